From an optimization exercise on the open Yosys and OpenROAD flow, aimed at small area; shortcuts taken in it are not production practice.
RTL that was checked went through simulation tests only; none was proved equivalent to the original.
The runs stand in the order in which they began. Some may have run side by side, so a run need not build on the results above it, and the first need not be the original design.
Not every run is shown, and edits may drop behaviour that the tests do not exercise.
No functional check of the RTL was part of runs 2 and 3.
No activity file was given, so power comes from the tool's default toggle rates.

`run.sh`:
```
#!/bin/bash
# synth_recipe.tcl (not shown) runs the flow's synth.tcl, then flattens the netlist and writes it again
# the make line also repeats each setting of config.mk as NAME=value (left out here)
make -C /OpenROAD-flow-scripts/flow DESIGN_CONFIG=/design/flow/config.mk WORK_HOME=/design/flow/orfs CLKGATE_MAP_FILE= SYNTH_SCRIPT=/design/flow/synth_recipe.tcl finish
```
`config.mk`:
```
export PLATFORM = sky130hd
export DESIGN_NAME = z80
export DESIGN_NICKNAME = z80
export VERILOG_FILES = /design/flow/design.v
export SDC_FILE = /design/flow/constraint.sdc
export NUM_CORES = 4
export LEC_CHECK = 0
export CAP_MARGIN = 20
export CORE_MARGIN = 2
export CORE_UTILIZATION = 40
export SLEW_MARGIN = 20
```
`constraint.sdc`:
```
create_clock -name core_clock -period 12.0 [get_ports {clk}]
set_input_delay 2.4000 -clock core_clock [delete_from_list [all_inputs] [get_ports {clk}]]
set_output_delay 2.4000 -clock core_clock [all_outputs]
set_load 0.01 [all_outputs]
```
`design.v`:
```
module tv80_alu ( 
  Q, F_Out,
  Arith16, Z16, ALU_Op, IR, ISet, BusA, BusB, F_In
  );
  parameter		Mode   = 0;
  parameter		Flag_C = 0;
  parameter		Flag_N = 1;
  parameter		Flag_P = 2;
  parameter		Flag_X = 3;
  parameter		Flag_H = 4;
  parameter		Flag_Y = 5;
  parameter		Flag_Z = 6;
  parameter		Flag_S = 7;
  input 		Arith16;
  input 		Z16;
  input [3:0]           ALU_Op ;
  input [5:0]           IR;
  input [1:0]           ISet;
  input [7:0]           BusA;
  input [7:0]           BusB;
  input [7:0]           F_In;
  output [7:0]          Q;
  output [7:0]          F_Out;
  reg [7:0]             Q;
  reg [7:0]             F_Out;
  function [4:0] AddSub4;
    input [3:0] A;
    input [3:0] B;
    input Sub;
    input Carry_In;
    begin
      AddSub4 = { 1'b0, A } + { 1'b0, (Sub)?~B:B } + {4'h0,Carry_In};
    end
  endfunction  
  function [3:0] AddSub3;
    input [2:0] A;
    input [2:0] B;
    input Sub;
    input Carry_In;
    begin
      AddSub3 = { 1'b0, A } + { 1'b0, (Sub)?~B:B } + {3'h0,Carry_In};
    end
  endfunction  
  function [1:0] AddSub1;
    input A;
    input B;
    input Sub;
    input Carry_In;
    begin
      AddSub1 = { 1'b0, A } + { 1'b0, (Sub)?~B:B } + {1'h0,Carry_In};
    end
  endfunction  
  reg UseCarry;
  reg Carry7_v;
  reg OverFlow_v;
  reg HalfCarry_v;
  reg Carry_v;
  reg [7:0] Q_v;
  reg [7:0] BitMask;
  always @( ALU_Op or BusA or BusB or F_In or IR)
    begin
      case (IR[5:3])
        3'b000 : BitMask = 8'b00000001;
        3'b001 : BitMask = 8'b00000010;
        3'b010 : BitMask = 8'b00000100;
        3'b011 : BitMask = 8'b00001000;
        3'b100 : BitMask = 8'b00010000;
        3'b101 : BitMask = 8'b00100000;
        3'b110 : BitMask = 8'b01000000;
        default: BitMask = 8'b10000000;
      endcase  
      UseCarry = ~ ALU_Op[2] && ALU_Op[0];
      { HalfCarry_v, Q_v[3:0] } = AddSub4(BusA[3:0], BusB[3:0], ALU_Op[1], ALU_Op[1] ^ (UseCarry && F_In[Flag_C]) );
      { Carry7_v, Q_v[6:4]  } = AddSub3(BusA[6:4], BusB[6:4], ALU_Op[1], HalfCarry_v);
      { Carry_v, Q_v[7] } = AddSub1(BusA[7], BusB[7], ALU_Op[1], Carry7_v);
      OverFlow_v = Carry_v ^ Carry7_v;
    end  
  reg [7:0] Q_t;
  reg [8:0] DAA_Q;
  always @ ( ALU_Op or Arith16 or BitMask or BusA or BusB
	    or Carry_v or F_In or HalfCarry_v or IR or ISet
	    or OverFlow_v or Q_v or Z16)
    begin
      Q_t = 8'hxx;
      DAA_Q = {9{1'bx}};
      F_Out = F_In;
      case (ALU_Op)
	4'b0000, 4'b0001,  4'b0010, 4'b0011, 4'b0100, 4'b0101, 4'b0110, 4'b0111 :
          begin
	    F_Out[Flag_N] = 1'b0;
	    F_Out[Flag_C] = 1'b0;
	    case (ALU_Op[2:0])
	      3'b000, 3'b001 :  
                begin
		  Q_t = Q_v;
		  F_Out[Flag_C] = Carry_v;
		  F_Out[Flag_H] = HalfCarry_v;
		  F_Out[Flag_P] = OverFlow_v;
                end
	      3'b010, 3'b011, 3'b111 :  
                begin
		  Q_t = Q_v;
		  F_Out[Flag_N] = 1'b1;
		  F_Out[Flag_C] = ~ Carry_v;
		  F_Out[Flag_H] = ~ HalfCarry_v;
		  F_Out[Flag_P] = OverFlow_v;
                end
	      3'b100 :  
                begin
		  Q_t[7:0] = BusA & BusB;
		  F_Out[Flag_H] = 1'b1;
                end
	      3'b101 :  
                begin
		  Q_t[7:0] = BusA ^ BusB;
		  F_Out[Flag_H] = 1'b0;
                end
	      default :  
                begin
		  Q_t[7:0] = BusA | BusB;
		  F_Out[Flag_H] = 1'b0;
                end
	    endcase  
	    if (ALU_Op[2:0] == 3'b111 )
              begin  
		F_Out[Flag_X] = BusB[3];
		F_Out[Flag_Y] = BusB[5];
	      end
            else
              begin
		F_Out[Flag_X] = Q_t[3];
		F_Out[Flag_Y] = Q_t[5];
	      end
	    if (Q_t[7:0] == 8'b00000000 )
              begin
		F_Out[Flag_Z] = 1'b1;
		if (Z16 == 1'b1 )
                  begin
		    F_Out[Flag_Z] = F_In[Flag_Z];	 
		  end
	      end
            else
              begin
		F_Out[Flag_Z] = 1'b0;
	      end  
	    F_Out[Flag_S] = Q_t[7];
	    case (ALU_Op[2:0])
	      3'b000, 3'b001, 3'b010, 3'b011, 3'b111 :  
                ;
	      default :
	        F_Out[Flag_P] = ~(^Q_t);
	    endcase  
	    if (Arith16 == 1'b1 )
              begin
		F_Out[Flag_S] = F_In[Flag_S];
		F_Out[Flag_Z] = F_In[Flag_Z];
		F_Out[Flag_P] = F_In[Flag_P];
	      end
          end  
	4'b1100 :
          begin
	    F_Out[Flag_H] = F_In[Flag_H];
	    F_Out[Flag_C] = F_In[Flag_C];
	    DAA_Q[7:0] = BusA;
	    DAA_Q[8] = 1'b0;
	    if (F_In[Flag_N] == 1'b0 )
              begin
		if (DAA_Q[3:0] > 9 || F_In[Flag_H] == 1'b1 )
                  begin
		    if ((DAA_Q[3:0] > 9) )
                      begin
			F_Out[Flag_H] = 1'b1;
		      end
                    else
                      begin
			F_Out[Flag_H] = 1'b0;
		      end
		    DAA_Q = DAA_Q + 6;
		  end  
		if (DAA_Q[8:4] > 9 || F_In[Flag_C] == 1'b1 )
                  begin
		    DAA_Q = DAA_Q + 96;  
		  end
	      end
            else
              begin
		if (DAA_Q[3:0] > 9 || F_In[Flag_H] == 1'b1 )
                  begin
		    if (DAA_Q[3:0] > 5 )
                      begin
			F_Out[Flag_H] = 1'b0;
		      end
		    DAA_Q[7:0] = DAA_Q[7:0] - 6;
		  end
		if (BusA > 153 || F_In[Flag_C] == 1'b1 )
                  begin
		    DAA_Q = DAA_Q - 352;  
		  end
	      end  
	    F_Out[Flag_X] = DAA_Q[3];
	    F_Out[Flag_Y] = DAA_Q[5];
	    F_Out[Flag_C] = F_In[Flag_C] || DAA_Q[8];
	    Q_t = DAA_Q[7:0];
	    if (DAA_Q[7:0] == 8'b00000000 )
              begin
		F_Out[Flag_Z] = 1'b1;
	      end
            else
              begin
		F_Out[Flag_Z] = 1'b0;
	      end
	    F_Out[Flag_S] = DAA_Q[7];
	    F_Out[Flag_P] = ~ (^DAA_Q);
          end  
	4'b1101, 4'b1110 :
          begin
	    Q_t[7:4] = BusA[7:4];
	    if (ALU_Op[0] == 1'b1 )
              begin
		Q_t[3:0] = BusB[7:4];
	      end
            else
              begin
		Q_t[3:0] = BusB[3:0];
	      end
	    F_Out[Flag_H] = 1'b0;
	    F_Out[Flag_N] = 1'b0;
	    F_Out[Flag_X] = Q_t[3];
	    F_Out[Flag_Y] = Q_t[5];
	    if (Q_t[7:0] == 8'b00000000 )
              begin
		F_Out[Flag_Z] = 1'b1;
	      end
            else
              begin
		F_Out[Flag_Z] = 1'b0;
	      end
	    F_Out[Flag_S] = Q_t[7];
            F_Out[Flag_P] = ~(^Q_t);
          end  
	4'b1001 :
          begin
	    Q_t[7:0] = BusB & BitMask;
	    F_Out[Flag_S] = Q_t[7];
	    if (Q_t[7:0] == 8'b00000000 )
              begin
		F_Out[Flag_Z] = 1'b1;
		F_Out[Flag_P] = 1'b1;
	      end
            else
              begin
		F_Out[Flag_Z] = 1'b0;
		F_Out[Flag_P] = 1'b0;
	      end
	    F_Out[Flag_H] = 1'b1;
	    F_Out[Flag_N] = 1'b0;
	    F_Out[Flag_X] = 1'b0;
	    F_Out[Flag_Y] = 1'b0;
	    if (IR[2:0] != 3'b110 )
              begin
		F_Out[Flag_X] = BusB[3];
		F_Out[Flag_Y] = BusB[5];
	      end
          end  
	4'b1010 :
	  Q_t[7:0] = BusB | BitMask;
	4'b1011 :
	  Q_t[7:0] = BusB & ~ BitMask;
	4'b1000 :
          begin
	    case (IR[5:3])
	      3'b000 :  
                begin
		  Q_t[7:1] = BusA[6:0];
		  Q_t[0] = BusA[7];
		  F_Out[Flag_C] = BusA[7];
                end
	      3'b010 :  
                begin
		  Q_t[7:1] = BusA[6:0];
		  Q_t[0] = F_In[Flag_C];
		  F_Out[Flag_C] = BusA[7];
                end
	      3'b001 :  
                begin
		  Q_t[6:0] = BusA[7:1];
		  Q_t[7] = BusA[0];
		  F_Out[Flag_C] = BusA[0];
                end
	      3'b011 :  
                begin
		  Q_t[6:0] = BusA[7:1];
		  Q_t[7] = F_In[Flag_C];
		  F_Out[Flag_C] = BusA[0];
                end
	      3'b100 :  
                begin
		  Q_t[7:1] = BusA[6:0];
		  Q_t[0] = 1'b0;
		  F_Out[Flag_C] = BusA[7];
                end
	      3'b110 :  
                begin
		  if (Mode == 3 )
                    begin
		      Q_t[7:4] = BusA[3:0];
		      Q_t[3:0] = BusA[7:4];
		      F_Out[Flag_C] = 1'b0;
		    end
                  else
                    begin
		      Q_t[7:1] = BusA[6:0];
		      Q_t[0] = 1'b1;
		      F_Out[Flag_C] = BusA[7];
		    end  
                end  
	      3'b101 :  
                begin
		  Q_t[6:0] = BusA[7:1];
		  Q_t[7] = BusA[7];
		  F_Out[Flag_C] = BusA[0];
                end
	      default :  
                begin
		  Q_t[6:0] = BusA[7:1];
		  Q_t[7] = 1'b0;
		  F_Out[Flag_C] = BusA[0];
                end
	    endcase  
	    F_Out[Flag_H] = 1'b0;
	    F_Out[Flag_N] = 1'b0;
	    F_Out[Flag_X] = Q_t[3];
	    F_Out[Flag_Y] = Q_t[5];
	    F_Out[Flag_S] = Q_t[7];
	    if (Q_t[7:0] == 8'b00000000 )
              begin
		F_Out[Flag_Z] = 1'b1;
	      end
            else
              begin
		F_Out[Flag_Z] = 1'b0;
	      end
            F_Out[Flag_P] = ~(^Q_t);
	    if (ISet == 2'b00 )
              begin
		F_Out[Flag_P] = F_In[Flag_P];
		F_Out[Flag_S] = F_In[Flag_S];
		F_Out[Flag_Z] = F_In[Flag_Z];
	      end
          end  
	default :
	  ;
      endcase  
      Q = Q_t;
    end  
endmodule  
module tv80_reg ( 
  DOBH, DOAL, DOCL, DOBL, DOCH, DOAH,
  AddrC, AddrA, AddrB, DIH, DIL, clk, CEN, WEH, WEL
  );
    input  [2:0] AddrC;
    output [7:0] DOBH;
    input  [2:0] AddrA;
    input  [2:0] AddrB;
    input  [7:0] DIH;
    output [7:0] DOAL;
    output [7:0] DOCL;
    input  [7:0] DIL;
    output [7:0] DOBL;
    output [7:0] DOCH;
    output [7:0] DOAH;
    input  clk, CEN, WEH, WEL;
  reg [7:0] RegsH [0:7];
  reg [7:0] RegsL [0:7];
  always @(posedge clk)
    begin
      if (CEN)
        begin
          if (WEH) RegsH[AddrA] <= DIH;
          if (WEL) RegsL[AddrA] <= DIL;
        end
    end
  assign DOAH = RegsH[AddrA];
  assign DOAL = RegsL[AddrA];
  assign DOBH = RegsH[AddrB];
  assign DOBL = RegsL[AddrB];
  assign DOCH = RegsH[AddrC];
  assign DOCL = RegsL[AddrC];
  wire [7:0] B = RegsH[0];
  wire [7:0] C = RegsL[0];
  wire [7:0] D = RegsH[1];
  wire [7:0] E = RegsL[1];
  wire [7:0] H = RegsH[2];
  wire [7:0] L = RegsL[2];
  wire [15:0] IX = { RegsH[3], RegsL[3] };
  wire [15:0] IY = { RegsH[7], RegsL[7] };
endmodule
module tv80_mcode
  ( 
  MCycles, TStates, Prefix, Inc_PC, Inc_WZ, IncDec_16, Read_To_Reg,
  Read_To_Acc, Set_BusA_To, Set_BusB_To, ALU_Op, Save_ALU, PreserveC,
  Arith16, Set_Addr_To, IORQ, Jump, JumpE, JumpXY, Call, RstP, LDZ,
  LDW, LDSPHL, Special_LD, ExchangeDH, ExchangeRp, ExchangeAF,
  ExchangeRS, I_DJNZ, I_CPL, I_CCF, I_SCF, I_RETN, I_BT, I_BC, I_BTR,
  I_RLD, I_RRD, I_INRC, SetDI, SetEI, IMode, Halt, NoRead, Write,
  IR, ISet, MCycle, F, NMICycle, IntCycle
  );
  parameter             Mode   = 0;
  parameter             Flag_C = 0;
  parameter             Flag_N = 1;
  parameter             Flag_P = 2;
  parameter             Flag_X = 3;
  parameter             Flag_H = 4;
  parameter             Flag_Y = 5;
  parameter             Flag_Z = 6;
  parameter             Flag_S = 7;
  input [7:0]           IR;
  input [1:0]           ISet                    ;
  input [6:0]           MCycle                  ;
  input [7:0]           F                       ;
  input                 NMICycle                ;
  input                 IntCycle                ;
  output [2:0]          MCycles                 ;
  output [2:0]          TStates                 ;
  output [1:0]          Prefix                  ;  
  output                Inc_PC                  ;
  output                Inc_WZ                  ;
  output [3:0]          IncDec_16               ;  
  output                Read_To_Reg             ;
  output                Read_To_Acc             ;
  output [3:0]          Set_BusA_To     ;  
  output [3:0]          Set_BusB_To     ;  
  output [3:0]          ALU_Op                  ;
  output                Save_ALU                ;
  output                PreserveC               ;
  output                Arith16                 ;
  output [2:0]          Set_Addr_To             ;  
  output                IORQ                    ;
  output                Jump                    ;
  output                JumpE                   ;
  output                JumpXY                  ;
  output                Call                    ;
  output                RstP                    ;
  output                LDZ                     ;
  output                LDW                     ;
  output                LDSPHL                  ;
  output [2:0]          Special_LD              ;  
  output                ExchangeDH              ;
  output                ExchangeRp              ;
  output                ExchangeAF              ;
  output                ExchangeRS              ;
  output                I_DJNZ                  ;
  output                I_CPL                   ;
  output                I_CCF                   ;
  output                I_SCF                   ;
  output                I_RETN                  ;
  output                I_BT                    ;
  output                I_BC                    ;
  output                I_BTR                   ;
  output                I_RLD                   ;
  output                I_RRD                   ;
  output                I_INRC                  ;
  output                SetDI                   ;
  output                SetEI                   ;
  output [1:0]          IMode                   ;
  output                Halt                    ;
  output                NoRead                  ;
  output                Write   ;
  reg [2:0]             MCycles                 ;
  reg [2:0]             TStates                 ;
  reg [1:0]             Prefix                  ;  
  reg                   Inc_PC                  ;
  reg                   Inc_WZ                  ;
  reg [3:0]             IncDec_16               ;  
  reg                   Read_To_Reg             ;
  reg                   Read_To_Acc             ;
  reg [3:0]             Set_BusA_To     ;  
  reg [3:0]             Set_BusB_To     ;  
  reg [3:0]             ALU_Op                  ;
  reg                   Save_ALU                ;
  reg                   PreserveC               ;
  reg                   Arith16                 ;
  reg [2:0]             Set_Addr_To             ;  
  reg                   IORQ                    ;
  reg                   Jump                    ;
  reg                   JumpE                   ;
  reg                   JumpXY                  ;
  reg                   Call                    ;
  reg                   RstP                    ;
  reg                   LDZ                     ;
  reg                   LDW                     ;
  reg                   LDSPHL                  ;
  reg [2:0]             Special_LD              ;  
  reg                   ExchangeDH              ;
  reg                   ExchangeRp              ;
  reg                   ExchangeAF              ;
  reg                   ExchangeRS              ;
  reg                   I_DJNZ                  ;
  reg                   I_CPL                   ;
  reg                   I_CCF                   ;
  reg                   I_SCF                   ;
  reg                   I_RETN                  ;
  reg                   I_BT                    ;
  reg                   I_BC                    ;
  reg                   I_BTR                   ;
  reg                   I_RLD                   ;
  reg                   I_RRD                   ;
  reg                   I_INRC                  ;
  reg                   SetDI                   ;
  reg                   SetEI                   ;
  reg [1:0]             IMode                   ;
  reg                   Halt                    ;
  reg                   NoRead                  ;
  reg                   Write   ;
  parameter             aNone   = 3'b111;
  parameter             aBC     = 3'b000;
  parameter             aDE     = 3'b001;
  parameter             aXY     = 3'b010;
  parameter             aIOA    = 3'b100;
  parameter             aSP     = 3'b101;
  parameter             aZI     = 3'b110;
  function is_cc_true;
    input [7:0] FF;
    input [2:0] cc;
    begin
      if (Mode == 3 )
        begin
          case (cc)
            3'b000  : is_cc_true = FF[7] == 1'b0;  
            3'b001  : is_cc_true = FF[7] == 1'b1;  
            3'b010  : is_cc_true = FF[4] == 1'b0;  
            3'b011  : is_cc_true = FF[4] == 1'b1;  
            3'b100  : is_cc_true = 0;
            3'b101  : is_cc_true = 0;
            3'b110  : is_cc_true = 0;
            3'b111  : is_cc_true = 0;
          endcase
        end
      else
        begin
          case (cc)
            3'b000  : is_cc_true = FF[6] == 1'b0;  
            3'b001  : is_cc_true = FF[6] == 1'b1;  
            3'b010  : is_cc_true = FF[0] == 1'b0;  
            3'b011  : is_cc_true = FF[0] == 1'b1;  
            3'b100  : is_cc_true = FF[2] == 1'b0;  
            3'b101  : is_cc_true = FF[2] == 1'b1;  
            3'b110  : is_cc_true = FF[7] == 1'b0;  
            3'b111  : is_cc_true = FF[7] == 1'b1;  
          endcase
        end
    end
  endfunction  
  reg [2:0] DDD;
  reg [2:0] SSS;
  reg [1:0] DPAIR;
  always @ ( F or IR or ISet or IntCycle or MCycle
            or NMICycle)
    begin
      DDD = IR[5:3];
      SSS = IR[2:0];
      DPAIR = IR[5:4];
      MCycles = 3'b001;
      if (MCycle[0] )
        begin
          TStates = 3'b100;
        end
      else
        begin
          TStates = 3'b011;
        end
      Prefix = 2'b00;
      Inc_PC = 1'b0;
      Inc_WZ = 1'b0;
      IncDec_16 = 4'b0000;
      Read_To_Acc = 1'b0;
      Read_To_Reg = 1'b0;
      Set_BusB_To = 4'b0000;
      Set_BusA_To = 4'b0000;
      ALU_Op = { 1'b0, IR[5:3] };
      Save_ALU = 1'b0;
      PreserveC = 1'b0;
      Arith16 = 1'b0;
      IORQ = 1'b0;
      Set_Addr_To = aNone;
      Jump = 1'b0;
      JumpE = 1'b0;
      JumpXY = 1'b0;
      Call = 1'b0;
      RstP = 1'b0;
      LDZ = 1'b0;
      LDW = 1'b0;
      LDSPHL = 1'b0;
      Special_LD = 3'b000;
      ExchangeDH = 1'b0;
      ExchangeRp = 1'b0;
      ExchangeAF = 1'b0;
      ExchangeRS = 1'b0;
      I_DJNZ = 1'b0;
      I_CPL = 1'b0;
      I_CCF = 1'b0;
      I_SCF = 1'b0;
      I_RETN = 1'b0;
      I_BT = 1'b0;
      I_BC = 1'b0;
      I_BTR = 1'b0;
      I_RLD = 1'b0;
      I_RRD = 1'b0;
      I_INRC = 1'b0;
      SetDI = 1'b0;
      SetEI = 1'b0;
      IMode = 2'b11;
      Halt = 1'b0;
      NoRead = 1'b0;
      Write = 1'b0;
      case (ISet)
        2'b00  :
          begin
            casez (IR)
              8'b01zzzzzz :
                begin
                  if (IR[5:0] == 6'b110110)
                    Halt = 1'b1;
                  else if (IR[2:0] == 3'b110)
                    begin
                      MCycles = 3'b010;
                      if (MCycle[0])
                        Set_Addr_To = aXY;
                      if (MCycle[1])
                        begin
                          Set_BusA_To[2:0] = DDD;
                          Read_To_Reg = 1'b1;
                        end
                    end  
                  else if (IR[5:3] == 3'b110)
                    begin
                      MCycles = 3'b010;
                      if (MCycle[0])
                        begin
                          Set_Addr_To = aXY;
                          Set_BusB_To[2:0] = SSS;
                          Set_BusB_To[3] = 1'b0;
                        end
                      if (MCycle[1])
                        Write = 1'b1;
                    end  
                  else
                    begin
                      Set_BusB_To[2:0] = SSS;
                      ExchangeRp = 1'b1;
                      Set_BusA_To[2:0] = DDD;
                      Read_To_Reg = 1'b1;
                    end  
                end  
              8'b00zzz110 :
                begin
                  if (IR[5:3] == 3'b110)
                    begin
                      MCycles = 3'b011;
                      if (MCycle[1])
                        begin
                          Inc_PC = 1'b1;
                          Set_Addr_To = aXY;
                          Set_BusB_To[2:0] = SSS;
                          Set_BusB_To[3] = 1'b0;
                        end
                      if (MCycle[2])
                        Write = 1'b1;
                    end  
                  else
                    begin
                      MCycles = 3'b010;
                      if (MCycle[1])
                        begin
                          Inc_PC = 1'b1;
                          Set_BusA_To[2:0] = DDD;
                          Read_To_Reg = 1'b1;
                        end
                    end
                end
              8'b00001010  :
                begin
                  MCycles = 3'b010;
                  if (MCycle[0])
                    Set_Addr_To = aBC;
                  if (MCycle[1])
                    Read_To_Acc = 1'b1;
                end  
              8'b00011010  :
                begin
                  MCycles = 3'b010;
                  if (MCycle[0])
                    Set_Addr_To = aDE;
                  if (MCycle[1])
                    Read_To_Acc = 1'b1;
                end  
              8'b00111010  :
                begin
                  if (Mode == 3 )
                    begin
                      MCycles = 3'b010;
                      if (MCycle[0])
                        Set_Addr_To = aXY;
                      if (MCycle[1])
                        begin
                          Read_To_Acc = 1'b1;
                          IncDec_16 = 4'b1110;
                        end
                    end
                  else
                    begin
                      MCycles = 3'b100;
                      if (MCycle[1])
                        begin
                          Inc_PC = 1'b1;
                          LDZ = 1'b1;
                        end
                      if (MCycle[2])
                        begin
                          Set_Addr_To = aZI;
                          Inc_PC = 1'b1;
                        end
                      if (MCycle[3])
                        begin
                          Read_To_Acc = 1'b1;
                        end
                    end  
                end  
              8'b00000010  :
                begin
                  MCycles = 3'b010;
                  if (MCycle[0])
                    begin
                      Set_Addr_To = aBC;
                      Set_BusB_To = 4'b0111;
                    end
                  if (MCycle[1])
                    begin
                      Write = 1'b1;
                    end
                end  
              8'b00010010  :
                begin
                  MCycles = 3'b010;
                  case (1'b1)  
                    MCycle[0] :
                      begin
                        Set_Addr_To = aDE;
                        Set_BusB_To = 4'b0111;
                      end
                    MCycle[1] :
                      Write = 1'b1;
                    default :;
                  endcase  
                end  
              8'b00110010  :
                begin
                  if (Mode == 3 )
                    begin
                      MCycles = 3'b010;
                      case (1'b1)  
                        MCycle[0] :
                          begin
                            Set_Addr_To = aXY;
                            Set_BusB_To = 4'b0111;
                          end
                        MCycle[1] :
                          begin
                            Write = 1'b1;
                            IncDec_16 = 4'b1110;
                          end
                        default :;
                      endcase  
                    end
                  else
                    begin
                      MCycles = 3'b100;
                      case (1'b1)  
                        MCycle[1] :
                          begin
                            Inc_PC = 1'b1;
                            LDZ = 1'b1;
                          end
                        MCycle[2] :
                          begin
                            Set_Addr_To = aZI;
                            Inc_PC = 1'b1;
                            Set_BusB_To = 4'b0111;
                          end
                        MCycle[3] :
                          begin
                            Write = 1'b1;
                          end
                        default :;
                      endcase
                    end  
                end  
              8'b00000001,8'b00010001,8'b00100001,8'b00110001  :
                begin
                  MCycles = 3'b011;
                  case (1'b1)  
                    MCycle[1] :
                      begin
                        Inc_PC = 1'b1;
                        Read_To_Reg = 1'b1;
                        if (DPAIR == 2'b11 )
                          begin
                            Set_BusA_To[3:0] = 4'b1000;
                          end
                        else
                          begin
                            Set_BusA_To[2:1] = DPAIR;
                            Set_BusA_To[0] = 1'b1;
                          end
                      end  
                    MCycle[2] :
                      begin
                        Inc_PC = 1'b1;
                        Read_To_Reg = 1'b1;
                        if (DPAIR == 2'b11 )
                          begin
                            Set_BusA_To[3:0] = 4'b1001;
                          end
                        else
                          begin
                            Set_BusA_To[2:1] = DPAIR;
                            Set_BusA_To[0] = 1'b0;
                          end
                      end  
                    default :;
                  endcase  
                end  
              8'b00101010  :
                begin
                  if (Mode == 3 )
                    begin
                      MCycles = 3'b010;
                      case (1'b1)  
                        MCycle[0] :
                          Set_Addr_To = aXY;
                        MCycle[1] :
                          begin
                            Read_To_Acc = 1'b1;
                            IncDec_16 = 4'b0110;
                          end
                        default :;
                      endcase
                    end
                  else
                    begin
                      MCycles = 3'b101;
                      case (1'b1)  
                        MCycle[1] :
                          begin
                            Inc_PC = 1'b1;
                            LDZ = 1'b1;
                          end
                        MCycle[2] :
                          begin
                            Set_Addr_To = aZI;
                            Inc_PC = 1'b1;
                            LDW = 1'b1;
                          end
                        MCycle[3] :
                          begin
                            Set_BusA_To[2:0] = 3'b101;  
                            Read_To_Reg = 1'b1;
                            Inc_WZ = 1'b1;
                            Set_Addr_To = aZI;
                          end
                        MCycle[4] :
                          begin
                            Set_BusA_To[2:0] = 3'b100;  
                            Read_To_Reg = 1'b1;
                          end
                        default :;
                      endcase
                    end  
                end  
              8'b00100010  :
                begin
                  if (Mode == 3 )
                    begin
                      MCycles = 3'b010;
                      case (1'b1)  
                        MCycle[0] :
                          begin
                            Set_Addr_To = aXY;
                            Set_BusB_To = 4'b0111;
                          end
                        MCycle[1] :
                          begin
                            Write = 1'b1;
                            IncDec_16 = 4'b0110;
                          end
                        default :;
                      endcase
                    end
                  else
                    begin
                      MCycles = 3'b101;
                      case (1'b1)  
                        MCycle[1] :
                          begin
                            Inc_PC = 1'b1;
                            LDZ = 1'b1;
                          end
                        MCycle[2] :
                          begin
                            Set_Addr_To = aZI;
                            Inc_PC = 1'b1;
                            LDW = 1'b1;
                            Set_BusB_To = 4'b0101;  
                          end
                        MCycle[3] :
                          begin
                            Inc_WZ = 1'b1;
                            Set_Addr_To = aZI;
                            Write = 1'b1;
                            Set_BusB_To = 4'b0100;  
                          end
                        MCycle[4] :
                          Write = 1'b1;
                        default :;
                      endcase
                    end  
                end  
              8'b11111001  :
                begin
                  TStates = 3'b110;
                  LDSPHL = 1'b1;
                end
              8'b11zz0101 :
                begin
                  MCycles = 3'b011;
                  case (1'b1)  
                    MCycle[0] :
                      begin
                        TStates = 3'b101;
                        IncDec_16 = 4'b1111;
                        Set_Addr_To = aSP;
                        if (DPAIR == 2'b11 )
                          begin
                            Set_BusB_To = 4'b0111;
                          end
                        else
                          begin
                            Set_BusB_To[2:1] = DPAIR;
                            Set_BusB_To[0] = 1'b0;
                            Set_BusB_To[3] = 1'b0;
                          end
                      end  
                    MCycle[1] :
                      begin
                        IncDec_16 = 4'b1111;
                        Set_Addr_To = aSP;
                        if (DPAIR == 2'b11 )
                          begin
                            Set_BusB_To = 4'b1011;
                          end
                        else
                          begin
                            Set_BusB_To[2:1] = DPAIR;
                            Set_BusB_To[0] = 1'b1;
                            Set_BusB_To[3] = 1'b0;
                          end
                        Write = 1'b1;
                      end  
                    MCycle[2] :
                      Write = 1'b1;
                    default :;
                  endcase  
                end  
              8'b11zz0001 :
                begin
                  MCycles = 3'b011;
                  case (1'b1)  
                    MCycle[0] :
                      Set_Addr_To = aSP;
                    MCycle[1] :
                      begin
                        IncDec_16 = 4'b0111;
                        Set_Addr_To = aSP;
                        Read_To_Reg = 1'b1;
                        if (DPAIR == 2'b11 )
                          begin
                            Set_BusA_To[3:0] = 4'b1011;
                          end
                        else
                          begin
                            Set_BusA_To[2:1] = DPAIR;
                            Set_BusA_To[0] = 1'b1;
                          end
                      end  
                    MCycle[2] :
                      begin
                        IncDec_16 = 4'b0111;
                        Read_To_Reg = 1'b1;
                        if (DPAIR == 2'b11 )
                          begin
                            Set_BusA_To[3:0] = 4'b0111;
                          end
                        else
                          begin
                            Set_BusA_To[2:1] = DPAIR;
                            Set_BusA_To[0] = 1'b0;
                          end
                      end  
                    default :;
                  endcase  
                end  
              8'b11101011  :
                begin
                  if (Mode != 3 )
                    begin
                      ExchangeDH = 1'b1;
                    end
                end
              8'b00001000  :
                begin
                  if (Mode == 3 )
                    begin
                      MCycles = 3'b101;
                      case (1'b1)  
                        MCycle[1] :
                          begin
                            Inc_PC = 1'b1;
                            LDZ = 1'b1;
                          end
                        MCycle[2] :
                          begin
                            Set_Addr_To = aZI;
                            Inc_PC = 1'b1;
                            LDW = 1'b1;
                            Set_BusB_To = 4'b1000;
                          end
                        MCycle[3] :
                          begin
                            Inc_WZ = 1'b1;
                            Set_Addr_To = aZI;
                            Write = 1'b1;
                            Set_BusB_To = 4'b1001;
                          end
                        MCycle[4] :
                          Write = 1'b1;
                        default :;
                      endcase
                    end
                  else if (Mode < 2 )
                    begin
                      ExchangeAF = 1'b1;
                    end
                end  
              8'b11011001  :
                begin
                  if (Mode == 3 )
                    begin
                      MCycles = 3'b011;
                      case (1'b1)  
                        MCycle[0] :
                          Set_Addr_To = aSP;
                        MCycle[1] :
                          begin
                            IncDec_16 = 4'b0111;
                            Set_Addr_To = aSP;
                            LDZ = 1'b1;
                          end
                        MCycle[2] :
                          begin
                            Jump = 1'b1;
                            IncDec_16 = 4'b0111;
                            I_RETN = 1'b1;
                            SetEI = 1'b1;
                          end
                        default :;
                      endcase
                    end
                  else if (Mode < 2 )
                    begin
                      ExchangeRS = 1'b1;
                    end
                end  
              8'b11100011  :
                begin
                  if (Mode != 3 )
                    begin
                      MCycles = 3'b101;
                      case (1'b1)  
                        MCycle[0] :
                          Set_Addr_To = aSP;
                        MCycle[1] :
                          begin
                            Read_To_Reg = 1'b1;
                            Set_BusA_To = 4'b0101;
                            Set_BusB_To = 4'b0101;
                            Set_Addr_To = aSP;
                          end
                        MCycle[2] :
                          begin
                            IncDec_16 = 4'b0111;
                            Set_Addr_To = aSP;
                            TStates = 3'b100;
                            Write = 1'b1;
                          end
                        MCycle[3] :
                          begin
                            Read_To_Reg = 1'b1;
                            Set_BusA_To = 4'b0100;
                            Set_BusB_To = 4'b0100;
                            Set_Addr_To = aSP;
                          end
                        MCycle[4] :
                          begin
                            IncDec_16 = 4'b1111;
                            TStates = 3'b101;
                            Write = 1'b1;
                          end
                        default :;
                      endcase
                    end  
                end  
              8'b10zzzzzz :
                begin
                  if (IR[2:0] == 3'b110)
                    begin
                      MCycles = 3'b010;
                      case (1'b1)  
                        MCycle[0] :
                          Set_Addr_To = aXY;
                        MCycle[1] :
                          begin
                            Read_To_Reg = 1'b1;
                            Save_ALU = 1'b1;
                            Set_BusB_To[2:0] = SSS;
                            Set_BusA_To[2:0] = 3'b111;
                          end
                        default :;
                      endcase  
                    end  
                  else
                    begin
                      Set_BusB_To[2:0] = SSS;
                      Set_BusA_To[2:0] = 3'b111;
                      Read_To_Reg = 1'b1;
                      Save_ALU = 1'b1;
                    end  
                end  
              8'b11zzz110 :
                begin
                  MCycles = 3'b010;
                  if (MCycle[1] )
                    begin
                      Inc_PC = 1'b1;
                      Read_To_Reg = 1'b1;
                      Save_ALU = 1'b1;
                      Set_BusB_To[2:0] = SSS;
                      Set_BusA_To[2:0] = 3'b111;
                    end
                end
              8'b00zzz100 :
                begin
                  if (IR[5:3] == 3'b110)
                    begin
                      MCycles = 3'b011;
                      case (1'b1)  
                        MCycle[0] :
                          Set_Addr_To = aXY;
                        MCycle[1] :
                          begin
                            TStates = 3'b100;
                            Set_Addr_To = aXY;
                            Read_To_Reg = 1'b1;
                            Save_ALU = 1'b1;
                            PreserveC = 1'b1;
                            ALU_Op = 4'b0000;
                            Set_BusB_To = 4'b1010;
                            Set_BusA_To[2:0] = DDD;
                          end  
                        MCycle[2] :
                          Write = 1'b1;
                        default :;
                      endcase  
                    end  
                  else
                    begin
                      Set_BusB_To = 4'b1010;
                      Set_BusA_To[2:0] = DDD;
                      Read_To_Reg = 1'b1;
                      Save_ALU = 1'b1;
                      PreserveC = 1'b1;
                      ALU_Op = 4'b0000;
                    end
                end
              8'b00zzz101 :
                begin
                  if (IR[5:3] == 3'b110)
                    begin
                      MCycles = 3'b011;
                      case (1'b1)  
                        MCycle[0] :
                          Set_Addr_To = aXY;
                        MCycle[1] :
                          begin
                            TStates = 3'b100;
                            Set_Addr_To = aXY;
                            ALU_Op = 4'b0010;
                            Read_To_Reg = 1'b1;
                            Save_ALU = 1'b1;
                            PreserveC = 1'b1;
                            Set_BusB_To = 4'b1010;
                            Set_BusA_To[2:0] = DDD;
                          end  
                        MCycle[2] :
                          Write = 1'b1;
                        default :;
                      endcase  
                    end
                  else
                    begin
                      Set_BusB_To = 4'b1010;
                      Set_BusA_To[2:0] = DDD;
                      Read_To_Reg = 1'b1;
                      Save_ALU = 1'b1;
                      PreserveC = 1'b1;
                      ALU_Op = 4'b0010;
                    end
                end
              8'b00100111  :
                begin
                  Set_BusA_To[2:0] = 3'b111;
                  Read_To_Reg = 1'b1;
                  ALU_Op = 4'b1100;
                  Save_ALU = 1'b1;
                end
              8'b00101111  :
                I_CPL = 1'b1;
              8'b00111111  :
                I_CCF = 1'b1;
              8'b00110111  :
                I_SCF = 1'b1;
              8'b00000000  :
                begin
                  if (NMICycle == 1'b1 )
                    begin
                      MCycles = 3'b011;
                      case (1'b1)  
                        MCycle[0] :
                          begin
                            TStates = 3'b101;
                            IncDec_16 = 4'b1111;
                            Set_Addr_To = aSP;
                            Set_BusB_To = 4'b1101;
                          end
                        MCycle[1] :
                          begin
                            TStates = 3'b100;
                            Write = 1'b1;
                            IncDec_16 = 4'b1111;
                            Set_Addr_To = aSP;
                            Set_BusB_To = 4'b1100;
                          end
                        MCycle[2] :
                          begin
                            TStates = 3'b100;
                            Write = 1'b1;
                          end
                        default :;
                      endcase  
                    end
                  else if (IntCycle == 1'b1 )
                    begin
                      MCycles = 3'b101;
                      case (1'b1)  
                        MCycle[0] :
                          begin
                            LDZ = 1'b1;
                            TStates = 3'b101;
                            IncDec_16 = 4'b1111;
                            Set_Addr_To = aSP;
                            Set_BusB_To = 4'b1101;
                          end
                        MCycle[1] :
                          begin
                            TStates = 3'b100;
                            Write = 1'b1;
                            IncDec_16 = 4'b1111;
                            Set_Addr_To = aSP;
                            Set_BusB_To = 4'b1100;
                          end
                        MCycle[2] :
                          begin
                            TStates = 3'b100;
                            Write = 1'b1;
                          end
                        MCycle[3] :
                          begin
                            Inc_PC = 1'b1;
                            LDZ = 1'b1;
                          end
                        MCycle[4] :
                          Jump = 1'b1;
                        default :;
                      endcase
                    end
                end  
              8'b11110011  :
                SetDI = 1'b1;
              8'b11111011  :
                SetEI = 1'b1;
              8'b00zz1001  :
                begin
                  MCycles = 3'b011;
                  case (1'b1)  
                    MCycle[1] :
                      begin
                        NoRead = 1'b1;
                        ALU_Op = 4'b0000;
                        Read_To_Reg = 1'b1;
                        Save_ALU = 1'b1;
                        Set_BusA_To[2:0] = 3'b101;
                        case (IR[5:4])
                          0,1,2  :
                            begin
                              Set_BusB_To[2:1] = IR[5:4];
                              Set_BusB_To[0] = 1'b1;
                            end
                          default :
                            Set_BusB_To = 4'b1000;
                        endcase  
                        TStates = 3'b100;
                        Arith16 = 1'b1;
                      end  
                    MCycle[2] :
                      begin
                        NoRead = 1'b1;
                        Read_To_Reg = 1'b1;
                        Save_ALU = 1'b1;
                        ALU_Op = 4'b0001;
                        Set_BusA_To[2:0] = 3'b100;
                        case (IR[5:4])
                          0,1,2  :
                            Set_BusB_To[2:1] = IR[5:4];
                          default :
                            Set_BusB_To = 4'b1001;
                        endcase
                        Arith16 = 1'b1;
                      end  
                    default :;
                  endcase  
                end  
              8'b00zz0011 :
                begin
                  TStates = 3'b110;
                  IncDec_16[3:2] = 2'b01;
                  IncDec_16[1:0] = DPAIR;
                end
              8'b00zz1011 :
                begin
                  TStates = 3'b110;
                  IncDec_16[3:2] = 2'b11;
                  IncDec_16[1:0] = DPAIR;
                end
              8'b00000111,
                  8'b00010111,
                  8'b00001111,
                  8'b00011111 :
                    begin
                      Set_BusA_To[2:0] = 3'b111;
                      ALU_Op = 4'b1000;
                      Read_To_Reg = 1'b1;
                      Save_ALU = 1'b1;
                    end  
              8'b11000011  :
                begin
                  MCycles = 3'b011;
                  if (MCycle[1])
                    begin
                      Inc_PC = 1'b1;
                      LDZ = 1'b1;
                    end
                  if (MCycle[2])
                    begin
                      Inc_PC = 1'b1;
                      Jump = 1'b1;
                    end
                end  
              8'b11zzz010  :
                begin
                  if (IR[5] == 1'b1 && Mode == 3 )
                    begin
                      case (IR[4:3])
                        2'b00  :
                          begin
                            MCycles = 3'b010;
                            case (1'b1)  
                              MCycle[0] :
                                begin
                                  Set_Addr_To = aBC;
                                  Set_BusB_To   = 4'b0111;
                                end
                              MCycle[1] :
                                begin
                                  Write = 1'b1;
                                  IORQ = 1'b1;
                                end
                              default :;
                            endcase  
                          end  
                        2'b01  :
                          begin
                            MCycles = 3'b100;
                            case (1'b1)  
                              MCycle[1] :
                                begin
                                  Inc_PC = 1'b1;
                                  LDZ = 1'b1;
                                end
                              MCycle[2] :
                                begin
                                  Set_Addr_To = aZI;
                                  Inc_PC = 1'b1;
                                  Set_BusB_To = 4'b0111;
                                end
                              MCycle[3] :
                                Write = 1'b1;
                              default :;
                            endcase  
                          end  
                        2'b10  :
                          begin
                            MCycles = 3'b010;
                            case (1'b1)  
                              MCycle[0] :
                                Set_Addr_To = aBC;
                              MCycle[1] :
                                begin
                                  Read_To_Acc = 1'b1;
                                  IORQ = 1'b1;
                                end
                              default :;
                            endcase  
                          end  
                        2'b11  :
                          begin
                            MCycles = 3'b100;
                            case (1'b1)  
                              MCycle[1] :
                                begin
                                  Inc_PC = 1'b1;
                                  LDZ = 1'b1;
                                end
                              MCycle[2] :
                                begin
                                  Set_Addr_To = aZI;
                                  Inc_PC = 1'b1;
                                end
                              MCycle[3] :
                                Read_To_Acc = 1'b1;
                              default :;
                            endcase  
                          end
                      endcase
                    end
                  else
                    begin
                      MCycles = 3'b011;
                      case (1'b1)  
                        MCycle[1] :
                          begin
                            Inc_PC = 1'b1;
                            LDZ = 1'b1;
                          end
                        MCycle[2] :
                          begin
                            Inc_PC = 1'b1;
                            if (is_cc_true(F, IR[5:3]) )
                              begin
                                Jump = 1'b1;
                              end
                          end
                        default :;
                      endcase
                    end  
                end  
              8'b00011000  :
                begin
                  if (Mode != 2 )
                    begin
                      MCycles = 3'b011;
                      case (1'b1)  
                        MCycle[1] :
                          Inc_PC = 1'b1;
                        MCycle[2] :
                          begin
                            NoRead = 1'b1;
                            JumpE = 1'b1;
                            TStates = 3'b101;
                          end
                        default :;
                      endcase
                    end  
                end  
              8'b001zz000  :
                begin
                  if (Mode != 2 )
                    begin
                      MCycles = 3'd3;
                      case (1'b1)  
                        MCycle[1] :
                          begin
                            Inc_PC = 1'b1;
                            case (IR[4:3])
                              0 : MCycles = (F[Flag_Z]) ? 3'd2 : 3'd3;
                              1 : MCycles = (!F[Flag_Z]) ? 3'd2 : 3'd3;
                              2 : MCycles = (F[Flag_C]) ? 3'd2 : 3'd3;
                              3 : MCycles = (!F[Flag_C]) ? 3'd2 : 3'd3;
                            endcase
                          end
                        MCycle[2] :
                          begin
                            NoRead = 1'b1;
                            JumpE = 1'b1;
                            TStates = 3'd5;
                          end
                        default :;
                      endcase
                    end  
                end  
              8'b11101001  :
                JumpXY = 1'b1;
              8'b00010000  :
                begin
                  if (Mode == 3 )
                    begin
                      I_DJNZ = 1'b1;
                    end
                  else if (Mode < 2 )
                    begin
                      MCycles = 3'b011;
                      case (1'b1)  
                        MCycle[0] :
                          begin
                            TStates = 3'b101;
                            I_DJNZ = 1'b1;
                            Set_BusB_To = 4'b1010;
                            Set_BusA_To[2:0] = 3'b000;
                            Read_To_Reg = 1'b1;
                            Save_ALU = 1'b1;
                            ALU_Op = 4'b0010;
                          end
                        MCycle[1] :
                          begin
                            I_DJNZ = 1'b1;
                            Inc_PC = 1'b1;
                          end
                        MCycle[2] :
                          begin
                            NoRead = 1'b1;
                            JumpE = 1'b1;
                            TStates = 3'b101;
                          end
                        default :;
                      endcase
                    end  
                end  
              8'b11001101  :
                begin
                  MCycles = 3'b101;
                  case (1'b1)  
                    MCycle[1] :
                      begin
                        Inc_PC = 1'b1;
                        LDZ = 1'b1;
                      end
                    MCycle[2] :
                      begin
                        IncDec_16 = 4'b1111;
                        Inc_PC = 1'b1;
                        TStates = 3'b100;
                        Set_Addr_To = aSP;
                        LDW = 1'b1;
                        Set_BusB_To = 4'b1101;
                      end
                    MCycle[3] :
                      begin
                        Write = 1'b1;
                        IncDec_16 = 4'b1111;
                        Set_Addr_To = aSP;
                        Set_BusB_To = 4'b1100;
                      end
                    MCycle[4] :
                      begin
                        Write = 1'b1;
                        Call = 1'b1;
                      end
                    default :;
                  endcase  
                end  
              8'b11zzz100  :
                begin
                  if (IR[5] == 1'b0 || Mode != 3 )
                    begin
                      MCycles = 3'b101;
                      case (1'b1)  
                        MCycle[1] :
                          begin
                            Inc_PC = 1'b1;
                            LDZ = 1'b1;
                          end
                        MCycle[2] :
                          begin
                            Inc_PC = 1'b1;
                            LDW = 1'b1;
                            if (is_cc_true(F, IR[5:3]) )
                              begin
                                IncDec_16 = 4'b1111;
                                Set_Addr_To = aSP;
                                TStates = 3'b100;
                                Set_BusB_To = 4'b1101;
                              end
                            else
                              begin
                                MCycles = 3'b011;
                              end  
                          end  
                        MCycle[3] :
                          begin
                            Write = 1'b1;
                            IncDec_16 = 4'b1111;
                            Set_Addr_To = aSP;
                            Set_BusB_To = 4'b1100;
                          end
                        MCycle[4] :
                          begin
                            Write = 1'b1;
                            Call = 1'b1;
                          end
                        default :;
                      endcase
                    end  
                end  
              8'b11001001  :
                begin
                  MCycles = 3'b011;
                  case (1'b1)  
                    MCycle[0] :
                      begin
                        TStates = 3'b101;
                        Set_Addr_To = aSP;
                      end
                    MCycle[1] :
                      begin
                        IncDec_16 = 4'b0111;
                        Set_Addr_To = aSP;
                        LDZ = 1'b1;
                      end
                    MCycle[2] :
                      begin
                        Jump = 1'b1;
                        IncDec_16 = 4'b0111;
                      end
                    default :;
                  endcase  
                end  
              8'b11000000,8'b11001000,8'b11010000,8'b11011000,8'b11100000,8'b11101000,8'b11110000,8'b11111000  :
                begin
                  if (IR[5] == 1'b1 && Mode == 3 )
                    begin
                      case (IR[4:3])
                        2'b00  :
                          begin
                            MCycles = 3'b011;
                            case (1'b1)  
                              MCycle[1] :
                                begin
                                  Inc_PC = 1'b1;
                                  Set_Addr_To = aIOA;
                                  Set_BusB_To   = 4'b0111;
                                end
                              MCycle[2] :
                                Write = 1'b1;
                              default :;
                            endcase  
                          end  
                        2'b01  :
                          begin
                            MCycles = 3'b011;
                            case (1'b1)  
                              MCycle[1] :
                                begin
                                  ALU_Op = 4'b0000;
                                  Inc_PC = 1'b1;
                                  Read_To_Reg = 1'b1;
                                  Save_ALU = 1'b1;
                                  Set_BusA_To = 4'b1000;
                                  Set_BusB_To = 4'b0110;
                                end
                              MCycle[2] :
                                begin
                                  NoRead = 1'b1;
                                  Read_To_Reg = 1'b1;
                                  Save_ALU = 1'b1;
                                  ALU_Op = 4'b0001;
                                  Set_BusA_To = 4'b1001;
                                  Set_BusB_To = 4'b1110;         
                                end
                              default :;
                            endcase  
                          end  
                        2'b10  :
                          begin
                            MCycles = 3'b011;
                            case (1'b1)  
                              MCycle[1] :
                                begin
                                  Inc_PC = 1'b1;
                                  Set_Addr_To = aIOA;
                                end
                              MCycle[2] :
                                Read_To_Acc = 1'b1;
                              default :;
                            endcase  
                          end  
                        2'b11  :
                          begin
                            MCycles = 3'b101;
                            case (1'b1)  
                              MCycle[1] :
                                begin
                                  Inc_PC = 1'b1;
                                  LDZ = 1'b1;
                                end
                              MCycle[2] :
                                begin
                                  Set_Addr_To = aZI;
                                  Inc_PC = 1'b1;
                                  LDW = 1'b1;
                                end
                              MCycle[3] :
                                begin
                                  Set_BusA_To[2:0] = 3'b101;  
                                  Read_To_Reg = 1'b1;
                                  Inc_WZ = 1'b1;
                                  Set_Addr_To = aZI;
                                end
                              MCycle[4] :
                                begin
                                  Set_BusA_To[2:0] = 3'b100;  
                                  Read_To_Reg = 1'b1;
                                end
                              default :;
                            endcase  
                          end  
                      endcase  
                    end
                  else
                    begin
                      MCycles = 3'b011;
                      case (1'b1)  
                        MCycle[0] :
                          begin
                            if (is_cc_true(F, IR[5:3]) )
                              begin
                                Set_Addr_To = aSP;
                              end
                            else
                              begin
                                MCycles = 3'b001;
                              end
                            TStates = 3'b101;
                          end  
                        MCycle[1] :
                          begin
                            IncDec_16 = 4'b0111;
                            Set_Addr_To = aSP;
                            LDZ = 1'b1;
                          end
                        MCycle[2] :
                          begin
                            Jump = 1'b1;
                            IncDec_16 = 4'b0111;
                          end
                        default :;
                      endcase
                    end  
                end  
              8'b11000111,8'b11001111,8'b11010111,8'b11011111,8'b11100111,8'b11101111,8'b11110111,8'b11111111  :
                begin
                  MCycles = 3'b011;
                  case (1'b1)  
                    MCycle[0] :
                      begin
                        TStates = 3'b101;
                        IncDec_16 = 4'b1111;
                        Set_Addr_To = aSP;
                        Set_BusB_To = 4'b1101;
                      end
                    MCycle[1] :
                      begin
                        Write = 1'b1;
                        IncDec_16 = 4'b1111;
                        Set_Addr_To = aSP;
                        Set_BusB_To = 4'b1100;
                      end
                    MCycle[2] :
                      begin
                        Write = 1'b1;
                        RstP = 1'b1;
                      end
                    default :;
                  endcase  
                end  
              8'b11011011  :
                begin
                  if (Mode != 3 )
                    begin
                      MCycles = 3'b011;
                      case (1'b1)  
                        MCycle[1] :
                          begin
                            Inc_PC = 1'b1;
                            Set_Addr_To = aIOA;
                          end
                        MCycle[2] :
                          begin
                            Read_To_Acc = 1'b1;
                            IORQ = 1'b1;
                          end
                        default :;
                      endcase
                    end  
                end  
              8'b11010011  :
                begin
                  if (Mode != 3 )
                    begin
                      MCycles = 3'b011;
                      case (1'b1)  
                        MCycle[1] :
                          begin
                            Inc_PC = 1'b1;
                            Set_Addr_To = aIOA;
                            Set_BusB_To = 4'b0111;
                          end
                        MCycle[2] :
                          begin
                            Write = 1'b1;
                            IORQ = 1'b1;
                          end
                        default :;
                      endcase
                    end  
                end  
              8'b11001011  :
                begin
                  if (Mode != 2 )
                    begin
                      Prefix = 2'b01;
                    end
                end
              8'b11101101  :
                begin
                  if (Mode < 2 )
                    begin
                      Prefix = 2'b10;
                    end
                end
              8'b11011101,8'b11111101  :
                begin
                  if (Mode < 2 )
                    begin
                      Prefix = 2'b11;
                    end
                end
            endcase  
          end  
        2'b01  :
          begin
            Set_BusA_To[2:0] = IR[2:0];
            Set_BusB_To[2:0] = IR[2:0];
            casez (IR)
              8'b00000000,8'b00000001,8'b00000010,8'b00000011,8'b00000100,8'b00000101,8'b00000111,
              8'b00010000,8'b00010001,8'b00010010,8'b00010011,8'b00010100,8'b00010101,8'b00010111,
              8'b00001000,8'b00001001,8'b00001010,8'b00001011,8'b00001100,8'b00001101,8'b00001111,
              8'b00011000,8'b00011001,8'b00011010,8'b00011011,8'b00011100,8'b00011101,8'b00011111,
              8'b00100000,8'b00100001,8'b00100010,8'b00100011,8'b00100100,8'b00100101,8'b00100111,
              8'b00101000,8'b00101001,8'b00101010,8'b00101011,8'b00101100,8'b00101101,8'b00101111,
              8'b00110000,8'b00110001,8'b00110010,8'b00110011,8'b00110100,8'b00110101,8'b00110111,
              8'b00111000,8'b00111001,8'b00111010,8'b00111011,8'b00111100,8'b00111101,8'b00111111 :
                begin
                  if (MCycle[0] ) begin
                    ALU_Op = 4'b1000;
                    Read_To_Reg = 1'b1;
                    Save_ALU = 1'b1;
                  end
                end  
              8'b00zzz110  :
                begin
                  MCycles = 3'b011;
                  case (1'b1)  
                    MCycle[0], MCycle[6] :
                      Set_Addr_To = aXY;
                    MCycle[1] :
                      begin
                        ALU_Op = 4'b1000;
                        Read_To_Reg = 1'b1;
                        Save_ALU = 1'b1;
                        Set_Addr_To = aXY;
                        TStates = 3'b100;
                      end
                    MCycle[2] :
                      Write = 1'b1;
                    default :;
                  endcase  
                end  
              8'b01000000,8'b01000001,8'b01000010,8'b01000011,8'b01000100,8'b01000101,8'b01000111,
                  8'b01001000,8'b01001001,8'b01001010,8'b01001011,8'b01001100,8'b01001101,8'b01001111,
                  8'b01010000,8'b01010001,8'b01010010,8'b01010011,8'b01010100,8'b01010101,8'b01010111,
                  8'b01011000,8'b01011001,8'b01011010,8'b01011011,8'b01011100,8'b01011101,8'b01011111,
                  8'b01100000,8'b01100001,8'b01100010,8'b01100011,8'b01100100,8'b01100101,8'b01100111,
                  8'b01101000,8'b01101001,8'b01101010,8'b01101011,8'b01101100,8'b01101101,8'b01101111,
                  8'b01110000,8'b01110001,8'b01110010,8'b01110011,8'b01110100,8'b01110101,8'b01110111,
                  8'b01111000,8'b01111001,8'b01111010,8'b01111011,8'b01111100,8'b01111101,8'b01111111 :
                    begin
                      if (MCycle[0] )
                        begin
                          Set_BusB_To[2:0] = IR[2:0];
                          ALU_Op = 4'b1001;
                        end
                    end  
              8'b01000110,8'b01001110,8'b01010110,8'b01011110,8'b01100110,8'b01101110,8'b01110110,8'b01111110  :
                begin
                  MCycles = 3'b010;
                  case (1'b1)  
                    MCycle[0], MCycle[6] :
                      Set_Addr_To = aXY;
                    MCycle[1] :
                      begin
                        ALU_Op = 4'b1001;
                        TStates = 3'b100;
                      end
                    default :;
                  endcase  
                end  
              8'b11000000,8'b11000001,8'b11000010,8'b11000011,8'b11000100,8'b11000101,8'b11000111,
                  8'b11001000,8'b11001001,8'b11001010,8'b11001011,8'b11001100,8'b11001101,8'b11001111,
                  8'b11010000,8'b11010001,8'b11010010,8'b11010011,8'b11010100,8'b11010101,8'b11010111,
                  8'b11011000,8'b11011001,8'b11011010,8'b11011011,8'b11011100,8'b11011101,8'b11011111,
                  8'b11100000,8'b11100001,8'b11100010,8'b11100011,8'b11100100,8'b11100101,8'b11100111,
                  8'b11101000,8'b11101001,8'b11101010,8'b11101011,8'b11101100,8'b11101101,8'b11101111,
                  8'b11110000,8'b11110001,8'b11110010,8'b11110011,8'b11110100,8'b11110101,8'b11110111,
                  8'b11111000,8'b11111001,8'b11111010,8'b11111011,8'b11111100,8'b11111101,8'b11111111 :
                    begin
                      if (MCycle[0] )
                        begin
                          ALU_Op = 4'b1010;
                          Read_To_Reg = 1'b1;
                          Save_ALU = 1'b1;
                        end
                    end  
              8'b11000110,8'b11001110,8'b11010110,8'b11011110,8'b11100110,8'b11101110,8'b11110110,8'b11111110  :
                begin
                  MCycles = 3'b011;
                  case (1'b1)  
                    MCycle[0], MCycle[6] :
                      Set_Addr_To = aXY;
                    MCycle[1] :
                      begin
                        ALU_Op = 4'b1010;
                        Read_To_Reg = 1'b1;
                        Save_ALU = 1'b1;
                        Set_Addr_To = aXY;
                        TStates = 3'b100;
                      end
                    MCycle[2] :
                      Write = 1'b1;
                    default :;
                  endcase  
                end  
              8'b10000000,8'b10000001,8'b10000010,8'b10000011,8'b10000100,8'b10000101,8'b10000111,
                  8'b10001000,8'b10001001,8'b10001010,8'b10001011,8'b10001100,8'b10001101,8'b10001111,
                  8'b10010000,8'b10010001,8'b10010010,8'b10010011,8'b10010100,8'b10010101,8'b10010111,
                  8'b10011000,8'b10011001,8'b10011010,8'b10011011,8'b10011100,8'b10011101,8'b10011111,
                  8'b10100000,8'b10100001,8'b10100010,8'b10100011,8'b10100100,8'b10100101,8'b10100111,
                  8'b10101000,8'b10101001,8'b10101010,8'b10101011,8'b10101100,8'b10101101,8'b10101111,
                  8'b10110000,8'b10110001,8'b10110010,8'b10110011,8'b10110100,8'b10110101,8'b10110111,
                  8'b10111000,8'b10111001,8'b10111010,8'b10111011,8'b10111100,8'b10111101,8'b10111111 :
                    begin
                      if (MCycle[0] )
                        begin
                          ALU_Op = 4'b1011;
                          Read_To_Reg = 1'b1;
                          Save_ALU = 1'b1;
                        end
                    end  
              8'b10000110,8'b10001110,8'b10010110,8'b10011110,8'b10100110,8'b10101110,8'b10110110,8'b10111110  :
                begin
                  MCycles = 3'b011;
                  case (1'b1)  
                    MCycle[0], MCycle[6] :
                      Set_Addr_To = aXY;
                    MCycle[1] :
                      begin
                        ALU_Op = 4'b1011;
                        Read_To_Reg = 1'b1;
                        Save_ALU = 1'b1;
                        Set_Addr_To = aXY;
                        TStates = 3'b100;
                      end
                    MCycle[2] :
                      Write = 1'b1;
                    default :;
                  endcase  
                end  
            endcase  
          end  
        default :
          begin : default_ed_block
            casez (IR)
              8'b01010111  :
                begin
                  Special_LD = 3'b100;
                  TStates = 3'b101;
                end
              8'b01011111  :
                begin
                  Special_LD = 3'b101;
                  TStates = 3'b101;
                end
              8'b01000111  :
                begin
                  Special_LD = 3'b110;
                  TStates = 3'b101;
                end
              8'b01001111  :
                begin
                  Special_LD = 3'b111;
                  TStates = 3'b101;
                end
              8'b01001011,8'b01011011,8'b01101011,8'b01111011  :
                begin
                  MCycles = 3'b101;
                  case (1'b1)  
                    MCycle[1] :
                      begin
                        Inc_PC = 1'b1;
                        LDZ = 1'b1;
                      end
                    MCycle[2] :
                      begin
                        Set_Addr_To = aZI;
                        Inc_PC = 1'b1;
                        LDW = 1'b1;
                      end
                    MCycle[3] :
                      begin
                        Read_To_Reg = 1'b1;
                        if (IR[5:4] == 2'b11 )
                          begin
                            Set_BusA_To = 4'b1000;
                          end
                        else
                          begin
                            Set_BusA_To[2:1] = IR[5:4];
                            Set_BusA_To[0] = 1'b1;
                          end
                        Inc_WZ = 1'b1;
                        Set_Addr_To = aZI;
                      end  
                    MCycle[4] :
                      begin
                        Read_To_Reg = 1'b1;
                        if (IR[5:4] == 2'b11 )
                          begin
                            Set_BusA_To = 4'b1001;
                          end
                        else
                          begin
                            Set_BusA_To[2:1] = IR[5:4];
                            Set_BusA_To[0] = 1'b0;
                          end
                      end  
                    default :;
                  endcase  
                end  
              8'b01000011,8'b01010011,8'b01100011,8'b01110011  :
                begin
                  MCycles = 3'b101;
                  case (1'b1)  
                    MCycle[1] :
                      begin
                        Inc_PC = 1'b1;
                        LDZ = 1'b1;
                      end
                    MCycle[2] :
                      begin
                        Set_Addr_To = aZI;
                        Inc_PC = 1'b1;
                        LDW = 1'b1;
                        if (IR[5:4] == 2'b11 )
                          begin
                            Set_BusB_To = 4'b1000;
                          end
                        else
                          begin
                            Set_BusB_To[2:1] = IR[5:4];
                            Set_BusB_To[0] = 1'b1;
                            Set_BusB_To[3] = 1'b0;
                          end
                      end  
                    MCycle[3] :
                      begin
                        Inc_WZ = 1'b1;
                        Set_Addr_To = aZI;
                        Write = 1'b1;
                        if (IR[5:4] == 2'b11 )
                          begin
                            Set_BusB_To = 4'b1001;
                          end
                        else
                          begin
                            Set_BusB_To[2:1] = IR[5:4];
                            Set_BusB_To[0] = 1'b0;
                            Set_BusB_To[3] = 1'b0;
                          end
                      end  
                    MCycle[4] :
                      begin
                        Write = 1'b1;
                      end
                    default :;
                  endcase  
                end  
              8'b10100000 , 8'b10101000 , 8'b10110000 , 8'b10111000  :
                begin
                  MCycles = 3'b100;
                  case (1'b1)  
                    MCycle[0] :
                      begin
                        Set_Addr_To = aXY;
                        IncDec_16 = 4'b1100;  
                      end
                    MCycle[1] :
                      begin
                        Set_BusB_To = 4'b0110;
                        Set_BusA_To[2:0] = 3'b111;
                        ALU_Op = 4'b0000;
                        Set_Addr_To = aDE;
                        if (IR[3] == 1'b0 )
                          begin
                            IncDec_16 = 4'b0110;  
                          end
                        else
                          begin
                            IncDec_16 = 4'b1110;
                          end
                      end  
                    MCycle[2] :
                      begin
                        I_BT = 1'b1;
                        TStates = 3'b101;
                        Write = 1'b1;
                        if (IR[3] == 1'b0 )
                          begin
                            IncDec_16 = 4'b0101;  
                          end
                        else
                          begin
                            IncDec_16 = 4'b1101;
                          end
                      end  
                    MCycle[3] :
                      begin
                        NoRead = 1'b1;
                        TStates = 3'b101;
                      end
                    default :;
                  endcase  
                end  
              8'b10100001 , 8'b10101001 , 8'b10110001 , 8'b10111001  :
                begin
                  MCycles = 3'b100;
                  case (1'b1)  
                    MCycle[0] :
                      begin
                        Set_Addr_To = aXY;
                        IncDec_16 = 4'b1100;  
                      end
                    MCycle[1] :
                      begin
                        Set_BusB_To = 4'b0110;
                        Set_BusA_To[2:0] = 3'b111;
                        ALU_Op = 4'b0111;
                        Save_ALU = 1'b1;
                        PreserveC = 1'b1;
                        if (IR[3] == 1'b0 )
                          begin
                            IncDec_16 = 4'b0110;
                          end
                        else
                          begin
                            IncDec_16 = 4'b1110;
                          end
                      end  
                    MCycle[2] :
                      begin
                        NoRead = 1'b1;
                        I_BC = 1'b1;
                        TStates = 3'b101;
                      end
                    MCycle[3] :
                      begin
                        NoRead = 1'b1;
                        TStates = 3'b101;
                      end
                    default :;
                  endcase  
                end  
              8'b01000100,8'b01001100,8'b01010100,8'b01011100,8'b01100100,8'b01101100,8'b01110100,8'b01111100  :
                begin
                  ALU_Op = 4'b0010;
                  Set_BusB_To = 4'b0111;
                  Set_BusA_To = 4'b1010;
                  Read_To_Acc = 1'b1;
                  Save_ALU = 1'b1;
                end
              8'b01000110,8'b01001110,8'b01100110,8'b01101110  :
                begin
                  IMode = 2'b00;
                end
              8'b01010110,8'b01110110  :
                IMode = 2'b01;
              8'b01011110,8'b01110111  :
                IMode = 2'b10;
              8'b01001010,8'b01011010,8'b01101010,8'b01111010  :
                begin
                  MCycles = 3'b011;
                  case (1'b1)  
                    MCycle[1] :
                      begin
                        NoRead = 1'b1;
                        ALU_Op = 4'b0001;
                        Read_To_Reg = 1'b1;
                        Save_ALU = 1'b1;
                        Set_BusA_To[2:0] = 3'b101;
                        case (IR[5:4])
                          0,1,2  :
                            begin
                              Set_BusB_To[2:1] = IR[5:4];
                              Set_BusB_To[0] = 1'b1;
                            end
                          default :
                            Set_BusB_To = 4'b1000;
                        endcase
                        TStates = 3'b100;
                      end  
                    MCycle[2] :
                      begin
                        NoRead = 1'b1;
                        Read_To_Reg = 1'b1;
                        Save_ALU = 1'b1;
                        ALU_Op = 4'b0001;
                        Set_BusA_To[2:0] = 3'b100;
                        case (IR[5:4])
                          0,1,2  :
                            begin
                              Set_BusB_To[2:1] = IR[5:4];
                              Set_BusB_To[0] = 1'b0;
                            end
                          default :
                            Set_BusB_To = 4'b1001;
                        endcase  
                      end  
                    default :;
                  endcase  
                end  
              8'b01000010,8'b01010010,8'b01100010,8'b01110010  :
                begin
                  MCycles = 3'b011;
                  case (1'b1)  
                    MCycle[1] :
                      begin
                        NoRead = 1'b1;
                        ALU_Op = 4'b0011;
                        Read_To_Reg = 1'b1;
                        Save_ALU = 1'b1;
                        Set_BusA_To[2:0] = 3'b101;
                        case (IR[5:4])
                          0,1,2  :
                            begin
                              Set_BusB_To[2:1] = IR[5:4];
                              Set_BusB_To[0] = 1'b1;
                            end
                          default :
                            Set_BusB_To = 4'b1000;
                        endcase
                        TStates = 3'b100;
                      end  
                    MCycle[2] :
                      begin
                        NoRead = 1'b1;
                        ALU_Op = 4'b0011;
                        Read_To_Reg = 1'b1;
                        Save_ALU = 1'b1;
                        Set_BusA_To[2:0] = 3'b100;
                        case (IR[5:4])
                          0,1,2  :
                            Set_BusB_To[2:1] = IR[5:4];
                          default :
                            Set_BusB_To = 4'b1001;
                        endcase
                      end  
                    default :;
                  endcase  
                end  
              8'b01101111  :
                begin
                  MCycles = 3'b100;
                  case (1'b1)  
                    MCycle[1] :
                      begin
                        NoRead = 1'b1;
                        Set_Addr_To = aXY;
                      end
                    MCycle[2] :
                      begin
                        Read_To_Reg = 1'b1;
                        Set_BusB_To[2:0] = 3'b110;
                        Set_BusA_To[2:0] = 3'b111;
                        ALU_Op = 4'b1101;
                        TStates = 3'b100;
                        Set_Addr_To = aXY;
                        Save_ALU = 1'b1;
                      end
                    MCycle[3] :
                      begin
                        I_RLD = 1'b1;
                        Write = 1'b1;
                      end
                    default :;
                  endcase  
                end  
              8'b01100111  :
                begin
                  MCycles = 3'b100;
                  case (1'b1)  
                    MCycle[1] :
                      Set_Addr_To = aXY;
                    MCycle[2] :
                      begin
                        Read_To_Reg = 1'b1;
                        Set_BusB_To[2:0] = 3'b110;
                        Set_BusA_To[2:0] = 3'b111;
                        ALU_Op = 4'b1110;
                        TStates = 3'b100;
                        Set_Addr_To = aXY;
                        Save_ALU = 1'b1;
                      end
                    MCycle[3] :
                      begin
                        I_RRD = 1'b1;
                        Write = 1'b1;
                      end
                    default :;
                  endcase  
                end  
              8'b01000101,8'b01001101,8'b01010101,8'b01011101,8'b01100101,8'b01101101,8'b01110101,8'b01111101  :
                begin
                  MCycles = 3'b011;
                  case (1'b1)  
                    MCycle[0] :
                      Set_Addr_To = aSP;
                    MCycle[1] :
                      begin
                        IncDec_16 = 4'b0111;
                        Set_Addr_To = aSP;
                        LDZ = 1'b1;
                      end
                    MCycle[2] :
                      begin
                        Jump = 1'b1;
                        IncDec_16 = 4'b0111;
                        I_RETN = 1'b1;
                      end
                    default :;
                  endcase  
                end  
              8'b01000000,8'b01001000,8'b01010000,8'b01011000,8'b01100000,8'b01101000,8'b01110000,8'b01111000  :
                begin
                  MCycles = 3'b010;
                  case (1'b1)  
                    MCycle[0] :
                      Set_Addr_To = aBC;
                    MCycle[1] :
                      begin
                        IORQ = 1'b1;
                        if (IR[5:3] != 3'b110 )
                          begin
                            Read_To_Reg = 1'b1;
                            Set_BusA_To[2:0] = IR[5:3];
                          end
                        I_INRC = 1'b1;
                      end
                    default :;
                  endcase  
                end  
              8'b01000001,8'b01001001,8'b01010001,8'b01011001,8'b01100001,8'b01101001,8'b01110001,8'b01111001  :
                begin
                  MCycles = 3'b010;
                  case (1'b1)  
                    MCycle[0] :
                      begin
                        Set_Addr_To = aBC;
                        Set_BusB_To[2:0]        = IR[5:3];
                        if (IR[5:3] == 3'b110 )
                          begin
                            Set_BusB_To[3] = 1'b1;
                          end
                      end
                    MCycle[1] :
                      begin
                        Write = 1'b1;
                        IORQ = 1'b1;
                      end
                    default :;
                  endcase  
                end  
              8'b10100010 , 8'b10101010 , 8'b10110010 , 8'b10111010  :
                begin
                  MCycles = 3'b100;
                  case (1'b1)  
                    MCycle[0] :
                      begin
                        Set_Addr_To = aBC;
                        Set_BusB_To = 4'b1010;
                        Set_BusA_To = 4'b0000;
                        Read_To_Reg = 1'b1;
                        Save_ALU = 1'b1;
                        ALU_Op = 4'b0010;
                      end
                    MCycle[1] :
                      begin
                        IORQ = 1'b1;
                        Set_BusB_To = 4'b0110;
                        Set_Addr_To = aXY;
                      end
                    MCycle[2] :
                      begin
                        if (IR[3] == 1'b0 )
                          begin
			    IncDec_16 = 4'b0110;
                          end
                        else
                          begin
			    IncDec_16 = 4'b1110;
                          end
                        TStates = 3'b100;
                        Write = 1'b1;
                        I_BTR = 1'b1;
                      end  
                    MCycle[3] :
                      begin
                        NoRead = 1'b1;
                        TStates = 3'b101;
                      end
                    default :;
                  endcase  
                end  
              8'b10100011 , 8'b10101011 , 8'b10110011 , 8'b10111011  :
                begin
                  MCycles = 3'b100;
                  case (1'b1)  
                    MCycle[0] :
                      begin
                        TStates = 3'b101;
                        Set_Addr_To = aXY;
                        Set_BusB_To = 4'b1010;
                        Set_BusA_To = 4'b0000;
                        Read_To_Reg = 1'b1;
                        Save_ALU = 1'b1;
                        ALU_Op = 4'b0010;
                      end
                    MCycle[1] :
                      begin
                        Set_BusB_To = 4'b0110;
                        Set_Addr_To = aBC;
                        if (IR[3] == 1'b0 )
                          begin
                            IncDec_16 = 4'b0110;
                          end
                        else
                          begin
                            IncDec_16 = 4'b1110;
                          end
                      end
                    MCycle[2] :
                      begin
                        if (IR[3] == 1'b0 )
                          begin
                            IncDec_16 = 4'b0010;
                          end
                        else
                          begin
                            IncDec_16 = 4'b1010;
                          end
                        IORQ = 1'b1;
                        Write = 1'b1;
                        I_BTR = 1'b1;
                      end  
                    MCycle[3] :
                      begin
                        NoRead = 1'b1;
                        TStates = 3'b101;
                      end
                    default :;
                  endcase  
                end  
              default : ;
            endcase  
          end  
      endcase  
      if (Mode == 1 )
        begin
          if (MCycle[0] )
            begin
            end
          else
            begin
              TStates = 3'b011;
            end
        end
      if (Mode == 3 )
        begin
          if (MCycle[0] )
            begin
            end
          else
            begin
              TStates = 3'b100;
            end
        end
      if (Mode < 2 )
        begin
          if (MCycle[5] )
            begin
              Inc_PC = 1'b1;
              if (Mode == 1 )
                begin
                  Set_Addr_To = aXY;
                  TStates = 3'b100;
                  Set_BusB_To[2:0] = SSS;
                  Set_BusB_To[3] = 1'b0;
                end
              if (IR == 8'b00110110 || IR == 8'b11001011 )
                begin
                  Set_Addr_To = aNone;
                end
            end
          if (MCycle[6] )
            begin
              if (Mode == 0 )
                begin
                  TStates = 3'b101;
                end
              if (ISet != 2'b01 )
                begin
                  Set_Addr_To = aXY;
                end
              Set_BusB_To[2:0] = SSS;
              Set_BusB_To[3] = 1'b0;
              if (IR == 8'b00110110 || ISet == 2'b01 )
                begin
                  Inc_PC = 1'b1;
                end
              else
                begin
                  NoRead = 1'b1;
                end
            end
        end  
    end  
endmodule  
module tv80_core ( 
  m1_n, iorq, no_read, write, rfsh_n, halt_n, busak_n, A, dout, mc,
  ts, intcycle_n, IntE, stop,
  reset_n, clk, cen, wait_n, int_n, nmi_n, busrq_n, dinst, di
  );
  parameter Mode = 1;    
  parameter IOWait = 1;  
  parameter Flag_C = 0;
  parameter Flag_N = 1;
  parameter Flag_P = 2;
  parameter Flag_X = 3;
  parameter Flag_H = 4;
  parameter Flag_Y = 5;
  parameter Flag_Z = 6;
  parameter Flag_S = 7;
  input     reset_n;
  input     clk;
  input     cen;
  input     wait_n;
  input     int_n;
  input     nmi_n;
  input     busrq_n;
  output    m1_n;
  output    iorq;
  output    no_read;
  output    write;
  output    rfsh_n;
  output    halt_n;
  output    busak_n;
  output [15:0] A;
  input [7:0]   dinst;
  input [7:0]   di;
  output [7:0]  dout;
  output [6:0]  mc;
  output [6:0]  ts;
  output        intcycle_n;
  output        IntE;
  output        stop;
  reg    m1_n;
  reg    iorq;
  reg    rfsh_n;
  reg    halt_n;
  reg    busak_n;
  reg [15:0] A;
  reg [7:0]  dout;
  reg [6:0]  mc;
  reg [6:0]  ts;
  reg   intcycle_n;
  reg   IntE;
  reg   stop;
  parameter     aNone    = 3'b111;
  parameter     aBC      = 3'b000;
  parameter     aDE      = 3'b001;
  parameter     aXY      = 3'b010;
  parameter     aIOA     = 3'b100;
  parameter     aSP      = 3'b101;
  parameter     aZI      = 3'b110;
  reg [7:0]     ACC, F;
  reg [7:0]     Ap, Fp;
  reg [7:0]     I;
  reg [7:0]     R;
  reg [15:0]    SP, PC;
  reg [7:0]     RegDIH;
  reg [7:0]     RegDIL;
  wire [15:0]   RegBusA;
  wire [15:0]   RegBusB;
  wire [15:0]   RegBusC;
  reg [2:0]     RegAddrA_r;
  reg [2:0]     RegAddrA;
  reg [2:0]     RegAddrB_r;
  reg [2:0]     RegAddrB;
  reg [2:0]     RegAddrC;
  reg           RegWEH;
  reg           RegWEL;
  reg           Alternate;
  reg [15:0]    TmpAddr;         
  reg [7:0]     IR;              
  reg [1:0]     ISet;            
  reg [15:0]    RegBusA_r;
  reg [15:0]    ID16;
  reg [7:0]     Save_Mux;
  reg [6:0]     tstate;
  reg [6:0]     mcycle;
  reg           last_mcycle, last_tstate;
  reg           IntE_FF1;
  reg           IntE_FF2;
  reg           Halt_FF;
  reg           BusReq_s;
  reg           BusAck;
  reg           ClkEn;
  reg           NMI_s;
  reg           INT_s;
  reg [1:0]     IStatus;
  reg [7:0]     DI_Reg;
  reg           T_Res;
  reg [1:0]     XY_State;
  reg [2:0]     Pre_XY_F_M;
  reg           NextIs_XY_Fetch;
  reg           XY_Ind;
  reg           No_BTR;
  reg           BTR_r;
  reg           Auto_Wait;
  reg           Auto_Wait_t1;
  reg           Auto_Wait_t2;
  reg           IncDecZ;
  reg [7:0]     BusB;
  reg [7:0]     BusA;
  wire [7:0]    ALU_Q;
  wire [7:0]    F_Out;
  reg [4:0]     Read_To_Reg_r;
  reg           Arith16_r;
  reg           Z16_r;
  reg [3:0]     ALU_Op_r;
  reg           Save_ALU_r;
  reg           PreserveC_r;
  reg [2:0]     mcycles;
  wire [2:0]    mcycles_d;
  wire [2:0]    tstates;
  reg           IntCycle;
  reg           NMICycle;
  wire          Inc_PC;
  wire          Inc_WZ;
  wire [3:0]    IncDec_16;
  wire [1:0]    Prefix;
  wire          Read_To_Acc;
  wire          Read_To_Reg;
  wire [3:0]     Set_BusB_To;
  wire [3:0]     Set_BusA_To;
  wire [3:0]     ALU_Op;
  wire           Save_ALU;
  wire           PreserveC;
  wire           Arith16;
  wire [2:0]     Set_Addr_To;
  wire           Jump;
  wire           JumpE;
  wire           JumpXY;
  wire           Call;
  wire           RstP;
  wire           LDZ;
  wire           LDW;
  wire           LDSPHL;
  wire           iorq_i;
  wire [2:0]     Special_LD;
  wire           ExchangeDH;
  wire           ExchangeRp;
  wire           ExchangeAF;
  wire           ExchangeRS;
  wire           I_DJNZ;
  wire           I_CPL;
  wire           I_CCF;
  wire           I_SCF;
  wire           I_RETN;
  wire           I_BT;
  wire           I_BC;
  wire           I_BTR;
  wire           I_RLD;
  wire           I_RRD;
  wire           I_INRC;
  wire           SetDI;
  wire           SetEI;
  wire [1:0]     IMode;
  wire           Halt;
  reg [15:0]     PC16;
  reg [15:0]     PC16_B;
  reg [15:0]     SP16, SP16_A, SP16_B;
  reg [15:0]     ID16_B;
  reg            Oldnmi_n;
  tv80_mcode #(Mode, Flag_C, Flag_N, Flag_P, Flag_X, Flag_H, Flag_Y, Flag_Z, Flag_S) i_mcode
    (
     .IR                   (IR),
     .ISet                 (ISet),
     .MCycle               (mcycle),
     .F                    (F),
     .NMICycle             (NMICycle),
     .IntCycle             (IntCycle),
     .MCycles              (mcycles_d),
     .TStates              (tstates),
     .Prefix               (Prefix),
     .Inc_PC               (Inc_PC),
     .Inc_WZ               (Inc_WZ),
     .IncDec_16            (IncDec_16),
     .Read_To_Acc          (Read_To_Acc),
     .Read_To_Reg          (Read_To_Reg),
     .Set_BusB_To          (Set_BusB_To),
     .Set_BusA_To          (Set_BusA_To),
     .ALU_Op               (ALU_Op),
     .Save_ALU             (Save_ALU),
     .PreserveC            (PreserveC),
     .Arith16              (Arith16),
     .Set_Addr_To          (Set_Addr_To),
     .IORQ                 (iorq_i),
     .Jump                 (Jump),
     .JumpE                (JumpE),
     .JumpXY               (JumpXY),
     .Call                 (Call),
     .RstP                 (RstP),
     .LDZ                  (LDZ),
     .LDW                  (LDW),
     .LDSPHL               (LDSPHL),
     .Special_LD           (Special_LD),
     .ExchangeDH           (ExchangeDH),
     .ExchangeRp           (ExchangeRp),
     .ExchangeAF           (ExchangeAF),
     .ExchangeRS           (ExchangeRS),
     .I_DJNZ               (I_DJNZ),
     .I_CPL                (I_CPL),
     .I_CCF                (I_CCF),
     .I_SCF                (I_SCF),
     .I_RETN               (I_RETN),
     .I_BT                 (I_BT),
     .I_BC                 (I_BC),
     .I_BTR                (I_BTR),
     .I_RLD                (I_RLD),
     .I_RRD                (I_RRD),
     .I_INRC               (I_INRC),
     .SetDI                (SetDI),
     .SetEI                (SetEI),
     .IMode                (IMode),
     .Halt                 (Halt),
     .NoRead               (no_read),
     .Write                (write)
     );
  tv80_alu #(Mode, Flag_C, Flag_N, Flag_P, Flag_X, Flag_H, Flag_Y, Flag_Z, Flag_S) i_alu
    (
     .Arith16              (Arith16_r),
     .Z16                  (Z16_r),
     .ALU_Op               (ALU_Op_r),
     .IR                   (IR[5:0]),
     .ISet                 (ISet),
     .BusA                 (BusA),
     .BusB                 (BusB),
     .F_In                 (F),
     .Q                    (ALU_Q),
     .F_Out                (F_Out)
     );
  function [6:0] number_to_bitvec;
    input [2:0] num;
    begin
      case (num)
        1 : number_to_bitvec = 7'b0000001;
        2 : number_to_bitvec = 7'b0000010;
        3 : number_to_bitvec = 7'b0000100;
        4 : number_to_bitvec = 7'b0001000;
        5 : number_to_bitvec = 7'b0010000;
        6 : number_to_bitvec = 7'b0100000;
        7 : number_to_bitvec = 7'b1000000;
        default : number_to_bitvec = 7'bx;
      endcase  
    end
  endfunction  
  function [2:0] mcyc_to_number;
    input [6:0] mcyc;
    begin
      casez (mcyc)
        7'b1zzzzzz : mcyc_to_number = 3'h7;
        7'b01zzzzz : mcyc_to_number = 3'h6;
        7'b001zzzz : mcyc_to_number = 3'h5;
        7'b0001zzz : mcyc_to_number = 3'h4;
        7'b00001zz : mcyc_to_number = 3'h3;
        7'b000001z : mcyc_to_number = 3'h2;
        7'b0000001 : mcyc_to_number = 3'h1;
        default : mcyc_to_number = 3'h1;
      endcase
    end
  endfunction
  always @( mcycle or mcycles or tstate or tstates)
    begin
      case (mcycles)
        1 : last_mcycle = mcycle[0];
        2 : last_mcycle = mcycle[1];
        3 : last_mcycle = mcycle[2];
        4 : last_mcycle = mcycle[3];
        5 : last_mcycle = mcycle[4];
        6 : last_mcycle = mcycle[5];
        7 : last_mcycle = mcycle[6];
        default : last_mcycle = 1'bx;
      endcase  
      case (tstates)
        0 : last_tstate = tstate[0];
        1 : last_tstate = tstate[1];
        2 : last_tstate = tstate[2];
        3 : last_tstate = tstate[3];
        4 : last_tstate = tstate[4];
        5 : last_tstate = tstate[5];
        6 : last_tstate = tstate[6];
        default : last_tstate = 1'bx;
      endcase
    end  
  always @( ALU_Q or BusAck or BusB or DI_Reg
	   or ExchangeRp or IR or Save_ALU_r or Set_Addr_To or XY_Ind
	   or XY_State or cen or last_tstate or mcycle)
    begin
      ClkEn = cen && ~ BusAck;
      if (last_tstate)
        T_Res = 1'b1;
      else T_Res = 1'b0;
      if (XY_State != 2'b00 && XY_Ind == 1'b0 &&
          ((Set_Addr_To == aXY) ||
           (mcycle[0] && IR == 8'b11001011) ||
           (mcycle[0] && IR == 8'b00110110)))
        NextIs_XY_Fetch = 1'b1;
      else
        NextIs_XY_Fetch = 1'b0;
      if (ExchangeRp)
        Save_Mux = BusB;
      else if (!Save_ALU_r)
        Save_Mux = DI_Reg;
      else
        Save_Mux = ALU_Q;
    end  
  always @ (posedge clk or negedge reset_n)
    begin
      if (reset_n == 1'b0 )
        begin
          PC <= 0;   
          A <= 0;
          TmpAddr <= 0;
          IR <= 8'b00000000;
          ISet <= 2'b00;
          XY_State <= 2'b00;
          IStatus <= 2'b00;
          mcycles <= 3'b000;
          dout <= 8'b00000000;
          ACC <= 8'hFF;
          F <= 8'hFF;
          Ap <= 8'hFF;
          Fp <= 8'hFF;
          I <= 0;
          R <= 0;
          SP <= 16'hFFFF;
          Alternate <= 1'b0;
          Read_To_Reg_r <= 5'b00000;
          Arith16_r <= 1'b0;
          BTR_r <= 1'b0;
          Z16_r <= 1'b0;
          ALU_Op_r <= 4'b0000;
          Save_ALU_r <= 1'b0;
          PreserveC_r <= 1'b0;
          XY_Ind <= 1'b0;
        end
      else
        begin
          if (ClkEn == 1'b1 )
            begin
              ALU_Op_r <= 4'b0000;
              Save_ALU_r <= 1'b0;
              Read_To_Reg_r <= 5'b00000;
              mcycles <= mcycles_d;
              if (IMode != 2'b11 )
                begin
                  IStatus <= IMode;
                end
              Arith16_r <= Arith16;
              PreserveC_r <= PreserveC;
              if (ISet == 2'b10 && ALU_Op[2] == 1'b0 && ALU_Op[0] == 1'b1 && mcycle[2] )
                begin
                  Z16_r <= 1'b1;
                end
              else
                begin
                  Z16_r <= 1'b0;
                end
              if (mcycle[0] && (tstate[1] | tstate[2] | tstate[3] ))
                begin
                  if (tstate[2] && wait_n == 1'b1 )
                    begin
                      if (Mode < 2 )
                        begin
                          A[7:0] <= R;
                          A[15:8] <= I;
                          R[6:0] <= R[6:0] + 1;
                        end
                      if (Jump == 1'b0 && Call == 1'b0 && NMICycle == 1'b0 && IntCycle == 1'b0 && ~ (Halt_FF == 1'b1 || Halt == 1'b1) )
                        begin
                          PC <= PC16;
                        end
                      if (IntCycle == 1'b1 && IStatus == 2'b01 )
                        begin
                          IR <= 8'b11111111;
                        end
                      else if (Halt_FF == 1'b1 || (IntCycle == 1'b1 && IStatus == 2'b10) || NMICycle == 1'b1 )
                        begin
                          IR <= 8'b00000000;
			  TmpAddr[7:0] <= dinst;  
                        end
                      else
                        begin
                          IR <= dinst;
                        end
                      ISet <= 2'b00;
                      if (Prefix != 2'b00 )
                        begin
                          if (Prefix == 2'b11 )
                            begin
                              if (IR[5] == 1'b1 )
                                begin
                                  XY_State <= 2'b10;
                                end
                              else
                                begin
                                  XY_State <= 2'b01;
                                end
                            end
                          else
                            begin
                              if (Prefix == 2'b10 )
                                begin
                                  XY_State <= 2'b00;
                                  XY_Ind <= 1'b0;
                                end
                              ISet <= Prefix;
                            end
                        end
                      else
                        begin
                          XY_State <= 2'b00;
                          XY_Ind <= 1'b0;
                        end
                    end  
                end
              else
                begin
                  if (mcycle[5] )
                    begin
                      XY_Ind <= 1'b1;
                      if (Prefix == 2'b01 )
                        begin
                          ISet <= 2'b01;
                        end
                    end
                  if (T_Res == 1'b1 )
                    begin
                      BTR_r <= (I_BT || I_BC || I_BTR) && ~ No_BTR;
                      if (Jump == 1'b1 )
                        begin
                          A[15:8] <= DI_Reg;
                          A[7:0] <= TmpAddr[7:0];
                          PC[15:8] <= DI_Reg;
                          PC[7:0] <= TmpAddr[7:0];
                        end
                      else if (JumpXY == 1'b1 )
                        begin
                          A <= RegBusC;
                          PC <= RegBusC;
                        end else if (Call == 1'b1 || RstP == 1'b1 )
                          begin
                            A <= TmpAddr;
                            PC <= TmpAddr;
                          end
                        else if (last_mcycle && NMICycle == 1'b1 )
                          begin
                            A <= 16'b0000000001100110;
                            PC <= 16'b0000000001100110;
                          end
                        else if (mcycle[2] && IntCycle == 1'b1 && IStatus == 2'b10 )
                          begin
                            A[15:8] <= I;
                            A[7:0] <= TmpAddr[7:0];
                            PC[15:8] <= I;
                            PC[7:0] <= TmpAddr[7:0];
                          end
                        else
                          begin
                            case (Set_Addr_To)
                              aXY :
                                begin
                                  if (XY_State == 2'b00 )
                                    begin
                                      A <= RegBusC;
                                    end
                                  else
                                    begin
                                      if (NextIs_XY_Fetch == 1'b1 )
                                        begin
                                          A <= PC;
                                        end
                                      else
                                        begin
                                          A <= TmpAddr;
                                        end
                                    end  
                                end  
                              aIOA :
                                begin
                                  if (Mode == 3 )
                                    begin
                                      A[15:8] <= 8'hFF;
                                    end
                                  else if (Mode == 2 )
                                    begin
                                      A[15:8] <= DI_Reg;
                                    end
                                  else
                                    begin
                                      A[15:8] <= ACC;
                                    end
                                  A[7:0] <= DI_Reg;
                                end  
                              aSP :
                                begin
                                  A <= SP;
                                end
                              aBC :
                                begin
                                  if (Mode == 3 && iorq_i == 1'b1 )
                                    begin
                                      A[15:8] <= 8'hFF;
                                      A[7:0] <= RegBusC[7:0];
                                    end
                                  else
                                    begin
                                      A <= RegBusC;
                                    end
                                end  
                              aDE :
                                begin
                                  A <= RegBusC;
                                end
                              aZI :
                                begin
                                  if (Inc_WZ == 1'b1 )
                                    begin
                                      A <= TmpAddr + 1;
                                    end
                                  else
                                    begin
                                      A[15:8] <= DI_Reg;
                                      A[7:0] <= TmpAddr[7:0];
                                    end
                                end  
                              default   :
                                begin
                                  A <= PC;
                                end
                            endcase  
                          end  
                      Save_ALU_r <= Save_ALU;
                      ALU_Op_r <= ALU_Op;
                      if (I_CPL == 1'b1 )
                        begin
                          ACC <= ~ ACC;
                          F[Flag_Y] <= ~ ACC[5];
                          F[Flag_H] <= 1'b1;
                          F[Flag_X] <= ~ ACC[3];
                          F[Flag_N] <= 1'b1;
                        end
                      if (I_CCF == 1'b1 )
                        begin
                          F[Flag_C] <= ~ F[Flag_C];
                          F[Flag_Y] <= ACC[5];
                          F[Flag_H] <= F[Flag_C];
                          F[Flag_X] <= ACC[3];
                          F[Flag_N] <= 1'b0;
                        end
                      if (I_SCF == 1'b1 )
                        begin
                          F[Flag_C] <= 1'b1;
                          F[Flag_Y] <= ACC[5];
                          F[Flag_H] <= 1'b0;
                          F[Flag_X] <= ACC[3];
                          F[Flag_N] <= 1'b0;
                        end
                    end  
                  if (tstate[2] && wait_n == 1'b1 )
                    begin
                      if (ISet == 2'b01 && mcycle[6] )
                        begin
                          IR <= dinst;
                        end
                      if (JumpE == 1'b1 )
                        begin
                          PC <= PC16;
                        end
                      else if (Inc_PC == 1'b1 )
                        begin
                          PC <= PC16;
                        end
                      if (BTR_r == 1'b1 )
                        begin
                          PC <= PC16;
                        end
                      if (RstP == 1'b1 )
                        begin
                          TmpAddr <= { 10'h0, IR[5:3], 3'h0 };
                        end
                    end
                  if (tstate[3] && mcycle[5] )
                    begin
                      TmpAddr <= SP16;
                    end
                  if ((tstate[2] && wait_n == 1'b1) || (tstate[4] && mcycle[0]) )
                    begin
                      if (IncDec_16[2:0] == 3'b111 )
                        begin
                          SP <= SP16;
                        end
                    end
                  if (LDSPHL == 1'b1 )
                    begin
                      SP <= RegBusC;
                    end
                  if (ExchangeAF == 1'b1 )
                    begin
                      Ap <= ACC;
                      ACC <= Ap;
                      Fp <= F;
                      F <= Fp;
                    end
                  if (ExchangeRS == 1'b1 )
                    begin
                      Alternate <= ~ Alternate;
                    end
                end  
              if (tstate[3] )
                begin
                  if (LDZ == 1'b1 )
                    begin
                      TmpAddr[7:0] <= DI_Reg;
                    end
                  if (LDW == 1'b1 )
                    begin
                      TmpAddr[15:8] <= DI_Reg;
                    end
                  if (Special_LD[2] == 1'b1 )
                    begin
                      case (Special_LD[1:0])
                        2'b00 :
                          begin
                            ACC <= I;
                            F[Flag_P] <= IntE_FF2;
			    F[Flag_Z] <= (I == 0);
			    F[Flag_S] <= I[7];
			    F[Flag_H] <= 0;
			    F[Flag_N] <= 0;
                          end
                        2'b01 :
                          begin
                            ACC <= R;
                            F[Flag_P] <= IntE_FF2;
			    F[Flag_Z] <= (I == 0);
			    F[Flag_S] <= I[7];
			    F[Flag_H] <= 0;
			    F[Flag_N] <= 0;
                          end
                        2'b10 :
                          I <= ACC;
                        default :
                          R <= ACC;
                      endcase
                    end
                end  
              if ((I_DJNZ == 1'b0 && Save_ALU_r == 1'b1) || ALU_Op_r == 4'b1001 )
                begin
                  if (Mode == 3 )
                    begin
                      F[6] <= F_Out[6];
                      F[5] <= F_Out[5];
                      F[7] <= F_Out[7];
                      if (PreserveC_r == 1'b0 )
                        begin
                          F[4] <= F_Out[4];
                        end
                    end
                  else
                    begin
                      F[7:1] <= F_Out[7:1];
                      if (PreserveC_r == 1'b0 )
                        begin
                          F[Flag_C] <= F_Out[0];
                        end
                    end
                end  
              if (T_Res == 1'b1 && I_INRC == 1'b1 )
                begin
                  F[Flag_H] <= 1'b0;
                  F[Flag_N] <= 1'b0;
                  if (DI_Reg[7:0] == 8'b00000000 )
                    begin
                      F[Flag_Z] <= 1'b1;
                    end
                  else
                    begin
                      F[Flag_Z] <= 1'b0;
                    end
                  F[Flag_S] <= DI_Reg[7];
                  F[Flag_P] <= ~ (^DI_Reg[7:0]);
                end  
              if (tstate[1] && Auto_Wait_t1 == 1'b0 )
                begin
                  dout <= BusB;
                  if (I_RLD == 1'b1 )
                    begin
                      dout[3:0] <= BusA[3:0];
                      dout[7:4] <= BusB[3:0];
                    end
                  if (I_RRD == 1'b1 )
                    begin
                      dout[3:0] <= BusB[7:4];
                      dout[7:4] <= BusA[3:0];
                    end
                end
              if (T_Res == 1'b1 )
                begin
                  Read_To_Reg_r[3:0] <= Set_BusA_To;
                  Read_To_Reg_r[4] <= Read_To_Reg;
                  if (Read_To_Acc == 1'b1 )
                    begin
                      Read_To_Reg_r[3:0] <= 4'b0111;
                      Read_To_Reg_r[4] <= 1'b1;
                    end
                end
              if (tstate[1] && I_BT == 1'b1 )
                begin
                  F[Flag_X] <= ALU_Q[3];
                  F[Flag_Y] <= ALU_Q[1];
                  F[Flag_H] <= 1'b0;
                  F[Flag_N] <= 1'b0;
                end
              if (I_BC == 1'b1 || I_BT == 1'b1 )
                begin
                  F[Flag_P] <= IncDecZ;
                end
              if ((tstate[1] && Save_ALU_r == 1'b0 && Auto_Wait_t1 == 1'b0) ||
                  (Save_ALU_r == 1'b1 && ALU_Op_r != 4'b0111) )
                begin
                  case (Read_To_Reg_r)
                    5'b10111 :
                      ACC <= Save_Mux;
                    5'b10110 :
                      dout <= Save_Mux;
                    5'b11000 :
                      SP[7:0] <= Save_Mux;
                    5'b11001 :
                      SP[15:8] <= Save_Mux;
                    5'b11011 :
                      F <= Save_Mux;
                    default : ;
                  endcase
                end  
            end  
        end  
    end
  always @ (posedge clk)
    begin
      if (ClkEn == 1'b1 )
        begin
          RegAddrA_r <=  { Alternate, Set_BusA_To[2:1] };
          if (XY_Ind == 1'b0 && XY_State != 2'b00 && Set_BusA_To[2:1] == 2'b10 )
            begin
              RegAddrA_r <= { XY_State[1],  2'b11 };
            end
          RegAddrB_r <= { Alternate, Set_BusB_To[2:1] };
          if (XY_Ind == 1'b0 && XY_State != 2'b00 && Set_BusB_To[2:1] == 2'b10 )
            begin
              RegAddrB_r <= { XY_State[1],  2'b11 };
            end
          RegAddrC <= { Alternate,  Set_Addr_To[1:0] };
          if ((JumpXY == 1'b1 || LDSPHL == 1'b1) )
            begin
              RegAddrC <= { Alternate, 2'b10 };
            end
          if (((JumpXY == 1'b1 || LDSPHL == 1'b1) && XY_State != 2'b00) || (mcycle[5]) )
            begin
              RegAddrC <= { XY_State[1],  2'b11 };
            end
          if (I_DJNZ == 1'b1 && Save_ALU_r == 1'b1 && Mode < 2 )
            begin
              IncDecZ <= F_Out[Flag_Z];
            end
          if ((tstate[2] || (tstate[3] && mcycle[0])) && IncDec_16[2:0] == 3'b100 )
            begin
              if (ID16 == 0 )
                begin
                  IncDecZ <= 1'b0;
                end
              else
                begin
                  IncDecZ <= 1'b1;
                end
            end
          RegBusA_r <= RegBusA;
        end
    end  
  always @( Alternate or ExchangeDH or IncDec_16
	   or RegAddrA_r or RegAddrB_r or XY_State or mcycle or tstate)
    begin
      if ((tstate[2] || (tstate[3] && mcycle[0] && IncDec_16[2] == 1'b1)) && XY_State == 2'b00)
        RegAddrA = { Alternate, IncDec_16[1:0] };
      else if ((tstate[2] || (tstate[3] && mcycle[0] && IncDec_16[2] == 1'b1)) && IncDec_16[1:0] == 2'b10)
        RegAddrA = { XY_State[1], 2'b11 };
      else if (ExchangeDH == 1'b1 && tstate[3])
        RegAddrA = { Alternate, 2'b10 };
      else if (ExchangeDH == 1'b1 && tstate[4])
        RegAddrA = { Alternate, 2'b01 };
      else
        RegAddrA = RegAddrA_r;
      if (ExchangeDH == 1'b1 && tstate[3])
        RegAddrB = { Alternate, 2'b01 };
      else
        RegAddrB = RegAddrB_r;
    end  
  always @( ALU_Op_r or Auto_Wait_t1 or ExchangeDH
	   or IncDec_16 or Read_To_Reg_r or Save_ALU_r or mcycle
	   or tstate or wait_n)
    begin
      RegWEH = 1'b0;
      RegWEL = 1'b0;
      if ((tstate[1] && ~Save_ALU_r && ~Auto_Wait_t1) ||
          (Save_ALU_r && (ALU_Op_r != 4'b0111)) )
        begin
          case (Read_To_Reg_r)
            5'b10000 , 5'b10001 , 5'b10010 , 5'b10011 , 5'b10100 , 5'b10101 :
              begin
                RegWEH = ~ Read_To_Reg_r[0];
                RegWEL = Read_To_Reg_r[0];
              end  
            default : ;
          endcase  
        end  
      if (ExchangeDH && (tstate[3] || tstate[4]) )
        begin
          RegWEH = 1'b1;
          RegWEL = 1'b1;
        end
      if (IncDec_16[2] && ((tstate[2] && wait_n && ~mcycle[0]) || (tstate[3] && mcycle[0])) )
        begin
          case (IncDec_16[1:0])
            2'b00 , 2'b01 , 2'b10 :
              begin
                RegWEH = 1'b1;
                RegWEL = 1'b1;
              end  
            default : ;
          endcase
        end
    end  
  always @( ExchangeDH or ID16 or IncDec_16 or RegBusA_r
	   or RegBusB or Save_Mux or mcycle or tstate)
    begin
      RegDIH = Save_Mux;
      RegDIL = Save_Mux;
      if (ExchangeDH == 1'b1 && tstate[3] )
        begin
          RegDIH = RegBusB[15:8];
          RegDIL = RegBusB[7:0];
        end
      else if (ExchangeDH == 1'b1 && tstate[4] )
        begin
          RegDIH = RegBusA_r[15:8];
          RegDIL = RegBusA_r[7:0];
        end
      else if (IncDec_16[2] == 1'b1 && ((tstate[2] && ~mcycle[0]) || (tstate[3] && mcycle[0])) )
        begin
          RegDIH = ID16[15:8];
          RegDIL = ID16[7:0];
        end
    end
  tv80_reg i_reg
    (
     .clk                  (clk),
     .CEN                  (ClkEn),
     .WEH                  (RegWEH),
     .WEL                  (RegWEL),
     .AddrA                (RegAddrA),
     .AddrB                (RegAddrB),
     .AddrC                (RegAddrC),
     .DIH                  (RegDIH),
     .DIL                  (RegDIL),
     .DOAH                 (RegBusA[15:8]),
     .DOAL                 (RegBusA[7:0]),
     .DOBH                 (RegBusB[15:8]),
     .DOBL                 (RegBusB[7:0]),
     .DOCH                 (RegBusC[15:8]),
     .DOCL                 (RegBusC[7:0])
     );
  always @ (posedge clk)
    begin
      if (ClkEn == 1'b1 )
        begin
          case (Set_BusB_To)
            4'b0111 :
              BusB <= ACC;
            4'b0000 , 4'b0001 , 4'b0010 , 4'b0011 , 4'b0100 , 4'b0101 :
              begin
                if (Set_BusB_To[0] == 1'b1 )
                  begin
                    BusB <= RegBusB[7:0];
                  end
                else
                  begin
                    BusB <= RegBusB[15:8];
                  end
              end
            4'b0110 :
              BusB <= DI_Reg;
            4'b1000 :
              BusB <= SP[7:0];
            4'b1001 :
              BusB <= SP[15:8];
            4'b1010 :
              BusB <= 8'b00000001;
            4'b1011 :
              BusB <= F;
            4'b1100 :
              BusB <= PC[7:0];
            4'b1101 :
              BusB <= PC[15:8];
            4'b1110 :
              BusB <= 8'b00000000;
            default :
              BusB <= 8'h0;
          endcase
          case (Set_BusA_To)
            4'b0111 :
              BusA <= ACC;
            4'b0000 , 4'b0001 , 4'b0010 , 4'b0011 , 4'b0100 , 4'b0101 :
              begin
                if (Set_BusA_To[0] == 1'b1 )
                  begin
                    BusA <= RegBusA[7:0];
                  end
                else
                  begin
                    BusA <= RegBusA[15:8];
                  end
              end
            4'b0110 :
              BusA <= DI_Reg;
            4'b1000 :
              BusA <= SP[7:0];
            4'b1001 :
              BusA <= SP[15:8];
            4'b1010 :
              BusA <= 8'b00000000;
            default :
              BusA <=  8'h0;
          endcase
        end
    end
  always @ (posedge clk or negedge reset_n)
    begin
      if (reset_n == 1'b0 )
        begin
          rfsh_n <= 1'b1;
        end
      else
        begin
          if (cen == 1'b1 )
            begin
              if (mcycle[0] && ((tstate[2]  && wait_n == 1'b1) || tstate[3]) )
                begin
                  rfsh_n <= 1'b0;
                end
              else
                begin
                  rfsh_n <= 1'b1;
                end
            end
        end
    end  
  always @( BusAck or Halt_FF or I_DJNZ or IntCycle
	   or IntE_FF1 or di or iorq_i or mcycle or tstate)
    begin
      mc = mcycle;
      ts = tstate;
      DI_Reg = di;
      halt_n = ~ Halt_FF;
      busak_n = ~ BusAck;
      intcycle_n = ~ IntCycle;
      IntE = IntE_FF1;
      iorq = iorq_i;
      stop = I_DJNZ;
    end
  always @ (posedge clk or negedge reset_n)
    begin : sync_inputs
      if (~reset_n)
        begin
          BusReq_s <= 1'b0;
          INT_s <= 1'b0;
          NMI_s <= 1'b0;
          Oldnmi_n <= 1'b0;
        end
      else
        begin
          if (cen == 1'b1 )
            begin
              BusReq_s <= ~ busrq_n;
              INT_s <= ~ int_n;
              if (NMICycle == 1'b1 )
                begin
                  NMI_s <= 1'b0;
                end
              else if (nmi_n == 1'b0 && Oldnmi_n == 1'b1 )
                begin
                  NMI_s <= 1'b1;
                end
              Oldnmi_n <= nmi_n;
            end
        end
    end
  always @ (posedge clk or negedge reset_n)
    begin
      if (reset_n == 1'b0 )
        begin
          mcycle <= 7'b0000001;
          tstate <= 7'b0000001;
          Pre_XY_F_M <= 3'b000;
          Halt_FF <= 1'b0;
          BusAck <= 1'b0;
          NMICycle <= 1'b0;
          IntCycle <= 1'b0;
          IntE_FF1 <= 1'b0;
          IntE_FF2 <= 1'b0;
          No_BTR <= 1'b0;
          Auto_Wait_t1 <= 1'b0;
          Auto_Wait_t2 <= 1'b0;
          m1_n <= 1'b1;
        end
      else
        begin
          if (cen == 1'b1 )
            begin
              if (T_Res == 1'b1 )
                begin
                  Auto_Wait_t1 <= 1'b0;
                end
              else
                begin
		  Auto_Wait_t1 <= Auto_Wait || (iorq_i & ~Auto_Wait_t2);
                end
              Auto_Wait_t2 <= Auto_Wait_t1 & !T_Res;
              No_BTR <= (I_BT && (~ IR[4] || ~ F[Flag_P])) ||
                        (I_BC && (~ IR[4] || F[Flag_Z] || ~ F[Flag_P])) ||
                        (I_BTR && (~ IR[4] || F[Flag_Z]));
              if (tstate[2] )
                begin
                  if (SetEI == 1'b1 )
                    begin
                      if (!NMICycle)
                        IntE_FF1 <= 1'b1;
                      IntE_FF2 <= 1'b1;
                    end
                  if (I_RETN == 1'b1 )
                    begin
                      IntE_FF1 <= IntE_FF2;
                    end
                end
              if (tstate[3] )
                begin
                  if (SetDI == 1'b1 )
                    begin
                      IntE_FF1 <= 1'b0;
                      IntE_FF2 <= 1'b0;
                    end
                end
              if (IntCycle == 1'b1 || NMICycle == 1'b1 )
                begin
                  Halt_FF <= 1'b0;
                end
              if (mcycle[0] && tstate[2] && wait_n == 1'b1 )
                begin
                  m1_n <= 1'b1;
                end
              if (BusReq_s == 1'b1 && BusAck == 1'b1 )
                begin
                end
              else
                begin
                  BusAck <= 1'b0;
                  if (tstate[2] && wait_n == 1'b0 )
                    begin
                    end
                  else if (T_Res == 1'b1 )
                    begin
                      if (Halt == 1'b1 )
                        begin
                          Halt_FF <= 1'b1;
                        end
                      if (BusReq_s == 1'b1 )
                        begin
                          BusAck <= 1'b1;
                        end
                      else
                        begin
                          tstate <= 7'b0000010;
                          if (NextIs_XY_Fetch == 1'b1 )
                            begin
                              mcycle <= 7'b0100000;
                              Pre_XY_F_M <= mcyc_to_number(mcycle);
                              if (IR == 8'b00110110 && Mode == 0 )
                                begin
                                  Pre_XY_F_M <= 3'b010;
                                end
                            end
                          else if ((mcycle[6]) || (mcycle[5] && Mode == 1 && ISet != 2'b01) )
                            begin
                              mcycle <= number_to_bitvec(Pre_XY_F_M + 1);
                            end
                          else if ((last_mcycle) ||
                                   No_BTR == 1'b1 ||
                                   (mcycle[1] && I_DJNZ == 1'b1 && IncDecZ == 1'b1) )
                            begin
                              m1_n <= 1'b0;
                              mcycle <= 7'b0000001;
                              IntCycle <= 1'b0;
                              NMICycle <= 1'b0;
                              if (NMI_s == 1'b1 && Prefix == 2'b00 )
                                begin
                                  NMICycle <= 1'b1;
                                  IntE_FF1 <= 1'b0;
                                end
                              else if ((IntE_FF1 == 1'b1 && INT_s == 1'b1) && Prefix == 2'b00 && SetEI == 1'b0 )
                                begin
                                  IntCycle <= 1'b1;
                                  IntE_FF1 <= 1'b0;
                                  IntE_FF2 <= 1'b0;
                                end
                            end
                          else
                            begin
                              mcycle <= { mcycle[5:0], mcycle[6] };
                            end
                        end
                    end
                  else
                    begin    
                      if ( ~(Auto_Wait == 1'b1 && Auto_Wait_t2 == 1'b0) &&
                           ~(IOWait == 1 && iorq_i == 1'b1 && Auto_Wait_t1 == 1'b0) )
                        begin
                          tstate <= { tstate[5:0], tstate[6] };
                        end
                    end
                end
              if (tstate[0])
                begin
                  m1_n <= 1'b0;
                end
            end
        end
    end
  always @( BTR_r or DI_Reg or IncDec_16 or JumpE or PC
	   or RegBusA or RegBusC or SP or tstate)
    begin
      if (JumpE == 1'b1 )
        begin
          PC16_B = { {8{DI_Reg[7]}}, DI_Reg };
        end
      else if (BTR_r == 1'b1 )
        begin
          PC16_B = -2;
        end
      else
        begin
          PC16_B = 1;
        end
      if (tstate[3])
        begin
          SP16_A = RegBusC;
          SP16_B = { {8{DI_Reg[7]}}, DI_Reg };
        end
      else
        begin
          SP16_A = SP;
          if (IncDec_16[3] == 1'b1)
            SP16_B = -1;
          else
            SP16_B = 1;
        end
      if (IncDec_16[3])
        ID16_B = -1;
      else
        ID16_B = 1;
      ID16 = RegBusA + ID16_B;
      PC16 = PC + PC16_B;
      SP16 = SP16_A + SP16_B;
    end  
  always @( IntCycle or NMICycle or mcycle)
    begin
      Auto_Wait = 1'b0;
      if (IntCycle == 1'b1 || NMICycle == 1'b1 )
        begin
          if (mcycle[0] )
            begin
              Auto_Wait = 1'b1;
            end
        end
    end  
endmodule  
module tv80s ( 
  m1_n, mreq_n, iorq_n, rd_n, wr_n, rfsh_n, halt_n, busak_n, A, dout, write,
  reset_n, clk, wait_n, int_n, nmi_n, busrq_n, di, cen
  );
  parameter Mode = 0;     
  parameter T2Write = 1;  
  parameter IOWait  = 1;  
  input         reset_n;
  input         clk;
  input         cen;
  input         wait_n;
  input         int_n;
  input         nmi_n;
  input         busrq_n;
  output        m1_n;
  output        mreq_n;
  output        iorq_n;
  output        rd_n;
  output        wr_n;
  output        rfsh_n;
  output        halt_n;
  output        busak_n;
  output [15:0] A;
  input [7:0]   di;
  output [7:0]  dout;
  reg           mreq_n;
  reg           iorq_n;
  reg           rd_n;
  reg           wr_n;
  wire          intcycle_n;
  wire          no_read;
  output wire   write;
  wire          iorq;
  reg [7:0]     di_reg;
  wire [6:0]    mcycle;
  wire [6:0]    tstate;
  tv80_core #(Mode, IOWait) i_tv80_core
    (
     .cen (cen),
     .m1_n (m1_n),
     .iorq (iorq),
     .no_read (no_read),
     .write (write),
     .rfsh_n (rfsh_n),
     .halt_n (halt_n),
     .wait_n (wait_n),
     .int_n (int_n),
     .nmi_n (nmi_n),
     .reset_n (reset_n),
     .busrq_n (busrq_n),
     .busak_n (busak_n),
     .clk (clk),
     .IntE (),
     .stop (),
     .A (A),
     .dinst (di),
     .di (di_reg),
     .dout (dout),
     .mc (mcycle),
     .ts (tstate),
     .intcycle_n (intcycle_n)
     );
  always @(posedge clk or negedge reset_n)
    begin
      if (!reset_n)
        begin
          rd_n   <= 1'b1;
          wr_n   <= 1'b1;
          iorq_n <= 1'b1;
          mreq_n <= 1'b1;
          di_reg <= 0;
        end
      else if(cen)
        begin
          rd_n <= 1'b1;
          wr_n <= 1'b1;
          iorq_n <= 1'b1;
          mreq_n <= 1'b1;
          if (mcycle[0])
            begin
              if (tstate[1] || (tstate[2] && wait_n == 1'b0))
                begin
                  rd_n <= ~ intcycle_n;
                  mreq_n <= ~ intcycle_n;
                  iorq_n <= intcycle_n;
                end
              if (tstate[3])
            mreq_n <= 1'b0;
            end  
          else
            begin
              if ((tstate[1] || (tstate[2] && wait_n == 1'b0)) && no_read == 1'b0 && write == 1'b0)
                begin
                  rd_n <= 1'b0;
                  iorq_n <= ~ iorq;
                  mreq_n <= iorq;
                end
              if (T2Write == 0)
                begin
                  if (tstate[2] && write == 1'b1)
                    begin
                      wr_n <= 1'b0;
                      iorq_n <= ~ iorq;
                      mreq_n <= iorq;
                    end
                end
              else
                begin
                  if ((tstate[1] || (tstate[2] && wait_n == 1'b0)) && write == 1'b1)
                    begin
                      wr_n <= 1'b0;
                      iorq_n <= ~ iorq;
                      mreq_n <= iorq;
                  end
                end  
            end  
          if (tstate[2] && wait_n == 1'b1)
            di_reg <= di;
        end  
    end  
endmodule  
module z80 (
    input  wire         clk,
    input  wire         cen,
    input  wire         reset_n,
    input  wire         wait_n,
    input  wire         int_n,
    input  wire         nmi_n,
    input  wire         busrq_n,
    input  wire [7:0]   di,
    output wire [7:0]   dout,
    output wire         doe,
    output wire [15:0]  A,
    output wire         m1_n,
    output wire         mreq_n,
    output wire         iorq_n,
    output wire         rd_n,
    output wire         wr_n,
    output wire         rfsh_n,
    output wire         halt_n,
    output wire         busak_n
);
    tv80s #(
        .Mode(0),    
        .T2Write(1), 
        .IOWait(1)   
    ) tv80s (
        .reset_n (reset_n),
        .clk (clk),
        .cen (cen),
        .wait_n (wait_n),
        .int_n (int_n),
        .nmi_n (nmi_n),
        .busrq_n (busrq_n),
        .m1_n (m1_n),
        .mreq_n (mreq_n),
        .iorq_n (iorq_n),
        .rd_n (rd_n),
        .wr_n (wr_n),
        .rfsh_n (rfsh_n),
        .halt_n (halt_n),
        .busak_n (busak_n),
        .A (A),
        .di (di),
        .dout (dout),
        .write (doe) 
    );
endmodule
```
==> results.txt, run 1 <==
slowest CP cell dfrtp_2; Top FF cell, synth edfxtp_1; Worst-Skew Late Latency 0.63 ns; GRT busiest layer met2; met3 usage in global routing 14.7%; clock buffer count from CTS 46; Setup Buffers After CTS 0; Final Hold Viols 0; period utilisation layout 82.7%; total grt overflow 0; core box area 85,300 µm²; Fmax 101 MHz; top flop regs tv80s.i_tv80_core.i_reg.RegsH (64), tv80s.i_tv80_core.i_reg.RegsL (64); Post-synth EDFFs 170; number of fill cells 8,664; largest family of logic cells by synthesized area compound AO/OA/AOI/OAI gates; Post-Synth Adder-Cell Area 4.02%; setup TNS 0 ns; CP Launch Type register; DP Cell Count 5,316; Yosys Warn Count 5; simple-gate share of the synthesized area 19.4%; max_slew headroom 14.9%; Crit Path Category register to register; DIE AREA 88,700 µm²; global-route wire length before repair 282,000 µm; Synth Instances 4,293; DR WL/cell 37.4 µm; Final Slew Violations 0; HPWL after DPL 152,000 µm; DRC viols 0; Post-CTS Resized 0; Critical Path Max Stage Delay 0.96 ns; Die Wd 298 µm; CP Data Required Time 12.37 ns; Routed WL 202,000 µm; crit path max fanout 38; ANT nets after route 0; Tmin final 9.92 ns; Post-synth ARST share 53.7%; GPL Wtd Cong 1.08; ratio of cells with drive above 1 in the final layout 12.7%; clock-pin slew on the worst setup and hold paths 0.07 ns; Arr. time, crit path 10.29 ns; min-delay worst type register to register; Slew @ Worst Pin 1.24 ns; Synth Cell Area 34,500 µm²; type of destination of the critical path register; met2 GRT Util 62.4%; hold_ws 0.474 ns; post-synthesis mux area share 9.66%; Synth Area in Compound Gates 29.4%; Mapped Nets 4,414; Sink Count 367; Initial Util 40.5%; Root Driver clkbuf_16; CTS tree yes; antenna violations before repair 13; Layout Nets 4,341; routing usage on met1 59.7%; status no timing/DRC/antenna violations; worst setup margin 2.08 ns; pre-CTS WS 2.53 ns; CTS HTree Levels 2; number of synthesized register bits 367; Max Clock Skew 0.0258 ns; Synth Area per Inst 8.04 µm²; area delta synth->final 10.3%; R2R Setup Slk 2.08 ns; cts-stage hold buffer count 0; CTS max path bufs 3; max_cap viols 0; cell row count 107; Final setup violation count 0; GRT Overall Usage 44.0%; IO buf count 47; via count 38,800; vias per inst 7.16; first drt pass iteration count 6; RSZ-0062 raised after global routing false; io pins 48; vias in the first global route 35,700; distinct cell type count of the synthesized netlist 120; DR iter-0 viols 6,269; register area share after synthesis 29.3%; Non-Filler Instances 5,412; xor and xnor area share after synthesis 2.59%; largest net degree at the start of global routing 93; die height 298 µm
cell usage after synthesis, drive strengths merged, types with 43 or more instances:
library cell / number / area share (%)
mux2: 80 / 2.6
nor2: 407 / 4.5
and2: 49 / 0.89
a21oi: 396 / 5.8
nand3: 106 / 1.6
dfstp: 56 / 4.3
o21ai: 358 / 5.2
o221ai: 47 / 1.2
a211oi: 94 / 2.1
inv: 112 / 1.2
o31ai: 43 / 1.0
xnor2: 73 / 1.9
clkbuf: 256 / 2.8
dfrtp: 141 / 10
buf: 95 / 1.5
mux2i: 153 / 4.4
nand2: 487 / 5.3
ha: 98 / 3.6
o22ai: 86 / 1.6
a22oi: 73 / 1.6
edfxtp: 170 / 15
a31oi: 72 / 1.3
o211ai: 63 / 1.4
nor3: 102 / 1.6
logic make-up (layout without fill, tap and decap cells):
family                   count (synthesis)  in the layout
other                                    0             10
AND/OR/NAND/NOR                       1423           1423
buffers and inverters                  469            434
multiplexers                           273            273
AO/OA/AOI/OAI                         1553           1553
XOR/XNOR                               102            102
flip-flops                             367            367
adder cells (fa/ha/maj)                106            106
per-layer routing:
layer	wire, µm	share of wire, %
met5	201	0.099
met4	12000	5.9
met1	79800	39
met2	81600	40
met3	28500	14
area by class of cell:
cell class	instances	area [µm²]	area share (%)
clock inverters	35	324	0.851
repair buffers	231	1870	4.91
inverters	117	442	1.16
well taps	1144	1430	3.76
clock buffers	51	1170	3.07
diodes	10	25.0	0.0658
multi-input cells	3457	22700	59.6
flip-flops and latches	367	10100	26.6
worst paths after layout:
path	start	end	depth (start not counted)
setup / recovery	tv80s.i_tv80_core.IR[2]$_DFFE_PN0P_	tv80s.i_tv80_core.IncDecZ$_DFFE_PP_	29
hold / removal	tv80s.mreq_n$_DFFE_PN1P_	tv80s.mreq_n$_DFFE_PN1P_	2
setup reg to reg	tv80s.i_tv80_core.IR[2]$_DFFE_PN0P_	tv80s.i_tv80_core.IncDecZ$_DFFE_PP_	29
hold reg to reg	tv80s.mreq_n$_DFFE_PN1P_	tv80s.mreq_n$_DFFE_PN1P_	2
max in group asynchronous	reset_n	tv80s.i_tv80_core.IR[4]$_DFFE_PN0P_	3
min in group asynchronous	reset_n	tv80s.i_tv80_core.IR[5]$_DFFE_PN0P_	1
worst max-delay path: cells and delay by family (launching register included):
family,cells,cell delay (ns)
AOI/OAI and AO/OA,11,2.82
xor gates and xnor gates,1,0.08
adders and majority gates,1,0.48
buffers and inverters,4,1.45
DFF,1,0.96
muxes,1,0.18
and+or+nand+nor,11,3.60
metrics by stage:
| step | utilization [%] | cell area, µm² |
|---|---|---|
| 6_report | 44.6 | 38100 |
| 5_1_grt | 44.6 | 38000 |
| 4_1_cts | 44.6 | 38000 |
| 3_5_place_dp | 42.8 | 36500 |
| 3_3_place_gp | 42.8 | 36500 |
| 2_1_floorplan | - | 34500 |
placed cells by master (no fill, tap or decap), types with 60 or more instances in the layout:
| cell type | instances |
|---|---|
| o211ai_1 | 60 |
| a21oi_1 | 391 |
| nor2_1 | 398 |
| nor3_1 | 89 |
| o22ai_1 | 82 |
| a211oi_1 | 91 |
| buf_4 | 183 |
| mux2i_1 | 151 |
| inv_1 | 110 |
| nand2_1 | 484 |
| nand3_1 | 105 |
| dfrtp_1 | 134 |
| edfxtp_1 | 170 |
| a22oi_1 | 70 |
| ha_1 | 98 |
| mux2_2 | 79 |
| xnor2_1 | 73 |
| a31oi_1 | 72 |
| o21ai_0 | 335 |
Power of run 1 is not shown: the default activity estimate is doubtful for this run.
==> inputs of run 2 (changes only) <==
--- a/design.v
+++ b/design.v
@@ -356,7 +356,7 @@
 endmodule  
 module tv80_reg ( 
   DOBH, DOAL, DOCL, DOBL, DOCH, DOAH,
-  AddrC, AddrA, AddrB, DIH, DIL, clk, CEN, WEH, WEL
+  AddrC, AddrA, AddrB, DIH, DIL, clk, CEN, WEH, WEL, SwapDH
   );
     input  [2:0] AddrC;
     output [7:0] DOBH;
@@ -370,22 +370,33 @@
     output [7:0] DOCH;
     output [7:0] DOAH;
     input  clk, CEN, WEH, WEL;
+    input  [1:0] SwapDH;    
+  function [2:0] phys;
+    input [2:0] a;
+    input [1:0] sw;
+    begin
+      phys = { a[2], a[1:0] ^ {2{sw[a[2]] & (a[1] ^ a[0])}} };
+    end
+  endfunction
+  wire [2:0] PA = phys(AddrA, SwapDH);
+  wire [2:0] PB = phys(AddrB, SwapDH);
+  wire [2:0] PC = phys(AddrC, SwapDH);
   reg [7:0] RegsH [0:7];
   reg [7:0] RegsL [0:7];
   always @(posedge clk)
     begin
       if (CEN)
         begin
-          if (WEH) RegsH[AddrA] <= DIH;
-          if (WEL) RegsL[AddrA] <= DIL;
+          if (WEH) RegsH[PA] <= DIH;
+          if (WEL) RegsL[PA] <= DIL;
         end
     end
-  assign DOAH = RegsH[AddrA];
-  assign DOAL = RegsL[AddrA];
-  assign DOBH = RegsH[AddrB];
-  assign DOBL = RegsL[AddrB];
-  assign DOCH = RegsH[AddrC];
-  assign DOCL = RegsL[AddrC];
+  assign DOAH = RegsH[PA];
+  assign DOAL = RegsL[PA];
+  assign DOBH = RegsH[PB];
+  assign DOBL = RegsL[PB];
+  assign DOCH = RegsH[PC];
+  assign DOCL = RegsL[PC];
   wire [7:0] B = RegsH[0];
   wire [7:0] C = RegsL[0];
   wire [7:0] D = RegsH[1];
@@ -2658,11 +2669,13 @@
   reg [15:0]    TmpAddr;         
   reg [7:0]     IR;              
   reg [1:0]     ISet;            
-  reg [15:0]    RegBusA_r;
+  reg [1:0]     SwapDH;          
   reg [15:0]    ID16;
   reg [7:0]     Save_Mux;
-  reg [6:0]     tstate;
-  reg [6:0]     mcycle;
+  reg [2:0]     tnum;            
+  reg [2:0]     mnum;            
+  wire [6:0]    tstate = 7'b0000001 << tnum;
+  wire [6:0]    mcycle = 7'b0000001 << (mnum - 3'd1);
   reg           last_mcycle, last_tstate;
   reg           IntE_FF1;
   reg           IntE_FF2;
@@ -2815,58 +2828,10 @@
      .Q                    (ALU_Q),
      .F_Out                (F_Out)
      );
-  function [6:0] number_to_bitvec;
-    input [2:0] num;
-    begin
-      case (num)
-        1 : number_to_bitvec = 7'b0000001;
-        2 : number_to_bitvec = 7'b0000010;
-        3 : number_to_bitvec = 7'b0000100;
-        4 : number_to_bitvec = 7'b0001000;
-        5 : number_to_bitvec = 7'b0010000;
-        6 : number_to_bitvec = 7'b0100000;
-        7 : number_to_bitvec = 7'b1000000;
-        default : number_to_bitvec = 7'bx;
-      endcase  
-    end
-  endfunction  
-  function [2:0] mcyc_to_number;
-    input [6:0] mcyc;
-    begin
-      casez (mcyc)
-        7'b1zzzzzz : mcyc_to_number = 3'h7;
-        7'b01zzzzz : mcyc_to_number = 3'h6;
-        7'b001zzzz : mcyc_to_number = 3'h5;
-        7'b0001zzz : mcyc_to_number = 3'h4;
-        7'b00001zz : mcyc_to_number = 3'h3;
-        7'b000001z : mcyc_to_number = 3'h2;
-        7'b0000001 : mcyc_to_number = 3'h1;
-        default : mcyc_to_number = 3'h1;
-      endcase
-    end
-  endfunction
-  always @( mcycle or mcycles or tstate or tstates)
+  always @( mnum or mcycles or tnum or tstates)
     begin
-      case (mcycles)
-        1 : last_mcycle = mcycle[0];
-        2 : last_mcycle = mcycle[1];
-        3 : last_mcycle = mcycle[2];
-        4 : last_mcycle = mcycle[3];
-        5 : last_mcycle = mcycle[4];
-        6 : last_mcycle = mcycle[5];
-        7 : last_mcycle = mcycle[6];
-        default : last_mcycle = 1'bx;
-      endcase  
-      case (tstates)
-        0 : last_tstate = tstate[0];
-        1 : last_tstate = tstate[1];
-        2 : last_tstate = tstate[2];
-        3 : last_tstate = tstate[3];
-        4 : last_tstate = tstate[4];
-        5 : last_tstate = tstate[5];
-        6 : last_tstate = tstate[6];
-        default : last_tstate = 1'bx;
-      endcase
+      last_mcycle = (mnum == mcycles);
+      last_tstate = (tnum == tstates);
     end  
   always @( ALU_Q or BusAck or BusB or DI_Reg
 	   or ExchangeRp or IR or Save_ALU_r or Set_Addr_To or XY_Ind
@@ -3360,7 +3325,8 @@
                   IncDecZ <= 1'b1;
                 end
             end
-          RegBusA_r <= RegBusA;
+          if (ExchangeDH == 1'b1 && tstate[3])
+            SwapDH[Alternate] <= ~SwapDH[Alternate];
         end
     end  
   always @( Alternate or ExchangeDH or IncDec_16
@@ -3370,16 +3336,9 @@
         RegAddrA = { Alternate, IncDec_16[1:0] };
       else if ((tstate[2] || (tstate[3] && mcycle[0] && IncDec_16[2] == 1'b1)) && IncDec_16[1:0] == 2'b10)
         RegAddrA = { XY_State[1], 2'b11 };
-      else if (ExchangeDH == 1'b1 && tstate[3])
-        RegAddrA = { Alternate, 2'b10 };
-      else if (ExchangeDH == 1'b1 && tstate[4])
-        RegAddrA = { Alternate, 2'b01 };
       else
         RegAddrA = RegAddrA_r;
-      if (ExchangeDH == 1'b1 && tstate[3])
-        RegAddrB = { Alternate, 2'b01 };
-      else
-        RegAddrB = RegAddrB_r;
+      RegAddrB = RegAddrB_r;
     end  
   always @( ALU_Op_r or Auto_Wait_t1 or ExchangeDH
 	   or IncDec_16 or Read_To_Reg_r or Save_ALU_r or mcycle
@@ -3399,11 +3358,6 @@
             default : ;
           endcase  
         end  
-      if (ExchangeDH && (tstate[3] || tstate[4]) )
-        begin
-          RegWEH = 1'b1;
-          RegWEL = 1'b1;
-        end
       if (IncDec_16[2] && ((tstate[2] && wait_n && ~mcycle[0]) || (tstate[3] && mcycle[0])) )
         begin
           case (IncDec_16[1:0])
@@ -3416,22 +3370,12 @@
           endcase
         end
     end  
-  always @( ExchangeDH or ID16 or IncDec_16 or RegBusA_r
+  always @( ID16 or IncDec_16
 	   or RegBusB or Save_Mux or mcycle or tstate)
     begin
       RegDIH = Save_Mux;
       RegDIL = Save_Mux;
-      if (ExchangeDH == 1'b1 && tstate[3] )
-        begin
-          RegDIH = RegBusB[15:8];
-          RegDIL = RegBusB[7:0];
-        end
-      else if (ExchangeDH == 1'b1 && tstate[4] )
-        begin
-          RegDIH = RegBusA_r[15:8];
-          RegDIL = RegBusA_r[7:0];
-        end
-      else if (IncDec_16[2] == 1'b1 && ((tstate[2] && ~mcycle[0]) || (tstate[3] && mcycle[0])) )
+      if (IncDec_16[2] == 1'b1 && ((tstate[2] && ~mcycle[0]) || (tstate[3] && mcycle[0])) )
         begin
           RegDIH = ID16[15:8];
           RegDIL = ID16[7:0];
@@ -3440,6 +3384,7 @@
   tv80_reg i_reg
     (
      .clk                  (clk),
+     .SwapDH               (SwapDH),
      .CEN                  (ClkEn),
      .WEH                  (RegWEH),
      .WEL                  (RegWEL),
@@ -3584,8 +3529,8 @@
     begin
       if (reset_n == 1'b0 )
         begin
-          mcycle <= 7'b0000001;
-          tstate <= 7'b0000001;
+          mnum <= 3'd1;
+          tnum <= 3'd0;
           Pre_XY_F_M <= 3'b000;
           Halt_FF <= 1'b0;
           BusAck <= 1'b0;
@@ -3664,11 +3609,11 @@
                         end
                       else
                         begin
-                          tstate <= 7'b0000010;
+                          tnum <= 3'd1;
                           if (NextIs_XY_Fetch == 1'b1 )
                             begin
-                              mcycle <= 7'b0100000;
-                              Pre_XY_F_M <= mcyc_to_number(mcycle);
+                              mnum <= 3'd6;
+                              Pre_XY_F_M <= mnum;
                               if (IR == 8'b00110110 && Mode == 0 )
                                 begin
                                   Pre_XY_F_M <= 3'b010;
@@ -3676,14 +3621,14 @@
                             end
                           else if ((mcycle[6]) || (mcycle[5] && Mode == 1 && ISet != 2'b01) )
                             begin
-                              mcycle <= number_to_bitvec(Pre_XY_F_M + 1);
+                              mnum <= Pre_XY_F_M + 3'd1;
                             end
                           else if ((last_mcycle) ||
                                    No_BTR == 1'b1 ||
                                    (mcycle[1] && I_DJNZ == 1'b1 && IncDecZ == 1'b1) )
                             begin
                               m1_n <= 1'b0;
-                              mcycle <= 7'b0000001;
+                              mnum <= 3'd1;
                               IntCycle <= 1'b0;
                               NMICycle <= 1'b0;
                               if (NMI_s == 1'b1 && Prefix == 2'b00 )
@@ -3700,7 +3645,7 @@
                             end
                           else
                             begin
-                              mcycle <= { mcycle[5:0], mcycle[6] };
+                              mnum <= (mnum == 3'd7) ? 3'd1 : mnum + 3'd1;
                             end
                         end
                     end
@@ -3709,7 +3654,7 @@
                       if ( ~(Auto_Wait == 1'b1 && Auto_Wait_t2 == 1'b0) &&
                            ~(IOWait == 1 && iorq_i == 1'b1 && Auto_Wait_t1 == 1'b0) )
                         begin
-                          tstate <= { tstate[5:0], tstate[6] };
+                          tnum <= (tnum == 3'd6) ? 3'd0 : tnum + 3'd1;
                         end
                     end
                 end
==> flow/run.sh (new file) <==
#!/bin/bash
set -euo pipefail
HERE=$(pwd)
FLOWDIR=$HERE/flow
sed 's#^source \$::env(SCRIPTS_DIR)/synth_preamble.tcl#source $::env(SCRIPTS_DIR)/synth_preamble.tcl\nset abc_args [lreplace $abc_args 1 1 '"$FLOWDIR"'/area.abc]#' \
  "$FLOW_HOME/scripts/synth.tcl" > "$HERE/my_synth.tcl"
grep -q "area.abc" "$HERE/my_synth.tcl"
sed 's#source \$::env(SCRIPTS_DIR)/synth.tcl#source '"$HERE"'/my_synth.tcl#' synth_recipe.tcl > "$HERE/my_synth_recipe.tcl"
grep -q "my_synth.tcl" "$HERE/my_synth_recipe.tcl"
sed -e 's#SYNTH_SCRIPT=[^ ]*#SYNTH_SCRIPT='"$HERE"'/my_synth_recipe.tcl#' standard.sh > "$HERE/my_standard.sh"
EXTRA=()
if [[ -f $FLOWDIR/extra.mk ]]; then
  while IFS= read -r line; do
    [[ -z "$line" || "$line" == \#* ]] && continue
    EXTRA+=("$line")
  done < "$FLOWDIR/extra.mk"
fi
printf '%s\n' "${EXTRA[@]}" > "$HERE/extra_args.log"
bash "$HERE/my_standard.sh" "${EXTRA[@]}" finish > "$HERE/flow_make.log" 2>&1
==> flow/area.abc (new file) <==
&get -n
&st
&syn2
&dch -f
&nf -p
&st
&syn2
&dch -f
&nf -p
&st
&syn2
&dch -f
&nf -p
&st
&syn2
&dch -f
&nf -p
&put
topo
==> flow/extra.mk (new file) <==
BUFFER_PORTS_ARGS=-buffer_cell sky130_fd_sc_hd__buf_1
CTS_ARGS=-sink_clustering_enable -repair_clock_nets -dont_use_dummy_load -buf_list sky130_fd_sc_hd__clkbuf_8
==> standard.sh (new file) <==
#!/bin/bash
# synth_recipe.tcl (not shown) runs the flow's synth.tcl, then flattens the netlist and writes it again
# the make line also repeats each setting of config.mk as NAME=value (left out here)
make -C /OpenROAD-flow-scripts/flow DESIGN_CONFIG=/design/flow/config.mk WORK_HOME=/design/flow/orfs CLKGATE_MAP_FILE= SYNTH_SCRIPT=/design/flow/synth_recipe.tcl "${@:-finish}"
--- a/config.mk
+++ b/config.mk
@@ -7,5 +7,5 @@
 export LEC_CHECK = 0
 export CAP_MARGIN = 20
 export CORE_MARGIN = 2
-export CORE_UTILIZATION = 40
+export CORE_UTILIZATION = 45
 export SLEW_MARGIN = 20
removed: run.sh
==> run 2 against run 1 <==
Effect of this change:
- still clean on timing, DRC and antenna
- cell area is 14% lower
- critical path depth grew 5
- sequential share of layout area grew 2.3 points
- setup slack worse by 0.75 ns
- global-route usage grew 4.1 points
- maximum frequency fell by 7.0%
- critical endpoint unchanged
- highest routed layer unchanged
==> results.txt, run 2 <==
vias in the first global route 32,600; period utilisation layout 88.9%; max_slew headroom 16.5%; status no timing/DRC/antenna violations; RSZ-0062 raised after global routing false; DIE AREA 67,600 µm²; DR iter-0 viols 5,735; type of destination of the critical path register; area of the multi-input gates 19,800 µm²; largest net degree at the start of global routing 154; Initial Util 45.6%; Max Clock Skew 0.0468 ns; top-area cell type share of the netlist area 15.9%; DR WL/cell 34.3 µm; area delta synth->final 11.3%; distinct cell type count of the synthesized netlist 71; commonest non-fill, non-tap cells in the layout a21oi_1, nand2_1, nor2_1; setup TNS 0 ns; top cells by area, synth edfxtp_1, dfrtp_1, a21oi_1, nand2_1, o21ai_0; Yosys Warn Count 5; top-count cell post-synth a21oi_1; Root Driver clkbuf_8; first drt pass iteration count 8; Mapped Nets 3,846; core box area 64,600 µm²; cell row count 93; clock-pin slew on the worst setup and hold paths 0.06 ns; CTS max path bufs 3; synth cell count leaders a21oi_1, nand2_1, nor2_1; Die Wd 260 µm; Synth Instances 3,715; ratio of cells with drive above 1 in the final layout 7.54%; most used cell, CP a21o_1; Synth Cell Area 29,500 µm²; number of fill cells 6,491; cts-stage hold buffer count 0; Final Slew Violations 0; Post-CTS Resized 0; Routed WL 166,000 µm; number of synthesized register bits 345; IO buf count 47; min-delay worst type register to register; Fmax 93.7 MHz; HPWL after DPL 124,000 µm; vias per inst 7.30; Final setup violation count 0; Crit Path Category register to register; commonest non-fill, non-tap cell in the layout a21oi_1; register area share after synthesis 32.2%; CP top delay family simple AND/OR/NAND/NOR gates; Final Core Density 50.8%; GPL Wtd Cong 1.11; Sequential Area 9480 µm²; Tmin final 10.67 ns; Setup Buffers After CTS 0; Synth Area per Inst 7.93 µm²; ANT nets after route 0; io pins 48; CTS tree yes; Arr. time, crit path 11.09 ns; Buf/Inv on CP 2; Post-synth EDFFs 156; die height 260 µm; slowest CP cell nor2b_1; GRT Overall Usage 48.1%; clock buffer count from CTS 57; via count 35,200; global-route wire length before repair 235,000 µm; Worst-Skew Late Latency 0.69 ns; max_cap viols 0; CP Data Required Time 12.42 ns; top flop regs tv80s.i_tv80_core.i_reg.RegsH (64), tv80s.i_tv80_core.i_reg.RegsL (64); Final Hold Viols 0; antenna violations before repair 10; CP Launch Type register; total grt overflow 0; Sink Count 345; Slew @ Worst Pin 1.22 ns; Layout Nets 4,098; CTS HTree Levels 2; Critical Path Max Stage Delay 0.75 ns; Top FF cell, synth edfxtp_1; cell taking the most area after synthesis edfxtp_1; DRC viols 0; Post-synth ARST share 54.8%; crit path max fanout 34
run 2: cell types whose count changed in the layout (fill, tap and decap cells not counted), moves of 41 or more:
cell	before	now
a21oi_1	391	507
inv_1	110	0
mux2i_1	151	54
mux2_2	79	2
clkinv_1	14	84
clkbuf_8	0	57
and2_1	49	1
buf_1	0	46
clkbuf_16	46	0
clkdlybuf4s50_1	46	0
a211oi_1	91	47
nor2_1	398	441
buf_4	183	141
mux2_1	1	42
run 2: area by class of cell:
class | count | area share, %
clock buffers | 57 | 2.39
inverters | 85 | 0.972
flip-flops and latches | 345 | 28.9
well taps | 855 | 3.26
diodes | 6 | 0.0457
repair buffers | 193 | 4.01
multi-input cells | 3285 | 60.4
run 2: path summary, 6_finish.rpt:
path                            cells past startpoint                                   end                             startpoint  slack, ns
worst max register to register                     34   tv80s.i_tv80_core.IncDecZ$_DFFE_PP_  tv80s.i_tv80_core.mnum[0]$_DFFE_PN1P_       1.33
min in group asynchronous                           1   tv80s.i_tv80_core.INT_s$_DFFE_PN0P_                                reset_n       1.76
worst min register to register                      2              tv80s.iorq_n$_DFFE_PN1P_               tv80s.iorq_n$_DFFE_PN1P_       0.47
worst min-delay path                                2              tv80s.iorq_n$_DFFE_PN1P_               tv80s.iorq_n$_DFFE_PN1P_       0.47
max in group asynchronous                           2  tv80s.i_tv80_core.PC[14]$_DFFE_PN0P_                                reset_n       8.89
worst max-delay path                               34   tv80s.i_tv80_core.IncDecZ$_DFFE_PP_  tv80s.i_tv80_core.mnum[0]$_DFFE_PN1P_       1.33
run 2: per-layer routing:
metal  share of wire (%)  up-vias  global-route usage, %
met5               0.024        -                  0.712
met4                 9.5        6                   36.0
met3                  13      809                   16.1
met2                  42     2919                   71.0
met1                  36    16600                   57.9
li1                    -    14900                      -
run 2: stage by stage:
step	area, µm²	hold WS, ns	std cells	setup slack [ns]
floorplan	29500	0.454	3715	0.660
global placement	32000	0.455	4758	1.90
detailed placement	32000	0.459	4760	1.62
CTS	32800	0.470	4817	1.63
global route	32800	0.487	4822	0.833
finish	32800	0.466	4826	1.33
run 2: cell families (layout without fill, tap and decap cells):
kind of cell | after synthesis | after routing | share of synthesized area [%]
DFF | 345 | 345 | 32.2
buffers and inverters | 85 | 335 | 1.08
and+or+nand+nor | 1454 | 1454 | 22.1
muxes | 114 | 114 | 4.57
xor gates and xnor gates | 110 | 110 | 3.32
adders and majority gates | 116 | 116 | 5.13
other | 0 | 6 | 0
AOI/OAI and AO/OA | 1491 | 1491 | 31.6
run 2: worst min-delay path: stages (launching register included):
cell	delay [ns]
dfstp_2	0.37
clkinv_1	0.03
o21ai_0	0.06
Power of run 2 is not shown: the default activity estimate is doubtful for this run.
==> inputs of run 3 (changes only) <==
--- a/design.v
+++ b/design.v
@@ -391,12 +391,27 @@
           if (WEL) RegsL[PA] <= DIL;
         end
     end
-  assign DOAH = RegsH[PA];
-  assign DOAL = RegsL[PA];
-  assign DOBH = RegsH[PB];
-  assign DOBL = RegsL[PB];
-  assign DOCH = RegsH[PC];
-  assign DOCL = RegsL[PC];
+  wire [7:0] selA = 8'b00000001 << PA;
+  wire [7:0] selB = 8'b00000001 << PB;
+  wire [7:0] selC = 8'b00000001 << PC;
+  function [7:0] rd;
+    input [7:0] sel;
+    input [63:0] regs;
+    integer i;
+    begin
+      rd = 8'h00;
+      for (i = 0; i < 8; i = i + 1)
+        rd = rd | ({8{sel[i]}} & regs[i*8 +: 8]);
+    end
+  endfunction
+  wire [63:0] allH = { RegsH[7], RegsH[6], RegsH[5], RegsH[4], RegsH[3], RegsH[2], RegsH[1], RegsH[0] };
+  wire [63:0] allL = { RegsL[7], RegsL[6], RegsL[5], RegsL[4], RegsL[3], RegsL[2], RegsL[1], RegsL[0] };
+  assign DOAH = rd(selA, allH);
+  assign DOAL = rd(selA, allL);
+  assign DOBH = rd(selB, allH);
+  assign DOBL = rd(selB, allL);
+  assign DOCH = rd(selC, allH);
+  assign DOCL = rd(selC, allL);
   wire [7:0] B = RegsH[0];
   wire [7:0] C = RegsL[0];
   wire [7:0] D = RegsH[1];
==> flow/area.abc (replaced) <==
&get -n
&st
&deepsyn -T 60
&dch -f
&nf -p
&put
topo
==> flow/extra.mk (replaced) <==
BUFFER_PORTS_ARGS=-buffer_cell sky130_fd_sc_hd__buf_1
CTS_ARGS=-sink_clustering_enable -repair_clock_nets -dont_use_dummy_load -buf_list sky130_fd_sc_hd__clkbuf_8 -sink_clustering_size 12 -sink_clustering_max_diameter 80
RECOVER_POWER=100
==> run 3 against run 2 <==
Effect of this change:
- via count decreased by 14%
- the layout now fails its checks (capacitance limit, slew limit)
- count of clock-buffer cells in the layout decreased by 20
- critical path type unchanged
- critical path depth unchanged
- die area decreased by 12%
==> results.txt, run 3 <==
Final setup violation count 0; Final Hold Viols 0; DR iter-0 viols 5,745; distinct cell type count of the synthesized netlist 70; slowest CP cell dfstp_1; DRC viols 0; first drt pass iteration count 10; Critical Path Max Stage Delay 0.70 ns; Post-synth ARST share 54.8%; RSZ-0062 raised after global routing false; CP Launch Type register; DR WL/cell 36.5 µm; Tmin final 10.54 ns; Worst Hold Launch tv80s.i_tv80_core.BTR_r$_DFFE_PN0P_; register area share after synthesis 36.5%; CP Data Required Time 12.34 ns; Max Clock Skew 0.0996 ns; synth cell count leaders nand2_1, nor2_1, a21oi_1; Top FF cell, synth edfxtp_1; antenna violations before repair 6; Setup Buffers After CTS 0; Synth Instances 3,041; CTS HTree Levels 2; setup TNS 0 ns; period utilisation layout 87.8%; largest net degree at the start of global routing 160; ratio of cells with drive above 1 in the final layout 6.28%; die height 244 µm; Die Wd 244 µm; top-count cell post-synth nand2_1; max_slew headroom -104%; cell row count 88; Yosys Warn Count 5; Sink Count 345; Post-synth EDFFs 156; core box area 57,400 µm²; status finished with violations; Fmax 94.9 MHz; io pins 48; Routed WL 146,000 µm; global-route wire length before repair 206,000 µm; Worst-Skew Late Latency 0.66 ns; area of the multi-input gates 16,300 µm²; Final Slew Violations 153; top cells by area, synth edfxtp_1, dfrtp_1, a21oi_1, dfstp_2, nand2_1; Crit Path Category register to register; hold_ws 0.485 ns; Post-CTS Resized 0; GRT Overall Usage 47.8%; clock-pin slew on the worst setup and hold paths 0.09 ns; Layout Check Fails capacitance limit, slew limit; Power Dens Cells 286 nW/µm²; clock buffer count from CTS 37; Worst R2R Start tv80s.i_tv80_core.mnum[0]$_DFFE_PN1P_; GPL Wtd Cong 1.14; max_cap viols 5; HPWL after DPL 111,000 µm; area delta synth->final 9.70%; Slew @ Worst Pin 3.05 ns; vias in the first global route 28,400; total grt overflow 0; type of destination of the critical path register; Synth Area per Inst 8.55 µm²; critical path startpoint tv80s.i_tv80_core.mnum[0]$_DFFE_PN1P_; Mapped Nets 3,172; top flop regs tv80s.i_tv80_core.i_reg.RegsH (64), tv80s.i_tv80_core.i_reg.RegsL (64); commonest non-fill, non-tap cell in the layout nand2_1; IO buf count 47; CTS tree yes; commonest non-fill, non-tap cells in the layout nand2_1, nor2_1, a21oi_1; cts-stage hold buffer count 0; CTS max path bufs 3; via count 30,300; number of fill cells 5,536; leakage 10.6 nW; DIE AREA 59,700 µm²; cell taking the most area after synthesis edfxtp_1; Arr. time, crit path 10.87 ns; Sequential Area 9480 µm²; worst IR drop on VDD 0.346 mV; vias per inst 7.58; crit path max fanout 18; Root Driver clkbuf_8; Synth Cell Area 26,000 µm²; min-delay worst type register to register; Layout Nets 3,364; number of synthesized register bits 345; Initial Util 45.3%; ANT nets after route 0; top-area cell type share of the netlist area 18.0%
run 3: cell type report:
type | count | area share [%]
Sequential cell | 345 | 33.2
Clock buffer | 37 | 1.79
Antenna cell | 4 | 0.0351
Multi-Input combinational cell | 2598 | 57.0
Inverter | 98 | 1.29
Tap cell | 765 | 3.36
Timing Repair Buffer | 153 | 3.31
run 3: worst max-delay path: cells and delay by family, from the launching register on:
kind	cells	cell delay, ns
and+or+nand+nor	6	2.27
adders and majority gates	2	0.59
DFF	1	0.70
AOI/OAI and AO/OA	20	4.70
xor gates and xnor gates	1	0.13
muxes	1	0.50
buffers and inverters	4	1.37
run 3: path summary, 6_finish.rpt:
path                                                                      end  slack [ns]  depth (start not counted)
min in group asynchronous               tv80s.i_tv80_core.mnum[2]$_DFFE_PN0P_        2.25                          1
max in group asynchronous           tv80s.i_tv80_core.TmpAddr[11]$_DFFE_PN0P_        7.90                          2
worst max-delay path            tv80s.i_tv80_core.i_reg.RegsH[7][7]$_DFFE_PP_        1.46                         34
worst min-delay path                      tv80s.i_tv80_core.BTR_r$_DFFE_PN0P_        0.49                          2
worst min register to register            tv80s.i_tv80_core.BTR_r$_DFFE_PN0P_        0.49                          2
worst max register to register  tv80s.i_tv80_core.i_reg.RegsH[7][7]$_DFFE_PP_        1.46                         34
run 3: where the power goes:
part,switching [W],total [W],internal (W)
registers,0.000469,0.00205,0.00158
clock network,0.000421,0.000696,0.000275
logic,0.00376,0.00541,0.00165
total,0.00465,0.00815,0.00351
run 3: per-stage QoR:
stage / area [µm²] / setup WS [ns] / cells / power (W) / utilization [%]
floorplan: 26000 / 3.01 / 3041 / 0.00488 / -
global placement: 28100 / 2.64 / 3959 / 0.00702 / 48.9
detailed placement: 28100 / 2.35 / 3959 / 0.00711 / 48.9
CTS: 28600 / 2.28 / 3996 / 0.00781 / 49.8
global route: 28500 / 0.745 / 3998 / 0.00840 / 49.7
finish: 28500 / 1.46 / 4000 / 0.00815 / 49.7
run 3: cells by family (layout without fill, tap and decap cells):
family | count (synthesis) | after routing | synth area share (%)
and+or+nand+nor | 1204 | 1204 | 21.4
AOI/OAI and AO/OA | 1124 | 1124 | 29.3
DFF | 345 | 345 | 36.5
adders and majority gates | 116 | 116 | 5.81
xor gates and xnor gates | 104 | 104 | 3.50
buffers and inverters | 98 | 288 | 1.41
muxes | 50 | 50 | 2.11
other | 0 | 4 | 0
run 3: metal layers:
metal / up-vias / part of all wire (%) / GRT usage (%)
li1: 12300 / - / -
met1: 14600 / 37 / 61.8
met2: 2777 / 40 / 67.4
met3: 681 / 16 / 18.6
met4: 2 / 7.6 / 28.1
met5: - / 0.076 / 1.55
==> inputs of run 4 (changes only) <==
--- a/design.v
+++ b/design.v
@@ -3341,7 +3341,7 @@
                 end
             end
           if (ExchangeDH == 1'b1 && tstate[3])
-            SwapDH[Alternate] <= ~SwapDH[Alternate];
+            SwapDH <= SwapDH ^ { Alternate, ~Alternate };
         end
     end  
   always @( Alternate or ExchangeDH or IncDec_16
==> flow/area.abc (replaced) <==
&get -n
&st
&deepsyn -T 60
&dch -f
&nf -p -R 1000
&put
topo
==> flow/extra.mk (replaced) <==
BUFFER_PORTS_ARGS=-buffer_cell sky130_fd_sc_hd__buf_1
CTS_ARGS=-sink_clustering_enable -repair_clock_nets -dont_use_dummy_load -buf_list sky130_fd_sc_hd__clkbuf_8 -sink_clustering_size 12 -sink_clustering_max_diameter 80
==> run 4 against run 3 <==
Effect of this change:
- hold slack is essentially flat
- the run now finishes clean
- utilization grew 0.85 points
- flip-flop and latch count is the same
- first-iteration DRC count grew 20%
- via count grew 2.1%
- critical path type unchanged
- maximum frequency shrank 3.9%
==> results.txt, run 4 <==
io pins 48; GRT Overall Usage 49.4%; Synth Instances 2,980; Initial Util 45.7%; Tmin final 10.97 ns; max_slew headroom 9.62%; DR iter-0 viols 6,886; Synth Area per Inst 8.68 µm²; global-route wire length before repair 213,000 µm; pre-CTS WS 1.31 ns; synth cell count leaders nand2_1, nor2_1, a21oi_1; ratio of cells with drive above 1 in the final layout 7.92%; period utilisation layout 91.4%; DR WL/cell 38.5 µm; min-delay worst type register to register; crit path max fanout 15; Root Driver clkbuf_8; GPL Wtd Cong 1.11; top-area cell type share of the netlist area 18.1%; hold path cells 2; Post-Synth Adder-Cell Area 5.85%; FF-to-FF path depth 40; Die Wd 244 µm; Sink Count 345; max_cap viols 0; CTS max path bufs 3; post-synthesis mux area share 1.95%; CP Launch Type register; Post-CTS Resized 0; xor and xnor area share after synthesis 3.35%; Arr. time, crit path 11.26 ns; via count 31,000; Max Clock Skew 0.105 ns; Worst Hold Launch tv80s.i_tv80_core.Read_To_Reg_r[4]$_DFFE_PN0P_; largest net degree at the start of global routing 84; total grt overflow 0; Worst-Skew Late Latency 0.68 ns; Layout Nets 3,315; cell taking the most area after synthesis edfxtp_1; Worst R2R Start tv80s.i_tv80_core.mnum[0]$_DFFE_PN1P_; Synth Area in Compound Gates 30.7%; DIE AREA 59,400 µm²; Final setup violation count 0; Post-synth EDFFs 156; top flop regs tv80s.i_tv80_core.i_reg.RegsH (64), tv80s.i_tv80_core.i_reg.RegsL (64); vias in the first global route 28,900; die height 244 µm; register area share after synthesis 36.7%; cell row count 87; Routed WL 152,000 µm; largest family of logic cells by synthesized area compound AO/OA/AOI/OAI gates; Top FF cell, synth edfxtp_1; type of destination of the critical path register; Setup Buffers After CTS 0; clock buffer count from CTS 38; HPWL after DPL 114,000 µm; clock-pin slew on the worst setup and hold paths 0.09 ns; status no timing/DRC/antenna violations; RSZ-0062 raised after global routing false; Mapped Nets 3,111; Fmax 91.2 MHz; first drt pass iteration count 14; worst setup margin 1.03 ns; area delta synth->final 10.7%; ANT nets after route 0; Post-synth ARST share 54.8%; setup TNS 0 ns; top-count cell post-synth nand2_1; Critical Path Max Stage Delay 0.79 ns; vias per inst 7.85; distinct cell type count of the synthesized netlist 66; core box area 56,600 µm²; antenna violations before repair 7; most used cell, CP a21o_1; Crit Path Category register to register; slowest CP cell mux2i_2; number of synthesized register bits 345; Yosys Warn Count 5; CTS tree yes; Slew @ Worst Pin 1.35 ns; Final Slew Violations 0; simple-gate share of the synthesized area 20.1%; commonest non-fill, non-tap cells in the layout nand2_1, nor2_1, a21oi_1; RR Endpoint tv80s.i_tv80_core.i_reg.RegsH[1][6]$_DFFE_PP_; CTS HTree Levels 2; IO buf count 47; worst hold endpoint tv80s.i_tv80_core.Read_To_Reg_r[4]$_DFFE_PN0P_; Final Hold Viols 0; DRC viols 0; commonest non-fill, non-tap cell in the layout nand2_1; cts-stage hold buffer count 0; R2R Setup Slk 1.03 ns; Synth Cell Area 25,900 µm²; CP Data Required Time 12.29 ns; top cells by area, synth edfxtp_1, dfrtp_1, dfstp_2, ha_1, a21oi_1
## run 4: how the worst max path moves through the flow
stage,startpoint,endpoint,cells past startpoint
after floorplan,tv80s.i_tv80_core.IR[3]$_DFFE_PN0P_,tv80s.i_tv80_core.i_reg.RegsH[0][7]$_DFFE_PP_,41
after global placement,tv80s.i_tv80_core.mnum[0]$_DFFE_PN1P_,tv80s.i_tv80_core.i_reg.RegsH[0][7]$_DFFE_PP_,44
after detailed placement,tv80s.i_tv80_core.mnum[0]$_DFFE_PN1P_,tv80s.i_tv80_core.i_reg.RegsH[6][7]$_DFFE_PP_,44
after CTS,tv80s.i_tv80_core.mnum[0]$_DFFE_PN1P_,tv80s.i_tv80_core.i_reg.RegsH[1][6]$_DFFE_PP_,40
after global routing,tv80s.i_tv80_core.mnum[1]$_DFFE_PN0P_,tv80s.i_tv80_core.i_reg.RegsH[3][7]$_DFFE_PP_,45
final,tv80s.i_tv80_core.mnum[0]$_DFFE_PN1P_,tv80s.i_tv80_core.i_reg.RegsH[1][6]$_DFFE_PP_,40
## run 4: cells by family after synthesis
group	count (synthesis)
multiplexers	47
flip-flops	345
AND/OR/NAND/NOR	1133
AO/OA/AOI/OAI	1142
XOR/XNOR	99
buffers and inverters	98
adder cells (fa/ha/maj)	116
## run 4: critical path: cells and delay by family, from the launching register on
kind                     cells  cell delay (ns)
multiplexers                 2             1.21
AND/OR/NAND/NOR             10             2.62
flip-flops                   1             0.62
AO/OA/AOI/OAI               21             4.52
adder cells (fa/ha/maj)      3             1.00
buffers and inverters        3             0.50
XOR/XNOR                     1             0.12
## run 4: metal layers
metal / part of all wire (%) / wire [µm] / vias to the layer above / global-route usage, %
met5: 0.038 / 57 / - / 0
met4: 7.2 / 11000 / 8 / 26.9
met3: 16 / 24700 / 791 / 20.0
met2: 40 / 60700 / 3111 / 69.9
met1: 36 / 55400 / 14800 / 63.9
li1: - / - / 12200 / -
## run 4: per-stage QoR
step | area, µm² | util, % | std cells | hold slack [ns]
floorplan | 25900 | - | 2980 | 0.444
global placement | 28100 | 49.6 | 3899 | 0.464
CTS | 28600 | 50.5 | 3937 | 0.488
global route | 28600 | 50.5 | 3938 | 0.526
detailed placement | 28100 | 49.6 | 3899 | 0.466
finish | 28600 | 50.6 | 3946 | 0.485
## run 4: cell type report
class | instances | area [µm²]
timing repair buffer | 164 | 1060
sequential | 345 | 9480
clock buffer | 38 | 523
fill | 5346 | 28000
tap | 756 | 946
antenna | 8 | 20.0
multi-input combinational | 2537 | 16200
inverter | 98 | 368
Power of run 4 is not shown: the default activity estimate is doubtful for this run.
==> inputs of run 5 (changes only) <==
==> run.sh (new file) <==
#!/bin/bash
# synth_recipe.tcl (not shown) runs the flow's synth.tcl, then flattens the netlist and writes it again
# the make line also repeats each setting of config.mk as NAME=value (left out here)
make -C /OpenROAD-flow-scripts/flow DESIGN_CONFIG=/design/flow/config.mk WORK_HOME=/design/flow/orfs CLKGATE_MAP_FILE= SYNTH_SCRIPT=/design/flow/synth_recipe.tcl finish
--- a/config.mk
+++ b/config.mk
@@ -8,4 +8,7 @@
 export CAP_MARGIN = 20
 export CORE_MARGIN = 2
 export CORE_UTILIZATION = 45
+export CTS_BUF_LIST = sky130_fd_sc_hd__clkbuf_8
+export CTS_CLUSTER_DIAMETER = 80
+export CTS_CLUSTER_SIZE = 12
 export SLEW_MARGIN = 20
removed: flow/run.sh
removed: flow/area.abc
removed: flow/extra.mk
removed: standard.sh
==> run 5 against run 4 <==
Effect of this change:
- clock skew is 0.028 ns lower
- synthesized area is 30% higher
- routed wire length is 26% higher
- utilization is 2.1 points lower
- via count is 26% higher
- critical path depth is 8 lower
- global-route usage is 1.1 points lower
- sequential share of layout area is 6.7 points lower
- cell area is 26% higher
- die area is 29% higher
- largest cell class unchanged
==> results.txt, run 5 <==
status no timing/DRC/antenna violations; global-route wire length before repair 270,000 µm; number of fill cells 7,352; DIE AREA 76,900 µm²; simple-gate share of the synthesized area 20.6%; Arr. time, crit path 10.27 ns; CTS max path bufs 3; Fmax 102 MHz; Sink Count 345; top flop regs tv80s.i_tv80_core.i_reg.RegsH (64), tv80s.i_tv80_core.i_reg.RegsL (64); Slew @ Worst Pin 1.25 ns; Worst-Skew Late Latency 0.69 ns; io pins 48; CP Launch Type register; Post-synth ARST share 54.8%; core box area 74,200 µm²; first drt pass iteration count 10; post-synthesis mux area share 6.28%; register area share after synthesis 28.2%; cts-stage hold buffer count 0; Tmin final 9.80 ns; largest family of logic cells by synthesized area compound AO/OA/AOI/OAI gates; period utilisation layout 81.6%; top-count cell post-synth nand2_1; synth cell count leaders nand2_1, a21oi_1, nor2_1; Synth Instances 4,322; cell taking the most area after synthesis edfxtp_1; DRC viols 0; setup TNS 0 ns; Crit Path Category register to register; via count 39,100; Final setup violation count 0; Max Clock Skew 0.0775 ns; Yosys Warn Count 5; FF-to-FF path depth 32; slowest CP cell nor3_2; ratio of cells with drive above 1 in the final layout 10.5%; Synth Area per Inst 7.78 µm²; cell row count 100; antenna violations before repair 15; max_slew headroom 16.5%; Top FF cell, synth edfxtp_1; Final Hold Viols 0; CP Data Required Time 12.48 ns; Initial Util 45.3%; commonest non-fill, non-tap cells in the layout nand2_1, a21oi_1, nor2_1; Post-synth EDFFs 156; GRT Overall Usage 48.3%; Setup Buffers After CTS 0; max_cap viols 0; CTS tree yes; DR WL/cell 36.8 µm; CP top delay family compound AO/OA/AOI/OAI gates; most used cell, CP o21ai_0; Buf/Inv on CP 3; crit path max fanout 41; Critical Path Max Stage Delay 1.08 ns; Synth Area in Compound Gates 31.5%; largest net degree at the start of global routing 93; clock-pin slew on the worst setup and hold paths 0.09 ns; die height 277 µm; total grt overflow 0; commonest non-fill, non-tap cell in the layout nand2_1; distinct cell type count of the synthesized netlist 127; Routed WL 192,000 µm; pre-CTS WS 2.59 ns; Post-Synth Adder-Cell Area 4.50%; vias per inst 7.50; Mapped Nets 4,453; Post-CTS Resized 0; area delta synth->final 6.94%; Root Driver clkbuf_8; DR iter-0 viols 7,601; Synth Cell Area 33,600 µm²; number of synthesized register bits 345; Final Core Density 48.4%; ANT nets after route 0; min-delay worst type register to register; HPWL after DPL 142,000 µm; top-area cell type share of the netlist area 13.9%; xor and xnor area share after synthesis 2.92%; hold path cells 2; clock buffer count from CTS 37; vias in the first global route 35,400; CTS HTree Levels 2; top cells by area, synth edfxtp_1, dfrtp_1, a21oi_1, nand2_1, mux2i_1; IO buf count 47; RSZ-0062 raised after global routing false; Critical Path Stages 32; Die Wd 277 µm; type of destination of the critical path register; worst setup margin 2.20 ns; Layout Nets 4,343; GPL Wtd Cong 1.09; hold_ws 0.475 ns; Final Slew Violations 0
-- run 5: layout make-up --
class	instances	area, µm²	area share (%)
inverter	128	482	1.34
clock buffer	37	509	1.42
multi-input combinational	3493	22300	62.1
timing repair buffer	207	1680	4.66
sequential	345	9490	26.4
antenna	5	12.5	0.0348
tap	969	1210	3.37
clock inverter	31	238	0.661
-- run 5: kinds of logic after synthesis --
group / after synthesis
compound gates: 1621
simple gates: 1441
buf+inv: 484
flops: 345
mux: 203
fa+ha+maj: 116
xor+xnor: 112
-- run 5: routing by layer --
layer  track usage [%]  vias to the layer above  wire length, µm
met3              15.1                      946            26200
met4              34.0                       18            18000
met2              70.3                     3407            78400
met1              60.7                    18700            69400
met5                 0                        -              135
li1                  -                    16100                -
-- run 5: stage by stage --
stage               area [µm²]  instances
floorplan                33600       4322
global placement         35100       5141
detailed placement       35100       5141
CTS                      35900       5209
global route             35900       5211
finish                   35900       5215
-- run 5: worst reg2reg max path, delay by kind of cell (launching register included) --
| family | cells | cell delay (ns) |
|---|---|---|
| buffers and inverters | 3 | 1.12 |
| DFF | 1 | 0.60 |
| adders and majority gates | 1 | 0.38 |
| and+or+nand+nor | 10 | 3.54 |
| AOI/OAI and AO/OA | 18 | 3.98 |
-- run 5: worst paths after layout --
check	start	end	slack, ns
max in group asynchronous	reset_n	tv80s.i_tv80_core.R[1]$_DFFE_PN0P_	8.79
min in group asynchronous	reset_n	tv80s.i_tv80_core.dout[4]$_DFFE_PN0P_	1.78
max	tv80s.i_tv80_core.IR[2]$_DFFE_PN0P_	tv80s.i_tv80_core.IncDecZ$_DFFE_PP_	2.20
max reg2reg	tv80s.i_tv80_core.IR[2]$_DFFE_PN0P_	tv80s.i_tv80_core.IncDecZ$_DFFE_PP_	2.20
min	tv80s.iorq_n$_DFFE_PN1P_	tv80s.iorq_n$_DFFE_PN1P_	0.48
min reg2reg	tv80s.iorq_n$_DFFE_PN1P_	tv80s.iorq_n$_DFFE_PN1P_	0.48
Power of run 5 is not shown: the default activity estimate is doubtful for this run.
==> inputs of run 6 (changes only) <==
==> flow/run.sh (new file) <==
#!/bin/bash
set -euo pipefail
HERE=$(pwd)
FLOWDIR=$HERE/flow
sed 's#^source \$::env(SCRIPTS_DIR)/synth_preamble.tcl#source $::env(SCRIPTS_DIR)/synth_preamble.tcl\nset abc_args [lreplace $abc_args 1 1 '"$FLOWDIR"'/area.abc]#' \
  "$FLOW_HOME/scripts/synth.tcl" > "$HERE/my_synth.tcl"
grep -q "area.abc" "$HERE/my_synth.tcl"
sed 's#source \$::env(SCRIPTS_DIR)/synth.tcl#source '"$HERE"'/my_synth.tcl#' synth_recipe.tcl > "$HERE/my_synth_recipe.tcl"
grep -q "my_synth.tcl" "$HERE/my_synth_recipe.tcl"
sed -e 's#SYNTH_SCRIPT=[^ ]*#SYNTH_SCRIPT='"$HERE"'/my_synth_recipe.tcl#' standard.sh > "$HERE/my_standard.sh"
EXTRA=()
if [[ -f $FLOWDIR/extra.mk ]]; then
  while IFS= read -r line; do
    [[ -z "$line" || "$line" == \#* ]] && continue
    EXTRA+=("$line")
  done < "$FLOWDIR/extra.mk"
fi
printf '%s\n' "${EXTRA[@]}" > "$HERE/extra_args.log"
bash "$HERE/my_standard.sh" "${EXTRA[@]}" finish > "$HERE/flow_make.log" 2>&1
==> flow/area.abc (new file) <==
&get -n
&st
&deepsyn -T 60
&dch -f
&nf -p -R 1000
&put
topo
==> flow/extra.mk (new file) <==
BUFFER_PORTS_ARGS=-buffer_cell sky130_fd_sc_hd__buf_1
CTS_ARGS=-sink_clustering_enable -repair_clock_nets -dont_use_dummy_load -buf_list sky130_fd_sc_hd__clkbuf_8 -sink_clustering_size 12 -sink_clustering_max_diameter 80
==> standard.sh (new file) <==
#!/bin/bash
# synth_recipe.tcl (not shown) runs the flow's synth.tcl, then flattens the netlist and writes it again
# the make line also repeats each setting of config.mk as NAME=value (left out here)
make -C /OpenROAD-flow-scripts/flow DESIGN_CONFIG=/design/flow/config.mk WORK_HOME=/design/flow/orfs CLKGATE_MAP_FILE= SYNTH_SCRIPT=/design/flow/synth_recipe.tcl "${@:-finish}"
==> config.mk (replaced) <==
export PLATFORM = sky130hd
export DESIGN_NAME = z80
export DESIGN_NICKNAME = z80
export VERILOG_FILES = /design/flow/design.v
export SDC_FILE = /design/flow/constraint.sdc
export NUM_CORES = 4
export LEC_CHECK = 0
export CAP_MARGIN = 10
export CORE_MARGIN = 2
export CORE_UTILIZATION = 52
export SLEW_MARGIN = 10
removed: run.sh
==> run 6 against run 5 <==
Effect of this change:
- flip-flop and latch count did not move
- critical path type unchanged
- synthesized area fell by 23%
- die area fell by 33%
- critical path depth rose by 13
- still clean
- hold slack improved by 0.020 ns
- maximum frequency fell by 12%
- setup slack got worse by 1.3 ns
- non-clock buffer count fell by 24
- routed wire length fell by 26%
==> results.txt, run 6 <==
setup TNS 0 ns; die height 227 µm; Synth Instances 3,005; type of destination of the critical path register; total grt overflow 0; Root Driver clkbuf_8; Max Clock Skew 0.0535 ns; GPL Wtd Cong 1.15; cell taking the most area after synthesis edfxtp_1; Slew @ Worst Pin 1.34 ns; Layout Nets 3,357; core box area 49,100 µm²; commonest non-fill, non-tap cell in the layout nand2_1; first drt pass iteration count 22; io pins 48; Setup Buffers After CTS 0; Arr. time, crit path 11.47 ns; CP top delay family compound AO/OA/AOI/OAI gates; distinct cell type count of the synthesized netlist 66; number of synthesized register bits 345; Initial Util 52.8%; synth cell count leaders nand2_1, nor2_1, a21oi_1; via count 31,400; crit path max fanout 16; commonest non-fill, non-tap cells in the layout nand2_1, nor2_1, a21oi_1; CTS max path bufs 3; Synth Cell Area 25,900 µm²; DRC viols 0; Sink Count 345; register area share after synthesis 36.6%; area delta synth->final 10.2%; clock buffer count from CTS 36; Synth Area per Inst 8.62 µm²; Fmax 89.8 MHz; status no timing/DRC/antenna violations; CP Launch Type register; vias in the first global route 29,400; number of fill cells 4,408; area of the multi-input gates 16,200 µm²; min-delay worst type register to register; period utilisation layout 92.8%; largest net degree at the start of global routing 165; Die Wd 227 µm; top-area cell type share of the netlist area 18.1%; Non-Filler Instances 3,893; DR WL/cell 36.5 µm; Critical Path Max Stage Delay 0.74 ns; Post-synth EDFFs 156; Crit Path Category register to register; Worst-Skew Late Latency 0.65 ns; Final Slew Violations 0; Yosys Warn Count 5; vias per inst 8.06; most used cell, CP a21o_1; IO buf count 47; clock-pin slew on the worst setup and hold paths 0.10 ns; Buf/Inv on CP 2; slowest CP cell dfrtp_1; DP Cell Count 3,852; top cells by area, synth edfxtp_1, dfrtp_1, dfstp_2, ha_1, nand2_1; CTS HTree Levels 2; CTS tree yes; top-count cell post-synth nand2_1; antenna violations before repair 11; global-route wire length before repair 202,000 µm; GRT Overall Usage 54.1%; RSZ-0062 raised after global routing false; max_cap viols 0; max_slew headroom 10.7%; top flop regs tv80s.i_tv80_core.i_reg.RegsH (64), tv80s.i_tv80_core.i_reg.RegsL (64); Tmin final 11.14 ns; Routed WL 142,000 µm; HPWL after DPL 105,000 µm; DR iter-0 viols 7,188; Final Hold Viols 0; Final setup violation count 0; CP Data Required Time 12.34 ns; Mapped Nets 3,136; Top FF cell, synth edfxtp_1; cts-stage hold buffer count 0; Post-synth ARST share 54.8%; Final Core Density 58.2%; Sequential Area 9480 µm²; ratio of cells with drive above 1 in the final layout 7.79%; DIE AREA 51,600 µm²; DP Area 28,100 µm²; ANT nets after route 0; cell row count 81; cell area after layout 28,600 µm²
## run 6: changes by cell type after synthesis, moves of 77 or more
cell / previous run / this run
clkbuf_1: 251 / 0
a21oi_1: 458 / 255
mux2i_1: 162 / 22
inv_1: 119 / 0
nand2_1: 463 / 349
o21ai_0: 312 / 206
nor2_1: 416 / 329
clkinv_1: 6 / 90
o22ai_1: 147 / 70
## run 6: worst paths after layout
path	start	end	slack [ns]	cells after the start
max	tv80s.i_tv80_core.IR[4]$_DFFE_PN0P_	tv80s.i_tv80_core.i_reg.RegsH[1][7]$_DFFE_PP_	0.86	45
min in group asynchronous	reset_n	tv80s.i_tv80_core.mnum[1]$_DFFE_PN0P_	1.74	1
max in group asynchronous	reset_n	tv80s.i_tv80_core.A[13]$_DFFE_PN0P_	8.85	2
min	tv80s.i_tv80_core.A[2]$_DFFE_PN0P_	tv80s.i_tv80_core.A[2]$_DFFE_PN0P_	0.50	2
min reg2reg	tv80s.i_tv80_core.A[2]$_DFFE_PN0P_	tv80s.i_tv80_core.A[2]$_DFFE_PN0P_	0.50	2
max reg2reg	tv80s.i_tv80_core.IR[4]$_DFFE_PN0P_	tv80s.i_tv80_core.i_reg.RegsH[1][7]$_DFFE_PP_	0.86	45
## run 6: area by class of cell
type	count	share of cell area (%)
multi-input cells	2570	56.7
flip-flops and latches	345	33.2
repair buffers	183	4.25
well taps	664	2.91
clock buffers	36	1.73
inverters	90	1.18
diodes	5	0.0438
## run 6: cells by family (layout without fill, tap and decap cells)
logic type / after synthesis / count (layout) / share of synthesized area [%]
simple gates: 1172 / 1172 / 20.9
mux: 44 / 44 / 1.81
buf+inv: 90 / 309 / 1.30
compound gates: 1133 / 1133 / 30.0
flops: 345 / 345 / 36.6
xor+xnor: 105 / 105 / 3.55
other cells: 0 / 5 / 0
fa+ha+maj: 116 / 116 / 5.83
## run 6: what timing repair did
| action | 4_1_cts | 5_1_grt |
|---|---|---|
| endpoints found under the setup margin | 0 | 8 |
| gates resized for setup | 0 | 1 |
| endpoints found under the hold margin | 0 | 0 |
## run 6: per-stage QoR
| step | hold slack [ns] | setup slack, ns |
|---|---|---|
| finish | 0.495 | 0.862 |
| global route | 0.509 | 0.167 |
| CTS | 0.494 | 0.874 |
| detailed placement | 0.478 | 0.969 |
| global placement | 0.451 | 1.36 |
| floorplan | 0.440 | 1.76 |
## run 6: layer usage
| metal | vias up | GRT usage, % | part of all wire [%] |
|---|---|---|---|
| met5 | - | 0.664 | 0.089 |
| met4 | 10 | 42.1 | 11 |
| met3 | 1159 | 24.5 | 17 |
| met2 | 3393 | 74.7 | 39 |
| met1 | 14500 | 65.3 | 33 |
| li1 | 12300 | - | - |
## run 6: worst min-delay path, cell delays in order (launching register included)
cell and delay, ns:
dfrtp_1 0.36, nand2_1 0.05, o21ai_0 0.06
Power of run 6 is not shown: the default activity estimate is doubtful for this run.

[what the ideal ports hide]
The results above use ideal ports. As a check the final layouts listed here were re-extracted and re-timed, cells and wires unchanged. Step 1, drivers: a clkbuf_16 drives clk and a buf_2 each remaining input, both assumed. Step 2 also shifts input and output timing later by t, the mid clock arrival at the registers, as if the neighbouring blocks saw the same clock. Three values: no drivers, after step 1, after step 2; two values: the first two.
run	t, ns	setup slack, ns	latest minus earliest clock arrival (ns)	slew at the worst register clock pin (ns)
run 1	0.688	2.076 / 2.076 / 2.076	0.026 / 0.026	0.07 / 0.07
run 2	0.733	1.326 / 1.326 / 1.326	0.048 / 0.048	0.07 / 0.07
run 3	0.674	1.464 / 1.464 / 1.464	0.100 / 0.099	0.10 / 0.10
run 4	0.690	1.034 / 1.034 / 1.034	0.106 / 0.106	0.10 / 0.10
run 5	0.716	2.203 / 2.203 / 2.203	0.077 / 0.077	0.10 / 0.10
run 6	0.678	0.862 / 0.862 / 0.862	0.053 / 0.053	0.10 / 0.10
